What follows belongs to an exercise in optimizing a design on an open flow for small area; a production flow would make more cautious choices. Where RTL was checked, it was by simulation tests only, not by an equivalence proof against the original. The runs stand in the order in which they began. Some may have run side by side, so a run need not build on the results above it, and the first need not be the original design. Some runs may be left out. An edit can pass the tests and still lose a function that they never use. No functional check of the RTL was part of runs 2, 4 and 8. Power is estimated from default activity; no workload was simulated.

==> flow/design.v <==
 module pong_main
#(
  parameter SCR_W = 1280,
  parameter SCR_H = 720,
  parameter SIM = 1'b0
)
(
	input wire        CLK,  
	input wire        RST,  
	input wire [10:0] H_CNT,  
	input wire [10:0] V_CNT,  
	input wire        EncA_QA, 
	input wire        EncA_QB,
	input wire        EncB_QA,
	input wire        EncB_QB,
	output wire [7:0] RED,
	output wire [7:0] GREEN,
	output wire [7:0] BLUE,
	output wire [3:0] LED
  );
	reg [5:0] state, next_state;				  					
	reg [10:0] posb_H;
	reg [10:0] posb_V;
	localparam bsize = 16;	   
reg [10:0] paddleL_H;
reg [10:0] paddleL_V;
reg [10:0] paddleR_H;
reg [10:0] paddleR_V;   
reg [25:0] C;
wire TR, TL, MR, ML, BR, BL;
localparam  paddlesize = (SCR_H/4);
	wire inside_ball_hu = (H_CNT > (posb_H-bsize/2)) ;
	wire inside_ball_hl = (H_CNT < (posb_H+bsize/2));
	wire inside_ball_vl = (V_CNT >(posb_V-bsize/2));
	wire inside_ball_vr = (V_CNT <(posb_V+bsize/2));
	wire inside_ball = inside_ball_hu && inside_ball_hl && inside_ball_vl && inside_ball_vr;  
 wire upper_touch = ((posb_V - (bsize/2))==2);
 wire lower_touch = ((posb_V + (bsize/2))==SCR_H-1);		
wire top = ((V_CNT == 0)||(V_CNT ==SCR_H-1));	 
wire paddlel=(V_CNT>=(paddleL_V - (paddlesize /2)))&&(V_CNT<=(paddleL_V + (paddlesize /2)))&&(H_CNT==paddleL_H||H_CNT==paddleL_H+8);
wire paddler=(V_CNT>=(paddleR_V - (paddlesize /2)))&&(V_CNT<=(paddleR_V + (paddlesize /2)))&&(H_CNT==paddleR_H||H_CNT==paddleR_H-8);
reg Apre,Bpre;
always@(posedge CLK or posedge RST)  
	if(RST) Apre <= 1'b0;
	else	Apre <= EncA_QA;
always@(posedge CLK or posedge RST)
	if(RST) 
		begin 
			paddleL_H <=(3);
           paddleR_H <=(SCR_W);			
	end	
always@(posedge CLK or posedge RST)
	if(RST) 
			paddleL_V <= (SCR_H/2);                    
	else if (Apre==1 && EncA_QA==0) 
		if (EncA_QB==0) begin if (paddleL_V+(paddlesize/2) >= ((SIM==1'b0)? (SCR_H-(paddlesize/2)): (19-(paddlesize/2))))
			                paddleL_V <= paddleL_V;
			            else paddleL_V <= paddleL_V + 5;	end  
		else if	(EncA_QB==1)  begin	if 	 (paddleL_V-(paddlesize/2) <= (1+ (paddlesize/2)))
						 paddleL_V <= paddleL_V;
			        else paddleL_V <= paddleL_V - 5; end 
	else  paddleL_V <= paddleL_V;
always@(posedge CLK or posedge RST)
	if(RST) Bpre <= 1'b0;
	else    Bpre <= EncB_QA;
always@(posedge RST or posedge CLK)
	if(RST) 
		begin 
			paddleR_V <= (SCR_H/2);
			end
	else if (Bpre==1 && EncB_QA==0)
		if (EncB_QB==0) begin	if (paddleR_V+(paddlesize/2) >= ((SIM==1'b0)? (SCR_H-(paddlesize/2)): (19-(paddlesize/2))))
						     paddleR_V <= paddleR_V;
			            else paddleR_V <= paddleR_V + 5;end
		else if (EncB_QB==1)        begin   if 	 (paddleR_V-(paddlesize/2) <= (1+(paddlesize/2)))
			                  paddleR_V <= paddleR_V;
			else paddleR_V <= paddleR_V - 5;
			   end
 	 else paddleR_V <= paddleR_V;
 assign TR = ((posb_H + (bsize/2)) == (paddleR_H-8))&& ( posb_V >= (paddleR_V-(paddlesize/2)) ) &&(posb_V < (paddleR_V)); 
 assign MR = ((posb_H + (bsize/2)) == (paddleL_H-8))&& ( posb_V < (paddleR_V+(paddlesize/2)) ) &&(posb_V > (paddleR_V-(paddlesize/2)));  
 assign BR = ((posb_H + (bsize/2)) == (paddleR_H-8))&& ( posb_V <= (paddleR_V+(paddlesize/2)) ) &&(posb_V > (paddleR_V)); 
assign TL = ((posb_H - (bsize/2)) == (paddleL_H+8))&& ( posb_V >= (paddleL_V-(paddlesize/2)) ) &&(posb_V < (paddleL_V));   
 assign ML = ((posb_H - (bsize/2)) == (paddleL_H+8))&& ( posb_V < (paddleL_V+(paddlesize/2)) ) &&(posb_V > (paddleL_V-(paddlesize/2))); 
assign BL = ((posb_H - (bsize/2)) == (paddleL_H+8))&& ( posb_V <= (paddleL_V+(paddlesize/2)) ) &&(posb_V > (paddleL_V));
	assign RED   = (inside_ball || top||paddlel||paddler)?8'hFF : 0;  
    assign GREEN = inside_ball || top?8'hFF : 0;   
    assign BLUE  =inside_ball || top?8'hFF : 0;  
  reg [31:0] heartbeat;
  always@(posedge CLK or posedge RST)
  if(RST) heartbeat <=             32'd0;
  else    heartbeat <= heartbeat + 32'd1;
  assign LED[3:0] = heartbeat[14:11];
  localparam start = 0, PRLM=1, DRLM=2,  RLM = 3,PLRM=4, DLRM=5, LRM = 6, PRLU=7, DRLU=8, RLU = 9, PRLL=10, DRLL=11, RLL =12, PLRU=13, DLRU=14, LRU =15,PLRL=16, DLRL=17, LRL =18, PBTR=19, DBTR=20, BTR =21, PTBR=22, DTBR=23, TBR =24 , PBTL=25, DBTL=26, BTL =27, PTBL=28, DTBL=29, TBL =30;
  always@(posedge CLK or posedge RST)
	if (RST) state <= start;
	else state <= next_state;
always@(*)															   																																																					
			begin 
				case (state)
				    start : next_state <= PRLM; 
					PRLM: next_state <= DRLM;
					DRLM:if	(C==0)next_state <= RLM;
					else next_state <= DRLM;  
				    RLM: 	if (((posb_H)==0)||(posb_H==SCR_W))next_state <= start;
							else if (BL) next_state <= PLRL; 
						else if (TL) next_state <= PLRU;
						else if (ML) next_state <= PLRM ;
						else next_state <= PRLM;	   
							PLRM: next_state <= DLRM;
					DLRM:if	(C==0)next_state <= LRM;
					else next_state <= DLRM;
					LRM: if (((posb_H-(bsize/2))==0)||(posb_H+(bsize/2)==SCR_W-1))next_state <= start;
						else if (TR) next_state <= PLRU ;
					     else if (BR) next_state <= PRLL;
	                     else if (MR) next_state <= PRLM;	  
						 else next_state <= PLRM; 
						PRLU: next_state <= DRLU;
					DRLU:if	(C==0)next_state <= RLU;
					else next_state <= DRLU;
					RLU:  if (((posb_H-(bsize/2))==0)||(posb_H+(bsize/2)==SCR_W-1))next_state <= start;
						  else if (upper_touch != 1) next_state <= PRLU;
						 else next_state <= PTBL; 
						PRLL: next_state <= DRLL;
					DRLL:if	(C==0)next_state <= RLL;
					else next_state <= DRLL;
					RLL : if (((posb_H-(bsize/2))==0)||(posb_H+(bsize/2)==SCR_W))next_state <= start;
						 else if (lower_touch != 1) next_state <= PRLL;
						 else next_state <= PBTL;
							 PLRU: next_state <= DLRU;
					DLRU:if	(C==0)next_state <= LRU;
					else next_state <= DLRU;
					LRU: if (((posb_H-(bsize/2))==0)||(posb_H+(bsize/2)==SCR_W))next_state <= start;
						 else if (upper_touch != 1) next_state <= PLRU;	
						 else next_state <= PTBR; 
							 PLRL: next_state <= DLRL;
					DLRL:if	(C==0)next_state <= LRL;
					else next_state <= DLRL;
					LRL:   if (((posb_H-(bsize/2))==0)||(posb_H+(bsize/2)==SCR_W))next_state <= start;
						   else if (lower_touch != 1) next_state <= PLRL;
						   else next_state <= PBTR; 
						PTBL: next_state <= DTBL;
					DTBL:if	(C==0)next_state <= TBL;
					else next_state <= DTBL;
					TBL:   if (((posb_H-(bsize/2))==0)||(posb_H+(bsize/2)==SCR_W))next_state <= start;
						   else if (TL) next_state <= PLRU;
						   else if (ML) next_state <= PLRM;
			   			   else if (BL) next_state <= PLRL;
						   else if ((posb_H + (bsize/2)) == 0) next_state <= start;
						   else next_state <= PTBL;
						 	PBTL: next_state <= DBTL;
					DBTL:if	(C==0)next_state <= BTL;
					else next_state <= DBTL;
					BTL:   if (((posb_H-(bsize/2))==0)||(posb_H+(bsize/2)==SCR_W))next_state <= start;
						   else if (TL) next_state <= PLRU;
							else if (ML)next_state <= PLRM;
						else if (BL) next_state <= PLRL;
							else if ((posb_H + (bsize/2)) == 0) next_state <= start;
								else next_state <= PBTL;
						PTBR: next_state <= DTBR;
					DTBR:if	(C==0)next_state <= TBR;
					else next_state <= DTBR;	  
					TBR: 		if (((posb_H-(bsize/2))==0)||(posb_H+(bsize/2)==SCR_W))next_state <= start;
								else if (TR)next_state <= PRLU;
			    		   else if (MR)next_state <= PRLM;
						   else if (BR)next_state <= PRLL;
					       else if ((posb_H + (bsize/2)) == 29)next_state <= start;
						   else next_state <= TBR; 
						PBTR: next_state <= DBTR;
					DBTR:if	(C==0)next_state <= BTR;
					else next_state <= DBTR;	 	 
					BTR :if (((posb_H-(bsize/2))==0)||(posb_H+(bsize/2)==SCR_W))next_state <= start; 
					else if (TR) next_state <= PRLU;
			                else if (MR)next_state <= PRLM;
						    else if (BR)next_state <= PRLL;
						   	else if ((posb_H + (bsize/2)) == 1280) next_state <= start;
							else  next_state <= PBTR;
					default : next_state <= start;
			    endcase
		    end 
always@( posedge CLK or posedge RST)
	 if (RST)
		begin
			C <=(SIM==1'b0)?25'h0001F  :32'h2A9 ;
			posb_H <= (SIM==1'b0)? SCR_W/2 :14	;posb_V <=(SIM==1'b0)? SCR_H/2 : 9;
		end
	 else if (next_state == start)
		begin
			C <=(SIM==1'b0)?25'h0001F   :32'h2A9 ;
			posb_H <= (SIM==1'b0)? SCR_W/2 :14	;posb_V <=(SIM==1'b0)? SCR_H/2 : 9;
			end
	else if (next_state == PRLM)C <=(SIM==1'b0)?25'h0001F   :32'h2A9 ;
	else if (next_state == DRLM)C <= C-25'b1;	
	else if (next_state == RLM)
		begin
			posb_H <= posb_H - 1;
			posb_V <= posb_V;
		end
	else if (next_state == PLRM)C <=(SIM==1'b0)?25'h0001F :32'h2A9 ;
	else if (next_state == DLRM)C <= C-25'b1;
	else if (next_state == LRM)
		begin
			posb_H <= posb_H + 1;
			posb_V <= posb_V;
		end								 
		else if (next_state == PRLU)C <=(SIM==1'b0)?25'h0001F   :32'h2A9 ;
	else if (next_state == DRLU)C <= C-25'b1;
	else if (next_state == RLU)
				begin
					posb_H <= posb_H - 1;
					posb_V <= posb_V - 1;
				end
			 else if (next_state == PRLL)C <=(SIM==1'b0)?25'h0001F   :32'h2A9 ;
			 else if (next_state == DRLL)C <= C-25'b1;
		 else if (next_state == RLL)
				begin
					posb_H <= posb_H - 1;
					posb_V <= posb_V + 1;
				end
		   else if (next_state == PLRU)C <=(SIM==1'b0)?25'h0001F :32'h2A9 ;
			 else if (next_state == DLRU)C <= C-25'b1;
	else if (next_state == LRU)
				begin
					posb_H <= posb_H + 1;
					posb_V <= posb_V - 1;
				end
		  	else if (next_state == PLRL)C <=(SIM==1'b0)?25'h0001F :32'h2A9 ;
			 else if (next_state == DLRL)C <= C-25'b1;	
	else if (next_state == LRL)
					begin
						posb_H <= posb_H + 1;
					posb_V <= posb_V + 1;
				end
		else if (next_state == PBTR)C <=(SIM==1'b0)?25'h0001F :32'h2A9 ;
			 else if (next_state == DBTR)C <= C-25'b1;	
	else if (next_state == BTR)
		begin
				posb_V <= posb_V - 1;
				posb_H <= posb_H + 1;
		end
		 else if (next_state == PTBR)C <=(SIM==1'b0)?25'h0001F   :32'h2A9 ;
			 else if (next_state == DTBR)C <= C-25'b1;	
	else if (next_state == TBR)
		begin
				posb_V <= posb_V + 1;
				posb_H <= posb_H + 1;
		end
	else if (next_state == PBTL)C <=(SIM==1'b0)?25'h0001F   :32'h2A9 ;
			 else if (next_state == DBTL)C <= C-25'b1;	
	else if (next_state == BTL)
		begin
				posb_V <= posb_V - 1;
				posb_H <= posb_H - 1;
		end
		else if (next_state == PTBL)C <=(SIM==1'b0)?25'h0001F   :32'h2A9 ;
		else if (next_state == DTBL)C <= C-25'b1;	
	else if (next_state == TBL)
		begin
				posb_V <= posb_V + 1;
				posb_H <= posb_H - 1;
		end
endmodule
==> flow/run.sh <==
#!/bin/bash
# synth_recipe.tcl (not shown) runs the flow's synth.tcl, then flattens the netlist and writes it again
# the make line also repeats each setting of config.mk as NAME=value (left out here)
make -C /OpenROAD-flow-scripts/flow DESIGN_CONFIG=/design/flow/config.mk WORK_HOME=/design/flow/orfs CLKGATE_MAP_FILE= SYNTH_SCRIPT=/design/flow/synth_recipe.tcl finish
==> flow/config.mk <==
export PLATFORM = sky130hd
export DESIGN_NAME = pong_main
export DESIGN_NICKNAME = pong_main
export VERILOG_FILES = /design/flow/design.v
export SDC_FILE = /design/flow/constraint.sdc
export NUM_CORES = 4
export LEC_CHECK = 0
export CAP_MARGIN = 20
export CORE_MARGIN = 2
export CORE_UTILIZATION = 40
export SLEW_MARGIN = 20
==> flow/constraint.sdc <==
create_clock -name core_clock -period 10.0 [get_ports {CLK}]
set_input_delay 2.0000 -clock core_clock [delete_from_list [all_inputs] [get_ports {CLK}]]
set_output_delay 2.0000 -clock core_clock [all_outputs]
set_load 0.01 [all_outputs]
==> results.cfg, run 1 <==
[floorplan]
placementRows = 62
die_w_um = 176
coreArea_um2 = 28900
die_h_um = 176
dieArea_um2 = 31000
ios = 56
initial_core_util_pct = 40.9

[worst_setup_path]
critical-path-top-delay-family = adder cells
crit_chain = clkdlybuf4s50_1 > ha_1 > a21oi_1 > o22ai_1 > o21ai_0 > a21oi_1 > maj3_1 > a22o_1 > maj3_1 > maj3_1 > maj3_1 > a21oi_1 > a211o_1 > clkdlybuf4s50_1
cp_slowest_cell = clkdlybuf4s50_1
max_stage_delay_ns = 0.66
worstPathRequired_ns = 8.00
r2r_slack_ns = 3.36
path_common_cell = maj3_1
rr_worst_depth = 19
path_max_fanout = 8
endpoint_kind = primary output
critPathKind = in -> out
cp-start-kind = primary input
worst-path-buf-inv = 2
worstPathArrival_ns = 6.14
reg2reg_from = paddleL_V[1]
r2r-end = C[5]

[routing]
routedWlPerCell_um = 18.2
first_pass_iters = 5
drc = 0
via_per_inst = 5.97
vias = 11000
wirelength_mm = 33.5
first_iter_violations = 951
ant_nets = 0

[cells_and_area]
final_nets = 1636
diodes = 0
final_cells = 1839
area_growth_pct = 7.45
drive_gt1_share_pct = 5.91
fillCellCount = 2889

[power_and_ir_drop]
power.switching_w = 0.00103
total_power_w = 0.00219
combPwrFrac_pct = 58.3
vdd_drop_max_uv = 88.2
seqPwrFrac_pct = 25.1
p_leak_nw = 5.77
switching_share_pct = 47.0
internal-power_w = 0.00116
powerDensity_nw_per_um2 = 172
p_clk_share_pct = 16.7

[clock_network]
hold_buffers = 0
postCtsSetupBuffers = 0
cts-resized-gates = 0
clkSinkCount = 92
cts_buffers = 9
clk_pin_slew_ns = 0.08
insertion_delay_ns = 0.37
clockBufferDepth = 2
htreeDepth = 3
root_buffer = clkbuf_16
cts_tree = done

[timing]
fin_worst_skew_ns = 0.00842
post-route-worst-setup-slack_ns = 1.86
rsz0062_at_grt = no
fmax_mhz = 123
fin_crit_sh_pct = 81.4
setup_viol = 0
relSlewSlack_pct = 30.5
worst_pin_slew_ns = 1.04
hold_viol = 0
finalSetupTns_ns = 0
slew_viol_final = 0
period_needed_ns = 8.14

[placed_design]
post-place-ws_ns = 1.87
hpwlAfterDp_mm = 25.3
place_inst = 1823
io_buffers = 55
gp_congestion = 0.920

[global_routing]
antenna_found_initial = 0
gr-usage-all-layers_pct = 22.0
grt_pass1_wl_mm = 54.9
grt_pass1_vias = 10200
grt_overflow = 0
grt_max_degree = 50

[yosys]
synthTopCellsByArea = ha_1 (17%), dfrtp_1 (15%), xnor2_1 (5.6%), dfstp_2 (4.2%), nand2_1 (3.4%)
synth_area_leader_cell = ha_1
synth_edf_count = 0
synthArstFlopShare_pct = 100
synth_nets = 1652
synth-main-ff-cell = dfrtp_1
syn_inst = 1466
synth_area_um2 = 11800
synth_top_area_share_pct = 16.5
synth_seq_cells = 92
syn_avg_cell_area_um2 = 8.07
ys_types = 97
yosysWarnings = 1
ys_seq_area_share_pct = 19.7

[run]
maxCapViolCount = 0

[min_path]
whs_endpoint = heartbeat[9]
min_from = heartbeat[9]
hp-class = reg -> reg
min_path_cells = 1

[run_status]
outcome = no timing/DRC/antenna violations
==> layout make-up <==
| class | instances | area [um2] | area share, % |
|---|---|---|---|
| Clock buffer | 9 | 225 | 1.77 |
| Clock inverter | 7 | 80.1 | 0.630 |
| Inverter | 81 | 307 | 2.41 |
| Multi-Input combinational cell | 1206 | 8700 | 68.5 |
| Sequential cell | 92 | 2330 | 18.3 |
| Tap cell | 384 | 480 | 3.78 |
| Timing Repair Buffer | 60 | 588 | 4.63 |
==> state kept, by name, summed over array words and instances (netlist names) <==
name / count
C: 26
heartbeat: 15
paddleL_V: 11
paddleR_V: 11
posb_H: 11
posb_V: 11
state: 5
Apre: 1
Bpre: 1
==> worst max path at each step <==
stage | from | to | depth (start not counted) | slack [ns]
5_1_grt | V_CNT[1] | RED[4] | 17 | 1.55
4_1_cts | V_CNT[1] | RED[6] | 17 | 1.85
3_5_place_dp | V_CNT[1] | RED[6] | 17 | 1.87
2_1_floorplan | V_CNT[1] | RED[1] | 13 | 3.12
3_3_place_gp | V_CNT[3] | RED[5] | 14 | 1.91
6_report | V_CNT[3] | RED[6] | 14 | 1.86
==> worst reg2reg max path, stage by stage, from the launching register on <==
cell and delay, ns:
dfrtp_1 0.56, ha_1 0.33, o31a_1 0.36, or2_2 0.31, xnor2_1 0.39, ha_1 0.21
nand3_1 0.10, o21a_1 0.20, a31oi_1 0.13, a211oi_1 0.07, nor4_1 0.76, a2111o_1 0.25
a21oi_1 0.09, a211oi_2 0.66, inv_2 0.24, mux2_2 0.35, o311a_1 0.33, a21oi_4 0.82
a31oi_1 0.21, a31oi_1 0.19
==> metrics by stage <==
step | util (%) | instance area, um2 | hold WS (ns)
after floorplan | - | 11800 | 0.438
after global placement | 42.9 | 12400 | 0.454
after detailed placement | 42.9 | 12400 | 0.457
after CTS | 43.9 | 12700 | 0.472
after global routing | 43.9 | 12700 | 0.506
final | 43.9 | 12700 | 0.471
==> Yosys cell counts (19+ instances only) <==
cell      number
ha_1         156
nand2_1      108
nor2_1        76
a21oi_1       75
xnor2_1       75
dfrtp_1       73
inv_1         73
o21ai_0       70
nand3_1       67
nor3_1        57
a21o_1        37
clkbuf_1      35
nand4_1       34
buf_4         32
a31oi_1       29
xor2_1        29
or3_1         25
and3_1        23
nand2b_1      23
nor2b_1       23
o21a_1        23
nor4_1        22
dfstp_2       19
==> placed cells by master (no fill, tap or decap), types with 7 or more instances in the layout <==
master	count
and3_1	23
nor2_1	76
nor4_1	22
nand2_1	108
or2_2	8
dfstp_2	19
o211ai_1	11
a2111oi_0	7
dfrtp_1	73
a211oi_1	11
o21ai_0	69
nor3_1	57
nand4_1	34
or3_1	25
a21o_1	37
maj3_1	8
mux2_2	7
inv_1	72
a211o_1	10
nand2b_1	23
clkbuf_16	9
o22ai_1	12
clkdlybuf4s50_1	55
o21bai_1	14
mux2i_1	16
a21oi_1	75
ha_1	156
and2_1	16
xnor2_1	75
o21a_1	23
nor2b_1	23
o21ai_1	9
nand3_1	67
xor2_1	29
a31oi_1	29
==> logic make-up after synthesis <==
family                   synth area share [%]
multiplexers                             2.12
buffers and inverters                    6.76
AO/OA/AOI/OAI                            21.7
AND/OR/NAND/NOR                          24.2
XOR/XNOR                                 7.89
adder cells (fa/ha/maj)                  17.6
flip-flops                               19.7
==> metal layers <==
metal,vias up,GRT usage (%),wire length (um)
met1,5265,32.1,16200
met3,40,2.82,1630
met5,-,0,0
li1,5389,-,-
met2,292,34.5,15100
met4,0,5.10,587
==> power by group through the flow <==
stage          Sequential (W)  Combinational [W]  Clock (W)
5_1_grt              0.000560            0.00145   0.000391
4_1_cts              0.000544            0.00127   0.000376
2_1_floorplan        0.000481            0.00102          0
6_report             0.000548            0.00127   0.000365
3_5_place_dp         0.000551            0.00126          0
3_3_place_gp         0.000551            0.00124          0
==> run 2, diff against run 1 <==
==> flow/design.v (replaced) <==
module pong_main
#(
  parameter SCR_W = 1280,
  parameter SCR_H = 720,
  parameter SIM = 1'b0
)
(
  input  wire        CLK,
  input  wire        RST,
  input  wire [10:0] H_CNT,
  input  wire [10:0] V_CNT,
  input  wire        EncA_QA,
  input  wire        EncA_QB,
  input  wire        EncB_QA,
  input  wire        EncB_QB,
  output wire [7:0]  RED,
  output wire [7:0]  GREEN,
  output wire [7:0]  BLUE,
  output wire [3:0]  LED
);
  function [11:0] sub11;             
    input [10:0] a, b;
    integer i;
    reg c;
    begin
      c = 1'b0;
      for (i = 0; i < 11; i = i + 1) begin
        sub11[i] = a[i] ^ b[i] ^ c;
        c = (~a[i] & b[i]) | (~(a[i] ^ b[i]) & c);
      end
      sub11[11] = c;
    end
  endfunction
  function [10:0] incdec11;          
    input [10:0] a;
    input        dn;
    integer i;
    reg c;
    begin
      c = 1'b1;
      for (i = 0; i < 11; i = i + 1) begin
        incdec11[i] = a[i] ^ c;
        c = c & (a[i] ^ dn);
      end
    end
  endfunction
  function [8:0] step5;              
    input [8:0] a;
    input       dn;
    integer i;
    reg c;
    reg [8:0] k;
    begin
      k = dn ? 9'h1FB : 9'd5;
      c = 1'b0;
      for (i = 0; i < 9; i = i + 1) begin
        step5[i] = a[i] ^ k[i] ^ c;
        c = (a[i] & k[i]) | ((a[i] ^ k[i]) & c);
      end
    end
  endfunction
  function gt8;                      
    input [7:0] x, k;
    integer i;
    begin
      gt8 = 1'b0;
      for (i = 0; i < 8; i = i + 1)
        gt8 = k[i] ? (x[i] & gt8) : (x[i] | gt8);
    end
  endfunction
  function [14:0] inc15;
    input [14:0] a;
    integer i;
    reg c;
    begin
      c = 1'b1;
      for (i = 0; i < 15; i = i + 1) begin
        inc15[i] = a[i] ^ c;
        c = c & a[i];
      end
    end
  endfunction
  function [5:0] inc6;
    input [5:0] a;
    integer i;
    reg c;
    begin
      c = 1'b1;
      for (i = 0; i < 6; i = i + 1) begin
        inc6[i] = a[i] ^ c;
        c = c & a[i];
      end
    end
  endfunction
  localparam [3:0] RLM = 4'b0000, RLU = 4'b0001, RLL = 4'b0010,
                   TBL = 4'b0101, BTL = 4'b0110,
                   LRM = 4'b1000, LRU = 4'b1001, LRL = 4'b1010,
                   TBR = 4'b1101, BTR = 4'b1110,
                   START = 4'b0111;
  reg [14:0] hb;           
  reg [10:0] bh, bv;       
  reg [8:0]  tl, tr;       
  reg        apre, bpre;
  reg [3:0]  dir;
  reg [5:0]  u;            
  wire mv    = u[5];
  wire start = (dir == START);
  wire [11:0] dh = sub11(H_CNT, bh);
  wire [11:0] dv = sub11(V_CNT, bv);
  wire in_h = (dh[11:3] == 9'h000) | ((dh[11:3] == 9'h1FF) & (dh[2:0] != 3'd0));
  wire in_v = (dv[11:3] == 9'h000) | ((dv[11:3] == 9'h1FF) & (dv[2:0] != 3'd0));
  wire ball = in_h & in_v & (bh[10:3] != 8'd0) & (bv[10:3] != 8'd0);
  wire top  = (V_CNT == 11'd0) | (V_CNT == 11'd719);
  wire [8:0]  tp = H_CNT[10] ? tr : tl;
  wire [11:0] dp = sub11(V_CNT, {2'b00, tp});
  wire pcol = (H_CNT == 11'd3) | (H_CNT == 11'd11) | (H_CNT == 11'd1272) | (H_CNT == 11'd1280);
  wire pad  = pcol & (dp[11:8] == 4'd0) & ~gt8(dp[7:0], 8'd180);   
  wire white = ball | top;
  assign RED   = {8{white | pad}};
  assign GREEN = {8{white}};
  assign BLUE  = {8{white}};
  always @(posedge CLK or posedge RST)
    if (RST) hb <= 15'd0;
    else     hb <= inc15(hb);
  assign LED = hb[14:11];
  wire a_fall = apre & ~EncA_QA;
  wire b_fall = bpre & ~EncB_QA;
  wire tl_max = tl[8] & tl[7] & tl[6];                 
  wire tl_min = ~tl[8] & ~tl[7] & ~tl[5] & ~tl[0];     
  wire tr_max = tr[8] & tr[7] & tr[6];
  wire tr_min = ~tr[8] & ~tr[7] & ~tr[5] & ~tr[0];
  always @(posedge CLK or posedge RST)
    if (RST) begin
      apre <= 1'b0;
      bpre <= 1'b0;
      tl   <= 9'd270;
      tr   <= 9'd270;
    end else begin
      apre <= EncA_QA;
      bpre <= EncB_QA;
      if (a_fall & ~(EncA_QB ? tl_min : tl_max)) tl <= step5(tl, EncA_QB);
      if (b_fall & ~(EncB_QB ? tr_min : tr_max)) tr <= step5(tr, EncB_QB);
    end
  wire [8:0]  th = bh[10] ? tr : tl;
  wire [11:0] dd = sub11(bv, {2'b00, th});
  wire at_l  = (bh == 11'd19);
  wire at_r  = (bh == 11'd1264);
  wire       d_hi0 = (dd[11:8] == 4'd0);
  wire [7:0] dl    = dd[7:0];
  wire lt90  = ~gt8(dl, 8'd89);
  wire le180 = ~gt8(dl, 8'd180);
  wire e90   = (dl == 8'd90);
  wire e180  = (dl == 8'd180);
  wire d_top = d_hi0 & lt90;                    
  wire d_bot = d_hi0 & ~lt90 & ~e90 & le180;    
  wire d_90  = d_hi0 & e90;
  wire d_mid = d_hi0 & ~lt90 & le180 & ~e180;   
  wire d_180 = d_hi0 & e180;
  wire ex_a  = (bh == 11'd8) | (bh == 11'd1271);
  wire ex_b  = (bh == 11'd8) | (bh == 11'd1272);
  wire v_up  = (bv == 11'd10);
  wire v_lo  = (bv == 11'd711);
  reg       go_start, stay;
  reg [3:0] ndir;
  always @(*) begin
    go_start = 1'b0;
    stay     = 1'b0;
    ndir     = dir;
    case (dir)
      RLM: if ((bh == 11'd0) | (bh == 11'd1280)) go_start = 1'b1;
           else if (at_l & d_bot) ndir = LRL;
           else if (at_l & d_top) ndir = LRU;
           else if (at_l & d_90)  ndir = LRM;
      LRM: if (ex_a) go_start = 1'b1;
           else if (at_r & d_top) ndir = LRU;
           else if (at_r & d_bot) ndir = RLL;
      RLU: if (ex_a) go_start = 1'b1;
           else if (v_up) ndir = TBL;
      RLL: if (ex_b) go_start = 1'b1;
           else if (v_lo) ndir = BTL;
      LRU: if (ex_b) go_start = 1'b1;
           else if (v_up) ndir = TBR;
      LRL: if (ex_b) go_start = 1'b1;
           else if (v_lo) ndir = BTR;
      TBL, BTL:
           if (ex_b) go_start = 1'b1;
           else if (at_l & d_top) ndir = LRU;
           else if (at_l & d_mid) ndir = LRM;
           else if (at_l & d_180) ndir = LRL;
      TBR: if (ex_b) go_start = 1'b1;
           else if (at_r & d_top) ndir = RLU;
           else if (at_r & d_bot) ndir = RLL;
           else if (bh == 11'd21) go_start = 1'b1;
           else stay = 1'b1;
      BTR: if (ex_b) go_start = 1'b1;
           else if (at_r & d_top) ndir = RLU;
           else if (at_r & d_bot) ndir = RLL;
      default: ;
    endcase
  end
  wire do_move = (~start & ~mv & (u[4:0] == 5'd31)) | (mv & stay);
  wire left    = ~dir[3];
  wire up      = (dir[1:0] == 2'b01) ^ dir[2];
  wire vmove   = (dir[1:0] != 2'b00);
  wire down    = vmove & ~up;
  always @(posedge CLK or posedge RST)
    if (RST) begin
      dir <= START;
      u   <= 6'd0;
      bh  <= 11'd640;
      bv  <= 11'd360;
    end else if (start) begin
      dir <= RLM;
    end else if (mv) begin
      if (go_start) begin
        dir <= START;
        u   <= 6'd0;
        bh  <= 11'd640;
        bv  <= 11'd360;
      end else if (stay) begin
        bh <= incdec11(bh, 1'b0);
        bv <= incdec11(bv, 1'b0);
      end else begin
        dir <= ndir;
        u   <= 6'd0;
      end
    end else begin
      u <= inc6(u);
      if (do_move) begin
        bh <= incdec11(bh, left);
        if (vmove) bv <= incdec11(bv, up);
      end
    end
endmodule
==> run 2 against run 1 <==
Via count is 53% lower. Non-clock buffer count is 4 higher. Clock power is 3% lower. Die area down 44%. Largest power group is now registers. Critical path type unchanged. Routed wire length down 52%. Still clean on timing, DRC and antenna. Sequential share of layout area grew 5.0 points. Clock skew about the same. Worst setup slack got worse by 1.6 ns.
==> results.cfg, run 2 <==
[run_status]
outcome = no timing/DRC/antenna violations

[yosys]
synth_area_um2 = 6460
syn_avg_cell_area_um2 = 9.62
synth_top_family_by_area = adder cells
synthMuxAreaShare_pct = 5.63
synth_compound_area_share_pct = 14.8
synthTopCellsByArea = dfrtp_1 (19%), fa_1 (15%), ha_1 (8.5%), dfstp_2 (6.9%), inv_1 (3.6%)
synth_edf_count = 0
yosysWarnings = 1
ys_seq_area_share_pct = 26.3
synth_nets = 794
synthTopCellsByCount = inv_1 (62), dfrtp_1 (50), fa_1 (50), ha_1 (44), nand2_1 (41)
synth-main-ff-cell = dfrtp_1
synth_top_area_share_pct = 19.4
synthArstFlopShare_pct = 100
synth_fa_ha_area_share_pct = 24.0
synth_seq_cells = 67
synth_area_leader_cell = dfrtp_1
synth_simple_gate_area_share_pct = 16.8
synth_most_common_cell = inv_1
synth_xor_area_share_pct = 2.85
ys_types = 84
syn_inst = 672

[cells_and_area]
fin_area_um2 = 7300
layout_commonest_cell = inv_1
final_cells = 912
fillCellCount = 1497
reg_top3 = hb (15), bh (11), bv (11)
drive_gt1_share_pct = 12.8
area_growth_pct = 13.0
diodes = 0
regMostFlops = hb
multi_input_area_um2 = 4160
final_nets = 813
layout_common_cells = inv_1 (61), dfrtp_1 (50), fa_1 (47)
fin_util_pct = 46.1
largest_reg_flops = 15
regArea_um2 = 1700

[routing]
vias = 5121
routedWlPerCell_um = 17.7
first_iter_violations = 379
first_pass_iters = 5
ant_nets = 0
wirelength_mm = 16.2
via_per_inst = 5.62
drc = 0

[global_routing]
grt_pass1_wl_mm = 27.2
grt_pass1_vias = 5199
grt_max_degree = 68
grt_overflow = 0
antenna_found_initial = 0
gr-usage-all-layers_pct = 19.7

[timing]
fin_worst_skew_ns = 0.00858
hold_ws_ns = 0.426
fmax_mhz = 102
relSlewSlack_pct = 35.5
rsz0062_at_grt = yes
setup_viol = 0
period_needed_ns = 9.79
fin_crit_sh_pct = 97.9
worst_pin_slew_ns = 0.955
slew_viol_final = 0
hold_viol = 0

[worst_setup_path]
worstPathRequired_ns = 8.00
critPathKind = in -> out
path_max_fanout = 16
worstPathArrival_ns = 7.79
cp-start-kind = primary input
rr_worst_depth = 20
endpoint_kind = primary output

[run]
maxCapViolCount = 0

[floorplan]
dieArea_um2 = 17200
coreArea_um2 = 15800
die_h_um = 131
die_w_um = 131
placementRows = 46
ios = 56
initial_core_util_pct = 40.8

[power_and_ir_drop]
seqPwrFrac_pct = 34.3
p_leak_nw = 3.23
p_clk_share_pct = 32.0
powerDensity_nw_per_um2 = 151
vdd_drop_max_uv = 114
internal-power_w = 0.000716
power.switching_w = 0.000386
combPwrFrac_pct = 33.7
switching_share_pct = 35.0

[clock_network]
clkSinkCount = 67
cts_tree = done
clk_pin_slew_ns = 0.06
clockBufferDepth = 2
insertion_delay_ns = 0.34
cts_buffers = 9
htreeDepth = 3
root_buffer = clkbuf_16
hold_buffers = 0

[placed_design]
place_inst = 894
gp_congestion = 0.891
dpl-instance-area_um2 = 6960
hpwlAfterDp_mm = 12.3
io_buffers = 55

[min_path]
hp-class = reg -> reg
min_path_cells = 1
==> run 2: worst paths after layout <==
check	from	endpoint	slack [ns]
max reg2reg	tl[0]	bv[1]	3.97
min	hb[0]	hb[0]	0.43
max in group asynchronous	RST	tr[0]	7.19
max	H_CNT[0]	BLUE[4]	0.21
min in group asynchronous	RST	hb[3]	2.24
min reg2reg	hb[0]	hb[0]	0.43
==> run 2: timing repair <==
action	CTS	global route
hold endpoints to repair	0	0
endpoints found under the setup margin	24	24
pin swaps	3	2
setup buffers	1	1
resized for setup	24	6
==> run 2: cell type report <==
class | instances | area share (%)
multi-input combinational | 487 | 57.0
tap | 216 | 3.70
sequential | 67 | 23.3
clock buffer | 9 | 3.09
clock inverter | 7 | 1.37
timing repair buffer | 64 | 8.35
inverter | 62 | 3.19
==> run 2: metrics by stage <==
step | total power (W) | setup TNS, ns | worst slack, ns
6_report | 0.00110 | 0 | 0.212
5_1_grt | 0.00119 | -1.14 | -0.0805
4_1_cts | 0.00112 | 0 | 0.0134
3_5_place_dp | 0.000758 | -2.43 | -0.114
3_3_place_gp | 0.000735 | 0 | 0.0475
2_1_floorplan | 0.000635 | 0 | 0.982
==> run 2: cell families after synthesis <==
kind of cell,Yosys count
multiplexers,34
adder cells (fa/ha/maj),94
AND/OR/NAND/NOR,201
AO/OA/AOI/OAI,137
buffers and inverters,118
flip-flops,67
XOR/XNOR,21
==> run 2: power by group through the flow <==
stage	Clock, W	Sequential (W)	Combinational (W)
after floorplan	0	0.000363	0.000272
after global placement	0	0.000381	0.000354
after detailed placement	0	0.000384	0.000374
after CTS	0.000362	0.000379	0.000376
after global routing	0.000373	0.000386	0.000430
final	0.000353	0.000378	0.000371
==> run 2: metal layers <==
| layer | vias to the layer above | GRT usage, % | wire length (um) |
|---|---|---|---|
| met5 | - | 0 | 0 |
| met4 | 0 | 6.46 | 301 |
| met3 | 20 | 2.66 | 661 |
| met2 | 138 | 31.8 | 7600 |
| met1 | 2546 | 27.6 | 7600 |
| li1 | 2417 | - | - |
==> run 2: critical path, cell delays in order <==
cell,delay [ns]
clkdlybuf4s50_1,0.42
inv_1,0.07
ha_1,0.14
inv_1,0.05
fa_1,0.34
inv_1,0.07
fa_1,0.15
inv_1,0.05
fa_1,0.37
fa_1,0.40
fa_2,0.35
fa_1,0.39
fa_2,0.35
fa_1,0.39
fa_1,0.37
inv_1,0.08
fa_1,0.43
nand4b_1,0.20
a311oi_1,0.22
nand2_1,0.07
o21ai_0,0.08
nand3_1,0.16
buf_4,0.17
nand2_2,0.07
buf_12,0.12
dlygate4sd2_1,0.27
==> run 3, diff against run 2 <==
--- a/flow/design.v
+++ b/flow/design.v
@@ -20,3 +20,3 @@
 );
-  function [11:0] sub11;             
+  function [11:0] add11;             
     input [10:0] a, b;
@@ -27,24 +27,25 @@
       for (i = 0; i < 11; i = i + 1) begin
-        sub11[i] = a[i] ^ b[i] ^ c;
-        c = (~a[i] & b[i]) | (~(a[i] ^ b[i]) & c);
-      end
-      sub11[11] = c;
-    end
-  endfunction
-  function [10:0] incdec11;          
+        add11[i] = a[i] ^ b[i] ^ c;
+        c = (a[i] & b[i]) | ((a[i] ^ b[i]) & c);
+      end
+      add11[11] = c;
+    end
+  endfunction
+  function [10:0] addk11;            
     input [10:0] a;
-    input        dn;
-    integer i;
-    reg c;
-    begin
-      c = 1'b1;
+    input        en, dn;
+    integer i;
+    reg c, k;
+    begin
+      c = 1'b0;
       for (i = 0; i < 11; i = i + 1) begin
-        incdec11[i] = a[i] ^ c;
-        c = c & (a[i] ^ dn);
-      end
-    end
-  endfunction
-  function [8:0] step5;              
+        k = (i == 0) ? en : (en & dn);
+        addk11[i] = a[i] ^ k ^ c;
+        c = (a[i] & k) | ((a[i] ^ k) & c);
+      end
+    end
+  endfunction
+  function [8:0] addk9;              
     input [8:0] a;
-    input       dn;
+    input       en, dn;
     integer i;
@@ -53,17 +54,8 @@
     begin
-      k = dn ? 9'h1FB : 9'd5;
+      k = {{6{en & dn}}, en & ~dn, en & dn, en};
       c = 1'b0;
       for (i = 0; i < 9; i = i + 1) begin
-        step5[i] = a[i] ^ k[i] ^ c;
+        addk9[i] = a[i] ^ k[i] ^ c;
         c = (a[i] & k[i]) | ((a[i] ^ k[i]) & c);
       end
-    end
-  endfunction
-  function gt8;                      
-    input [7:0] x, k;
-    integer i;
-    begin
-      gt8 = 1'b0;
-      for (i = 0; i < 8; i = i + 1)
-        gt8 = k[i] ? (x[i] & gt8) : (x[i] | gt8);
     end
@@ -92,2 +84,13 @@
       end
+    end
+  endfunction
+  function gec12;                    
+    input [11:0] x, k;
+    integer i;
+    reg ge;
+    begin
+      ge = 1'b1;
+      for (i = 0; i < 12; i = i + 1)
+        ge = k[i] ? (x[i] & ge) : (x[i] | ge);
+      gec12 = ge;
     end
@@ -100,3 +103,3 @@
   reg [14:0] hb;           
-  reg [10:0] bh, bv;       
+  reg [10:0] bhn, bvn;     
   reg [8:0]  tl, tr;       
@@ -105,14 +108,16 @@
   reg [5:0]  u;            
+  wire [10:0] bh = ~bhn;
+  wire [10:0] bv = ~bvn;
   wire mv    = u[5];
   wire start = (dir == START);
-  wire [11:0] dh = sub11(H_CNT, bh);
-  wire [11:0] dv = sub11(V_CNT, bv);
-  wire in_h = (dh[11:3] == 9'h000) | ((dh[11:3] == 9'h1FF) & (dh[2:0] != 3'd0));
-  wire in_v = (dv[11:3] == 9'h000) | ((dv[11:3] == 9'h1FF) & (dv[2:0] != 3'd0));
-  wire ball = in_h & in_v & (bh[10:3] != 8'd0) & (bv[10:3] != 8'd0);
+  wire [11:0] sh = add11(H_CNT, bhn);
+  wire [11:0] sv = add11(V_CNT, bvn);
+  wire in_h = gec12(sh, 12'd2040) & ~gec12(sh, 12'd2055);
+  wire in_v = gec12(sv, 12'd2040) & ~gec12(sv, 12'd2055);
+  wire ball = in_h & in_v & (bhn[10:3] != 8'hFF) & (bvn[10:3] != 8'hFF);
   wire top  = (V_CNT == 11'd0) | (V_CNT == 11'd719);
-  wire [8:0]  tp = H_CNT[10] ? tr : tl;
-  wire [11:0] dp = sub11(V_CNT, {2'b00, tp});
+  wire [8:0]  tpn = H_CNT[10] ? ~tr : ~tl;
+  wire [11:0] sp  = add11(V_CNT, {2'b00, tpn});
   wire pcol = (H_CNT == 11'd3) | (H_CNT == 11'd11) | (H_CNT == 11'd1272) | (H_CNT == 11'd1280);
-  wire pad  = pcol & (dp[11:8] == 4'd0) & ~gt8(dp[7:0], 8'd180);   
+  wire pad  = pcol & gec12(sp, 12'd511) & ~gec12(sp, 12'd692);
   wire white = ball | top;
@@ -131,2 +136,4 @@
   wire tr_min = ~tr[8] & ~tr[7] & ~tr[5] & ~tr[0];
+  wire a_en = a_fall & ~(EncA_QB ? tl_min : tl_max);
+  wire b_en = b_fall & ~(EncB_QB ? tr_min : tr_max);
   always @(posedge CLK or posedge RST)
@@ -140,20 +147,14 @@
       bpre <= EncB_QA;
-      if (a_fall & ~(EncA_QB ? tl_min : tl_max)) tl <= step5(tl, EncA_QB);
-      if (b_fall & ~(EncB_QB ? tr_min : tr_max)) tr <= step5(tr, EncB_QB);
+      tl   <= addk9(tl, a_en, EncA_QB);
+      tr   <= addk9(tr, b_en, EncB_QB);
     end
   wire [8:0]  th = bh[10] ? tr : tl;
-  wire [11:0] dd = sub11(bv, {2'b00, th});
+  wire [11:0] sd = add11(bvn, {2'b00, th});
+  wire d_top = gec12(sd, 12'd1958) & ~gec12(sd, 12'd2048);    
+  wire d_bot = gec12(sd, 12'd1867) & ~gec12(sd, 12'd1957);    
+  wire d_90  = (sd == 12'd1957);
+  wire d_mid = gec12(sd, 12'd1868) & ~gec12(sd, 12'd1958);    
+  wire d_180 = (sd == 12'd1867);
   wire at_l  = (bh == 11'd19);
   wire at_r  = (bh == 11'd1264);
-  wire       d_hi0 = (dd[11:8] == 4'd0);
-  wire [7:0] dl    = dd[7:0];
-  wire lt90  = ~gt8(dl, 8'd89);
-  wire le180 = ~gt8(dl, 8'd180);
-  wire e90   = (dl == 8'd90);
-  wire e180  = (dl == 8'd180);
-  wire d_top = d_hi0 & lt90;                    
-  wire d_bot = d_hi0 & ~lt90 & ~e90 & le180;    
-  wire d_90  = d_hi0 & e90;
-  wire d_mid = d_hi0 & ~lt90 & le180 & ~e180;   
-  wire d_180 = d_hi0 & e180;
   wire ex_a  = (bh == 11'd8) | (bh == 11'd1271);
@@ -200,7 +201,13 @@
   end
-  wire do_move = (~start & ~mv & (u[4:0] == 5'd31)) | (mv & stay);
-  wire left    = ~dir[3];
-  wire up      = (dir[1:0] == 2'b01) ^ dir[2];
-  wire vmove   = (dir[1:0] != 2'b00);
-  wire down    = vmove & ~up;
+  wire step  = ~start & ~mv & (u[4:0] == 5'd31);
+  wire left  = ~dir[3];
+  wire up    = (dir[1:0] == 2'b01) ^ dir[2];
+  wire vmove = (dir[1:0] != 2'b00);
+  wire h_en  = step | (mv & stay);
+  wire v_en  = (step & vmove) | (mv & stay);
+  wire h_dn  = mv | ~left;
+  wire v_dn  = mv | ~up;
+  wire [10:0] bhn_step = addk11(bhn, h_en, h_dn);
+  wire [10:0] bvn_step = addk11(bvn, v_en, v_dn);
+  wire reload = mv & go_start;
   always @(posedge CLK or posedge RST)
@@ -209,25 +216,19 @@
       u   <= 6'd0;
-      bh  <= 11'd640;
-      bv  <= 11'd360;
-    end else if (start) begin
-      dir <= RLM;
-    end else if (mv) begin
-      if (go_start) begin
-        dir <= START;
-        u   <= 6'd0;
-        bh  <= 11'd640;
-        bv  <= 11'd360;
-      end else if (stay) begin
-        bh <= incdec11(bh, 1'b0);
-        bv <= incdec11(bv, 1'b0);
-      end else begin
-        dir <= ndir;
-        u   <= 6'd0;
-      end
+      bhn <= ~11'd640;
+      bvn <= ~11'd360;
     end else begin
-      u <= inc6(u);
-      if (do_move) begin
-        bh <= incdec11(bh, left);
-        if (vmove) bv <= incdec11(bv, up);
-      end
+      bhn <= reload ? ~11'd640 : bhn_step;
+      bvn <= reload ? ~11'd360 : bvn_step;
+      if (start)
+        dir <= RLM;
+      else if (mv) begin
+        if (go_start) begin
+          dir <= START;
+          u   <= 6'd0;
+        end else if (!stay) begin
+          dir <= ndir;
+          u   <= 6'd0;
+        end
+      end else
+        u <= inc6(u);
     end
==> run 3 against run 2 <==
Combinational power fell by 24%. Utilization is 2.0 points higher. Die area is 11% lower. Cell area decreased by 8.5%. Power is 8.0% lower. Maximum frequency grew 0.15%. Highest routed layer unchanged.
==> results.cfg, run 3 <==
[floorplan]
coreArea_um2 = 13900
ios = 56
initial_core_util_pct = 41.1
dieArea_um2 = 15200
die_w_um = 123
die_h_um = 123
placementRows = 43

[global_routing]
grt_pass1_vias = 4301
grt_max_degree = 68
grt_overflow = 0
grt_pass1_wl_mm = 22.1
gr-usage-all-layers_pct = 19.2
antenna_found_initial = 0

[worst_setup_path]
cp-start-kind = primary input
endpoint_kind = primary output
critPathKind = in -> out
path_max_fanout = 8
worstPathRequired_ns = 8.00
worstPathArrival_ns = 7.77

[yosys]
synth_area_um2 = 5700
syn_inst = 520
ys_types = 63
synthTopCellsByCount = inv_1 (70), fa_1 (68), dfrtp_1 (40), ha_1 (29), buf_4 (28)
synth_seq_cells = 67
synth_nets = 645
synth_top_area_share_pct = 23.9
ys_seq_area_share_pct = 30.0
synthTopCellsByArea = fa_1 (24%), dfrtp_1 (18%), dfstp_2 (12%), ha_1 (6.4%), inv_1 (4.6%)
yosysWarnings = 1
synthArstFlopShare_pct = 100
synth-main-ff-cell = dfrtp_1
synth_most_common_cell = inv_1
synth_edf_count = 0
synth_area_leader_cell = fa_1
syn_avg_cell_area_um2 = 11.0

[timing]
setup_viol = 0
worst_pin_slew_ns = 0.858
fin_worst_skew_ns = 0.00593
slew_viol_final = 0
fmax_mhz = 102
period_needed_ns = 9.77
hold_viol = 0
post-route-worst-setup-slack_ns = 0.227
relSlewSlack_pct = 42.8
hold_ws_ns = 0.426
rsz0062_at_grt = yes
finalSetupTns_ns = 0
fin_crit_sh_pct = 97.7

[cells_and_area]
fin_area_um2 = 6680
fillCellCount = 1284
largest_reg_flops = 15
regMostFlops = hb
area_growth_pct = 17.2
final_nets = 687
layout_commonest_cell = inv_1
drive_gt1_share_pct = 14.3
diodes = 0
reg_top3 = hb (15), bhn (11), bvn (11)
layout_common_cells = inv_1 (69), fa_1 (66), dfrtp_1 (40)

[placed_design]
io_buffers = 55
post-place-ws_ns = -0.211
dpl-instance-area_um2 = 6320
hpwlAfterDp_mm = 10.2
gp_congestion = 0.864

[routing]
vias = 3934
ant_nets = 0
via_per_inst = 5.27
wirelength_mm = 12.8
first_pass_iters = 4
first_iter_violations = 267
drc = 0
routedWlPerCell_um = 17.1

[run]
maxCapViolCount = 0

[clock_network]
clk_pin_slew_ns = 0.05
clkSinkCount = 67
cts_buffers = 9
cts_tree = done
root_buffer = clkbuf_16
clockBufferDepth = 2
hold_buffers = 0
htreeDepth = 3
insertion_delay_ns = 0.34

[power_and_ir_drop]
powerDensity_nw_per_um2 = 152
p_leak_nw = 3.09
vdd_drop_max_uv = 144

[min_path]
hp-class = reg -> reg

[run_status]
outcome = no timing/DRC/antenna violations
## run 3: changes by cell type after synthesis, sizes merged, moves of 8 or more
cell and change:
dfstp +10, clkbuf -15, o21ai -24, inv +8
nand2b +17, nor2 -10, mux2 -16, dfrtp -10
fa +18, a21oi -15, ha -15, nand2 -22
nand3 -20
## run 3: logic make-up (layout without fill, tap and decap cells)
group	count (synthesis)	count (layout)	synth area share [%]
and+or+nand+nor	154	154	16.9
muxes	19	19	3.53
buffers and inverters	110	157	9.22
DFF	67	67	30.0
adders and majority gates	97	97	30.3
AOI/OAI and AO/OA	60	60	8.04
xor gates and xnor gates	13	13	2.00
## run 3: final timing paths
kind                           end  startpoint  depth (start not counted)  slack (ns)
hold / removal               hb[0]       hb[0]                          1        0.43
setup / recovery            RED[4]    V_CNT[0]                         21        0.23
hold reg to reg              hb[0]       hb[0]                          1        0.43
setup reg to reg           bhn[10]     bhn[10]                         35        0.55
max in group asynchronous   bhn[7]         RST                          3        7.21
min in group asynchronous   bvn[8]         RST                          3        2.24
## run 3: where the power goes
part,leakage (nW),switching [W],total [W],internal (W)
Sequential,0.793,0.0000573,0.000382,0.000325
Combinational,2.14,0.000156,0.000282,0.000126
Clock,0.156,0.000123,0.000350,0.000226
Total,3.09,0.000337,0.00101,0.000677
## run 3: final cells by class
cell class	instances	area [um2]	share of cell area, %
Clock inverter	5	85.1	1.27
Timing Repair Buffer	71	672	10.1
Tap cell	180	225	3.37
Clock buffer	11	243	3.63
Inverter	70	263	3.93
Multi-Input combinational cell	343	3480	52.1
Sequential cell	67	1710	25.6
## run 3: per-layer routing
| layer | GRT usage (%) | up-vias | routed length [um] |
|---|---|---|---|
| li1 | - | 1859 | - |
| met1 | 24.7 | 1994 | 5690 |
| met5 | 0 | - | 0 |
| met3 | 4.94 | 19 | 512 |
| met4 | 5.82 | 0 | 204 |
| met2 | 31.7 | 62 | 6360 |
## run 3: timing repair
| item | in CTS | in global routing |
|---|---|---|
| buffers inserted | 2 | 1 |
| resized for setup | 18 | 14 |
| pin swaps | 0 | 1 |
| endpoints found under the setup margin | 18 | 17 |
## run 3: through the flow
| step | utilization (%) | power (W) | std cells |
|---|---|---|---|
| floorplan | - | 0.000571 | 520 |
| global placement | 45.5 | 0.000658 | 728 |
| detailed placement | 45.5 | 0.000668 | 728 |
| CTS | 47.9 | 0.00103 | 746 |
| global route | 48.1 | 0.00109 | 747 |
| finish | 48.1 | 0.00101 | 747 |
## run 3: worst max-delay path, stage by stage
cell	delay (ns)
clkdlybuf4s50_1	0.48
ha_1	0.17
fa_1	0.18
fa_1	0.16
inv_1	0.05
fa_1	0.38
fa_1	0.39
fa_1	0.38
fa_1	0.39
fa_2	0.36
fa_2	0.35
fa_1	0.39
fa_1	0.45
or4_1	0.43
o21ai_2	0.16
o31ai_1	0.11
o41ai_2	0.21
buf_4	0.16
buf_4	0.10
nand2b_2	0.16
dlygate4sd2_1	0.28
==> run 4, diff against run 3 <==
--- a/flow/design.v
+++ b/flow/design.v
@@ -97,17 +97,31 @@
   endfunction
-  localparam [3:0] RLM = 4'b0000, RLU = 4'b0001, RLL = 4'b0010,
-                   TBL = 4'b0101, BTL = 4'b0110,
-                   LRM = 4'b1000, LRU = 4'b1001, LRL = 4'b1010,
-                   TBR = 4'b1101, BTR = 4'b1110,
-                   START = 4'b0111;
+  localparam [3:0] START = 4'd0, RLM = 4'd1, LRM = 4'd2, LRUL = 4'd3,
+                   LRUR = 4'd4, LRL = 4'd5, TBR = 4'd6, BTR = 4'd7,
+                   RLL = 4'd8, BTL = 4'd9;
   reg [14:0] hb;           
-  reg [10:0] bhn, bvn;     
+  reg [10:0] bhn;          
   reg [8:0]  tl, tr;       
   reg        apre, bpre;
-  reg [3:0]  dir;
+  reg [3:0]  seg;
   reg [5:0]  u;            
   wire [10:0] bh = ~bhn;
-  wire [10:0] bv = ~bvn;
   wire mv    = u[5];
-  wire start = (dir == START);
+  wire start = (seg == START);
+  reg        cm, cinv;
+  reg [10:0] A;
+  always @(*) begin
+    case (seg)
+      LRUL:    begin cm = 1'b1; cinv = 1'b1; A = 11'd1668; end   
+      LRUR:    begin cm = 1'b1; cinv = 1'b1; A = 11'd423;  end   
+      RLL:     begin cm = 1'b1; cinv = 1'b1; A = 11'd423;  end   
+      BTR:     begin cm = 1'b1; cinv = 1'b1; A = 11'd966;  end   
+      LRL:     begin cm = 1'b1; cinv = 1'b0; A = 11'd1707; end   
+      TBR:     begin cm = 1'b1; cinv = 1'b0; A = 11'd359;  end   
+      BTL:     begin cm = 1'b1; cinv = 1'b0; A = 11'd202;  end   
+      default: begin cm = 1'b0; cinv = 1'b0; A = 11'd1687; end   
+    endcase
+  end
+  wire [10:0] bvx = {11{cm}} & (bhn ^ {11{cinv}});
+  wire [11:0] bvs = add11(A, bvx);
+  wire [10:0] bvn = bvs[10:0];
   wire [11:0] sh = add11(H_CNT, bhn);
@@ -150,17 +164,9 @@
     end
-  wire [8:0]  th = bh[10] ? tr : tl;
-  wire [11:0] sd = add11(bvn, {2'b00, th});
-  wire d_top = gec12(sd, 12'd1958) & ~gec12(sd, 12'd2048);    
-  wire d_bot = gec12(sd, 12'd1867) & ~gec12(sd, 12'd1957);    
-  wire d_90  = (sd == 12'd1957);
-  wire d_mid = gec12(sd, 12'd1868) & ~gec12(sd, 12'd1958);    
-  wire d_180 = (sd == 12'd1867);
-  wire at_l  = (bh == 11'd19);
-  wire at_r  = (bh == 11'd1264);
-  wire ex_a  = (bh == 11'd8) | (bh == 11'd1271);
-  wire ex_b  = (bh == 11'd8) | (bh == 11'd1272);
-  wire v_up  = (bv == 11'd10);
-  wire v_lo  = (bv == 11'd711);
+  wire l_top = gec12({3'd0, tl}, 12'd271) & ~gec12({3'd0, tl}, 12'd361);
+  wire l_bot = gec12({3'd0, tl}, 12'd180) & ~gec12({3'd0, tl}, 12'd270);
+  wire l_mid = (tl == 9'd270);
+  wire r_top = gec12({3'd0, tr}, 12'd271) & ~gec12({3'd0, tr}, 12'd361);
+  wire r_bot = gec12({3'd0, tr}, 12'd180) & ~gec12({3'd0, tr}, 12'd270);
   reg       go_start, stay;
-  reg [3:0] ndir;
+  reg [3:0] nseg;
   always @(*) begin
@@ -168,33 +174,23 @@
     stay     = 1'b0;
-    ndir     = dir;
-    case (dir)
-      RLM: if ((bh == 11'd0) | (bh == 11'd1280)) go_start = 1'b1;
-           else if (at_l & d_bot) ndir = LRL;
-           else if (at_l & d_top) ndir = LRU;
-           else if (at_l & d_90)  ndir = LRM;
-      LRM: if (ex_a) go_start = 1'b1;
-           else if (at_r & d_top) ndir = LRU;
-           else if (at_r & d_bot) ndir = RLL;
-      RLU: if (ex_a) go_start = 1'b1;
-           else if (v_up) ndir = TBL;
-      RLL: if (ex_b) go_start = 1'b1;
-           else if (v_lo) ndir = BTL;
-      LRU: if (ex_b) go_start = 1'b1;
-           else if (v_up) ndir = TBR;
-      LRL: if (ex_b) go_start = 1'b1;
-           else if (v_lo) ndir = BTR;
-      TBL, BTL:
-           if (ex_b) go_start = 1'b1;
-           else if (at_l & d_top) ndir = LRU;
-           else if (at_l & d_mid) ndir = LRM;
-           else if (at_l & d_180) ndir = LRL;
-      TBR: if (ex_b) go_start = 1'b1;
-           else if (at_r & d_top) ndir = RLU;
-           else if (at_r & d_bot) ndir = RLL;
-           else if (bh == 11'd21) go_start = 1'b1;
-           else stay = 1'b1;
-      BTR: if (ex_b) go_start = 1'b1;
-           else if (at_r & d_top) ndir = RLU;
-           else if (at_r & d_bot) ndir = RLL;
-      default: ;
+    nseg     = seg;
+    case (seg)
+      RLM:  if (bh == 11'd0) go_start = 1'b1;
+            else if (bh == 11'd19) begin
+              if (l_bot)      nseg = LRL;
+              else if (l_top) nseg = LRUL;
+              else if (l_mid) nseg = LRM;
+            end
+      LRM:  if (bh == 11'd1271) go_start = 1'b1;
+            else if (bh == 11'd1264) begin
+              if (r_top)      nseg = LRUR;
+              else if (r_bot) nseg = RLL;
+            end
+      LRUL: if (bh == 11'd369) nseg = TBR;
+      LRL:  if (bh == 11'd370) nseg = BTR;
+      RLL:  if (bh == 11'd913) nseg = BTL;
+      BTL:  if (bh == 11'd8) go_start = 1'b1;
+      TBR:  if (bh == 11'd1272) go_start = 1'b1;
+            else stay = 1'b1;
+      default:                        
+            if (bh == 11'd1272) go_start = 1'b1;
     endcase
@@ -202,29 +198,20 @@
   wire step  = ~start & ~mv & (u[4:0] == 5'd31);
-  wire left  = ~dir[3];
-  wire up    = (dir[1:0] == 2'b01) ^ dir[2];
-  wire vmove = (dir[1:0] != 2'b00);
+  wire left  = (seg == RLM) | (seg == RLL) | (seg == BTL);
   wire h_en  = step | (mv & stay);
-  wire v_en  = (step & vmove) | (mv & stay);
-  wire h_dn  = mv | ~left;
-  wire v_dn  = mv | ~up;
-  wire [10:0] bhn_step = addk11(bhn, h_en, h_dn);
-  wire [10:0] bvn_step = addk11(bvn, v_en, v_dn);
-  wire reload = mv & go_start;
+  wire [10:0] bhn_step = addk11(bhn, h_en, ~left);
   always @(posedge CLK or posedge RST)
     if (RST) begin
-      dir <= START;
+      seg <= START;
       u   <= 6'd0;
       bhn <= ~11'd640;
-      bvn <= ~11'd360;
     end else begin
-      bhn <= reload ? ~11'd640 : bhn_step;
-      bvn <= reload ? ~11'd360 : bvn_step;
+      bhn <= (mv & go_start) ? ~11'd640 : bhn_step;
       if (start)
-        dir <= RLM;
+        seg <= RLM;
       else if (mv) begin
         if (go_start) begin
-          dir <= START;
+          seg <= START;
           u   <= 6'd0;
         end else if (!stay) begin
-          dir <= ndir;
+          seg <= nseg;
           u   <= 6'd0;
==> run 4 against run 3 <==
Count of clock-buffer cells in the layout fell by 5. Sequential share of layout area fell by 1.7 points. Still clean on timing, DRC and antenna. Flip-flop and latch count decreased by 11. Cell count is 4.3% lower. Critical path type unchanged. Via count decreased by 2.4%. Routed wire length shrank 10%.
==> results.cfg, run 4 <==
[timing]
fin_worst_skew_ns = 0.00685
setup_viol = 0
fin_crit_sh_pct = 96.5
fmax_mhz = 104
finalSetupTns_ns = 0
slew_viol_final = 0
hold_viol = 0
rsz0062_at_grt = no
period_needed_ns = 9.65
worst_pin_slew_ns = 0.726
relSlewSlack_pct = 51.6

[yosys]
synthTopCellsByCount = inv_1 (67), fa_1 (60), dfrtp_1 (39), nand2_1 (30), buf_4 (27)
synth_area_leader_cell = fa_1
synth_nets = 606
synth_seq_cells = 56
synth_most_common_cell = inv_1
synthArstFlopShare_pct = 100
syn_inst = 492
synth-main-ff-cell = dfrtp_1
ys_types = 69
synthTopCellsByArea = fa_1 (24%), dfrtp_1 (19%), dfstp_2 (8.8%), ha_1 (6.4%), inv_1 (5.0%)
synth_edf_count = 0
yosysWarnings = 1
synth_area_um2 = 5080
syn_avg_cell_area_um2 = 10.3
synth_top_area_share_pct = 23.7
ys_seq_area_share_pct = 28.0

[cells_and_area]
largest_reg_flops = 15
regArea_um2 = 1420
reg_top3 = hb (15), bhn (11)
final_nets = 656
layout_common_cells = inv_1 (66), fa_1 (56), dfrtp_1 (39)
diodes = 0
layout_commonest_cell = inv_1
drive_gt1_share_pct = 16.8
fin_util_pct = 47.6
multi_input_area_um2 = 3210
area_growth_pct = 17.3
regMostFlops = hb
fillCellCount = 1194

[clock_network]
clkSinkCount = 56
hold_buffers = 0
clk_pin_slew_ns = 0.07
root_buffer = clkbuf_16
insertion_delay_ns = 0.29
htreeDepth = 2
clockBufferDepth = 2
cts_buffers = 5
cts_tree = done

[global_routing]
grt_overflow = 0
globalRouteMet2Util_pct = 29.7
met1_usage_pct = 25.2
busiest_layer = met2
antenna_found_initial = 0
grt_max_degree = 57
grt_pass1_vias = 3828
gr-usage-all-layers_pct = 18.0
use_met3_pct = 2.85
grt_pass1_wl_mm = 19.0

[routing]
via_per_inst = 5.37
routedWlPerCell_um = 16.0
first_pass_iters = 5
vias = 3839
ant_nets = 0
drc = 0
wirelength_mm = 11.5
first_iter_violations = 206

[worst_setup_path]
reg2reg_from = bhn[4]
endpoint_kind = primary output
worstPathRequired_ns = 8.00
cp-start-kind = primary input
rr_worst_depth = 20
worstPathArrival_ns = 7.65
r2r_slack_ns = 4.68
startpoint = H_CNT[0]
r2r-end = bhn[10]
path_max_fanout = 8
critPathKind = in -> out

[min_path]
whs_endpoint = hb[0]
min_path_cells = 1
hp-class = reg -> reg
min_from = hb[0]

[floorplan]
initial_core_util_pct = 40.6
die_w_um = 117
placementRows = 41
coreArea_um2 = 12500
ios = 56
dieArea_um2 = 13600
die_h_um = 117

[run]
maxCapViolCount = 0

[run_status]
outcome = no timing/DRC/antenna violations

[placed_design]
gp_congestion = 0.839
io_buffers = 55
hpwlAfterDp_mm = 9.21

[power_and_ir_drop]
powerDensity_nw_per_um2 = 135
vdd_drop_max_uv = 75.3
p_leak_nw = 2.73
==> run 4: cell types whose count changed in the layout (fill, tap and decap cells not counted), sizes merged, moves of 6 or more <==
cell / delta
fa: -8
dfstp: -10
nand2b: -16
or2: +8
buf: +11
mux2i: -6
nand2: +11
dlygate4sd2: -8
==> run 4: how the worst max path moves through the flow <==
| stage | slack [ns] | to | cells past startpoint |
|---|---|---|---|
| finish | 0.35 | RED[1] | 23 |
| floorplan | 0.03 | RED[1] | 29 |
| CTS | 0.0008 | GREEN[2] | 25 |
| detailed placement | -0.16 | RED[1] | 25 |
| global placement | -0.02 | RED[7] | 21 |
| global route | 0.01 | RED[5] | 23 |
==> run 4: timing repair <==
item,4_1_cts,5_1_grt
setup buffers,2,2
pin swaps,3,5
gates resized for setup,30,32
endpoints found under the setup margin,24,24
==> run 4: routing by layer <==
layer / routed length, um / part of all wire, %
met4: 134 / 1.2
met1: 5080 / 44
met3: 785 / 6.9
met2: 5460 / 48
met5: 0 / 0
==> run 4: logic make-up after synthesis <==
logic type                 after synthesis  share of synthesized area [%]
AOI/OAI and AO/OA                       74                           10.7
xor gates and xnor gates                19                           3.28
adders and majority gates               86                           30.1
buffers and inverters                  107                           10.0
DFF                                     56                           28.0
muxes                                   10                           1.97
and+or+nand+nor                        140                           16.0
==> run 4: cell type report <==
| cell class | count | area share, % |
|---|---|---|
| clock inverters | 2 | 0.168 |
| inverters | 68 | 4.28 |
| multi-input cells | 329 | 53.9 |
| repair buffers | 82 | 11.9 |
| well taps | 172 | 3.61 |
| flip-flops and latches | 56 | 23.9 |
| clock buffers | 6 | 2.33 |
==> run 4: stage by stage <==
| stage | total power (W) | cells | setup slack (ns) | instance area (um2) | hold WS (ns) |
|---|---|---|---|---|---|
| floorplan | 0.000531 | 492 | 0.0293 | 5090 | 0.401 |
| global placement | 0.000619 | 703 | -0.0199 | 5780 | 0.413 |
| detailed placement | 0.000632 | 703 | -0.157 | 5780 | 0.418 |
| CTS | 0.000816 | 713 | 0.000822 | 5950 | 0.429 |
| global route | 0.000880 | 715 | 0.0149 | 5960 | 0.435 |
| finish | 0.000807 | 715 | 0.345 | 5960 | 0.422 |
==> run 4: power breakdown <==
part	internal, W	switching [W]
Clock	0.0000989	0.0000771
Combinational	0.000128	0.000144
Sequential	0.000280	0.0000789
Total	0.000507	0.000300
==> run 4: worst max-delay path, stage by stage <==
cell             delay (ns)
clkdlybuf4s50_1        0.51
ha_2                   0.19
fa_1                   0.19
fa_1                   0.18
inv_1                  0.05
fa_1                   0.37
fa_1                   0.39
fa_1                   0.39
fa_1                   0.39
fa_1                   0.39
fa_1                   0.40
fa_2                   0.36
fa_1                   0.55
nand4b_1               0.10
a311oi_1               0.20
nand2_1                0.07
o21ai_0                0.08
o211ai_1               0.16
o21ai_4                0.17
buf_4                  0.13
buf_4                  0.09
nand2b_4               0.14
clkbuf_2               0.14
==> run 5, diff against run 4 <==
--- a/flow/design.v
+++ b/flow/design.v
@@ -62,4 +62,5 @@
   endfunction
-  function [14:0] inc15;
-    input [14:0] a;
+  function [3:0] addk4;              
+    input [3:0] a;
+    input       en;
     integer i;
@@ -67,17 +68,5 @@
     begin
-      c = 1'b1;
-      for (i = 0; i < 15; i = i + 1) begin
-        inc15[i] = a[i] ^ c;
-        c = c & a[i];
-      end
-    end
-  endfunction
-  function [5:0] inc6;
-    input [5:0] a;
-    integer i;
-    reg c;
-    begin
-      c = 1'b1;
-      for (i = 0; i < 6; i = i + 1) begin
-        inc6[i] = a[i] ^ c;
+      c = en;
+      for (i = 0; i < 4; i = i + 1) begin
+        addk4[i] = a[i] ^ c;
         c = c & a[i];
@@ -100,3 +89,4 @@
                    RLL = 4'd8, BTL = 4'd9;
-  reg [14:0] hb;           
+  reg [10:0] lf;           
+  reg [3:0]  hb;           
   reg [10:0] bhn;          
@@ -105,5 +95,5 @@
   reg [3:0]  seg;
-  reg [5:0]  u;            
+  reg [4:0]  u;            
+  reg        mv;           
   wire [10:0] bh = ~bhn;
-  wire mv    = u[5];
   wire start = (seg == START);
@@ -140,6 +130,13 @@
   assign BLUE  = {8{white}};
+  wire lf_z    = (lf[9:0] == 10'd0);
+  wire lf_wrap = lf[10] & lf_z;
   always @(posedge CLK or posedge RST)
-    if (RST) hb <= 15'd0;
-    else     hb <= inc15(hb);
-  assign LED = hb[14:11];
+    if (RST) begin
+      lf <= 11'd0;
+      hb <= 4'd0;
+    end else begin
+      lf <= {lf[9:0], lf[10] ^ lf[8] ^ lf_z};
+      hb <= addk4(hb, lf_wrap);
+    end
+  assign LED = hb;
   wire a_fall = apre & ~EncA_QA;
@@ -197,3 +194,4 @@
   end
-  wire step  = ~start & ~mv & (u[4:0] == 5'd31);
+  wire u_z   = (u[3:0] == 4'd0);
+  wire step  = ~start & ~mv & u[4] & u_z;
   wire left  = (seg == RLM) | (seg == RLL) | (seg == BTL);
@@ -204,3 +202,4 @@
       seg <= START;
-      u   <= 6'd0;
+      u   <= 5'd0;
+      mv  <= 1'b0;
       bhn <= ~11'd640;
@@ -213,9 +212,11 @@
           seg <= START;
-          u   <= 6'd0;
+          mv  <= 1'b0;
         end else if (!stay) begin
           seg <= nseg;
-          u   <= 6'd0;
+          mv  <= 1'b0;
         end
-      end else
-        u <= inc6(u);
+      end else begin
+        u  <= {u[3:0], u[4] ^ u[2] ^ u_z};
+        mv <= step;
+      end
     end
==> run 5 against run 4 <==
Still clean. Area after synthesis fell by 1.3%. Synthesized cell count is 1.0% higher. Routed wire length about the same. Sequential power about the same. Critical path depth fell by 4. Worst setup slack got worse by 0.14 ns. First-iteration DRC count increased by 57%. Register-to-register slack got worse by 0.58 ns. Critical path type unchanged. Largest power group unchanged.
==> results.cfg, run 5 <==
[cells_and_area]
diodes = 0
reg_top3 = bhn (11), lf (11)
layout_common_cells = inv_1 (60), fa_1 (60), dfrtp_1 (36)
drive_gt1_share_pct = 13.3
fin_util_pct = 49.0
final_nets = 642
area_growth_pct = 18.4

[yosys]
syn_avg_cell_area_um2 = 10.1
synth-main-ff-cell = dfrtp_1
synthTopCellsByArea = fa_1 (24%), dfrtp_1 (19%), dfstp_2 (8.9%), inv_1 (4.6%), buf_4 (3.7%)
synth_edf_count = 0
synth_area_um2 = 5010
ys_types = 67
synth_seq_cells = 56
synth_area_leader_cell = fa_1
synth_most_common_cell = inv_1
syn_inst = 497
synth_top_area_share_pct = 24.0
synthTopCellsByCount = inv_1 (61), fa_1 (60), dfrtp_1 (39), nor2_1 (29), nand2_1 (26)
ys_seq_area_share_pct = 28.4
yosysWarnings = 1
synthArstFlopShare_pct = 100
synth_nets = 597

[power_and_ir_drop]
power.switching_w = 0.000309
powerDensity_nw_per_um2 = 137
p_leak_nw = 2.80
combPwrFrac_pct = 34.2
vdd_drop_max_uv = 86.1
internal-power_w = 0.000504
seqPwrFrac_pct = 44.0
p_clk_share_pct = 21.9
switching_share_pct = 38.1

[worst_setup_path]
worstPathArrival_ns = 7.80
cp-start-kind = primary input
rr_worst_depth = 18
worstPathRequired_ns = 8.00
critPathKind = in -> out
endpoint_kind = primary output
path_max_fanout = 5

[clock_network]
clkSinkCount = 56
htreeDepth = 2
root_buffer = clkbuf_16
insertion_delay_ns = 0.30
clk_pin_slew_ns = 0.07
cts_tree = done
hold_buffers = 0
clockBufferDepth = 2
cts_buffers = 5

[floorplan]
dieArea_um2 = 13400
initial_core_util_pct = 41.4
die_w_um = 116
die_h_um = 116
placementRows = 40
ios = 56
coreArea_um2 = 12100

[routing]
ant_nets = 0
drc = 0
routedWlPerCell_um = 16.1
first_pass_iters = 4
vias = 3821
first_iter_violations = 323
via_per_inst = 5.37
wirelength_mm = 11.5

[timing]
setup_viol = 0
finalSetupTns_ns = 0
slew_viol_final = 0
fin_crit_sh_pct = 98.0
relSlewSlack_pct = 42.8
fmax_mhz = 102
hold_viol = 0
period_needed_ns = 9.80
fin_worst_skew_ns = 0.00672
worst_pin_slew_ns = 0.850
post-route-worst-setup-slack_ns = 0.201

[run]
maxCapViolCount = 0

[placed_design]
gp_congestion = 0.853
hpwlAfterDp_mm = 9.09
post-place-ws_ns = -0.0561
io_buffers = 55

[global_routing]
grt_max_degree = 57
grt_pass1_vias = 4004
grt_pass1_wl_mm = 19.8
gr-usage-all-layers_pct = 18.6
grt_overflow = 0
antenna_found_initial = 1

[min_path]
hp-class = reg -> reg
min_path_cells = 0

[run_status]
outcome = no timing/DRC/antenna violations
-- run 5: changes by cell type in the layout (fill, tap and decap cells not counted), sizes merged, moves of 4 or more --
cell | before | now
dlymetal6s2s | 2 | 23
ha | 26 | 12
buf | 27 | 18
clkbuf | 15 | 6
a21oi | 13 | 21
clkdlybuf4s15 | 8 | 0
nor2b | 4 | 12
inv | 68 | 61
nor2 | 24 | 30
dlygate4sd2 | 5 | 0
mux2 | 0 | 5
a22o | 5 | 1
nand2b | 3 | 7
nor4bb | 4 | 0
-- run 5: per-stage QoR --
stage               instance area (um2)  power (W)  instances  hold WS (ns)
floorplan                          5010   0.000541        497         0.354
global placement                   5660   0.000623        699         0.363
detailed placement                 5660   0.000640        699         0.367
CTS                                5810   0.000821        707         0.381
global route                       5940   0.000882        711         0.391
finish                             5940   0.000813        711         0.383
-- run 5: worst max-delay path, cell delays in order --
cell and delay [ns]:
clkdlybuf4s50_1 0.51, ha_1 0.18, fa_1 0.18, fa_1 0.17, inv_1 0.05, fa_1 0.38
fa_1 0.39, fa_1 0.39, fa_1 0.39, fa_1 0.39, fa_1 0.40, fa_1 0.40
fa_1 0.39, nand4b_1 0.18, a311o_1 0.32, a21oi_1 0.18, o2111ai_2 0.17, nand3_2 0.15
clkdlybuf4s50_1 0.55
-- run 5: worst paths after layout --
kind	from	to	slack [ns]
setup / recovery	H_CNT[0]	RED[0]	0.20
hold / removal	lf[0]	lf[1]	0.38
setup reg to reg	bhn[4]	bhn[10]	4.10
hold reg to reg	lf[0]	lf[1]	0.38
max in group asynchronous	RST	seg[1]	7.28
min in group asynchronous	RST	lf[6]	2.20
-- run 5: cell families (layout without fill, tap and decap cells) --
logic type	Yosys count	after routing	synth area share, %
adder cells (fa/ha/maj)	72	72	27.0
multiplexers	14	14	2.92
XOR/XNOR	21	21	3.67
AND/OR/NAND/NOR	161	161	18.0
AO/OA/AOI/OAI	76	76	10.7
buffers and inverters	97	143	9.34
flip-flops	56	56	28.4
-- run 5: layout make-up --
| type | count | area, um2 |
|---|---|---|
| Clock buffer | 6 | 129 |
| Clock inverter | 2 | 16.3 |
| Fill cell | 1144 | 6180 |
| Timing Repair Buffer | 73 | 768 |
| Tap cell | 168 | 210 |
| Sequential cell | 56 | 1430 |
| Multi-Input combinational cell | 344 | 3150 |
| Inverter | 62 | 233 |
-- run 5: power groups by stage --
| stage | logic [W] | registers, W | clock network, W |
|---|---|---|---|
| final | 0.000278 | 0.000357 | 0.000178 |
| after global routing | 0.000323 | 0.000369 | 0.000190 |
| after CTS | 0.000280 | 0.000358 | 0.000183 |
| after detailed placement | 0.000279 | 0.000361 | 0 |
| after global placement | 0.000263 | 0.000360 | 0 |
| after floorplan | 0.000207 | 0.000334 | 0 |
-- run 5: per-layer routing --
metal	vias to the layer above	global-route usage [%]	share of wire [%]
met2	107	30.2	47
met3	12	3.14	5.9
li1	1782	-	-
met5	-	0	0
met4	0	6.51	1.6
met1	1920	25.4	46
-- run 5: timing repair --
item                                    4_1_cts  5_1_grt
pin swaps                                     0        3
hold endpoints to repair                      0        0
gates cloned                                  0        0
endpoints found under the setup margin        8       24
setup buffers                                 0        4
resized for setup                             1       32
==> run 6, diff against run 5 <==
--- a/flow/config.mk
+++ b/flow/config.mk
@@ -10,2 +10,5 @@
 export CORE_UTILIZATION = 40
+export CTS_BUF_LIST = sky130_fd_sc_hd__clkbuf_4 sky130_fd_sc_hd__clkbuf_8
+export CTS_CLUSTER_DIAMETER = 100
+export CTS_CLUSTER_SIZE = 16
 export SLEW_MARGIN = 20
==> run 6 against run 5 <==
Still clean. Register-to-register slack barely moved. Critical path depth unchanged. Hold slack improved by 0.0067 ns. Flip-flop and latch count did not move. Highest routed layer unchanged. Clock skew is 0.0028 ns higher. Power decreased by 5.4%.
==> results.cfg, run 6 <==
[clock_network]
hold_buffers = 0
htreeDepth = 2
clk_pin_slew_ns = 0.10
clockBufferDepth = 2
clkSinkCount = 56
cts_buffers = 5
insertion_delay_ns = 0.33
root_buffer = clkbuf_8
cts_tree = done

[timing]
worst_pin_slew_ns = 0.885
fmax_mhz = 102
slew_viol_final = 0
fin_worst_skew_ns = 0.00954
hold_viol = 0
period_needed_ns = 9.83
setup_viol = 0
fin_crit_sh_pct = 98.3
relSlewSlack_pct = 40.4

[worst_setup_path]
worstPathRequired_ns = 8.00
cp-start-kind = primary input
path_max_fanout = 5
r2r_slack_ns = 4.09
critPathKind = in -> out
endpoint_kind = primary output
worstPathArrival_ns = 7.83

[min_path]
hp-class = reg -> reg

[routing]
drc = 0
wirelength_mm = 11.5
ant_nets = 0
first_iter_violations = 357
routedWlPerCell_um = 16.2
first_pass_iters = 5
via_per_inst = 5.42
vias = 3856

[power_and_ir_drop]
p_clk_share_pct = 17.1
powerDensity_nw_per_um2 = 130
switching_share_pct = 39.8
p_leak_nw = 2.79
seqPwrFrac_pct = 46.6
power.switching_w = 0.000306
total_power_w = 0.000769
internal-power_w = 0.000463
combPwrFrac_pct = 36.3
vdd_drop_max_uv = 77.2

[yosys]
synth_edf_count = 0
synth_top_family_by_area = adder cells
yosysWarnings = 1
synthMuxAreaShare_pct = 2.92
synthTopCellsByArea = fa_1 (24%), dfrtp_1 (19%), dfstp_2 (8.9%), inv_1 (4.6%), buf_4 (3.7%)
synth_seq_cells = 56
ys_types = 67
synth_area_leader_cell = fa_1
syn_avg_cell_area_um2 = 10.1
synth_top_area_share_pct = 24.0
synth_area_um2 = 5010
synth_compound_area_share_pct = 10.7
syn_inst = 497
synth-main-ff-cell = dfrtp_1
ys_seq_area_share_pct = 28.4
synth_simple_gate_area_share_pct = 18.0
synth_xor_area_share_pct = 3.67
synth_fa_ha_area_share_pct = 27.0
synth_nets = 597
synth_most_common_cell = inv_1
synthArstFlopShare_pct = 100
synthTopCellsByCount = inv_1 (61), fa_1 (60), dfrtp_1 (39), nor2_1 (29), nand2_1 (26)

[floorplan]
die_h_um = 116
ios = 56
placementRows = 40
initial_core_util_pct = 41.4
coreArea_um2 = 12100
dieArea_um2 = 13400
die_w_um = 116

[run_status]
outcome = no timing/DRC/antenna violations

[placed_design]
io_buffers = 55
gp_congestion = 0.853
hpwlAfterDp_mm = 9.09

[cells_and_area]
fillCellCount = 1146
diodes = 0
fin_util_pct = 48.7
layout_common_cells = inv_1 (60), fa_1 (60), dfrtp_1 (36)
area_growth_pct = 17.8
drive_gt1_share_pct = 13.8
final_nets = 643
reg_top3 = bhn (11), lf (11)

[global_routing]
grt_pass1_vias = 4007
antenna_found_initial = 1
grt_overflow = 0
grt_max_degree = 57
gr-usage-all-layers_pct = 18.7
grt_pass1_wl_mm = 19.7

[run]
maxCapViolCount = 0
[run 6: changes by cell type in the layout (fill, tap and decap cells not counted)]
| cell | change |
|---|---|
| clkbuf_16 | -5 |
| clkbuf_8 | +5 |
| a21oi_1 | -1 |
| a21oi_2 | +1 |
| buf_4 | +1 |
| clkbuf_1 | -1 |
| clkbuf_4 | +1 |
| nor4b_2 | -1 |
| nor4b_4 | +1 |
[run 6: critical path: stages]
cell             delay (ns)
clkdlybuf4s50_1        0.51
ha_1                   0.18
fa_1                   0.18
fa_1                   0.17
inv_1                  0.05
fa_1                   0.39
fa_1                   0.39
fa_1                   0.39
fa_1                   0.39
fa_1                   0.39
fa_1                   0.40
fa_1                   0.40
fa_1                   0.39
nand4b_1               0.18
a311o_1                0.32
a21oi_1                0.20
o2111ai_2              0.18
nand3_2                0.15
clkdlybuf4s50_1        0.55
[run 6: final timing paths]
kind	cells past startpoint	end	from
worst max-delay path	19	RED[0]	H_CNT[0]
worst min-delay path	0	lf[1]	lf[0]
worst max register to register	18	bhn[10]	bhn[4]
worst min register to register	0	lf[1]	lf[0]
max in group asynchronous	3	seg[1]	RST
min in group asynchronous	3	lf[6]	RST
[run 6: cells by family after synthesis]
kind of cell,count (synthesis)
adder cells (fa/ha/maj),72
buffers and inverters,97
XOR/XNOR,21
flip-flops,56
AO/OA/AOI/OAI,76
multiplexers,14
AND/OR/NAND/NOR,161
[run 6: stage by stage]
step,TNS [ns],instances,setup slack (ns),hold slack (ns),instance area (um2)
floorplan,0,497,0.644,0.354,5010
global placement,0,699,0.0174,0.363,5660
detailed placement,-0.387,699,-0.0561,0.367,5660
CTS,0,707,0.00942,0.388,5750
global route,-0.136,712,-0.0689,0.400,5900
finish,0,712,0.175,0.390,5900
[run 6: area by class of cell]
class / count / area, um2 / share of cell area, %
multi-input combinational: 344 / 3170 / 53.6
sequential: 56 / 1430 / 24.2
timing repair buffer: 74 / 776 / 13.1
inverter: 62 / 233 / 3.94
tap: 168 / 210 / 3.56
clock buffer: 6 / 76.3 / 1.29
clock inverter: 2 / 16.3 / 0.276
[run 6: per-layer routing]
| metal | routed length (um) | global-route usage (%) | part of all wire (%) | up-vias |
|---|---|---|---|---|
| met2 | 5350 | 30.0 | 47 | 125 |
| li1 | - | - | - | 1784 |
| met1 | 5220 | 25.1 | 45 | 1931 |
| met3 | 705 | 3.77 | 6.1 | 16 |
| met5 | 0 | 0 | 0 | - |
| met4 | 230 | 6.98 | 2.0 | 0 |
[run 6: power groups by stage]
stage | combinational [W] | clock [W] | sequential [W]
after floorplan | 0.000207 | 0 | 0.000334
after global placement | 0.000263 | 0 | 0.000360
after detailed placement | 0.000279 | 0 | 0.000361
after CTS | 0.000280 | 0.000137 | 0.000358
after global routing | 0.000324 | 0.000144 | 0.000369
final | 0.000279 | 0.000132 | 0.000358
[run 6: repair_timing]
action                                  in CTS  in global routing
endpoints found under the setup margin       8                 24
resized for setup                            1                 34
pin swaps                                    0                  3
buffers inserted                             0                  5
==> run 7, diff against run 6 <==
==> flow/flow/run.sh (new file) <==
#!/bin/bash
set -euo pipefail
export BUFFER_PORTS_ARGS="-buffer_cell sky130_fd_sc_hd__buf_1"
bash standard.sh > standard.log 2>&1
==> flow/standard.sh (new file) <==
#!/bin/bash
# synth_recipe.tcl (not shown) runs the flow's synth.tcl, then flattens the netlist and writes it again
# the make line also repeats each setting of config.mk as NAME=value (left out here)
make -C /OpenROAD-flow-scripts/flow DESIGN_CONFIG=/design/flow/config.mk WORK_HOME=/design/flow/orfs CLKGATE_MAP_FILE= SYNTH_SCRIPT=/design/flow/synth_recipe.tcl "${@:-finish}"
removed: flow/run.sh
==> run 7 against run 6 <==
Still clean on timing, DRC and antenna. Die area did not move. Register-to-register slack lost 0.02 ns. Cell area shrank 9.3%. Sequential share of layout area increased by 2.4 points. Non-clock buffer count decreased by 12. Combinational power fell by 4%. Hold slack worse by 0.0047 ns. Via count fell by 2.5%. Clock skew is 0.0052 ns lower. Critical path type is now reg -> out. Largest cell class unchanged. Highest routed layer unchanged.
==> results.cfg, run 7 <==
[worst_setup_path]
worstPathRequired_ns = 8.00
critPathKind = reg -> out
cp-start-kind = flip-flop
r2r-end = bhn[10]
reg2reg_from = seg[2]
worstPathArrival_ns = 7.53
path_max_fanout = 9
endpoint_kind = primary output
rr_worst_depth = 20
r2r_slack_ns = 4.07

[yosys]
synthTopCellsByArea = fa_1 (24%), dfrtp_1 (19%), dfstp_2 (8.9%), inv_1 (4.6%), buf_4 (3.7%)
synth_seq_cells = 56
synth_nets = 597
synthArstFlopShare_pct = 100
ys_types = 67
synth-main-ff-cell = dfrtp_1
synth_top_area_share_pct = 24.0
syn_avg_cell_area_um2 = 10.1
synth_area_um2 = 5010
ys_seq_area_share_pct = 28.4
synth_edf_count = 0
yosysWarnings = 1
synth_most_common_cell = inv_1
synthTopCellsByCount = inv_1 (61), fa_1 (60), dfrtp_1 (39), nor2_1 (29), nand2_1 (26)
syn_inst = 497
synth_area_leader_cell = fa_1

[min_path]
min_from = lf[1]
hp-class = reg -> reg
min_path_cells = 0
whs_endpoint = lf[2]

[run]
maxCapViolCount = 0

[routing]
route.met3.wl_um = 491
drc = 0
via_per_inst = 5.37
wl_met1_mm = 4.96
first_iter_violations = 228
highest_layer = met4
routedWlPerCell_um = 15.6
first_pass_iters = 5
wirelength_mm = 10.9
vias = 3760
dr_wl_met2_mm = 5.26
ant_nets = 0

[clock_network]
root_buffer = clkbuf_8
htreeDepth = 2
clockBufferDepth = 2
clk_pin_slew_ns = 0.11
insertion_delay_ns = 0.32
cts_tree = done
clkSinkCount = 56
cts_buffers = 5

[power_and_ir_drop]
vdd_drop_max_uv = 64.3
p_leak_nw = 2.17
powerDensity_nw_per_um2 = 142

[floorplan]
die_h_um = 116
initial_core_util_pct = 41.4
ios = 56
dieArea_um2 = 13400
die_w_um = 116
coreArea_um2 = 12100
placementRows = 40

[timing]
post-route-worst-setup-slack_ns = 0.472
fin_worst_skew_ns = 0.00439
finalSetupTns_ns = 0
rsz0062_at_grt = no
slew_viol_final = 0
worst_pin_slew_ns = 0.760
hold_viol = 0
period_needed_ns = 9.53
fin_crit_sh_pct = 95.3
fmax_mhz = 105
relSlewSlack_pct = 48.8
setup_viol = 0

[placed_design]
dpl-instance-area_um2 = 5250
gp_congestion = 0.908
io_buffers = 55
place_inst = 692
hpwlAfterDp_mm = 8.84
post-place-ws_ns = 0.538

[cells_and_area]
fillCellCount = 1186
multi_input_area_um2 = 3130
drive_gt1_share_pct = 10.3
layout_common_cells = inv_1 (60), fa_1 (60), buf_1 (55)
area_growth_pct = 6.79
final_nets = 631
diodes = 0
regArea_um2 = 1420
fin_area_um2 = 5350
reg_top3 = bhn (11), lf (11)
final_cells = 700

[global_routing]
grt_pass1_vias = 3721
antenna_found_initial = 0
grt_pass1_wl_mm = 18.3
gr-usage-all-layers_pct = 17.4
grt_overflow = 0
grt_max_degree = 57

[run_status]
outcome = no timing/DRC/antenna violations
[run 7: cell counts after synthesis]
No cell type changed its count.
[run 7: worst max-delay path by stage]
stage,startpoint,to,slack [ns],cells past startpoint
3_5_place_dp,seg[3],GREEN[4],0.54,25
2_1_floorplan,H_CNT[10],RED[1],0.64,19
6_report,seg[1],RED[6],0.47,26
4_1_cts,seg[3],GREEN[4],0.17,25
3_3_place_gp,seg[3],BLUE[0],0.80,25
5_1_grt,seg[1],BLUE[2],0.03,26
[run 7: logic make-up (layout without fill, tap and decap cells)]
family,Yosys count,in the layout,share of synthesized area [%]
AND/OR/NAND/NOR,161,161,18.0
multiplexers,14,14,2.92
buffers and inverters,97,132,9.34
XOR/XNOR,21,21,3.67
flip-flops,56,56,28.4
AO/OA/AOI/OAI,76,76,10.7
adder cells (fa/ha/maj),72,72,27.0
[run 7: layout make-up]
cell class,count,share of cell area [%]
clock buffer,5,1.29
multi-input combinational,344,58.5
sequential,56,26.6
clock inverter,3,0.514
inverter,62,4.35
tap,168,3.93
timing repair buffer,62,4.84
[run 7: per-stage QoR]
step	hold WS, ns	util, %	power, W
after floorplan	0.354	-	0.000541
after global placement	0.360	43.3	0.000614
after detailed placement	0.364	43.3	0.000631
after CTS	0.391	44.1	0.000768
after global routing	0.406	44.2	0.000827
final	0.385	44.2	0.000759
[run 7: timing repair]
action / in CTS / in global routing
setup endpoints to repair: 0 / 24
hold endpoints to repair: 0 / 0
setup buffers: 0 / 0
gates resized for setup: 0 / 3
hold buffers: 0 / 0
[run 7: power breakdown]
group | internal [W] | leakage (nW) | switching [W] | total, W
clock | 0.0000516 | 0.0463 | 0.0000813 | 0.000133
combinational | 0.000120 | 1.47 | 0.000148 | 0.000268
sequential | 0.000280 | 0.654 | 0.0000776 | 0.000358
[run 7: worst max-delay path: stages (launching register included)]
cell and delay [ns]:
dfrtp_1 0.50, clkinv_1 0.28, nor2_1 0.23, a22o_1 0.26
xnor2_1 0.11, nor2_1 0.10, ha_1 0.14, inv_1 0.04
fa_1 0.37, fa_1 0.39, fa_1 0.37, inv_1 0.07
fa_1 0.16, inv_1 0.05, fa_1 0.39, fa_1 0.50
fa_1 0.43, fa_1 0.39, fa_1 0.39, fa_1 0.39
fa_1 0.51, nor4b_1 0.25, a31oi_1 0.14, a21oi_1 0.15
o2111ai_1 0.16, nand3_1 0.25, buf_1 0.18
[run 7: per-layer routing]
| metal | vias up | global-route usage [%] |
|---|---|---|
| met5 | - | 0 |
| met4 | 0 | 5.63 |
| met3 | 17 | 1.67 |
| met2 | 122 | 29.3 |
| met1 | 1857 | 23.8 |
| li1 | 1764 | - |
==> run 8, diff against run 7 <==
--- a/flow/design.v
+++ b/flow/design.v
@@ -103,25 +103,26 @@
     case (seg)
-      LRUL:    begin cm = 1'b1; cinv = 1'b1; A = 11'd1668; end   
-      LRUR:    begin cm = 1'b1; cinv = 1'b1; A = 11'd423;  end   
-      RLL:     begin cm = 1'b1; cinv = 1'b1; A = 11'd423;  end   
-      BTR:     begin cm = 1'b1; cinv = 1'b1; A = 11'd966;  end   
-      LRL:     begin cm = 1'b1; cinv = 1'b0; A = 11'd1707; end   
-      TBR:     begin cm = 1'b1; cinv = 1'b0; A = 11'd359;  end   
-      BTL:     begin cm = 1'b1; cinv = 1'b0; A = 11'd202;  end   
-      default: begin cm = 1'b0; cinv = 1'b0; A = 11'd1687; end   
+      LRUL:    begin cm = 1'b1; cinv = 1'b1; A = 11'd380;  end   
+      LRUR:    begin cm = 1'b1; cinv = 1'b1; A = 11'd1625; end   
+      RLL:     begin cm = 1'b1; cinv = 1'b1; A = 11'd1625; end   
+      BTR:     begin cm = 1'b1; cinv = 1'b1; A = 11'd1082; end   
+      LRL:     begin cm = 1'b1; cinv = 1'b0; A = 11'd341;  end   
+      TBR:     begin cm = 1'b1; cinv = 1'b0; A = 11'd1689; end   
+      BTL:     begin cm = 1'b1; cinv = 1'b0; A = 11'd1846; end   
+      default: begin cm = 1'b0; cinv = 1'b0; A = 11'd360;  end   
     endcase
   end
-  wire [10:0] bvx = {11{cm}} & (bhn ^ {11{cinv}});
+  wire [10:0] bvx = {11{cm}} & (bh ^ {11{cinv}});
   wire [11:0] bvs = add11(A, bvx);
-  wire [10:0] bvn = bvs[10:0];
-  wire [11:0] sh = add11(H_CNT, bhn);
-  wire [11:0] sv = add11(V_CNT, bvn);
-  wire in_h = gec12(sh, 12'd2040) & ~gec12(sh, 12'd2055);
-  wire in_v = gec12(sv, 12'd2040) & ~gec12(sv, 12'd2055);
+  wire [10:0] bv  = bvs[10:0];
+  wire [10:0] bvn = ~bv;
+  wire [11:0] sh = ~add11(~H_CNT, bh);
+  wire [11:0] sv = ~add11(~V_CNT, bv);
+  wire in_h = gec12(sh, 12'd2041) & ~gec12(sh, 12'd2056);
+  wire in_v = gec12(sv, 12'd2041) & ~gec12(sv, 12'd2056);
   wire ball = in_h & in_v & (bhn[10:3] != 8'hFF) & (bvn[10:3] != 8'hFF);
   wire top  = (V_CNT == 11'd0) | (V_CNT == 11'd719);
-  wire [8:0]  tpn = H_CNT[10] ? ~tr : ~tl;
-  wire [11:0] sp  = add11(V_CNT, {2'b00, tpn});
+  wire [8:0]  tp = H_CNT[10] ? tr : tl;
+  wire [11:0] sp  = ~add11(~V_CNT, {2'b00, tp});
   wire pcol = (H_CNT == 11'd3) | (H_CNT == 11'd11) | (H_CNT == 11'd1272) | (H_CNT == 11'd1280);
-  wire pad  = pcol & gec12(sp, 12'd511) & ~gec12(sp, 12'd692);
+  wire pad  = pcol & gec12(sp, 12'd2048) & ~gec12(sp, 12'd2229);
   wire white = ball | top;
==> flow/flow/run.sh (replaced) <==
#!/bin/bash
set -euo pipefail
export BUFFER_PORTS_ARGS="-buffer_cell sky130_fd_sc_hd__buf_1"
export CTS_ARGS="-sink_clustering_enable -repair_clock_nets -dont_use_dummy_load -buf_list sky130_fd_sc_hd__clkbuf_8 -sink_clustering_size 16 -sink_clustering_max_diameter 100"
bash standard.sh > standard.log 2>&1
--- a/flow/config.mk
+++ b/flow/config.mk
@@ -10,5 +10,2 @@
 export CORE_UTILIZATION = 40
-export CTS_BUF_LIST = sky130_fd_sc_hd__clkbuf_4 sky130_fd_sc_hd__clkbuf_8
-export CTS_CLUSTER_DIAMETER = 100
-export CTS_CLUSTER_SIZE = 16
 export SLEW_MARGIN = 20
==> run 8 against run 7 <==
Still clean. Die area shrank 2.2%. Cell count fell by 5.0%. Area after synthesis shrank 2.2%. Sequential share of layout area grew 0.60 points. Flip-flop and latch count unchanged. Critical path depth up 2. Via count decreased by 5.1%. Clock power down 16%. Critical path type unchanged.
==> results.cfg, run 8 <==
[clock_network]
htreeDepth = 2
insertion_delay_ns = 0.31
clockBufferDepth = 2
root_buffer = clkbuf_8
cts_tree = done
hold_buffers = 0
clk_pin_slew_ns = 0.10
clkSinkCount = 56
cts_buffers = 5

[global_routing]
grt_max_degree = 57
grt_pass1_vias = 3624
gr-usage-all-layers_pct = 17.2
grt_overflow = 0
antenna_found_initial = 0
grt_pass1_wl_mm = 17.9

[timing]
relSlewSlack_pct = 54.4
hold_viol = 0
hold_ws_ns = 0.388
period_needed_ns = 9.43
fmax_mhz = 106
worst_pin_slew_ns = 0.685
setup_viol = 0
fin_crit_sh_pct = 94.3
fin_worst_skew_ns = 0.0200
rsz0062_at_grt = no
slew_viol_final = 0
finalSetupTns_ns = 0

[power_and_ir_drop]
powerDensity_nw_per_um2 = 131
switching_share_pct = 36.9
power.switching_w = 0.000253
p_leak_nw = 2.28
seqPwrFrac_pct = 50.9
p_clk_share_pct = 16.3
vdd_drop_max_uv = 70.9
internal-power_w = 0.000434
combPwrFrac_pct = 32.8

[cells_and_area]
reg_top3 = bhn (11), lf (11)
layout_commonest_cell = inv_1
layout_common_cells = inv_1 (63), fa_1 (60), buf_1 (55)
area_growth_pct = 6.82
diodes = 0
drive_gt1_share_pct = 11.2
final_nets = 620

[floorplan]
initial_core_util_pct = 41.0
placementRows = 40
die_h_um = 115
ios = 56
coreArea_um2 = 12000
die_w_um = 115
dieArea_um2 = 13200

[routing]
first_iter_violations = 193
routedWlPerCell_um = 15.7
via_per_inst = 5.37
wirelength_mm = 10.4
wl_met1_mm = 4.96
first_pass_iters = 4
vias = 3568
ant_nets = 0
drc = 0
route.met3.wl_um = 398
highest_layer = met4
dr_wl_met2_mm = 4.95

[yosys]
ys_types = 64
syn_avg_cell_area_um2 = 10.2
synthTopCellsByCount = inv_1 (64), fa_1 (60), dfrtp_1 (39), nand2_1 (29), nor2_1 (26)
synthArstFlopShare_pct = 100
synth_top_area_share_pct = 24.5
synth-main-ff-cell = dfrtp_1
synth_nets = 582
ys_seq_area_share_pct = 29.0
synth_area_leader_cell = fa_1
yosysWarnings = 1
synth_area_um2 = 4900
synth_most_common_cell = inv_1
synth_seq_cells = 56
synthTopCellsByArea = fa_1 (25%), dfrtp_1 (20%), dfstp_2 (9.1%), inv_1 (4.9%), buf_4 (3.5%)
syn_inst = 482
synth_edf_count = 0

[placed_design]
gp_congestion = 0.879
io_buffers = 55
hpwlAfterDp_mm = 8.43

[worst_setup_path]
max_stage_delay_ns = 0.54
critPathKind = reg -> out
endpoint_kind = primary output
path_common_cell = fa_1
cp-start-kind = flip-flop
worstPathRequired_ns = 8.00
worst-path-buf-inv = 5
worstPathArrival_ns = 7.43
critical-path-top-delay-family = adder cells
path_max_fanout = 11
cp_slowest_cell = dfrtp_1

[run]
maxCapViolCount = 0

[run_status]
outcome = no timing/DRC/antenna violations

[min_path]
hp-class = reg -> reg
## run 8: cell count changes in the layout (fill, tap and decap cells not counted), sizes merged, moves of 4 or more
cell    delta
o21a       +4
nand2b     +4
mux2       +4
or2        -6
nor3b      +4
a21oi      -5
nor2b      -7
buf        +5
or3        +6
a31oi      +4
nor2       -4
mux2i      -6
## run 8: power groups by stage
stage / Clock (W) / Combinational (W) / Sequential, W
3_5_place_dp: 0 / 0.000229 / 0.000355
6_report: 0.000112 / 0.000226 / 0.000350
5_1_grt: 0.000127 / 0.000273 / 0.000362
3_3_place_gp: 0 / 0.000217 / 0.000354
2_1_floorplan: 0 / 0.000178 / 0.000330
4_1_cts: 0.000117 / 0.000232 / 0.000350
## run 8: routing by layer
layer,global-route usage (%),up-vias
li1,-,1702
met4,3.66,0
met1,24.3,1768
met3,2.06,10
met5,0,-
met2,28.6,88
## run 8: path summary, 6_finish.rpt
check	from	end	slack, ns	depth (start not counted)
worst max-delay path	seg[1]	RED[3]	0.57	28
worst min-delay path	lf[0]	lf[1]	0.39	0
worst max register to register	seg[0]	bhn[9]	4.35	22
worst min register to register	lf[0]	lf[1]	0.39	0
max in group asynchronous	RST	seg[3]	7.68	3
min in group asynchronous	RST	lf[5]	1.85	3
## run 8: kinds of logic after synthesis
logic type | count (synthesis) | synth area share (%)
buffers and inverters | 100 | 9.47
AOI/OAI and AO/OA | 72 | 10.2
muxes | 12 | 2.68
adders and majority gates | 72 | 27.6
DFF | 56 | 29.0
xor gates and xnor gates | 21 | 3.75
and+or+nand+nor | 149 | 17.2
## run 8: area by class of cell
cell class | instances | area (um2)
fill | 1133 | 6730
inverter | 64 | 240
tap | 147 | 184
clock buffer | 5 | 68.8
multi-input combinational | 326 | 3020
timing repair buffer | 67 | 297
sequential | 56 | 1420
## run 8: what timing repair did
action	CTS	global route
gates resized for setup	0	3
setup buffers	0	2
setup endpoints to repair	0	24
endpoints found under the hold margin	0	0
## run 8: stage by stage
stage / std cells / utilization [%] / setup WS (ns) / area, um2 / total power (W)
final: 665 / 43.8 / 0.567 / 5230 / 0.000687
after CTS: 663 / 43.6 / 0.231 / 5210 / 0.000699
after detailed placement: 658 / 43.0 / 0.609 / 5140 / 0.000584
after global placement: 658 / 43.0 / 0.729 / 5140 / 0.000571
after floorplan: 482 / - / 0.257 / 4900 / 0.000507
after global routing: 665 / 43.8 / 0.0484 / 5230 / 0.000761
## run 8: worst reg2reg max path: cells and delay by family, from the launching register on
kind / cells / cell delay (ns)
simple gates: 4 / 0.86
buf+inv: 7 / 0.85
fa+ha+maj: 9 / 3.00
flops: 1 / 0.46
compound gates: 2 / 0.40
==> run 9, diff against run 8 <==
--- a/flow/design.v
+++ b/flow/design.v
@@ -47,14 +47,28 @@
   endfunction
-  function [8:0] addk9;              
-    input [8:0] a;
+  function [6:0] addk7;              
+    input [6:0] a;
     input       en, dn;
     integer i;
+    reg c, k;
+    begin
+      c = 1'b0;
+      for (i = 0; i < 7; i = i + 1) begin
+        k = (i == 0) ? en : (en & dn);
+        addk7[i] = a[i] ^ k ^ c;
+        c = (a[i] & k) | ((a[i] ^ k) & c);
+      end
+    end
+  endfunction
+  function [8:0] mul5;               
+    input [6:0] a;
+    integer i;
     reg c;
-    reg [8:0] k;
-    begin
-      k = {{6{en & dn}}, en & ~dn, en & dn, en};
+    reg [8:0] x, y;
+    begin
+      x = {2'b00, a};
+      y = {a, 2'b00};
       c = 1'b0;
       for (i = 0; i < 9; i = i + 1) begin
-        addk9[i] = a[i] ^ k[i] ^ c;
-        c = (a[i] & k[i]) | ((a[i] ^ k[i]) & c);
+        mul5[i] = x[i] ^ y[i] ^ c;
+        c = (x[i] & y[i]) | ((x[i] ^ y[i]) & c);
       end
@@ -92,3 +106,3 @@
   reg [10:0] bhn;          
-  reg [8:0]  tl, tr;       
+  reg [6:0]  jl, jr;       
   reg        apre, bpre;
@@ -123,6 +137,7 @@
   wire top  = (V_CNT == 11'd0) | (V_CNT == 11'd719);
-  wire [8:0]  tp = H_CNT[10] ? tr : tl;
-  wire [11:0] sp  = ~add11(~V_CNT, {2'b00, tp});
+  wire [6:0]  jp = H_CNT[10] ? jr : jl;
+  wire [8:0]  t5 = mul5(jp);
+  wire [11:0] sp = ~add11(~V_CNT, {2'b00, t5});
   wire pcol = (H_CNT == 11'd3) | (H_CNT == 11'd11) | (H_CNT == 11'd1272) | (H_CNT == 11'd1280);
-  wire pad  = pcol & gec12(sp, 12'd2048) & ~gec12(sp, 12'd2229);
+  wire pad  = pcol & gec12(sp, 12'd2138) & ~gec12(sp, 12'd2319);
   wire white = ball | top;
@@ -144,8 +159,8 @@
   wire b_fall = bpre & ~EncB_QA;
-  wire tl_max = tl[8] & tl[7] & tl[6];                 
-  wire tl_min = ~tl[8] & ~tl[7] & ~tl[5] & ~tl[0];     
-  wire tr_max = tr[8] & tr[7] & tr[6];
-  wire tr_min = ~tr[8] & ~tr[7] & ~tr[5] & ~tr[0];
-  wire a_en = a_fall & ~(EncA_QB ? tl_min : tl_max);
-  wire b_en = b_fall & ~(EncB_QB ? tr_min : tr_max);
+  wire jl_max = jl[6] & jl[3];                        
+  wire jl_min = (jl == 7'd0);
+  wire jr_max = jr[6] & jr[3];
+  wire jr_min = (jr == 7'd0);
+  wire a_en = a_fall & ~(EncA_QB ? jl_min : jl_max);
+  wire b_en = b_fall & ~(EncB_QB ? jr_min : jr_max);
   always @(posedge CLK or posedge RST)
@@ -154,4 +169,4 @@
       bpre <= 1'b0;
-      tl   <= 9'd270;
-      tr   <= 9'd270;
+      jl   <= 7'd36;
+      jr   <= 7'd36;
     end else begin
@@ -159,10 +174,10 @@
       bpre <= EncB_QA;
-      tl   <= addk9(tl, a_en, EncA_QB);
-      tr   <= addk9(tr, b_en, EncB_QB);
-    end
-  wire l_top = gec12({3'd0, tl}, 12'd271) & ~gec12({3'd0, tl}, 12'd361);
-  wire l_bot = gec12({3'd0, tl}, 12'd180) & ~gec12({3'd0, tl}, 12'd270);
-  wire l_mid = (tl == 9'd270);
-  wire r_top = gec12({3'd0, tr}, 12'd271) & ~gec12({3'd0, tr}, 12'd361);
-  wire r_bot = gec12({3'd0, tr}, 12'd180) & ~gec12({3'd0, tr}, 12'd270);
+      jl   <= addk7(jl, a_en, EncA_QB);
+      jr   <= addk7(jr, b_en, EncB_QB);
+    end
+  wire l_top = gec12({5'd0, jl}, 12'd37) & ~gec12({5'd0, jl}, 12'd55);
+  wire l_bot = gec12({5'd0, jl}, 12'd18) & ~gec12({5'd0, jl}, 12'd36);
+  wire l_mid = (jl == 7'd36);
+  wire r_top = gec12({5'd0, jr}, 12'd37) & ~gec12({5'd0, jr}, 12'd55);
+  wire r_bot = gec12({5'd0, jr}, 12'd18) & ~gec12({5'd0, jr}, 12'd36);
   reg       go_start, stay;
==> run 9 against run 8 <==
Still clean on timing, DRC and antenna. Power increased by 25%. Synthesized cell count decreased by 1.2%. Clock power decreased by 4%. Non-clock buffer count decreased by 4. Sequential share of layout area decreased by 1.8 points. Clock skew increased by 0.0046 ns. Area after synthesis increased by 0.20%. Count of clock-buffer cells in the layout unchanged. Cell count decreased by 1.7%. Combinational power increased by 97%. Flip-flop and latch count decreased by 4.
==> results.cfg, run 9 <==
[cells_and_area]
drive_gt1_share_pct = 10.3
diodes = 0
final_cells = 654
final_nets = 611
layout_common_cells = inv_1 (65), fa_1 (60), buf_1 (55)
reg_top3 = bhn (11), lf (11)
fillCellCount = 1153
layout_commonest_cell = inv_1
fin_util_pct = 43.2
fin_area_um2 = 5180
area_growth_pct = 5.58

[placed_design]
io_buffers = 55
hpwlAfterDp_mm = 8.14
place_inst = 649
dpl-instance-area_um2 = 5110
gp_congestion = 0.870

[worst_setup_path]
rr_worst_depth = 22
cp-start-kind = flip-flop
max_stage_delay_ns = 0.51
worstPathRequired_ns = 8.00
cp_slowest_cell = fa_1
worstPathArrival_ns = 7.50
path_max_fanout = 10
critPathKind = reg -> out
worst-path-buf-inv = 6
critical_path_cell_count = 28
critical-path-top-delay-family = adder cells
endpoint_kind = primary output
path_common_cell = fa_1

[floorplan]
coreArea_um2 = 12000
dieArea_um2 = 13200
initial_core_util_pct = 40.9
die_h_um = 115
ios = 56
placementRows = 40
die_w_um = 115

[timing]
setup_viol = 0
worst_pin_slew_ns = 0.644
slew_viol_final = 0
period_needed_ns = 9.50
hold_viol = 0
finalSetupTns_ns = 0
relSlewSlack_pct = 57.1
fmax_mhz = 105
fin_crit_sh_pct = 95.0
fin_worst_skew_ns = 0.0246
rsz0062_at_grt = no

[yosys]
synth_compound_area_share_pct = 9.66
yosysWarnings = 1
synthArstFlopShare_pct = 100
synth_top_area_share_pct = 24.5
syn_avg_cell_area_um2 = 10.3
synth_nets = 578
synth_edf_count = 0
synth_seq_cells = 52
synth_simple_gate_area_share_pct = 17.7
synth_area_um2 = 4910
synth_xor_area_share_pct = 4.28
synthTopCellsByArea = fa_1 (24%), dfrtp_1 (20%), dfstp_2 (7.0%), inv_1 (5.0%), buf_4 (3.7%)
synth_fa_ha_area_share_pct = 28.0
synth_top_family_by_area = adder cells
ys_types = 71
synth_most_common_cell = inv_1
synthTopCellsByCount = inv_1 (66), fa_1 (60), dfrtp_1 (39), nor2_1 (28), buf_4 (24)
ys_seq_area_share_pct = 26.8
synth_area_leader_cell = fa_1
synth-main-ff-cell = dfrtp_1
synthMuxAreaShare_pct = 3.24
syn_inst = 476

[routing]
first_pass_iters = 4
via_per_inst = 5.31
routedWlPerCell_um = 15.3
wirelength_mm = 10.0
drc = 0
vias = 3470
first_iter_violations = 181
ant_nets = 0

[clock_network]
cts_buffers = 5
clockBufferDepth = 2
clkSinkCount = 52
postCtsSetupBuffers = 0
cts_tree = done
clk_pin_slew_ns = 0.10
htreeDepth = 2
hold_buffers = 0
root_buffer = clkbuf_8
insertion_delay_ns = 0.31

[global_routing]
grt_overflow = 0
gr-usage-all-layers_pct = 16.2
antenna_found_initial = 0
grt_pass1_vias = 3398
grt_pass1_wl_mm = 17.0
grt_max_degree = 53

[min_path]
min_path_cells = 0
hp-class = reg -> reg

[power_and_ir_drop]
powerDensity_nw_per_um2 = 166
p_leak_nw = 2.34
vdd_drop_max_uv = 88.6

[run]
maxCapViolCount = 0

[run_status]
outcome = no timing/DRC/antenna violations
## run 9: what timing repair did
item / CTS / global route
hold endpoints to repair: 0 / 0
resized for setup: 0 / 3
endpoints found under the setup margin: 0 / 24
## run 9: worst register-to-register path: cells and delay by family (launching register included)
kind | cells | cell delay (ns)
buffers and inverters | 6 | 0.76
AO/OA/AOI/OAI | 2 | 0.59
adder cells (fa/ha/maj) | 9 | 2.88
XOR/XNOR | 2 | 0.28
AND/OR/NAND/NOR | 3 | 0.71
flip-flops | 1 | 0.51
## run 9: path summary, 6_finish.rpt
| kind | startpoint | end | slack [ns] |
|---|---|---|---|
| max in group asynchronous | RST | seg[2] | 7.70 |
| setup / recovery | seg[3] | RED[1] | 0.50 |
| setup reg to reg | seg[1] | bhn[10] | 4.22 |
| min in group asynchronous | RST | hb[3] | 1.82 |
| hold reg to reg | lf[0] | lf[1] | 0.39 |
| hold / removal | lf[0] | lf[1] | 0.39 |
## run 9: cell families (layout without fill, tap and decap cells)
family,Yosys count,after routing
AO/OA/AOI/OAI,62,62
XOR/XNOR,24,24
adder cells (fa/ha/maj),74,74
buffers and inverters,104,135
flip-flops,52,52
multiplexers,15,15
AND/OR/NAND/NOR,145,145
## run 9: cell type report
cell class | instances | area [um2] | share of cell area, %
well taps | 147 | 184 | 3.55
multi-input cells | 320 | 3090 | 59.7
flip-flops and latches | 52 | 1320 | 25.4
repair buffers | 63 | 267 | 5.14
clock buffers | 5 | 68.8 | 1.33
inverters | 67 | 251 | 4.85
## run 9: metal layers
layer	global-route usage [%]	vias up	share of wire, %
li1	-	1655	-
met1	22.1	1713	46
met2	26.6	86	49
met3	2.21	16	3.2
met4	5.70	0	2.4
met5	0	-	0
## run 9: where the power goes
group | internal (W) | switching (W)
combinational | 0.000207 | 0.000239
clock | 0.0000453 | 0.0000619
sequential | 0.000248 | 0.0000610
## run 9: per-stage QoR
| step | hold slack (ns) | setup WS (ns) | total power (W) |
|---|---|---|---|
| after floorplan | 0.354 | 0.000166 | 0.000642 |
| after global placement | 0.362 | 0.649 | 0.000744 |
| after detailed placement | 0.365 | 0.533 | 0.000764 |
| after CTS | 0.392 | 0.335 | 0.000876 |
| after global routing | 0.396 | 0.0248 | 0.000958 |
| final | 0.387 | 0.504 | 0.000862 |
==> run 10, diff against run 9 <==
--- a/flow/design.v
+++ b/flow/design.v
@@ -33,2 +33,16 @@
   endfunction
+  function [11:0] add11c;            
+    input [10:0] a, b;
+    input        ci;
+    integer i;
+    reg c;
+    begin
+      c = ci;
+      for (i = 0; i < 11; i = i + 1) begin
+        add11c[i] = a[i] ^ b[i] ^ c;
+        c = (a[i] & b[i]) | ((a[i] ^ b[i]) & c);
+      end
+      add11c[11] = c;
+    end
+  endfunction
   function [10:0] addk11;            
@@ -99,2 +113,7 @@
     end
+  endfunction
+  function win;                      
+    input [10:0] y;
+    input [11:0] a;
+    win = gec12({1'b0, y}, a - 12'd7) & ~gec12({1'b0, y}, a + 12'd8);
   endfunction
@@ -113,25 +132,31 @@
   wire start = (seg == START);
-  reg        cm, cinv;
-  reg [10:0] A;
+  wire [11:0] sh = ~add11(~H_CNT, bh);
+  wire in_h = gec12(sh, 12'd2041) & ~gec12(sh, 12'd2056);
+  wire cp   = (seg == LRL) | (seg == TBR) | (seg == BTL);              
+  wire [11:0] y2s = add11c(V_CNT, bh ^ {11{cp}}, cp);
+  wire [10:0] y2 = y2s[10:0];
+  wire w_lrul = win(y2, 12'd379);
+  wire w_r    = win(y2, 12'd1624);
+  wire w_btr  = win(y2, 12'd1081);
+  wire w_lrl  = win(y2, 12'd341);
+  wire w_tbr  = win(y2, 12'd1689);
+  wire w_btl  = win(y2, 12'd1846);
+  wire bh_btr_lo = gec12({1'b0, bh}, 12'd1074) & ~gec12({1'b0, bh}, 12'd1082);   
+  wire bh_btr_hi = gec12({1'b0, bh}, 12'd1082) & ~gec12({1'b0, bh}, 12'd1089);   
+  wire bh_btl_lo = gec12({1'b0, bh}, 12'd202) & ~gec12({1'b0, bh}, 12'd210);
+  wire bh_btl_hi = gec12({1'b0, bh}, 12'd195) & ~gec12({1'b0, bh}, 12'd202);
+  wire vsmall = (V_CNT[10:3] == 8'd0);
+  reg in_v;
   always @(*) begin
     case (seg)
-      LRUL:    begin cm = 1'b1; cinv = 1'b1; A = 11'd380;  end   
-      LRUR:    begin cm = 1'b1; cinv = 1'b1; A = 11'd1625; end   
-      RLL:     begin cm = 1'b1; cinv = 1'b1; A = 11'd1625; end   
-      BTR:     begin cm = 1'b1; cinv = 1'b1; A = 11'd1082; end   
-      LRL:     begin cm = 1'b1; cinv = 1'b0; A = 11'd341;  end   
-      TBR:     begin cm = 1'b1; cinv = 1'b0; A = 11'd1689; end   
-      BTL:     begin cm = 1'b1; cinv = 1'b0; A = 11'd1846; end   
-      default: begin cm = 1'b0; cinv = 1'b0; A = 11'd360;  end   
+      LRUL:       in_v = w_lrul;
+      LRUR, RLL:  in_v = w_r;
+      BTR:        in_v = w_btr & ~bh_btr_lo & ~(bh_btr_hi & vsmall);
+      LRL:        in_v = w_lrl;
+      TBR:        in_v = w_tbr;
+      BTL:        in_v = w_btl & ~bh_btl_lo & ~(bh_btl_hi & vsmall);
+      default:    in_v = gec12({1'b0, V_CNT}, 12'd353) & ~gec12({1'b0, V_CNT}, 12'd368);
     endcase
   end
-  wire [10:0] bvx = {11{cm}} & (bh ^ {11{cinv}});
-  wire [11:0] bvs = add11(A, bvx);
-  wire [10:0] bv  = bvs[10:0];
-  wire [10:0] bvn = ~bv;
-  wire [11:0] sh = ~add11(~H_CNT, bh);
-  wire [11:0] sv = ~add11(~V_CNT, bv);
-  wire in_h = gec12(sh, 12'd2041) & ~gec12(sh, 12'd2056);
-  wire in_v = gec12(sv, 12'd2041) & ~gec12(sv, 12'd2056);
-  wire ball = in_h & in_v & (bhn[10:3] != 8'hFF) & (bvn[10:3] != 8'hFF);
+  wire ball = in_h & in_v & (bhn[10:3] != 8'hFF);
   wire top  = (V_CNT == 11'd0) | (V_CNT == 11'd719);
==> run 10 against run 9 <==
Area after synthesis down 3.3%. Critical path type is now in -> out. Critical path depth down 6. Via count is 4.4% higher. Non-clock buffer count down 4. Power is 0.76% higher.
==> results.cfg, run 10 <==
[worst_setup_path]
endpoint_kind = primary output
path_common_cell = fa_1
reg2reg_from = bhn[4]
max_stage_delay_ns = 0.52
path_max_fanout = 16
cp-start-kind = primary input
critPathKind = in -> out
worst-path-buf-inv = 4
critical-path-top-delay-family = adder cells
r2r-end = bhn[9]
startpoint = V_CNT[0]
worstPathArrival_ns = 7.52
cp_slowest_cell = fa_1
worstPathRequired_ns = 8.00
r2r_slack_ns = 4.38
crit_chain = buf_1 > nor2_1 > a21oi_1 > fa_1 > fa_1 > fa_1 > fa_1 > fa_1 > inv_1 > fa_1 > inv_1 > fa_1 > fa_1 > fa_1 > nor3_1 > and4_1 > o31ai_1 > a311o_1 > a31oi_1 > o21ai_1 > nand2_1 > buf_1
rr_worst_depth = 20

[placed_design]
post-place-ws_ns = 0.489
hpwlAfterDp_mm = 8.65
io_buffers = 55
gp_congestion = 0.824

[yosys]
synth_most_common_cell = inv_1
yosysWarnings = 1
synth_seq_cells = 52
synth_edf_count = 0
syn_inst = 488
synthArstFlopShare_pct = 100
ys_types = 70
synth_nets = 578
synth_area_leader_cell = fa_1
synth_top_area_share_pct = 21.1
synth-main-ff-cell = dfrtp_1
synthTopCellsByArea = fa_1 (21%), dfrtp_1 (21%), dfstp_2 (7.2%), inv_1 (4.4%), buf_4 (3.6%)
synthTopCellsByCount = inv_1 (56), fa_1 (50), dfrtp_1 (39), nand2_1 (25), nor2_1 (25)
synth_area_um2 = 4750
ys_seq_area_share_pct = 27.8
syn_avg_cell_area_um2 = 9.73

[cells_and_area]
drive_gt1_share_pct = 7.23
diodes = 0
area_growth_pct = 5.17
layout_common_cells = inv_1 (55), buf_1 (55), fa_1 (50)
reg_top3 = bhn (11), lf (11)
final_nets = 604

[min_path]
min_path_cells = 0
min_from = lf[1]
whs_endpoint = lf[2]
hp-class = reg -> reg

[timing]
relSlewSlack_pct = 42.0
hold_viol = 0
fmax_mhz = 105
rsz0062_at_grt = no
period_needed_ns = 9.52
slew_viol_final = 0
post-route-worst-setup-slack_ns = 0.484
fin_crit_sh_pct = 95.2
worst_pin_slew_ns = 0.869
setup_viol = 0
finalSetupTns_ns = 0
fin_worst_skew_ns = 0.0270

[clock_network]
insertion_delay_ns = 0.31
cts_tree = done
hold_buffers = 0
postCtsSetupBuffers = 0
clkSinkCount = 52
cts-resized-gates = 0
root_buffer = clkbuf_8
htreeDepth = 2
cts_buffers = 5
clk_pin_slew_ns = 0.09
clockBufferDepth = 2

[routing]
drc = 0
vias = 3623
first_pass_iters = 23
ant_nets = 0
wirelength_mm = 10.8
via_per_inst = 5.53
first_iter_violations = 368
routedWlPerCell_um = 16.4

[power_and_ir_drop]
p_clk_share_pct = 12.5
seqPwrFrac_pct = 35.7
vdd_drop_max_uv = 118
combPwrFrac_pct = 51.8
power.switching_w = 0.000368
internal-power_w = 0.000501
p_leak_nw = 2.06
powerDensity_nw_per_um2 = 174
switching_share_pct = 42.3
total_power_w = 0.000869

[global_routing]
grt_pass1_wl_mm = 18.7
antenna_found_initial = 0
grt_overflow = 0
grt_max_degree = 53
gr-usage-all-layers_pct = 18.3
grt_pass1_vias = 3709

[run_status]
outcome = no timing/DRC/antenna violations

[floorplan]
placementRows = 39
dieArea_um2 = 12800
die_h_um = 113
die_w_um = 113
initial_core_util_pct = 41.2
ios = 56
coreArea_um2 = 11500

[run]
maxCapViolCount = 0
[run 10: how the worst max path moves through the flow]
stage | end | cells past startpoint | slack, ns
after floorplan | RED[1] | 20 | 0.98
after global placement | BLUE[0] | 22 | 0.55
after detailed placement | BLUE[3] | 22 | 0.49
after CTS | BLUE[3] | 22 | 0.46
after global routing | GREEN[2] | 22 | 0.08
final | BLUE[3] | 22 | 0.48
[run 10: power by group through the flow]
stage	clock [W]	combinational (W)	sequential, W
floorplan	0	0.000361	0.000288
global placement	0	0.000438	0.000312
detailed placement	0	0.000453	0.000314
CTS	0.000112	0.000456	0.000309
global route	0.000120	0.000535	0.000318
finish	0.000109	0.000450	0.000310
[run 10: logic make-up (layout without fill, tap and decap cells)]
group,count (synthesis),count (layout),synth area share (%)
AO/OA/AOI/OAI,75,75,10.8
XOR/XNOR,25,25,4.61
flip-flops,52,52,27.8
AND/OR/NAND/NOR,162,162,19.5
buffers and inverters,96,120,9.49
adder cells (fa/ha/maj),63,63,24.5
multiplexers,15,15,3.40
[run 10: area by class of cell]
type / instances / area [um2]
clock buffers: 5 / 68.8
flip-flops and latches: 52 / 1320
fillers: 1148 / 6530
repair buffers: 59 / 236
well taps: 143 / 179
inverters: 56 / 211
multi-input cells: 340 / 2980
[run 10: per-layer routing]
metal  wire, um  part of all wire, %  track usage (%)
met1       5240                   49             28.0
met2       4860                   45             28.0
met3        544                  5.1             1.98
met4        124                  1.2             4.39
met5          0                    0                0
[run 10: worst reg2reg max path: stages, from the launching register on]
cell and delay [ns]:
dfstp_2 0.44, or3_1 0.42, or2_1 0.27, nand2b_1 0.18, a41o_1 0.24, a22o_1 0.36, inv_1 0.24, fa_1 0.20
inv_1 0.05, fa_1 0.37, fa_1 0.39, fa_1 0.39, fa_1 0.39, fa_1 0.39, inv_1 0.08, fa_1 0.16
inv_1 0.05, fa_1 0.35, inv_1 0.07, fa_1 0.40, a21oi_1 0.14
[run 10: per-stage QoR]
| stage | instances | area [um2] | hold WS [ns] | util, % |
|---|---|---|---|---|
| 6_report | 655 | 4990 | 0.392 | 43.3 |
| 4_1_cts | 655 | 4990 | 0.392 | 43.3 |
| 2_1_floorplan | 488 | 4750 | 0.354 | - |
| 3_5_place_dp | 650 | 4920 | 0.366 | 42.7 |
| 3_3_place_gp | 650 | 4920 | 0.364 | 42.7 |
| 5_1_grt | 655 | 4990 | 0.412 | 43.3 |
==> run 11, diff against run 10 <==
==> flow/flow/run.sh (replaced) <==
#!/bin/bash
# Layout flow: the standard flow (standard.sh), with three changes.
#  1. After the standard synthesis, its combinational logic is optimised
#     further; flip-flops (names and cells), full adders and half adders are
#     kept.  polarity.py picks the polarity of each full adder so that fewer
#     inverters sit between adders, ports and flip-flops; remap.sh re-maps the
#     remaining gates with ABC for area.  The result is proven equivalent to
#     the standard netlist (flip-flops cut, SAT on a miter) before it replaces
#     it; if anything fails the standard netlist is kept.
#  2. The port buffers are the smallest buffer (buf_1) instead of the default
#     choice (a delay cell).
#  3. Clock tree synthesis uses clkbuf_8 buffers and no dummy loads.
# Each tool writes its full output to its own log file in this folder.
set -euo pipefail
export BUFFER_PORTS_ARGS="-buffer_cell sky130_fd_sc_hd__buf_1"
export CTS_ARGS="-sink_clustering_enable -repair_clock_nets -dont_use_dummy_load -buf_list sky130_fd_sc_hd__clkbuf_8 -sink_clustering_size 16 -sink_clustering_max_diameter 100"

bash standard.sh synth > standard_synth.log 2>&1

R=orfs/results/${FLOW_PLATFORM}/pong_main/base
LIB=${FLOW_HOME}/platforms/${FLOW_PLATFORM}/lib/sky130_fd_sc_hd__tt_025C_1v80.lib
YOSYS=$(dirname "${FLOW_HOME}")/tools/install/yosys/bin/yosys
mkdir -p opt
cp "$R/1_2_yosys.v" opt/standard.v

optimise() {
  python3 flow/polarity.py opt/standard.v opt/polarity.v > opt/polarity.log 2>&1
  bash flow/remap.sh opt/polarity.v opt/remap.v "$LIB" "$YOSYS" > opt/remap_sh.log 2>&1
  python3 flow/cutff.py opt/standard.v opt/standard_cut.v > opt/cutff.log 2>&1
  python3 flow/cutff.py opt/remap.v opt/remap_cut.v >> opt/cutff.log 2>&1
  cat > opt/equiv.ys <<EOT
read_liberty -ignore_miss_func $LIB
read_verilog opt/standard_cut.v
rename pong_main gold
read_verilog opt/remap_cut.v
rename pong_main gate
flatten gold gate
miter -equiv -flatten -make_outputs gold gate miter
hierarchy -top miter
sat -verify -prove trigger 0 miter
EOT
  "$YOSYS" -l opt/equiv.log opt/equiv.ys > /dev/null 2>&1
  grep -q 'SUCCESS' opt/equiv.log
  # same flip-flops, by name and cell
  diff <(grep -o 'sky130_fd_sc_hd__df[a-z0-9_]* *[^ (]*' opt/standard.v | sort) \
       <(grep -o 'sky130_fd_sc_hd__df[a-z0-9_]* *[^ (]*' opt/remap.v | sort) > opt/ff_diff.log
}

if optimise; then
  cp opt/remap.v "$R/1_2_yosys.v"
  rm -f "$R/1_synth.odb" "$R/1_synth.sdc"
  echo "optimised netlist used" > opt/status.txt
else
  echo "optimisation failed; standard netlist kept" > opt/status.txt
fi

bash standard.sh > standard.log 2>&1
==> flow/flow/cutff.py (new file) <==
#!/usr/bin/env python3
"""Cut every flip-flop out of a mapped netlist: its outputs become inputs of
the module and its inputs outputs of it, named after the flip-flop, so that
two netlists with the same flip-flops can be checked for combinational
equivalence.  usage: cutff.py IN.v OUT.v"""
import re, sys
src = open(sys.argv[1]).read()
inst_re = re.compile(r'^(\s*)(sky130_fd_sc_hd__df\w+)\s+(\\\S+\s|\S+)\s*\((.*?)\);', re.S | re.M)
pin_re = re.compile(r'\.(\w+)\(([^()]*)\)')
ports, decls, assigns = [], [], []
def esc(x): return x + ' ' if x.startswith('\\') else x
def rep(m):
    name = re.sub(r'[^A-Za-z0-9_]', '_', m.group(3).strip().lstrip('\\'))
    for pin, net in pin_re.findall(m.group(4)):
        net = net.strip()
        p = 'ff_%s_%s' % (name, pin)
        ports.append(p)
        if pin in ('Q', 'Q_N'):
            decls.append('  input %s;' % p); assigns.append('  assign %s = %s;' % (esc(net), p))
        else:
            decls.append('  output %s;' % p); assigns.append('  assign %s = %s;' % (p, esc(net)))
    return ''
src = inst_re.sub(rep, src)
m = re.search(r'module\s+(\S+)\s*\((.*?)\);', src, re.S)
src = src[:m.end(2)] + ', ' + ', '.join(ports) + src[m.end(2):]
i = src.index(';', src.index('module')) + 1
src = src[:i] + '\n' + '\n'.join(decls) + '\n' + src[i:]
j = src.rindex('endmodule')
src = src[:j] + '\n'.join(assigns) + '\n' + src[j:]
open(sys.argv[2], 'w').write(src)
==> flow/flow/polarity.py (new file) <==
#!/usr/bin/env python3
"""Choose a polarity for each full adder cell of a mapped netlist.

A full adder is self-dual: fa(~a, ~b, ~c) = ~fa(a, b, c).  Synthesis leaves
inverters between adder cells, and between adders and ports or flip-flops,
where the chosen polarity of neighbouring adders disagrees.  This script
picks, per adder, whether to use the inverted form so that as few such
"hard" inverters as possible are needed, then writes the netlist with the
flipped adders wrapped in inverters; a following logic re-mapping removes
the inverter pairs this creates.

usage: polarity.py IN.v OUT.v
"""
import re, sys, random

src = open(sys.argv[1]).read()
m = re.search(r'^(\s*)(sky130_fd_sc_hd__\w+)\s+(\S+)\s*\(', src, re.M)
head = src[:m.start()]
tail = src[src.rindex('endmodule'):]
body = src[m.start():src.rindex('endmodule')]
inst_re = re.compile(r'\s*(sky130_fd_sc_hd__\w+)\s+(\S+)\s*\((.*?)\);', re.S)
pin_re = re.compile(r'\.(\w+)\(([^()]*)\)')
insts = []
pos = 0
for mm in inst_re.finditer(body):
    assert body[pos:mm.start()].strip() == '', body[pos:mm.start()][:200]
    pos = mm.end()
    pins = {k: v.strip() for k, v in pin_re.findall(mm.group(3))}
    insts.append([mm.group(1), mm.group(2), pins])
assert body[pos:].strip() == ''

OUTS = {'X', 'Y', 'Q', 'Q_N', 'SUM', 'COUT'}
def is_inv(c): return re.search(r'__(inv|clkinv)_\d+$', c) is not None
def is_fa(c): return re.search(r'__fa_\d+$', c) is not None
def is_hard(c): return re.search(r'__(df\w*|fa_\d+|ha_\d+|conb_\d+)$', c) is not None

drv = {}
loads = {}
for i, (c, n, p) in enumerate(insts):
    for k, v in p.items():
        if k in OUTS: drv[v] = (i, k)
        else: loads.setdefault(v, []).append((i, k))

# ports
ports_out = set()
for mm in re.finditer(r'^\s*output\s+(\[(\d+):(\d+)\]\s*)?(\S+);', head, re.M):
    if mm.group(1):
        for b in range(int(mm.group(3)), int(mm.group(2)) + 1): ports_out.add('%s[%d]' % (mm.group(4), b))
    else: ports_out.add(mm.group(4))

def source(net):
    """(root net, parity) following inverters back."""
    par = 0
    while net in drv and is_inv(insts[drv[net][0]][0]):
        net = insts[drv[net][0]][2]['A']; par ^= 1
    return net, par

def root_kind(net):
    if net not in drv: return ('port', None)
    i, k = drv[net]
    c = insts[i][0]
    if is_fa(c): return ('fa', i)
    if is_hard(c): return ('hard', None)
    return ('soft', None)

fas = [i for i, (c, n, p) in enumerate(insts) if is_fa(c)]
# hard sinks: fa inputs, other hard cell inputs, output ports
# constraints: for each hard root net r (kind port/hard/fa), list of (sink fa or None, parity)
groups = {}
for i, (c, n, p) in enumerate(insts):
    if is_inv(c): continue
    if not is_hard(c): continue
    for k, v in p.items():
        if k in OUTS: continue
        r, par = source(v)
        kind, a = root_kind(r)
        if kind == 'soft': continue
        groups.setdefault(r, []).append((a, i if is_fa(c) else None, par))
for po in ports_out:
    r, par = source(po)
    kind, a = root_kind(r)
    if kind == 'soft' or r == po and par == 0: continue
    groups.setdefault(r, []).append((a, None, par))

fl = {i: 0 for i in fas}
def cost(fl):
    t = 0
    for r, lst in groups.items():
        if any(par ^ (fl[a] if a is not None else 0) ^ (fl[b] if b is not None else 0) for a, b, par in lst):
            t += 1
    return t
best = cost(fl)
start = best
improved = True
random.seed(1)
while improved:
    improved = False
    for i in fas:
        fl[i] ^= 1
        c = cost(fl)
        if c < best: best = c; improved = True
        else: fl[i] ^= 1
print('hard inverted nets: %d -> %d, flipped %d of %d adders' % (start, best, sum(fl.values()), len(fas)), file=sys.stderr)

# rewrite
def esc(x):
    return x + ' ' if x.startswith('\\') else x
out = []
k = [0]
def newnet():
    k[0] += 1
    return '_pol%d_' % k[0]
for i, (c, n, p) in enumerate(insts):
    if is_fa(c) and fl[i]:
        newp = {}
        for pin, v in p.items():
            w = newnet()
            if pin in OUTS:
                out.append('  sky130_fd_sc_hd__inv_1 %s_po%s (.A(%s), .Y(%s));' % (n, pin, w, esc(v)))
            else:
                out.append('  sky130_fd_sc_hd__inv_1 %s_pi%s (.A(%s), .Y(%s));' % (n, pin, esc(v), w))
            newp[pin] = w
        p = newp
    out.append('  %s %s (%s);' % (c, esc(n), ', '.join('.%s(%s)' % (a, esc(b)) for a, b in p.items())))
wires = ''.join('  wire _pol%d_;\n' % j for j in range(1, k[0] + 1))
open(sys.argv[2], 'w').write(head + wires + '\n'.join(out) + '\n' + tail)
==> flow/flow/remap.sh (new file) <==
#!/bin/bash
# remap.sh IN.v OUT.v LIB YOSYS
# Re-maps the combinational logic of a mapped netlist with ABC, keeping the
# flip-flops, full adders and half adders as they are.
set -euo pipefail
in=$1; out=$2; lib=$3; yosys=$4
ys=$out.ys
{
  echo "read_liberty -ignore_miss_func $lib"
  echo "read_verilog $in"
  echo "hierarchy -top pong_main"
  for c in $(grep -o 'sky130_fd_sc_hd__\(df\|fa_\|ha_\|conb_\)[a-z0-9_]*' "$in" | sort -u); do echo "blackbox $c"; done
  echo "flatten"
  echo "opt_clean -purge"
  echo "abc -liberty $lib -dont_use *lpflow* -dont_use *probe* -script +strash;&get,-n;&deepsyn,-T,20;&put;dch;map,-a;topo"
  echo "opt_clean -purge"
  echo "splitnets"
  echo "opt_clean -purge"
  echo "hilomap -singleton -hicell sky130_fd_sc_hd__conb_1 HI -locell sky130_fd_sc_hd__conb_1 LO"
  echo "insbuf -buf sky130_fd_sc_hd__buf_4 A X"
  echo "opt_clean -purge"
  echo "stat -liberty $lib"
  echo "write_verilog -noattr -noexpr $out"
} > "$ys"
"$yosys" -q -l "$out.log" "$ys" > /dev/null
==> run 11 against run 10 <==
Global-route usage down 0.44 points. Hold slack lost 0.010 ns. Area after synthesis down 6.4%. Flip-flop and latch count unchanged. Power down 10%. Still clean on timing, DRC and antenna. Cell area down 7.1%. Combinational power fell by 16%. Sequential power is 5% lower. Worst setup slack got worse by 0.11 ns.
==> results.cfg, run 11 <==
[run_status]
outcome = no timing/DRC/antenna violations

[yosys]
yosysWarnings = 1
syn_inst = 501
synth_nets = 591
syn_avg_cell_area_um2 = 8.87
synth_area_um2 = 4440

[floorplan]
ios = 56
coreArea_um2 = 10800
placementRows = 38
initial_core_util_pct = 41.0
dieArea_um2 = 12000
die_h_um = 109
die_w_um = 109

[clock_network]
cts_buffers = 5
hold_buffers = 0
root_buffer = clkbuf_8
clkSinkCount = 52
clk_pin_slew_ns = 0.09
postCtsSetupBuffers = 0
clockBufferDepth = 2
cts_tree = done
htreeDepth = 2
cts-resized-gates = 0
insertion_delay_ns = 0.31

[routing]
first_pass_iters = 4
routedWlPerCell_um = 15.2
ant_nets = 0
vias = 3304
first_iter_violations = 188
via_per_inst = 5.17
wirelength_mm = 9.73
drc = 0

[global_routing]
grt_max_degree = 53
grt_overflow = 0
grt_pass1_wl_mm = 16.6
grt_pass1_vias = 3369
antenna_found_initial = 0
gr-usage-all-layers_pct = 17.8

[timing]
finalSetupTns_ns = 0
fin_worst_skew_ns = 0.0241
worst_pin_slew_ns = 0.876
period_needed_ns = 9.63
hold_ws_ns = 0.382
hold_viol = 0
fin_crit_sh_pct = 96.3
setup_viol = 0
relSlewSlack_pct = 41.5
fmax_mhz = 104
slew_viol_final = 0
rsz0062_at_grt = no

[cells_and_area]
final_nets = 591
diodes = 0
area_growth_pct = 4.34
drive_gt1_share_pct = 10.4
reg_top3 = bhn (11), lf (11)
layout_commonest_cell = clkinv_1
fin_util_pct = 42.8
layout_common_cells = clkinv_1 (71), fa_1 (48), buf_1 (47)

[run]
maxCapViolCount = 0

[worst_setup_path]
r2r-end = bhn[9]
worstPathRequired_ns = 8.00
cp-start-kind = primary input
worstPathArrival_ns = 7.63
critPathKind = in -> out
reg2reg_from = bhn[8]
endpoint_kind = primary output
rr_worst_depth = 20
path_max_fanout = 8
r2r_slack_ns = 3.66

[min_path]
whs_endpoint = lf[3]
min_path_cells = 0
min_from = lf[2]
hp-class = reg -> reg

[power_and_ir_drop]
vdd_drop_max_uv = 116
powerDensity_nw_per_um2 = 168
p_leak_nw = 1.83

[placed_design]
hpwlAfterDp_mm = 8.12
io_buffers = 55
gp_congestion = 0.874
[run 11: critical path, stage by stage]
cell and delay [ns]:
buf_1 0.09, clkinv_1 0.06, ha_1 0.16, clkinv_1 0.08, fa_1 0.39, fa_1 0.39
fa_1 0.39, fa_1 0.40, fa_2 0.35, fa_1 0.39, fa_1 0.39, fa_1 0.40
fa_2 0.36, fa_1 0.53, nand4_1 0.12, o41ai_2 0.29, o221ai_1 0.18, o21ai_2 0.29
a41o_2 0.23, clkbuf_2 0.15
[run 11: routing by layer]
metal,up-vias,wire length (um),GRT usage [%]
li1,1601,-,-
met1,1605,4320,23.4
met2,83,4800,29.8
met3,15,377,2.90
met4,0,239,6.51
met5,-,0,0
[run 11: where the power goes]
part           switching [W]  internal (W)  total (W)
logic               0.000214      0.000164   0.000377
clock network      0.0000626     0.0000453   0.000108
registers          0.0000464      0.000248   0.000294
[run 11: final cells by class]
class,instances,area [um2]
inverters,73,279
clock buffers,5,68.8
well taps,140,175
multi-input cells,310,2540
flip-flops and latches,52,1320
repair buffers,59,250
fillers,1068,6200
[run 11: worst max-delay path by stage]
stage | from | endpoint | slack (ns) | depth (start not counted)
floorplan | H_CNT[0] | RED[1] | 0.19 | 23
global placement | H_CNT[0] | GREEN[2] | 0.46 | 20
detailed placement | H_CNT[0] | BLUE[5] | 0.25 | 20
CTS | H_CNT[0] | RED[5] | 0.24 | 20
global route | seg[0] | RED[5] | 0.02 | 25
finish | H_CNT[0] | RED[5] | 0.37 | 20
[run 11: stage by stage]
step	setup WS (ns)	instance area, um2	power, W	cells
after floorplan	0.191	4450	0.000578	501
after global placement	0.462	4530	0.000666	634
after detailed placement	0.253	4530	0.000684	634
after CTS	0.239	4590	0.000796	639
after global routing	0.0182	4640	0.000859	639
final	0.372	4640	0.000780	639
==> run 12, diff against run 11 <==
--- a/flow/flow/run.sh
+++ b/flow/flow/run.sh
@@ -27,3 +27,20 @@
   python3 flow/polarity.py opt/standard.v opt/polarity.v > opt/polarity.log 2>&1
-  bash flow/remap.sh opt/polarity.v opt/remap.v "$LIB" "$YOSYS" > opt/remap_sh.log 2>&1
+  # a few ABC scripts; the smallest result is used
+  local best="" best_area="" i=0 s a
+  for s in "strash;&get,-n;&deepsyn,-T,20;&put;dch;map,-a;topo" \
+           "strash;&get,-n;&deepsyn,-T,20;&put;dch;map,-a;topo;strash;dch;map,-a;topo" \
+           "strash;&get,-n;&deepsyn,-T,20;&put;dch,-f;map,-a,-B,0;topo" \
+           "strash;dch,-f;map,-a;topo;strash;dch,-f;map,-a;topo"; do
+    i=$((i + 1))
+    if bash flow/remap.sh opt/polarity.v opt/remap$i.v "$LIB" "$YOSYS" "$s" > opt/remap_sh$i.log 2>&1; then
+      a=$(python3 flow/area.py "$LIB" opt/remap$i.v)
+      echo "script $i: $s area $a" >> opt/remap_choice.log
+      if [[ -z "$best" ]] || python3 -c "import sys; sys.exit(0 if $a < $best_area else 1)"; then
+        best=opt/remap$i.v; best_area=$a
+      fi
+    fi
+  done
+  [[ -n "$best" ]]
+  echo "chosen: $best" >> opt/remap_choice.log
+  cp "$best" opt/remap.v
   python3 flow/cutff.py opt/standard.v opt/standard_cut.v > opt/cutff.log 2>&1
==> flow/flow/area.py (new file) <==
#!/usr/bin/env python3
"""Print the total cell area of a mapped netlist.  usage: area.py LIB NETLIST"""
import re, sys
area = {}
cell = None
for line in open(sys.argv[1]):
    m = re.match(r'\s*cell\s*\(\s*"?([\w]+)"?\s*\)', line)
    if m: cell = m.group(1); continue
    m = re.match(r'\s*area\s*:\s*([\d.]+)', line)
    if m and cell and cell not in area: area[cell] = float(m.group(1))
t = open(sys.argv[2]).read()
print('%.4f' % sum(area[c] for c in re.findall(r'^\s*(sky130_fd_sc_hd__\w+)\s+\S+\s*\(', t, re.M)))
--- a/flow/flow/remap.sh
+++ b/flow/flow/remap.sh
@@ -1,3 +1,3 @@
 #!/bin/bash
-# remap.sh IN.v OUT.v LIB YOSYS
+# remap.sh IN.v OUT.v LIB YOSYS [ABC_SCRIPT]
 # Re-maps the combinational logic of a mapped netlist with ABC, keeping the
@@ -6,2 +6,3 @@
 in=$1; out=$2; lib=$3; yosys=$4
+script=${5:-"strash;&get,-n;&deepsyn,-T,20;&put;dch;map,-a;topo"}
 ys=$out.ys
@@ -14,3 +15,3 @@
   echo "opt_clean -purge"
-  echo "abc -liberty $lib -dont_use *lpflow* -dont_use *probe* -script +strash;&get,-n;&deepsyn,-T,20;&put;dch;map,-a;topo"
+  echo "abc -liberty $lib -dont_use *lpflow* -dont_use *probe* -script +$script"
   echo "opt_clean -purge"
==> run 12 against run 11 <==
Hold slack worse by 0.0053 ns. Critical path depth grew 2. Register-to-register slack worse by 0.28 ns. Combinational power up 2%. Power is 1.7% higher. Largest cell class unchanged.
==> results.cfg, run 12 <==
[worst_setup_path]
r2r-end = bhn[10]
rr_worst_depth = 23
critPathKind = in -> out
startpoint = V_CNT[0]
reg2reg_from = bhn[8]
cp-endpoint = GREEN[4]
endpoint_kind = primary output
crit_chain = buf_1 > nor2_1 > a21oi_1 > fa_1 > fa_1 > fa_1 > fa_1 > fa_1 > fa_1 > fa_1 > fa_1 > fa_1 > nand4_1 > nor4_1 > a31oi_1 > o31ai_1 > nand2_1 > nand3_1 > nand4_1 > o311ai_1 > buf_4 > buf_1
path_common_cell = fa_1
path_max_fanout = 16
cp_slowest_cell = fa_1
cp-start-kind = primary input
max_stage_delay_ns = 0.59
r2r_slack_ns = 3.38
worstPathRequired_ns = 8.00
worstPathArrival_ns = 7.56

[min_path]
hp-class = reg -> reg

[clock_network]
clockBufferDepth = 2
postCtsSetupBuffers = 0
htreeDepth = 2
clkSinkCount = 52
hold_buffers = 0
clk_pin_slew_ns = 0.11
cts-resized-gates = 0
cts_buffers = 5
insertion_delay_ns = 0.31
cts_tree = done
root_buffer = clkbuf_8

[floorplan]
ios = 56
coreArea_um2 = 10800
placementRows = 38
dieArea_um2 = 12000
die_h_um = 109
initial_core_util_pct = 41.0
die_w_um = 109

[cells_and_area]
final_cells = 639
area_growth_pct = 3.35
layout_commonest_cell = clkinv_1
reg_top3 = bhn (11), lf (11)
fillCellCount = 1046
drive_gt1_share_pct = 7.62
fin_area_um2 = 4590
layout_common_cells = clkinv_1 (70), buf_1 (54), nor2_1 (51)
final_nets = 591
diodes = 0

[placed_design]
gp_congestion = 0.914
dpl-instance-area_um2 = 4510
place_inst = 634
hpwlAfterDp_mm = 7.68
io_buffers = 55

[yosys]
synth_area_um2 = 4440
syn_inst = 503
synth_nets = 593
yosysWarnings = 1
syn_avg_cell_area_um2 = 8.83

[timing]
worst_pin_slew_ns = 0.883
relSlewSlack_pct = 41.1
finalSetupTns_ns = 0
hold_ws_ns = 0.376
slew_viol_final = 0
hold_viol = 0
fmax_mhz = 105
period_needed_ns = 9.56
setup_viol = 0
fin_crit_sh_pct = 95.6
rsz0062_at_grt = no
fin_worst_skew_ns = 0.0354

[run]
maxCapViolCount = 0

[routing]
wirelength_mm = 9.42
first_pass_iters = 4
ant_nets = 0
first_iter_violations = 191
via_per_inst = 5.13
vias = 3281
drc = 0
routedWlPerCell_um = 14.7

[run_status]
outcome = no timing/DRC/antenna violations

[global_routing]
gr-usage-all-layers_pct = 17.1
grt_pass1_vias = 3247
grt_pass1_wl_mm = 15.9
antenna_found_initial = 0
grt_overflow = 0
grt_max_degree = 53

[power_and_ir_drop]
vdd_drop_max_uv = 114
powerDensity_nw_per_um2 = 173
p_leak_nw = 1.81
total_power_w = 0.000793
run 12: cell types whose count changed in the layout (fill, tap and decap cells not counted), moves of 4 or more:
cell	before	now
nor2_1	43	51
buf_1	47	54
clkbuf_2	8	1
nor4_1	5	12
o21ai_0	20	27
nand3_1	28	22
nand2_1	37	33
nand4_1	11	7
run 12: critical path: cells and delay by family:
family	cells	cell delay [ns]
AO/OA/AOI/OAI	4	0.48
adder cells (fa/ha/maj)	9	3.72
buffers and inverters	3	0.52
AND/OR/NAND/NOR	6	0.84
run 12: power breakdown:
part	internal [W]	switching, W
Sequential	0.000248	0.0000501
Clock	0.0000454	0.0000635
Combinational	0.000167	0.000219
run 12: area by class of cell:
| type | count | area (um2) | area share (%) |
|---|---|---|---|
| multi-input cells | 314 | 2540 | 55.3 |
| flip-flops and latches | 52 | 1320 | 28.7 |
| inverters | 71 | 268 | 5.84 |
| repair buffers | 57 | 223 | 4.85 |
| well taps | 140 | 175 | 3.82 |
| clock buffers | 5 | 68.8 | 1.50 |
run 12: stage by stage:
step / utilization [%] / setup slack, ns
5_1_grt: 42.3 / 0.0856
6_report: 42.3 / 0.438
3_3_place_gp: 41.6 / 0.555
4_1_cts: 42.2 / 0.444
2_1_floorplan: - / 0.197
3_5_place_dp: 41.6 / 0.471
run 12: per-layer routing:
layer / vias up / part of all wire (%) / wire, um / global-route usage [%]
li1: 1608 / - / - / -
met1: 1568 / 45 / 4210 / 23.4
met2: 94 / 48 / 4560 / 28.4
met3: 11 / 4.8 / 456 / 2.37
met4: 0 / 2.0 / 187 / 5.33
met5: - / 0 / 0 / 0
run 12: worst min-delay path by stage:
| stage | start | endpoint | slack [ns] | cells after the start |
|---|---|---|---|---|
| floorplan | lf[4] | lf[5] | 0.35 | 0 |
| global placement | lf[9] | lf[10] | 0.36 | 0 |
| detailed placement | lf[3] | lf[4] | 0.37 | 0 |
| CTS | lf[6] | lf[7] | 0.38 | 0 |
| global route | lf[6] | lf[7] | 0.38 | 0 |
| finish | lf[6] | lf[7] | 0.38 | 0 |
==> run 13, diff against run 12 <==
==> flow/design.v: back to that of run 9 <==
==> run 13 against run 12 <==
Area after synthesis is 1.9% higher. Sequential power is essentially flat. Flip-flop and latch count unchanged. Cell count fell by 2.3%. Count of clock-buffer cells in the layout is the same. Non-clock buffer count increased by 11. Sequential share of layout area fell by 1.6 points. Global-route usage fell by 0.70 points. Synthesized cell count down 1.4%. Critical path depth increased by 5.
==> results.cfg, run 13 <==
[yosys]
synth_area_um2 = 4520
yosysWarnings = 1
syn_inst = 496
syn_avg_cell_area_um2 = 9.12
synth_nets = 598

[routing]
vias = 3230
routedWlPerCell_um = 15.0
first_iter_violations = 153
drc = 0
first_pass_iters = 4
wirelength_mm = 9.36
ant_nets = 0
via_per_inst = 5.18

[clock_network]
clkSinkCount = 52
clk_pin_slew_ns = 0.10
htreeDepth = 2
insertion_delay_ns = 0.32
cts_tree = done
clockBufferDepth = 2
hold_buffers = 0
root_buffer = clkbuf_8
cts_buffers = 5

[timing]
hold_viol = 0
fin_worst_skew_ns = 0.0208
slew_viol_final = 0
period_needed_ns = 9.68
relSlewSlack_pct = 41.4
fmax_mhz = 103
worst_pin_slew_ns = 0.872
finalSetupTns_ns = 0
setup_viol = 0
rsz0062_at_grt = no
fin_crit_sh_pct = 96.8

[cells_and_area]
final_nets = 588
fillCellCount = 1064
drive_gt1_share_pct = 20.9
multi_input_area_um2 = 2700
fin_util_pct = 44.5
fin_area_um2 = 4870
reg_top3 = bhn (11), lf (11)
final_cells = 624
regArea_um2 = 1320
layout_commonest_cell = clkinv_1
layout_common_cells = clkinv_1 (58), fa_1 (45), nand2_1 (38)
area_growth_pct = 7.72
diodes = 0

[global_routing]
grt_pass1_wl_mm = 15.2
grt_overflow = 0
antenna_found_initial = 0
grt_pass1_vias = 3067
gr-usage-all-layers_pct = 16.4
grt_max_degree = 53

[worst_setup_path]
cp-start-kind = flip-flop
worstPathRequired_ns = 8.00
r2r-end = bhn[10]
path_max_fanout = 10
r2r_slack_ns = 3.88
worstPathArrival_ns = 7.68
endpoint_kind = primary output
rr_worst_depth = 22
reg2reg_from = seg[2]
critPathKind = reg -> out

[min_path]
min_from = lf[4]
min_path_cells = 0
whs_endpoint = lf[5]
hp-class = reg -> reg

[floorplan]
ios = 56
die_w_um = 110
initial_core_util_pct = 41.4
coreArea_um2 = 10900
placementRows = 38
dieArea_um2 = 12200
die_h_um = 110

[placed_design]
hpwlAfterDp_mm = 7.70
io_buffers = 55
gp_congestion = 0.861
dpl-instance-area_um2 = 4650
place_inst = 612

[run]
maxCapViolCount = 0

[power_and_ir_drop]
powerDensity_nw_per_um2 = 159
vdd_drop_max_uv = 168
p_leak_nw = 2.02

[run_status]
outcome = no timing/DRC/antenna violations
run 13: how the worst max path moves through the flow:
stage	from	slack, ns	end
floorplan	seg[2]	-0.18	RED[1]
global placement	seg[2]	0.29	BLUE[0]
detailed placement	seg[2]	0.08	BLUE[5]
CTS	seg[1]	0.0009	BLUE[7]
global route	seg[2]	0.007	RED[2]
finish	seg[3]	0.32	RED[7]
run 13: final cells by class:
| type | count | share of cell area, % |
|---|---|---|
| clock buffer | 5 | 1.41 |
| multi-input combinational | 295 | 55.3 |
| tap | 140 | 3.60 |
| inverter | 64 | 5.16 |
| timing repair buffer | 68 | 7.37 |
| sequential | 52 | 27.1 |
run 13: metrics by stage:
stage | setup slack (ns) | hold slack (ns) | total power, W
after floorplan | -0.184 | 0.354 | 0.000586
after global placement | 0.295 | 0.361 | 0.000660
after detailed placement | 0.0760 | 0.367 | 0.000669
after CTS | 0.000925 | 0.390 | 0.000781
after global routing | 0.00690 | 0.403 | 0.000855
final | 0.323 | 0.385 | 0.000773
run 13: what timing repair did:
item,in CTS,in global routing
cloned,0,1
endpoints found under the setup margin,24,24
setup buffers,4,2
hold endpoints to repair,0,0
resized for setup,14,29
pin swaps,3,9
run 13: worst max-delay path, cell delays in order, from the launching register on:
cell	delay (ns)
dfrtp_2	0.44
clkinv_1	0.18
a21oi_1	0.32
nor2_2	0.12
nor2_4	0.18
inv_4	0.06
nor2_4	0.18
nor2_4	0.10
o21ai_2	0.17
ha_2	0.19
clkinv_2	0.05
fa_2	0.33
fa_2	0.35
fa_2	0.36
fa_2	0.36
fa_2	0.35
fa_2	0.34
fa_2	0.34
fa_2	0.36
fa_1	0.53
fa_2	0.38
fa_1	0.57
nand3b_1	0.10
o41ai_2	0.29
nand3_1	0.16
o22ai_4	0.25
a41o_4	0.18
buf_2	0.14
run 13: where the power goes:
part | switching (W) | leakage [nW] | internal, W
Sequential | 0.0000500 | 0.610 | 0.000248
Clock | 0.0000637 | 0.0359 | 0.0000453
Combinational | 0.000212 | 1.37 | 0.000154
Total | 0.000326 | 2.02 | 0.000447
run 13: layer usage:
metal	wire length, um	share of wire, %	track usage (%)
met1	4200	45	21.9
met2	4580	49	27.7
met3	410	4.4	2.12
met4	165	1.8	5.63
met5	0	0	0
==> run 14, diff against run 13 <==
--- a/flow/design.v
+++ b/flow/design.v
@@ -33,2 +33,16 @@
   endfunction
+  function [11:0] add11c;            
+    input [10:0] a, b;
+    input        ci;
+    integer i;
+    reg c;
+    begin
+      c = ci;
+      for (i = 0; i < 11; i = i + 1) begin
+        add11c[i] = a[i] ^ b[i] ^ c;
+        c = (a[i] & b[i]) | ((a[i] ^ b[i]) & c);
+      end
+      add11c[11] = c;
+    end
+  endfunction
   function [10:0] addk11;            
@@ -99,2 +113,7 @@
     end
+  endfunction
+  function win;                      
+    input [10:0] y;
+    input [11:0] a;
+    win = gec12({1'b0, y}, a - 12'd7) & ~gec12({1'b0, y}, a + 12'd8);
   endfunction
@@ -113,25 +132,30 @@
   wire start = (seg == START);
-  reg        cm, cinv;
-  reg [10:0] A;
+  wire [11:0] sh = ~add11(~H_CNT, bh);
+  wire in_h = gec12(sh, 12'd2041) & ~gec12(sh, 12'd2056);
+  wire cp   = (seg == LRL) | (seg == TBR) | (seg == BTL);              
+  wire [11:0] y2s = add11c(V_CNT, bh ^ {11{cp}}, cp);
+  wire [10:0] y2 = y2s[10:0];
+  wire w_lrul = win(y2, 12'd379);
+  wire w_r    = win(y2, 12'd1624);
+  wire w_btr  = win(y2, 12'd1081);
+  wire w_lrl  = win(y2, 12'd341);
+  wire w_tbr  = win(y2, 12'd1689);
+  wire w_btl  = win(y2, 12'd1846);
+  wire bh_btr_lo = gec12({1'b0, bh}, 12'd1074) & ~gec12({1'b0, bh}, 12'd1082);   
+  wire bh_btr_hi = gec12({1'b0, bh}, 12'd1082) & ~gec12({1'b0, bh}, 12'd1089);   
+  wire bh_btl_lo = gec12({1'b0, bh}, 12'd202) & ~gec12({1'b0, bh}, 12'd210);
+  wire bh_btl_hi = gec12({1'b0, bh}, 12'd195) & ~gec12({1'b0, bh}, 12'd202);
+  reg in_v;
   always @(*) begin
     case (seg)
-      LRUL:    begin cm = 1'b1; cinv = 1'b1; A = 11'd380;  end   
-      LRUR:    begin cm = 1'b1; cinv = 1'b1; A = 11'd1625; end   
-      RLL:     begin cm = 1'b1; cinv = 1'b1; A = 11'd1625; end   
-      BTR:     begin cm = 1'b1; cinv = 1'b1; A = 11'd1082; end   
-      LRL:     begin cm = 1'b1; cinv = 1'b0; A = 11'd341;  end   
-      TBR:     begin cm = 1'b1; cinv = 1'b0; A = 11'd1689; end   
-      BTL:     begin cm = 1'b1; cinv = 1'b0; A = 11'd1846; end   
-      default: begin cm = 1'b0; cinv = 1'b0; A = 11'd360;  end   
+      LRUL:       in_v = w_lrul;
+      LRUR, RLL:  in_v = w_r;
+      BTR:        in_v = w_btr & ~bh_btr_lo & ~(bh_btr_hi & ~V_CNT[10]);
+      LRL:        in_v = w_lrl;
+      TBR:        in_v = w_tbr;
+      BTL:        in_v = w_btl & ~bh_btl_lo & ~(bh_btl_hi & ~V_CNT[10]);
+      default:    in_v = gec12({1'b0, V_CNT}, 12'd353) & ~gec12({1'b0, V_CNT}, 12'd368);
     endcase
   end
-  wire [10:0] bvx = {11{cm}} & (bh ^ {11{cinv}});
-  wire [11:0] bvs = add11(A, bvx);
-  wire [10:0] bv  = bvs[10:0];
-  wire [10:0] bvn = ~bv;
-  wire [11:0] sh = ~add11(~H_CNT, bh);
-  wire [11:0] sv = ~add11(~V_CNT, bv);
-  wire in_h = gec12(sh, 12'd2041) & ~gec12(sh, 12'd2056);
-  wire in_v = gec12(sv, 12'd2041) & ~gec12(sv, 12'd2056);
-  wire ball = in_h & in_v & (bhn[10:3] != 8'hFF) & (bvn[10:3] != 8'hFF);
+  wire ball = in_h & in_v & (bhn[10:3] != 8'hFF);
   wire top  = (V_CNT == 11'd0) | (V_CNT == 11'd719);
--- a/flow/flow/run.sh
+++ b/flow/flow/run.sh
@@ -26,23 +26,34 @@
 optimise() {
-  python3 flow/polarity.py opt/standard.v opt/polarity.v > opt/polarity.log 2>&1
-  # a few ABC scripts; the smallest result is used
-  local best="" best_area="" i=0 s a
-  for s in "strash;&get,-n;&deepsyn,-T,20;&put;dch;map,-a;topo" \
-           "strash;&get,-n;&deepsyn,-T,20;&put;dch;map,-a;topo;strash;dch;map,-a;topo" \
-           "strash;&get,-n;&deepsyn,-T,20;&put;dch,-f;map,-a,-B,0;topo" \
-           "strash;dch,-f;map,-a;topo;strash;dch,-f;map,-a;topo"; do
-    i=$((i + 1))
-    if bash flow/remap.sh opt/polarity.v opt/remap$i.v "$LIB" "$YOSYS" "$s" > opt/remap_sh$i.log 2>&1; then
-      a=$(python3 flow/area.py "$LIB" opt/remap$i.v)
-      echo "script $i: $s area $a" >> opt/remap_choice.log
-      if [[ -z "$best" ]] || python3 -c "import sys; sys.exit(0 if $a < $best_area else 1)"; then
-        best=opt/remap$i.v; best_area=$a
-      fi
+  python3 flow/polarity.py opt/standard.v opt/polarity.v > opt/polarity.log 2>&1 || return 1
+  # several ABC scripts (and random seeds), run side by side; the smallest
+  # result is used
+  local scripts=(
+    "strash;&get,-n;&deepsyn,-T,30,-S,1;&put;dch;map,-a;topo;strash;dch;map,-a;topo"
+    "strash;&get,-n;&deepsyn,-T,30,-S,2;&put;dch;map,-a;topo;strash;dch;map,-a;topo"
+    "strash;&get,-n;&deepsyn,-T,30,-S,3;&put;dch;map,-a;topo;strash;dch;map,-a;topo"
+    "strash;&get,-n;&deepsyn,-T,30,-S,4;&put;dch,-f;map,-a,-B,0;topo"
+    "strash;&get,-n;&deepsyn,-T,30,-S,5;&put;dch;map,-a;topo"
+    "strash;&get,-n;&deepsyn,-T,30,-S,6;&put;dch;map,-a;topo;strash;dch;map,-a;topo"
+    "strash;&get,-n;&deepsyn,-T,30,-S,7;&put;dch;map,-a;topo;strash;dch;map,-a;topo"
+    "strash;&get,-n;&deepsyn,-T,30,-S,8;&put;dch,-f;map,-a,-B,0;topo"
+  )
+  local best="" best_area="" i a
+  for i in "${!scripts[@]}"; do
+    bash flow/remap.sh opt/polarity.v opt/remap$i.v "$LIB" "$YOSYS" "${scripts[$i]}" > opt/remap_sh$i.log 2>&1 &
+    if (( i % 4 == 3 )); then wait; fi
+  done
+  wait
+  for i in "${!scripts[@]}"; do
+    [[ -s opt/remap$i.v ]] || continue
+    a=$(python3 flow/area.py "$LIB" opt/remap$i.v) || continue
+    echo "script $i: ${scripts[$i]} area $a" >> opt/remap_choice.log
+    if [[ -z "$best" ]] || python3 -c "import sys; sys.exit(0 if $a < $best_area else 1)"; then
+      best=opt/remap$i.v; best_area=$a
     fi
   done
-  [[ -n "$best" ]]
+  [[ -n "$best" ]] || return 1
   echo "chosen: $best" >> opt/remap_choice.log
-  cp "$best" opt/remap.v
-  python3 flow/cutff.py opt/standard.v opt/standard_cut.v > opt/cutff.log 2>&1
-  python3 flow/cutff.py opt/remap.v opt/remap_cut.v >> opt/cutff.log 2>&1
+  cp "$best" opt/remap.v || return 1
+  python3 flow/cutff.py opt/standard.v opt/standard_cut.v > opt/cutff.log 2>&1 || return 1
+  python3 flow/cutff.py opt/remap.v opt/remap_cut.v >> opt/cutff.log 2>&1 || return 1
   cat > opt/equiv.ys <<EOT
@@ -58,7 +69,7 @@
 EOT
-  "$YOSYS" -l opt/equiv.log opt/equiv.ys > /dev/null 2>&1
-  grep -q 'SUCCESS' opt/equiv.log
+  "$YOSYS" -l opt/equiv.log opt/equiv.ys > /dev/null 2>&1 || return 1
+  grep -q 'SUCCESS' opt/equiv.log || return 1
   # same flip-flops, by name and cell
   diff <(grep -o 'sky130_fd_sc_hd__df[a-z0-9_]* *[^ (]*' opt/standard.v | sort) \
-       <(grep -o 'sky130_fd_sc_hd__df[a-z0-9_]* *[^ (]*' opt/remap.v | sort) > opt/ff_diff.log
+       <(grep -o 'sky130_fd_sc_hd__df[a-z0-9_]* *[^ (]*' opt/remap.v | sort) > opt/ff_diff.log || return 1
 }
==> run 14 against run 13 <==
Still clean. Cell area decreased by 6.6%. Die area down 3.0%. Count of clock-buffer cells in the layout stayed put. Hold slack worse by 0.034 ns. Cell count grew 0.48%. Maximum frequency is 1.6% higher. First-iteration DRC count rose by 50%. Largest cell class unchanged. Highest routed layer unchanged.
==> results.cfg, run 14 <==
[floorplan]
placementRows = 38
ios = 56
die_h_um = 109
initial_core_util_pct = 40.8
coreArea_um2 = 10700
die_w_um = 109
dieArea_um2 = 11800

[routing]
first_iter_violations = 229
vias = 3317
ant_nets = 0
first_pass_iters = 4
wirelength_mm = 9.45
via_per_inst = 5.29
routedWlPerCell_um = 15.1
drc = 0

[worst_setup_path]
worstPathRequired_ns = 8.00
cp-start-kind = primary input
cp_slowest_cell = fa_1
path_common_cell = fa_1
path_max_fanout = 16
worst-path-buf-inv = 6
endpoint_kind = primary output
critical-path-top-delay-family = adder cells
max_stage_delay_ns = 0.41
worstPathArrival_ns = 7.52
crit_chain = buf_1 > clkinv_1 > ha_1 > clkinv_1 > fa_1 > fa_1 > fa_1 > fa_1 > fa_1 > fa_1 > fa_1 > fa_1 > fa_1 > fa_1 > clkinv_1 > nand4_1 > o31ai_1 > o21ai_0 > o41ai_4 > buf_4 > buf_1
critPathKind = in -> out

[clock_network]
clkSinkCount = 52
cts-resized-gates = 0
postCtsSetupBuffers = 0
clk_pin_slew_ns = 0.10
root_buffer = clkbuf_8
htreeDepth = 2
hold_buffers = 0
clockBufferDepth = 2
insertion_delay_ns = 0.31
cts_tree = done
cts_buffers = 5

[yosys]
syn_avg_cell_area_um2 = 8.96
yosysWarnings = 1
syn_inst = 489
synth_area_um2 = 4380
synth_nets = 579

[min_path]
hp-class = reg -> reg

[global_routing]
grt_pass1_vias = 3326
met1_usage_pct = 23.2
globalRouteMet2Util_pct = 29.1
antenna_found_initial = 0
grt_max_degree = 53
busiest_layer = met2
use_met3_pct = 2.39
grt_overflow = 0
gr-usage-all-layers_pct = 17.4
grt_pass1_wl_mm = 16.1

[placed_design]
place_inst = 622
dpl-instance-area_um2 = 4480
io_buffers = 55
post-place-ws_ns = 0.485
gp_congestion = 0.932
hpwlAfterDp_mm = 7.78

[timing]
finalSetupTns_ns = 0
relSlewSlack_pct = 41.9
period_needed_ns = 9.52
fmax_mhz = 105
worst_pin_slew_ns = 0.871
fin_worst_skew_ns = 0.0268
rsz0062_at_grt = no
hold_viol = 0
slew_viol_final = 0
post-route-worst-setup-slack_ns = 0.477
hold_ws_ns = 0.350
fin_crit_sh_pct = 95.2
setup_viol = 0

[cells_and_area]
final_nets = 579
final_cells = 627
layout_common_cells = clkinv_1 (68), buf_1 (55), fa_1 (50)
diodes = 0
drive_gt1_share_pct = 6.98
fin_area_um2 = 4550
fillCellCount = 1051
layout_commonest_cell = clkinv_1
area_growth_pct = 3.80
reg_top3 = bhn (11), lf (11)

[power_and_ir_drop]
p_leak_nw = 1.81
vdd_drop_max_uv = 168
powerDensity_nw_per_um2 = 171

[run_status]
outcome = no timing/DRC/antenna violations

[run]
maxCapViolCount = 0
==> run 14: changes by cell type in the layout (fill, tap and decap cells not counted), sizes merged, moves of 4 or more <==
cell / before / now
a31oi: 4 / 11
nor3: 21 / 12
fa: 60 / 50
nand3b: 5 / 0
nor2: 38 / 43
inv: 4 / 0
clkinv: 60 / 69
buf: 51 / 59
nor4: 7 / 14
xor2: 6 / 17
nand4: 11 / 15
a21oi: 14 / 18
o21ai: 28 / 21
clkbuf: 22 / 5
==> run 14: layer usage <==
metal | vias up | wire (um)
met5 | - | 0
met4 | 0 | 253
met3 | 16 | 553
met2 | 121 | 4580
met1 | 1608 | 4060
li1 | 1572 | -
==> run 14: cell type report <==
cell class | count | area (um2) | area share [%]
Multi-Input combinational cell | 302 | 2490 | 54.8
Sequential cell | 52 | 1320 | 29.0
Inverter | 69 | 260 | 5.72
Timing Repair Buffer | 59 | 236 | 5.20
Tap cell | 140 | 175 | 3.85
Clock buffer | 5 | 68.8 | 1.51
==> run 14: final timing paths <==
kind	startpoint	to	slack (ns)	depth (start not counted)
setup / recovery	H_CNT[0]	BLUE[1]	0.48	21
hold / removal	lf[2]	lf[3]	0.35	0
setup reg to reg	seg[1]	bhn[10]	3.11	25
hold reg to reg	lf[2]	lf[3]	0.35	0
max in group asynchronous	RST	mv	7.64	2
min in group asynchronous	RST	hb[0]	1.81	2
==> run 14: stage by stage <==
stage	power, W	utilization [%]
after floorplan	0.000597	-
after global placement	0.000663	41.7
after detailed placement	0.000682	41.7
after CTS	0.000792	42.3
after global routing	0.000861	42.3
final	0.000777	42.3
==> run 14: where the power goes <==
| group | internal, W | switching [W] |
|---|---|---|
| clock network | 0.0000453 | 0.0000614 |
| registers | 0.000248 | 0.0000520 |
| logic | 0.000158 | 0.000212 |
| total | 0.000451 | 0.000326 |
==> run 15, diff against run 14 <==
--- a/flow/design.v
+++ b/flow/design.v
@@ -208,2 +208,8 @@
   reg [3:0] nseg;
+  wire at_1271 = bh[10] & (&bh[7:4]) & (&bh[2:0]);              
+  wire at_1264 = bh[10] & (&bh[7:4]) & ~bh[2] & ~bh[1] & ~bh[0];  
+  wire at_369  = bh[8] & (&bh[6:4]) & bh[0];                    
+  wire at_370  = bh[8] & (&bh[6:4]) & bh[1];                    
+  wire at_913  = ~bh[10] & ~bh[6] & ~bh[5] & ~(|bh[3:1]);       
+  wire at_1272 = bh[10] & (&bh[7:3]);                           
   always @(*) begin
@@ -219,4 +225,4 @@
             end
-      LRM:  if (bh == 11'd1271) go_start = 1'b1;
-            else if (bh == 11'd1264) begin
+      LRM:  if (at_1271) go_start = 1'b1;
+            else if (at_1264) begin
               if (r_top)      nseg = LRUR;
@@ -224,10 +230,10 @@
             end
-      LRUL: if (bh == 11'd369) nseg = TBR;
-      LRL:  if (bh == 11'd370) nseg = BTR;
-      RLL:  if (bh == 11'd913) nseg = BTL;
+      LRUL: if (at_369) nseg = TBR;
+      LRL:  if (at_370) nseg = BTR;
+      RLL:  if (at_913) nseg = BTL;
       BTL:  if (bh == 11'd8) go_start = 1'b1;
-      TBR:  if (bh == 11'd1272) go_start = 1'b1;
+      TBR:  if (at_1272) go_start = 1'b1;
             else stay = 1'b1;
       default:                        
-            if (bh == 11'd1272) go_start = 1'b1;
+            if (at_1272) go_start = 1'b1;
     endcase
==> run 15 against run 14 <==
Clock skew decreased by 0.0070 ns. Utilization decreased by 0.21 points. Worst setup slack got worse by 0.14 ns. Sequential power decreased by 2%. Cell area decreased by 0.94%. Die area decreased by 0.85%. Largest power group unchanged. Highest routed layer unchanged.
==> results.cfg, run 15 <==
[worst_setup_path]
reg2reg_from = seg[1]
critical_path_cell_count = 21
cp-start-kind = primary input
rr_worst_depth = 19
critical-path-top-delay-family = adder cells
path_common_cell = fa_1
worstPathArrival_ns = 7.66
worst-path-buf-inv = 4
path_max_fanout = 8
crit_chain = buf_1 > clkinv_1 > nor2_1 > o21bai_1 > fa_1 > fa_1 > fa_1 > fa_1 > fa_1 > fa_1 > fa_1 > fa_1 > fa_1 > clkinv_1 > a2111oi_0 > a22oi_1 > o21ai_0 > a22oi_1 > o21ai_2 > o21bai_1 > buf_1
critPathKind = in -> out
r2r-end = bhn[10]
cp_slowest_cell = fa_1
max_stage_delay_ns = 0.52
worstPathRequired_ns = 8.00
endpoint_kind = primary output
r2r_slack_ns = 3.45

[clock_network]
postCtsSetupBuffers = 0
clkSinkCount = 52
root_buffer = clkbuf_8
htreeDepth = 2
insertion_delay_ns = 0.30
cts_tree = done
cts-resized-gates = 0
clockBufferDepth = 2
cts_buffers = 5
clk_pin_slew_ns = 0.09
hold_buffers = 0

[timing]
fmax_mhz = 103
slew_viol_final = 0
finalSetupTns_ns = 0
hold_viol = 0
setup_viol = 0
worst_pin_slew_ns = 1.01
fin_worst_skew_ns = 0.0197
rsz0062_at_grt = no
period_needed_ns = 9.66
fin_crit_sh_pct = 96.6
relSlewSlack_pct = 32.7

[floorplan]
ios = 56
coreArea_um2 = 10700
die_w_um = 108
dieArea_um2 = 11700
initial_core_util_pct = 40.6
die_h_um = 108
placementRows = 38

[cells_and_area]
drive_gt1_share_pct = 7.52
layout_common_cells = clkinv_1 (63), buf_1 (55), fa_1 (50)
area_growth_pct = 3.74
final_nets = 571
final_cells = 619
reg_top3 = bhn (11), lf (11)
diodes = 0
layout_commonest_cell = clkinv_1

[global_routing]
gr-usage-all-layers_pct = 16.9
grt_overflow = 0
antenna_found_initial = 0
grt_pass1_wl_mm = 15.8
grt_max_degree = 53
grt_pass1_vias = 3260

[routing]
via_per_inst = 5.30
wirelength_mm = 9.04
ant_nets = 0
vias = 3279
routedWlPerCell_um = 14.6
first_iter_violations = 203
drc = 0
first_pass_iters = 4

[min_path]
min_path_cells = 0
whs_endpoint = lf[1]
hp-class = reg -> reg
min_from = lf[0]

[power_and_ir_drop]
powerDensity_nw_per_um2 = 169
p_leak_nw = 1.81
seqPwrFrac_pct = 38.4
internal-power_w = 0.000450
p_clk_share_pct = 13.7
vdd_drop_max_uv = 106
power.switching_w = 0.000312
switching_share_pct = 40.9
combPwrFrac_pct = 47.9

[placed_design]
place_inst = 614
io_buffers = 55
gp_congestion = 0.958
hpwlAfterDp_mm = 7.42

[yosys]
yosysWarnings = 1
synth_area_um2 = 4340
synth_nets = 566
syn_avg_cell_area_um2 = 9.13
syn_inst = 476

[run_status]
outcome = no timing/DRC/antenna violations

[run]
maxCapViolCount = 0
==> run 15: cell types whose count changed in the layout (fill, tap and decap cells not counted), moves of 4 or more <==
cell / change
a21oi_1: -6
clkinv_1: -5
nand3_1: +5
a2111oi_0: +4
nor3_1: +5
a31oi_1: -4
nor4_1: -9
==> run 15: worst reg2reg max path, stage by stage, from the launching register on <==
cell	delay, ns
dfrtp_1	0.58
clkinv_1	0.21
nor2_1	0.24
nor2_1	0.10
nand2_1	0.43
o41ai_1	0.20
nand2_1	0.14
clkinv_1	0.42
fa_1	0.58
fa_1	0.39
fa_1	0.39
fa_1	0.41
fa_1	0.42
fa_1	0.40
fa_1	0.40
fa_1	0.39
fa_1	0.38
xor2_1	0.16
a21oi_1	0.13
o21ai_0	0.10
==> run 15: layout make-up <==
class	instances	area, um2
Tap cell	140	175
Timing Repair Buffer	57	221
Clock buffer	5	68.8
Sequential cell	52	1320
Inverter	64	241
Multi-Input combinational cell	301	2480
Fill cell	1054	6190
==> run 15: metal layers <==
metal | vias to the layer above | GRT usage [%] | routed length [um]
met5 | - | 0 | 0
met1 | 1608 | 24.2 | 4170
met2 | 110 | 27.8 | 4220
met3 | 11 | 1.93 | 525
li1 | 1550 | - | -
met4 | 0 | 3.85 | 117
==> run 15: worst max-delay path by stage <==
stage               slack, ns  endpoint      from
floorplan                0.17    RED[1]  H_CNT[0]
global placement         0.53    RED[1]  H_CNT[0]
detailed placement       0.34    RED[6]  V_CNT[0]
CTS                      0.39    RED[6]  V_CNT[0]
global route             0.04    RED[3]    seg[1]
finish                   0.34    RED[4]  V_CNT[0]
==> run 15: power by group through the flow <==
stage                     registers, W  logic (W)  clock network, W
final                         0.000293   0.000365          0.000104
after global routing          0.000301   0.000429          0.000117
after CTS                     0.000294   0.000373          0.000110
after detailed placement      0.000298   0.000368                 0
after global placement        0.000298   0.000359                 0
after floorplan               0.000283   0.000309                 0
==> run 15: metrics by stage <==
stage | power, W | hold WS, ns | instance area [um2] | setup slack (ns) | utilization [%]
2_1_floorplan | 0.000591 | 0.354 | 4350 | 0.172 | -
3_3_place_gp | 0.000657 | 0.358 | 4440 | 0.527 | 41.5
3_5_place_dp | 0.000666 | 0.362 | 4440 | 0.341 | 41.5
4_1_cts | 0.000777 | 0.374 | 4510 | 0.388 | 42.1
5_1_grt | 0.000846 | 0.392 | 4510 | 0.0394 | 42.1
6_report | 0.000762 | 0.368 | 4510 | 0.337 | 42.1
==> run 16, diff against run 15 <==
--- a/flow/flow/run.sh
+++ b/flow/flow/run.sh
@@ -38,2 +38,6 @@
     "strash;&get,-n;&deepsyn,-T,30,-S,8;&put;dch,-f;map,-a,-B,0;topo"
+    "strash;&get,-n;&deepsyn,-T,30,-S,1;&put;&get,-n;&dch,-f;&nf,-R,1000;&put;topo"
+    "strash;&get,-n;&deepsyn,-T,30,-S,6;&put;&get,-n;&dch,-f;&nf,-R,1000;&put;topo"
+    "strash;&get,-n;&deepsyn,-T,30,-S,9;&put;&get,-n;&dch,-f;&nf,-R,1000;&put;topo"
+    "strash;&get,-n;&deepsyn,-T,30,-S,10;&put;&get,-n;&dch,-f;&nf,-R,1000;&put;topo"
   )
==> run 16 against run 15 <==
Still clean on timing, DRC and antenna. Sequential power up 4%. Non-clock buffer count up 3. Power up 11%. Critical path type unchanged. Largest cell class unchanged.
==> results.cfg, run 16 <==
[cells_and_area]
fillCellCount = 1055
layout_commonest_cell = buf_1
diodes = 0
area_growth_pct = 5.22
fin_area_um2 = 4560
layout_common_cells = buf_1 (52), fa_1 (49), dfrtp_1 (39)
drive_gt1_share_pct = 7.42
fin_util_pct = 42.7
final_nets = 523
reg_top3 = bhn (11), lf (11)
final_cells = 571

[timing]
fin_worst_skew_ns = 0.0180
finalSetupTns_ns = 0
post-route-worst-setup-slack_ns = 0.304
fin_crit_sh_pct = 97.0
hold_viol = 0
period_needed_ns = 9.70
setup_viol = 0
worst_pin_slew_ns = 0.871
fmax_mhz = 103
relSlewSlack_pct = 41.9
slew_viol_final = 0

[worst_setup_path]
cp_slowest_cell = fa_2
critical_path_cell_count = 21
r2r-end = bhn[10]
r2r_slack_ns = 4.31
critical-path-top-delay-family = adder cells
worstPathArrival_ns = 7.70
rr_worst_depth = 15
crit_chain = buf_1 > nor2_1 > a21oi_1 > fa_1 > fa_1 > fa_1 > fa_1 > fa_1 > fa_1 > fa_1 > fa_1 > fa_2 > or4b_1 > a221o_1 > a21oi_1 > a211oi_1 > a211oi_2 > a31oi_1 > o21ai_2 > a41o_2 > buf_1
endpoint_kind = primary output
cp-start-kind = primary input
startpoint = V_CNT[0]
path_max_fanout = 8
critPathKind = in -> out
worst-path-buf-inv = 2
reg2reg_from = seg[1]
worstPathRequired_ns = 8.00
path_common_cell = fa_1
max_stage_delay_ns = 0.57

[placed_design]
post-place-ws_ns = 0.210
io_buffers = 55
place_inst = 566
hpwlAfterDp_mm = 7.42
dpl-instance-area_um2 = 4470
gp_congestion = 0.914

[floorplan]
die_h_um = 108
die_w_um = 108
ios = 56
dieArea_um2 = 11700
initial_core_util_pct = 40.5
coreArea_um2 = 10700
placementRows = 38

[power_and_ir_drop]
p_leak_nw = 1.78
combPwrFrac_pct = 51.5
powerDensity_nw_per_um2 = 186
power.switching_w = 0.000362
p_clk_share_pct = 12.6
seqPwrFrac_pct = 36.0
internal-power_w = 0.000488
switching_share_pct = 42.6
vdd_drop_max_uv = 124

[routing]
drc = 0
first_pass_iters = 4
wirelength_mm = 9.34
first_iter_violations = 204
ant_nets = 0
via_per_inst = 5.44
routedWlPerCell_um = 16.4
vias = 3107

[global_routing]
grt_pass1_vias = 3159
antenna_found_initial = 0
grt_max_degree = 53
gr-usage-all-layers_pct = 17.4
grt_pass1_wl_mm = 15.9
grt_overflow = 0

[clock_network]
htreeDepth = 2
clockBufferDepth = 2
root_buffer = clkbuf_8
insertion_delay_ns = 0.31
clkSinkCount = 52
cts_tree = done
postCtsSetupBuffers = 0
cts_buffers = 5
clk_pin_slew_ns = 0.10

[yosys]
yosysWarnings = 1
synth_nets = 509
syn_avg_cell_area_um2 = 10.4
synth_area_um2 = 4340
syn_inst = 419

[min_path]
min_from = lf[1]
whs_endpoint = lf[2]
min_path_cells = 0
hp-class = reg -> reg

[run]
maxCapViolCount = 0

[run_status]
outcome = no timing/DRC/antenna violations
-- run 16: changes by cell type in the layout (fill, tap and decap cells not counted), sizes merged, moves of 7 or more --
cell,before,now
clkinv,64,23
nor2,44,20
nand2,37,22
nand4,16,4
nand2b,0,10
or2,11,1
xnor2,2,11
o21ai,21,13
mux2,0,7
mux2i,0,7
nand4b,0,7
-- run 16: worst max path at each step --
stage | to | slack [ns]
4_1_cts | RED[2] | 0.21
3_3_place_gp | RED[0] | 0.34
3_5_place_dp | RED[2] | 0.21
6_report | RED[7] | 0.30
5_1_grt | RED[4] | -0.008
2_1_floorplan | RED[1] | 0.06
-- run 16: metrics by stage --
| step | hold slack (ns) | power [W] |
|---|---|---|
| 6_report | 0.382 | 0.000850 |
| 3_5_place_dp | 0.361 | 0.000747 |
| 5_1_grt | 0.391 | 0.000939 |
| 3_3_place_gp | 0.365 | 0.000738 |
| 4_1_cts | 0.385 | 0.000858 |
| 2_1_floorplan | 0.354 | 0.000627 |
-- run 16: power by group through the flow --
stage          Clock, W  Sequential, W  Combinational (W)
3_5_place_dp          0       0.000311           0.000436
4_1_cts        0.000112       0.000307           0.000438
3_3_place_gp          0       0.000311           0.000428
5_1_grt        0.000121       0.000316           0.000502
6_report       0.000107       0.000306           0.000438
2_1_floorplan         0       0.000290           0.000337
-- run 16: timing repair --
item                                    4_1_cts  5_1_grt
endpoints found under the hold margin         0        0
gates resized for setup                       0        8
hold buffers                                  0        0
endpoints found under the setup margin        0       24
-- run 16: area by class of cell --
| type | count | area (um2) | share of cell area [%] |
|---|---|---|---|
| Clock buffer | 5 | 68.8 | 1.51 |
| Inverter | 23 | 87.6 | 1.92 |
| Multi-Input combinational cell | 291 | 2660 | 58.3 |
| Sequential cell | 52 | 1320 | 28.9 |
| Tap cell | 140 | 175 | 3.84 |
| Timing Repair Buffer | 60 | 251 | 5.51 |
-- run 16: per-layer routing --
metal  GRT usage (%)  vias to the layer above  wire length (um)
met3            2.89                       10               559
met1            25.1                     1533              4320
met4            4.85                        0               120
li1                -                     1467                 -
met2            27.4                       97              4350
met5               0                        -                 0

static timing again, ports no longer ideal:
The results above use ideal ports. As a check the final layouts listed here were re-extracted and re-timed, cells and wires unchanged.
Step 1 assumes that a clkbuf_16 drives the clock port and a buf_2 every other input.
Step 2 times the ports against the registers' clock, not the clock port: input delays grow and output delays shrink by t, the midpoint of the rising clock arrivals with the driver on.
Slacks: ideal ports / drivers / drivers and shift; pairs: ideal ports / drivers.
run | t (ns) | slack for setup (ns) | worst hold slack (ns) | worst register clock-pin slew, ns
run 1 | 0.408 | 1.859 / 1.827 / 1.827 | 0.471 / 0.471 / 0.471 | 0.08 / 0.08
run 2 | 0.381 | 0.212 / 0.190 / 0.190 | 0.426 / 0.426 / 0.426 | 0.06 / 0.06
run 3 | 0.383 | 0.227 / 0.202 / 0.202 | 0.426 / 0.426 / 0.426 | 0.06 / 0.06
run 4 | 0.326 | 0.345 / 0.315 / 0.315 | 0.422 / 0.422 / 0.422 | 0.07 / 0.07
run 5 | 0.339 | 0.201 / 0.172 / 0.172 | 0.383 / 0.383 / 0.383 | 0.07 / 0.07
run 6 | 0.360 | 0.175 / 0.146 / 0.146 | 0.390 / 0.390 / 0.390 | 0.11 / 0.11
run 7 | 0.350 | 0.472 / 0.440 / 0.628 | 0.385 / 0.385 / 0.385 | 0.11 / 0.11
run 8 | 0.334 | 0.567 / 0.537 / 0.624 | 0.388 / 0.388 / 0.388 | 0.10 / 0.10
run 9 | 0.336 | 0.504 / 0.469 / 0.566 | 0.387 / 0.387 / 0.387 | 0.10 / 0.10
run 10 | 0.325 | 0.484 / 0.462 / 0.462 | 0.392 / 0.392 / 0.392 | 0.10 / 0.10
run 11 | 0.328 | 0.372 / 0.351 / 0.351 | 0.382 / 0.382 / 0.382 | 0.10 / 0.10
run 12 | 0.331 | 0.438 / 0.416 / 0.416 | 0.376 / 0.376 / 0.376 | 0.11 / 0.11
run 13 | 0.333 | 0.323 / 0.295 / 0.305 | 0.385 / 0.385 / 0.385 | 0.10 / 0.10
run 14 | 0.320 | 0.477 / 0.453 / 0.453 | 0.350 / 0.350 / 0.350 | 0.10 / 0.10
run 15 | 0.315 | 0.337 / 0.315 / 0.315 | 0.368 / 0.368 / 0.368 | 0.09 / 0.09
run 16 | 0.324 | 0.304 / 0.280 / 0.280 | 0.382 / 0.382 / 0.382 | 0.10 / 0.10
After both steps setup and hold are still met in every run listed. The setup slack of run 1, which loses most, moves by -0.032 ns with the drivers and by -0.032 ns with both steps.
